This is an optimization exercise on Yosys and OpenROAD, whose aim is small area, not a production implementation.
At most, simulation tests tie the RTL to the original design; equivalence was not proved.
Order is by start time. A run may have started before the one above it ended, and the first run may already hold edits.
Not every run is shown, and edits may drop behaviour that the tests do not exercise.
For run 1, only the layout was checked, not whether the RTL still works.
No activity file was given, so power comes from the tool's default toggle rates. The flow treats the clock pin as an ideal source, which a real chip does not have.

File: design/flow/design.v
`default_nettype none
`timescale 1ns/1ps
module lix_and  #(
    parameter  W = 32
  )(
    input  wire [W-1:0] i_x,
    input  wire [W-1:0] i_y,
    output wire [W-1:0] o_z);
  genvar i;
  generate
  for (i = 0 ; i < W ; i = i + 1)begin: GAND
    assign o_z[i] = i_x[i] & i_y[i];
  end
  endgenerate
endmodule
`default_nettype none
`timescale 1ns/1ps
module lix_not #(
    parameter  W = 32
  )(
    input  wire  [W-1:0] i_x,
    output wire  [W-1:0] o_z);
  genvar i;
  generate
  for (i = 0 ; i < W ; i = i + 1)begin: GNOT
    assign o_z[i] = ~ i_x[i];
  end
  endgenerate
endmodule
`default_nettype none
`timescale 1ns/1ps
module lix_or  #(
    parameter  W = 32
  )(
    input  wire [W-1:0] i_x,
    input  wire [W-1:0] i_y,
    output wire [W-1:0] o_z);
  genvar i;
  generate
  for (i = 0 ; i < W ; i = i + 1)begin: GOR
    assign o_z[i] = i_x[i] | i_y[i];
  end
  endgenerate
endmodule
`default_nettype none
`timescale 1ns/1ps
module lix_reg #(
    parameter  W = 32
  )(
    input  wire          clk_i,
    input  wire          rst_ni,
    input  wire          i_vld,
    input  wire          i_en,
    input  wire  [W-1:0] i_x,
    output wire  [W-1:0] o_z);
  reg [W-1:0] data;
  genvar i;
  generate
  for (i = 0 ; i < W ; i = i + 1)begin: GREG
    always@(negedge rst_ni or posedge clk_i) begin
      if (~rst_ni)begin
        data[i] <= 1'b0;
      end else if (i_vld && i_en) begin
        data[i] <= i_x[i];
      end
    end
    assign o_z[i] = data[i];
  end
  endgenerate
endmodule
`default_nettype none
`timescale 1ns/1ps
module lix_shr0 #(
    parameter  W = 32   ,
    parameter  N = 2    
  )(
    input  wire          clk_i,
    input  wire          rst_ni,
    input  wire          i_vld,
    input  wire          i_en,
    input  wire  [W-1:0] i_x,
    output wire  [W-1:0] o_z);
  genvar i;
  wire [N-1:0] valid;
  wire [W-1:0] data [N:0];
  assign valid[0] = i_vld;
  generate
    for (i = 0 ; i < N -1; i = i +1)begin: GVLD
      lix_reg #(.W(1))
      u_reg_vld(
        .clk_i   (clk_i),
        .rst_ni  (rst_ni),
        .i_vld   (i_en),
        .i_en    (i_en),
        .i_x     (valid[i]),
        .o_z     (valid[i+1]));
    end
  endgenerate
  assign data[0] = i_x;
  generate
    for (i = 0 ; i < N ; i = i +1) begin: GDAT
      lix_reg #(.W(W))
      u_reg_dat(
        .clk_i   (clk_i),
        .rst_ni  (rst_ni),
        .i_vld   (valid[i]),
        .i_en    (i_en),
        .i_x     (data[i]),
        .o_z     (data[i+1]));
    end
  endgenerate
  assign o_z = data[N];
endmodule
`default_nettype none
`timescale 1ns/1ps
module lix_shr1 #(
    parameter  W = 32   ,
    parameter  N = 2    
  )(
    input  wire          clk_i,
    input  wire          rst_ni,
    input  wire          i_vld,
    input  wire          i_en,
    input  wire  [W-1:0] i_x,
    output wire          o_vld,
    output wire  [W-1:0] o_z);
  genvar i;
  wire [N:0] valid;
  wire [W-1:0] data [N:0];
  assign valid[0] = i_vld;
  generate
    for (i = 0 ; i < N ; i = i +1)begin: GVLD
      lix_reg #(.W(1))
      u_reg_vld(
        .clk_i   (clk_i),
        .rst_ni  (rst_ni),
        .i_vld   (i_en),
        .i_en    (i_en),
        .i_x     (valid[i]),
        .o_z     (valid[i+1]));
    end
  endgenerate
  assign o_vld = valid[N];
  assign data[0] = i_x;
  generate
    for (i = 0 ; i < N ; i = i +1) begin: GDAT
      lix_reg #(.W(W))
      u_reg_dat(
        .clk_i   (clk_i),
        .rst_ni  (rst_ni),
        .i_vld   (valid[i]),
        .i_en    (i_en),
        .i_x     (data[i]),
        .o_z     (data[i+1]));
    end
  endgenerate
  assign o_z = data[N];
endmodule
`default_nettype none
`timescale 1ns/1ps
module lix_xor  #(
    parameter  W = 32
  )(
    input  wire [W-1:0] i_x,
    input  wire [W-1:0] i_y,
    output wire [W-1:0] o_z);
  genvar i;
  generate
  for (i = 0 ; i < W ; i = i + 1)begin: GXOR
    assign o_z[i] = i_x[i] ^ i_y[i];
  end
  endgenerate
endmodule
`timescale 1ns/1ps
module SecCSATree_n3k32(
    input  wire        clk_i,
    input  wire        rst_ni,
    input  wire        i_dvld,
    input  wire        i_rvld,
    input  wire [95:0] i_n,
    input  wire [95:0] i_x,
    output wire [95:0] o_s,
    output wire [95:0] o_c,
    output wire        o_dvld);
wire     [95:0] y1;
wire     [95:0] y2;
wire     [95:0] y3;
wire            vc;
assign y1[0+:32] = i_x[0+:32];
assign y1[32+:32] = 32'd0;
assign y1[64+:32] = 32'd0;
assign y2[0+:32] = 32'd0;
assign y2[32+:32] = i_x[32+:32];
assign y2[64+:32] = 32'd0;
assign y3[0+:32] = 32'd0;
assign y3[32+:32] = 32'd0;
assign y3[64+:32] = i_x[64+:32];
assign vc = i_dvld;
SecCSA_n3k32
  u0_SecCSA_n3k32
   (.clk_i  (clk_i),
    .rst_ni (rst_ni),
    .i_dvld (vc),
    .i_rvld (i_rvld),
    .i_n    (i_n[0+:96]),
    .i_x    (y1),
    .i_y    (y2),
    .i_c_in (y3),
    .o_s    (o_s),
    .o_c    (o_c),
    .o_dvld (o_dvld));
endmodule
`timescale 1ns/1ps
module SecAnd_PINI1_n3k32_1(
    input  wire        clk_i,
    input  wire        rst_ni,
    input  wire        i_dvld,
    input  wire        i_rvld,
    input  wire [95:0] i_n,
    input  wire [95:0] i_x,
    input  wire [95:0] i_y,
    output wire [95:0] o_c,
    output wire        o_dvld);
(*DONT_TOUCH="YES"*)(*KEEP="TRUE"*)wire  vldd1; 
(*DONT_TOUCH="YES"*)(*KEEP="TRUE"*)wire [31:0] xd_0; 
(*DONT_TOUCH="YES"*)(*KEEP="TRUE"*)wire [31:0] xd_1; 
(*DONT_TOUCH="YES"*)(*KEEP="TRUE"*)wire [31:0] xd_2; 
(*DONT_TOUCH="YES"*)(*KEEP="TRUE"*)wire [31:0] yd_0; 
(*DONT_TOUCH="YES"*)(*KEEP="TRUE"*)wire [31:0] yd_1; 
(*DONT_TOUCH="YES"*)(*KEEP="TRUE"*)wire [31:0] yd_2; 
(*DONT_TOUCH="YES"*)(*KEEP="TRUE"*)wire [31:0] r_0; 
(*DONT_TOUCH="YES"*)(*KEEP="TRUE"*)wire [31:0] r_1; 
(*DONT_TOUCH="YES"*)(*KEEP="TRUE"*)wire [31:0] r_2; 
(*DONT_TOUCH="YES"*)(*KEEP="TRUE"*)wire [31:0] r_3; 
(*DONT_TOUCH="YES"*)(*KEEP="TRUE"*)wire [31:0] r_4; 
(*DONT_TOUCH="YES"*)(*KEEP="TRUE"*)wire [31:0] r_5; 
(*DONT_TOUCH="YES"*)(*KEEP="TRUE"*)wire [31:0] yxn_0; 
(*DONT_TOUCH="YES"*)(*KEEP="TRUE"*)wire [31:0] yxn_1; 
(*DONT_TOUCH="YES"*)(*KEEP="TRUE"*)wire [31:0] yxn_2; 
(*DONT_TOUCH="YES"*)(*KEEP="TRUE"*)wire [31:0] yxn_3; 
(*DONT_TOUCH="YES"*)(*KEEP="TRUE"*)wire [31:0] yxn_4; 
(*DONT_TOUCH="YES"*)(*KEEP="TRUE"*)wire [31:0] yxn_5; 
(*DONT_TOUCH="YES"*)(*KEEP="TRUE"*)wire [31:0] v_0; 
(*DONT_TOUCH="YES"*)(*KEEP="TRUE"*)wire [31:0] v_1; 
(*DONT_TOUCH="YES"*)(*KEEP="TRUE"*)wire [31:0] v_2; 
(*DONT_TOUCH="YES"*)(*KEEP="TRUE"*)wire [31:0] v_3; 
(*DONT_TOUCH="YES"*)(*KEEP="TRUE"*)wire [31:0] v_4; 
(*DONT_TOUCH="YES"*)(*KEEP="TRUE"*)wire [31:0] v_5; 
(*DONT_TOUCH="YES"*)(*KEEP="TRUE"*)wire vldd2;
(*DONT_TOUCH="YES"*)(*KEEP="TRUE"*)wire [31:0] xdn_0; 
(*DONT_TOUCH="YES"*)(*KEEP="TRUE"*)wire [31:0] xdn_1; 
(*DONT_TOUCH="YES"*)(*KEEP="TRUE"*)wire [31:0] xdn_2; 
(*DONT_TOUCH="YES"*)(*KEEP="TRUE"*)wire [31:0] xdn_3; 
(*DONT_TOUCH="YES"*)(*KEEP="TRUE"*)wire [31:0] xdn_4; 
(*DONT_TOUCH="YES"*)(*KEEP="TRUE"*)wire [31:0] xdn_5; 
(*DONT_TOUCH="YES"*)(*KEEP="TRUE"*)wire [31:0] xar_0; 
(*DONT_TOUCH="YES"*)(*KEEP="TRUE"*)wire [31:0] xar_1; 
(*DONT_TOUCH="YES"*)(*KEEP="TRUE"*)wire [31:0] xar_2; 
(*DONT_TOUCH="YES"*)(*KEEP="TRUE"*)wire [31:0] xar_3; 
(*DONT_TOUCH="YES"*)(*KEEP="TRUE"*)wire [31:0] xar_4; 
(*DONT_TOUCH="YES"*)(*KEEP="TRUE"*)wire [31:0] xar_5; 
(*DONT_TOUCH="YES"*)(*KEEP="TRUE"*)wire [31:0] u_0; 
(*DONT_TOUCH="YES"*)(*KEEP="TRUE"*)wire [31:0] u_1; 
(*DONT_TOUCH="YES"*)(*KEEP="TRUE"*)wire [31:0] u_2; 
(*DONT_TOUCH="YES"*)(*KEEP="TRUE"*)wire [31:0] u_3; 
(*DONT_TOUCH="YES"*)(*KEEP="TRUE"*)wire [31:0] u_4; 
(*DONT_TOUCH="YES"*)(*KEEP="TRUE"*)wire [31:0] u_5; 
(*DONT_TOUCH="YES"*)(*KEEP="TRUE"*)wire [31:0] xay_0; 
(*DONT_TOUCH="YES"*)(*KEEP="TRUE"*)wire [31:0] xay_1; 
(*DONT_TOUCH="YES"*)(*KEEP="TRUE"*)wire [31:0] xay_2; 
(*DONT_TOUCH="YES"*)(*KEEP="TRUE"*)wire [31:0] k_0; 
(*DONT_TOUCH="YES"*)(*KEEP="TRUE"*)wire [31:0] k_1; 
(*DONT_TOUCH="YES"*)(*KEEP="TRUE"*)wire [31:0] k_2; 
(*DONT_TOUCH="YES"*)(*KEEP="TRUE"*)wire [31:0] xav_0; 
(*DONT_TOUCH="YES"*)(*KEEP="TRUE"*)wire [31:0] xav_1; 
(*DONT_TOUCH="YES"*)(*KEEP="TRUE"*)wire [31:0] xav_2; 
(*DONT_TOUCH="YES"*)(*KEEP="TRUE"*)wire [31:0] xav_3; 
(*DONT_TOUCH="YES"*)(*KEEP="TRUE"*)wire [31:0] xav_4; 
(*DONT_TOUCH="YES"*)(*KEEP="TRUE"*)wire [31:0] xav_5; 
(*DONT_TOUCH="YES"*)(*KEEP="TRUE"*)wire [31:0] t_0; 
(*DONT_TOUCH="YES"*)(*KEEP="TRUE"*)wire [31:0] t_1; 
(*DONT_TOUCH="YES"*)(*KEEP="TRUE"*)wire [31:0] t_2; 
(*DONT_TOUCH="YES"*)(*KEEP="TRUE"*)wire [31:0] t_3; 
(*DONT_TOUCH="YES"*)(*KEEP="TRUE"*)wire [31:0] t_4; 
(*DONT_TOUCH="YES"*)(*KEEP="TRUE"*)wire [31:0] t_5; 
(*DONT_TOUCH="YES"*)(*KEEP="TRUE"*)wire [31:0] z_0; 
(*DONT_TOUCH="YES"*)(*KEEP="TRUE"*)wire [31:0] z_1; 
(*DONT_TOUCH="YES"*)(*KEEP="TRUE"*)wire [31:0] z_2; 
(*DONT_TOUCH="YES"*)(*KEEP="TRUE"*)wire [31:0] z_3; 
(*DONT_TOUCH="YES"*)(*KEEP="TRUE"*)wire [31:0] z_4; 
(*DONT_TOUCH="YES"*)(*KEEP="TRUE"*)wire [31:0] z_5; 
(*DONT_TOUCH="YES"*)(*KEEP="TRUE"*)wire [31:0] zxz_0; 
(*DONT_TOUCH="YES"*)(*KEEP="TRUE"*)wire [31:0] zxz_1; 
(*DONT_TOUCH="YES"*)(*KEEP="TRUE"*)wire [31:0] zxz_2; 
lix_reg
  #(.W (1))
  u0_lix_reg
   (.clk_i  (clk_i),
    .rst_ni (rst_ni),
    .i_vld  (1'd1),
    .i_en   (i_rvld),
    .i_x    (i_dvld),
    .o_z    (vldd1));
lix_reg
  #(.W (32))
  u1_lix_reg
   (.clk_i  (clk_i),
    .rst_ni (rst_ni),
    .i_vld  (i_dvld),
    .i_en   (i_rvld),
    .i_x    (i_x[0+:32]),
    .o_z    (xd_0));
lix_reg
  #(.W (32))
  u2_lix_reg
   (.clk_i  (clk_i),
    .rst_ni (rst_ni),
    .i_vld  (i_dvld),
    .i_en   (i_rvld),
    .i_x    (i_x[32+:32]),
    .o_z    (xd_1));
lix_reg
  #(.W (32))
  u3_lix_reg
   (.clk_i  (clk_i),
    .rst_ni (rst_ni),
    .i_vld  (i_dvld),
    .i_en   (i_rvld),
    .i_x    (i_x[64+:32]),
    .o_z    (xd_2));
lix_reg
  #(.W (32))
  u4_lix_reg
   (.clk_i  (clk_i),
    .rst_ni (rst_ni),
    .i_vld  (i_dvld),
    .i_en   (i_rvld),
    .i_x    (i_y[0+:32]),
    .o_z    (yd_0));
lix_reg
  #(.W (32))
  u5_lix_reg
   (.clk_i  (clk_i),
    .rst_ni (rst_ni),
    .i_vld  (i_dvld),
    .i_en   (i_rvld),
    .i_x    (i_y[32+:32]),
    .o_z    (yd_1));
lix_reg
  #(.W (32))
  u6_lix_reg
   (.clk_i  (clk_i),
    .rst_ni (rst_ni),
    .i_vld  (i_dvld),
    .i_en   (i_rvld),
    .i_x    (i_y[64+:32]),
    .o_z    (yd_2));
lix_reg
  #(.W (32))
  u7_lix_reg
   (.clk_i  (clk_i),
    .rst_ni (rst_ni),
    .i_vld  (i_dvld),
    .i_en   (i_rvld),
    .i_x    (i_n[0+:32]),
    .o_z    (r_0));
lix_reg
  #(.W (32))
  u8_lix_reg
   (.clk_i  (clk_i),
    .rst_ni (rst_ni),
    .i_vld  (i_dvld),
    .i_en   (i_rvld),
    .i_x    (i_n[32+:32]),
    .o_z    (r_1));
lix_reg
  #(.W (32))
  u9_lix_reg
   (.clk_i  (clk_i),
    .rst_ni (rst_ni),
    .i_vld  (i_dvld),
    .i_en   (i_rvld),
    .i_x    (i_n[0+:32]),
    .o_z    (r_2));
lix_reg
  #(.W (32))
  u10_lix_reg
   (.clk_i  (clk_i),
    .rst_ni (rst_ni),
    .i_vld  (i_dvld),
    .i_en   (i_rvld),
    .i_x    (i_n[64+:32]),
    .o_z    (r_3));
lix_reg
  #(.W (32))
  u11_lix_reg
   (.clk_i  (clk_i),
    .rst_ni (rst_ni),
    .i_vld  (i_dvld),
    .i_en   (i_rvld),
    .i_x    (i_n[32+:32]),
    .o_z    (r_4));
lix_reg
  #(.W (32))
  u12_lix_reg
   (.clk_i  (clk_i),
    .rst_ni (rst_ni),
    .i_vld  (i_dvld),
    .i_en   (i_rvld),
    .i_x    (i_n[64+:32]),
    .o_z    (r_5));
lix_xor
  #(.W (32))
  u13_lix_xor
   (.i_x (i_y[32+:32]),
    .i_y (i_n[0+:32]),
    .o_z (yxn_0));
lix_xor
  #(.W (32))
  u14_lix_xor
   (.i_x (i_y[64+:32]),
    .i_y (i_n[32+:32]),
    .o_z (yxn_1));
lix_xor
  #(.W (32))
  u15_lix_xor
   (.i_x (i_y[0+:32]),
    .i_y (i_n[0+:32]),
    .o_z (yxn_2));
lix_xor
  #(.W (32))
  u16_lix_xor
   (.i_x (i_y[64+:32]),
    .i_y (i_n[64+:32]),
    .o_z (yxn_3));
lix_xor
  #(.W (32))
  u17_lix_xor
   (.i_x (i_y[0+:32]),
    .i_y (i_n[32+:32]),
    .o_z (yxn_4));
lix_xor
  #(.W (32))
  u18_lix_xor
   (.i_x (i_y[32+:32]),
    .i_y (i_n[64+:32]),
    .o_z (yxn_5));
lix_reg
  #(.W (32))
  u19_lix_reg
   (.clk_i  (clk_i),
    .rst_ni (rst_ni),
    .i_vld  (i_dvld),
    .i_en   (i_rvld),
    .i_x    (yxn_0),
    .o_z    (v_0));
lix_reg
  #(.W (32))
  u20_lix_reg
   (.clk_i  (clk_i),
    .rst_ni (rst_ni),
    .i_vld  (i_dvld),
    .i_en   (i_rvld),
    .i_x    (yxn_1),
    .o_z    (v_1));
lix_reg
  #(.W (32))
  u21_lix_reg
   (.clk_i  (clk_i),
    .rst_ni (rst_ni),
    .i_vld  (i_dvld),
    .i_en   (i_rvld),
    .i_x    (yxn_2),
    .o_z    (v_2));
lix_reg
  #(.W (32))
  u22_lix_reg
   (.clk_i  (clk_i),
    .rst_ni (rst_ni),
    .i_vld  (i_dvld),
    .i_en   (i_rvld),
    .i_x    (yxn_3),
    .o_z    (v_3));
lix_reg
  #(.W (32))
  u23_lix_reg
   (.clk_i  (clk_i),
    .rst_ni (rst_ni),
    .i_vld  (i_dvld),
    .i_en   (i_rvld),
    .i_x    (yxn_4),
    .o_z    (v_4));
lix_reg
  #(.W (32))
  u24_lix_reg
   (.clk_i  (clk_i),
    .rst_ni (rst_ni),
    .i_vld  (i_dvld),
    .i_en   (i_rvld),
    .i_x    (yxn_5),
    .o_z    (v_5));
lix_reg
  #(.W (1))
  u25_lix_reg
   (.clk_i  (clk_i),
    .rst_ni (rst_ni),
    .i_vld  (1'd1),
    .i_en   (i_rvld),
    .i_x    (vldd1),
    .o_z    (vldd2));
lix_not
  #(.W (32))
  u26_lix_not
   (.i_x (xd_0),
    .o_z (xdn_0));
lix_not
  #(.W (32))
  u27_lix_not
   (.i_x (xd_1),
    .o_z (xdn_1));
lix_not
  #(.W (32))
  u28_lix_not
   (.i_x (xd_2),
    .o_z (xdn_2));
lix_and
  #(.W (32))
  u29_lix_and
   (.i_x (xdn_0),
    .i_y (r_0),
    .o_z (xar_0));
lix_and
  #(.W (32))
  u30_lix_and
   (.i_x (xdn_0),
    .i_y (r_1),
    .o_z (xar_1));
lix_and
  #(.W (32))
  u31_lix_and
   (.i_x (xdn_1),
    .i_y (r_2),
    .o_z (xar_2));
lix_and
  #(.W (32))
  u32_lix_and
   (.i_x (xdn_1),
    .i_y (r_3),
    .o_z (xar_3));
lix_and
  #(.W (32))
  u33_lix_and
   (.i_x (xdn_2),
    .i_y (r_4),
    .o_z (xar_4));
lix_and
  #(.W (32))
  u34_lix_and
   (.i_x (xdn_2),
    .i_y (r_5),
    .o_z (xar_5));
lix_reg
  #(.W (32))
  u35_lix_reg
   (.clk_i  (clk_i),
    .rst_ni (rst_ni),
    .i_vld  (vldd1),
    .i_en   (i_rvld),
    .i_x    (xar_0),
    .o_z    (u_0));
lix_reg
  #(.W (32))
  u36_lix_reg
   (.clk_i  (clk_i),
    .rst_ni (rst_ni),
    .i_vld  (vldd1),
    .i_en   (i_rvld),
    .i_x    (xar_1),
    .o_z    (u_1));
lix_reg
  #(.W (32))
  u37_lix_reg
   (.clk_i  (clk_i),
    .rst_ni (rst_ni),
    .i_vld  (vldd1),
    .i_en   (i_rvld),
    .i_x    (xar_2),
    .o_z    (u_2));
lix_reg
  #(.W (32))
  u38_lix_reg
   (.clk_i  (clk_i),
    .rst_ni (rst_ni),
    .i_vld  (vldd1),
    .i_en   (i_rvld),
    .i_x    (xar_3),
    .o_z    (u_3));
lix_reg
  #(.W (32))
  u39_lix_reg
   (.clk_i  (clk_i),
    .rst_ni (rst_ni),
    .i_vld  (vldd1),
    .i_en   (i_rvld),
    .i_x    (xar_4),
    .o_z    (u_4));
lix_reg
  #(.W (32))
  u40_lix_reg
   (.clk_i  (clk_i),
    .rst_ni (rst_ni),
    .i_vld  (vldd1),
    .i_en   (i_rvld),
    .i_x    (xar_5),
    .o_z    (u_5));
lix_and
  #(.W (32))
  u41_lix_and
   (.i_x (xd_0),
    .i_y (yd_0),
    .o_z (xay_0));
lix_and
  #(.W (32))
  u42_lix_and
   (.i_x (xd_1),
    .i_y (yd_1),
    .o_z (xay_1));
lix_and
  #(.W (32))
  u43_lix_and
   (.i_x (xd_2),
    .i_y (yd_2),
    .o_z (xay_2));
lix_reg
  #(.W (32))
  u44_lix_reg
   (.clk_i  (clk_i),
    .rst_ni (rst_ni),
    .i_vld  (vldd1),
    .i_en   (i_rvld),
    .i_x    (xay_0),
    .o_z    (k_0));
lix_reg
  #(.W (32))
  u45_lix_reg
   (.clk_i  (clk_i),
    .rst_ni (rst_ni),
    .i_vld  (vldd1),
    .i_en   (i_rvld),
    .i_x    (xay_1),
    .o_z    (k_1));
lix_reg
  #(.W (32))
  u46_lix_reg
   (.clk_i  (clk_i),
    .rst_ni (rst_ni),
    .i_vld  (vldd1),
    .i_en   (i_rvld),
    .i_x    (xay_2),
    .o_z    (k_2));
lix_and
  #(.W (32))
  u47_lix_and
   (.i_x (xd_0),
    .i_y (v_0),
    .o_z (xav_0));
lix_and
  #(.W (32))
  u48_lix_and
   (.i_x (xd_0),
    .i_y (v_1),
    .o_z (xav_1));
lix_and
  #(.W (32))
  u49_lix_and
   (.i_x (xd_1),
    .i_y (v_2),
    .o_z (xav_2));
lix_and
  #(.W (32))
  u50_lix_and
   (.i_x (xd_1),
    .i_y (v_3),
    .o_z (xav_3));
lix_and
  #(.W (32))
  u51_lix_and
   (.i_x (xd_2),
    .i_y (v_4),
    .o_z (xav_4));
lix_and
  #(.W (32))
  u52_lix_and
   (.i_x (xd_2),
    .i_y (v_5),
    .o_z (xav_5));
lix_reg
  #(.W (32))
  u53_lix_reg
   (.clk_i  (clk_i),
    .rst_ni (rst_ni),
    .i_vld  (vldd1),
    .i_en   (i_rvld),
    .i_x    (xav_0),
    .o_z    (t_0));
lix_reg
  #(.W (32))
  u54_lix_reg
   (.clk_i  (clk_i),
    .rst_ni (rst_ni),
    .i_vld  (vldd1),
    .i_en   (i_rvld),
    .i_x    (xav_1),
    .o_z    (t_1));
lix_reg
  #(.W (32))
  u55_lix_reg
   (.clk_i  (clk_i),
    .rst_ni (rst_ni),
    .i_vld  (vldd1),
    .i_en   (i_rvld),
    .i_x    (xav_2),
    .o_z    (t_2));
lix_reg
  #(.W (32))
  u56_lix_reg
   (.clk_i  (clk_i),
    .rst_ni (rst_ni),
    .i_vld  (vldd1),
    .i_en   (i_rvld),
    .i_x    (xav_3),
    .o_z    (t_3));
lix_reg
  #(.W (32))
  u57_lix_reg
   (.clk_i  (clk_i),
    .rst_ni (rst_ni),
    .i_vld  (vldd1),
    .i_en   (i_rvld),
    .i_x    (xav_4),
    .o_z    (t_4));
lix_reg
  #(.W (32))
  u58_lix_reg
   (.clk_i  (clk_i),
    .rst_ni (rst_ni),
    .i_vld  (vldd1),
    .i_en   (i_rvld),
    .i_x    (xav_5),
    .o_z    (t_5));
lix_xor
  #(.W (32))
  u59_lix_xor
   (.i_x (u_0),
    .i_y (t_0),
    .o_z (z_0));
lix_xor
  #(.W (32))
  u60_lix_xor
   (.i_x (u_1),
    .i_y (t_1),
    .o_z (z_1));
lix_xor
  #(.W (32))
  u61_lix_xor
   (.i_x (u_2),
    .i_y (t_2),
    .o_z (z_2));
lix_xor
  #(.W (32))
  u62_lix_xor
   (.i_x (u_3),
    .i_y (t_3),
    .o_z (z_3));
lix_xor
  #(.W (32))
  u63_lix_xor
   (.i_x (u_4),
    .i_y (t_4),
    .o_z (z_4));
lix_xor
  #(.W (32))
  u64_lix_xor
   (.i_x (u_5),
    .i_y (t_5),
    .o_z (z_5));
lix_xor
  #(.W (32))
  u65_lix_xor
   (.i_x (z_0),
    .i_y (z_1),
    .o_z (zxz_0));
lix_xor
  #(.W (32))
  u66_lix_xor
   (.i_x (z_2),
    .i_y (z_3),
    .o_z (zxz_1));
lix_xor
  #(.W (32))
  u67_lix_xor
   (.i_x (z_4),
    .i_y (z_5),
    .o_z (zxz_2));
lix_xor
  #(.W (32))
  u68_lix_xor
   (.i_x (k_0),
    .i_y (zxz_0),
    .o_z (o_c[0+:32]));
lix_xor
  #(.W (32))
  u69_lix_xor
   (.i_x (k_1),
    .i_y (zxz_1),
    .o_z (o_c[32+:32]));
lix_xor
  #(.W (32))
  u70_lix_xor
   (.i_x (k_2),
    .i_y (zxz_2),
    .o_z (o_c[64+:32]));
assign o_dvld = vldd2;
endmodule
`timescale 1ns/1ps
module SecCSA_n3k32(
    input  wire        clk_i,
    input  wire        rst_ni,
    input  wire        i_dvld,
    input  wire        i_rvld,
    input  wire [95:0] i_n,
    input  wire [95:0] i_x,
    input  wire [95:0] i_y,
    input  wire [95:0] i_c_in,
    output wire [95:0] o_c,
    output wire [95:0] o_s,
    output wire        o_dvld);
wire     [95:0] a;
wire     [95:0] s;
wire     [95:0] w;
wire     [95:0] v;
wire     [95:0] vls;
wire     [95:0] sd;
wire     [95:0] xd;
wire     [95:0] xxv;
lix_xor
  #(.W (96))
  u0_lix_xor
   (.i_x (i_x),
    .i_y (i_y),
    .o_z (a));
lix_xor
  #(.W (96))
  u1_lix_xor
   (.i_x (a),
    .i_y (i_c_in),
    .o_z (s));
lix_xor
  #(.W (96))
  u2_lix_xor
   (.i_x (i_x),
    .i_y (i_c_in),
    .o_z (w));
SecAnd_PINI1_n3k32_1
  u3_SecAnd_PINI1_n3k32_1
   (.clk_i  (clk_i),
    .rst_ni (rst_ni),
    .i_dvld (i_dvld),
    .i_rvld (i_rvld),
    .i_n    (i_n),
    .i_x    (a),
    .i_y    (w),
    .o_c    (v),
    .o_dvld (o_dvld));
lix_shr0
  #(.W (96),
    .N (2))
  u4_lix_shr0
   (.clk_i  (clk_i),
    .rst_ni (rst_ni),
    .i_vld  (i_dvld),
    .i_en   (i_rvld),
    .i_x    (s),
    .o_z    (sd));
lix_shr0
  #(.W (96),
    .N (2))
  u5_lix_shr0
   (.clk_i  (clk_i),
    .rst_ni (rst_ni),
    .i_vld  (i_dvld),
    .i_en   (i_rvld),
    .i_x    (i_x),
    .o_z    (xd));
lix_xor
  #(.W (96))
  u6_lix_xor
   (.i_x (xd),
    .i_y (v),
    .o_z (xxv));
assign vls[ 0+:32] = xxv[ 0+:32]  <<  1;
assign vls[32+:32] = xxv[32+:32]  <<  1;
assign vls[64+:32] = xxv[64+:32]  <<  1;
assign o_c[ 0+:96] = vls[ 0+:96];
assign o_s[ 0+:96] = sd[ 0+:96];
endmodule
`timescale 1ns/1ps
module SecAnd_PINI1_n3k32_0(
    input  wire        clk_i,
    input  wire        rst_ni,
    input  wire        i_dvld,
    input  wire        i_rvld,
    input  wire [95:0] i_n,
    input  wire [95:0] i_x,
    input  wire [95:0] i_y,
    output wire [95:0] o_c);
(*DONT_TOUCH="YES"*)(*KEEP="TRUE"*)wire  vldd1; 
(*DONT_TOUCH="YES"*)(*KEEP="TRUE"*)wire [31:0] xd_0; 
(*DONT_TOUCH="YES"*)(*KEEP="TRUE"*)wire [31:0] xd_1; 
(*DONT_TOUCH="YES"*)(*KEEP="TRUE"*)wire [31:0] xd_2; 
(*DONT_TOUCH="YES"*)(*KEEP="TRUE"*)wire [31:0] yd_0; 
(*DONT_TOUCH="YES"*)(*KEEP="TRUE"*)wire [31:0] yd_1; 
(*DONT_TOUCH="YES"*)(*KEEP="TRUE"*)wire [31:0] yd_2; 
(*DONT_TOUCH="YES"*)(*KEEP="TRUE"*)wire [31:0] r_0; 
(*DONT_TOUCH="YES"*)(*KEEP="TRUE"*)wire [31:0] r_1; 
(*DONT_TOUCH="YES"*)(*KEEP="TRUE"*)wire [31:0] r_2; 
(*DONT_TOUCH="YES"*)(*KEEP="TRUE"*)wire [31:0] r_3; 
(*DONT_TOUCH="YES"*)(*KEEP="TRUE"*)wire [31:0] r_4; 
(*DONT_TOUCH="YES"*)(*KEEP="TRUE"*)wire [31:0] r_5; 
(*DONT_TOUCH="YES"*)(*KEEP="TRUE"*)wire [31:0] yxn_0; 
(*DONT_TOUCH="YES"*)(*KEEP="TRUE"*)wire [31:0] yxn_1; 
(*DONT_TOUCH="YES"*)(*KEEP="TRUE"*)wire [31:0] yxn_2; 
(*DONT_TOUCH="YES"*)(*KEEP="TRUE"*)wire [31:0] yxn_3; 
(*DONT_TOUCH="YES"*)(*KEEP="TRUE"*)wire [31:0] yxn_4; 
(*DONT_TOUCH="YES"*)(*KEEP="TRUE"*)wire [31:0] yxn_5; 
(*DONT_TOUCH="YES"*)(*KEEP="TRUE"*)wire [31:0] v_0; 
(*DONT_TOUCH="YES"*)(*KEEP="TRUE"*)wire [31:0] v_1; 
(*DONT_TOUCH="YES"*)(*KEEP="TRUE"*)wire [31:0] v_2; 
(*DONT_TOUCH="YES"*)(*KEEP="TRUE"*)wire [31:0] v_3; 
(*DONT_TOUCH="YES"*)(*KEEP="TRUE"*)wire [31:0] v_4; 
(*DONT_TOUCH="YES"*)(*KEEP="TRUE"*)wire [31:0] v_5; 
(*DONT_TOUCH="YES"*)(*KEEP="TRUE"*)wire [31:0] xdn_0; 
(*DONT_TOUCH="YES"*)(*KEEP="TRUE"*)wire [31:0] xdn_1; 
(*DONT_TOUCH="YES"*)(*KEEP="TRUE"*)wire [31:0] xdn_2; 
(*DONT_TOUCH="YES"*)(*KEEP="TRUE"*)wire [31:0] xdn_3; 
(*DONT_TOUCH="YES"*)(*KEEP="TRUE"*)wire [31:0] xdn_4; 
(*DONT_TOUCH="YES"*)(*KEEP="TRUE"*)wire [31:0] xdn_5; 
(*DONT_TOUCH="YES"*)(*KEEP="TRUE"*)wire [31:0] xar_0; 
(*DONT_TOUCH="YES"*)(*KEEP="TRUE"*)wire [31:0] xar_1; 
(*DONT_TOUCH="YES"*)(*KEEP="TRUE"*)wire [31:0] xar_2; 
(*DONT_TOUCH="YES"*)(*KEEP="TRUE"*)wire [31:0] xar_3; 
(*DONT_TOUCH="YES"*)(*KEEP="TRUE"*)wire [31:0] xar_4; 
(*DONT_TOUCH="YES"*)(*KEEP="TRUE"*)wire [31:0] xar_5; 
(*DONT_TOUCH="YES"*)(*KEEP="TRUE"*)wire [31:0] u_0; 
(*DONT_TOUCH="YES"*)(*KEEP="TRUE"*)wire [31:0] u_1; 
(*DONT_TOUCH="YES"*)(*KEEP="TRUE"*)wire [31:0] u_2; 
(*DONT_TOUCH="YES"*)(*KEEP="TRUE"*)wire [31:0] u_3; 
(*DONT_TOUCH="YES"*)(*KEEP="TRUE"*)wire [31:0] u_4; 
(*DONT_TOUCH="YES"*)(*KEEP="TRUE"*)wire [31:0] u_5; 
(*DONT_TOUCH="YES"*)(*KEEP="TRUE"*)wire [31:0] xay_0; 
(*DONT_TOUCH="YES"*)(*KEEP="TRUE"*)wire [31:0] xay_1; 
(*DONT_TOUCH="YES"*)(*KEEP="TRUE"*)wire [31:0] xay_2; 
(*DONT_TOUCH="YES"*)(*KEEP="TRUE"*)wire [31:0] k_0; 
(*DONT_TOUCH="YES"*)(*KEEP="TRUE"*)wire [31:0] k_1; 
(*DONT_TOUCH="YES"*)(*KEEP="TRUE"*)wire [31:0] k_2; 
(*DONT_TOUCH="YES"*)(*KEEP="TRUE"*)wire [31:0] xav_0; 
(*DONT_TOUCH="YES"*)(*KEEP="TRUE"*)wire [31:0] xav_1; 
(*DONT_TOUCH="YES"*)(*KEEP="TRUE"*)wire [31:0] xav_2; 
(*DONT_TOUCH="YES"*)(*KEEP="TRUE"*)wire [31:0] xav_3; 
(*DONT_TOUCH="YES"*)(*KEEP="TRUE"*)wire [31:0] xav_4; 
(*DONT_TOUCH="YES"*)(*KEEP="TRUE"*)wire [31:0] xav_5; 
(*DONT_TOUCH="YES"*)(*KEEP="TRUE"*)wire [31:0] t_0; 
(*DONT_TOUCH="YES"*)(*KEEP="TRUE"*)wire [31:0] t_1; 
(*DONT_TOUCH="YES"*)(*KEEP="TRUE"*)wire [31:0] t_2; 
(*DONT_TOUCH="YES"*)(*KEEP="TRUE"*)wire [31:0] t_3; 
(*DONT_TOUCH="YES"*)(*KEEP="TRUE"*)wire [31:0] t_4; 
(*DONT_TOUCH="YES"*)(*KEEP="TRUE"*)wire [31:0] t_5; 
(*DONT_TOUCH="YES"*)(*KEEP="TRUE"*)wire [31:0] z_0; 
(*DONT_TOUCH="YES"*)(*KEEP="TRUE"*)wire [31:0] z_1; 
(*DONT_TOUCH="YES"*)(*KEEP="TRUE"*)wire [31:0] z_2; 
(*DONT_TOUCH="YES"*)(*KEEP="TRUE"*)wire [31:0] z_3; 
(*DONT_TOUCH="YES"*)(*KEEP="TRUE"*)wire [31:0] z_4; 
(*DONT_TOUCH="YES"*)(*KEEP="TRUE"*)wire [31:0] z_5; 
(*DONT_TOUCH="YES"*)(*KEEP="TRUE"*)wire [31:0] zxz_0; 
(*DONT_TOUCH="YES"*)(*KEEP="TRUE"*)wire [31:0] zxz_1; 
(*DONT_TOUCH="YES"*)(*KEEP="TRUE"*)wire [31:0] zxz_2; 
lix_reg
  #(.W (1))
  u0_lix_reg
   (.clk_i  (clk_i),
    .rst_ni (rst_ni),
    .i_vld  (1'd1),
    .i_en   (i_rvld),
    .i_x    (i_dvld),
    .o_z    (vldd1));
lix_reg
  #(.W (32))
  u1_lix_reg
   (.clk_i  (clk_i),
    .rst_ni (rst_ni),
    .i_vld  (i_dvld),
    .i_en   (i_rvld),
    .i_x    (i_x[0+:32]),
    .o_z    (xd_0));
lix_reg
  #(.W (32))
  u2_lix_reg
   (.clk_i  (clk_i),
    .rst_ni (rst_ni),
    .i_vld  (i_dvld),
    .i_en   (i_rvld),
    .i_x    (i_x[32+:32]),
    .o_z    (xd_1));
lix_reg
  #(.W (32))
  u3_lix_reg
   (.clk_i  (clk_i),
    .rst_ni (rst_ni),
    .i_vld  (i_dvld),
    .i_en   (i_rvld),
    .i_x    (i_x[64+:32]),
    .o_z    (xd_2));
lix_reg
  #(.W (32))
  u4_lix_reg
   (.clk_i  (clk_i),
    .rst_ni (rst_ni),
    .i_vld  (i_dvld),
    .i_en   (i_rvld),
    .i_x    (i_y[0+:32]),
    .o_z    (yd_0));
lix_reg
  #(.W (32))
  u5_lix_reg
   (.clk_i  (clk_i),
    .rst_ni (rst_ni),
    .i_vld  (i_dvld),
    .i_en   (i_rvld),
    .i_x    (i_y[32+:32]),
    .o_z    (yd_1));
lix_reg
  #(.W (32))
  u6_lix_reg
   (.clk_i  (clk_i),
    .rst_ni (rst_ni),
    .i_vld  (i_dvld),
    .i_en   (i_rvld),
    .i_x    (i_y[64+:32]),
    .o_z    (yd_2));
lix_reg
  #(.W (32))
  u7_lix_reg
   (.clk_i  (clk_i),
    .rst_ni (rst_ni),
    .i_vld  (i_dvld),
    .i_en   (i_rvld),
    .i_x    (i_n[0+:32]),
    .o_z    (r_0));
lix_reg
  #(.W (32))
  u8_lix_reg
   (.clk_i  (clk_i),
    .rst_ni (rst_ni),
    .i_vld  (i_dvld),
    .i_en   (i_rvld),
    .i_x    (i_n[32+:32]),
    .o_z    (r_1));
lix_reg
  #(.W (32))
  u9_lix_reg
   (.clk_i  (clk_i),
    .rst_ni (rst_ni),
    .i_vld  (i_dvld),
    .i_en   (i_rvld),
    .i_x    (i_n[0+:32]),
    .o_z    (r_2));
lix_reg
  #(.W (32))
  u10_lix_reg
   (.clk_i  (clk_i),
    .rst_ni (rst_ni),
    .i_vld  (i_dvld),
    .i_en   (i_rvld),
    .i_x    (i_n[64+:32]),
    .o_z    (r_3));
lix_reg
  #(.W (32))
  u11_lix_reg
   (.clk_i  (clk_i),
    .rst_ni (rst_ni),
    .i_vld  (i_dvld),
    .i_en   (i_rvld),
    .i_x    (i_n[32+:32]),
    .o_z    (r_4));
lix_reg
  #(.W (32))
  u12_lix_reg
   (.clk_i  (clk_i),
    .rst_ni (rst_ni),
    .i_vld  (i_dvld),
    .i_en   (i_rvld),
    .i_x    (i_n[64+:32]),
    .o_z    (r_5));
lix_xor
  #(.W (32))
  u13_lix_xor
   (.i_x (i_y[32+:32]),
    .i_y (i_n[0+:32]),
    .o_z (yxn_0));
lix_xor
  #(.W (32))
  u14_lix_xor
   (.i_x (i_y[64+:32]),
    .i_y (i_n[32+:32]),
    .o_z (yxn_1));
lix_xor
  #(.W (32))
  u15_lix_xor
   (.i_x (i_y[0+:32]),
    .i_y (i_n[0+:32]),
    .o_z (yxn_2));
lix_xor
  #(.W (32))
  u16_lix_xor
   (.i_x (i_y[64+:32]),
    .i_y (i_n[64+:32]),
    .o_z (yxn_3));
lix_xor
  #(.W (32))
  u17_lix_xor
   (.i_x (i_y[0+:32]),
    .i_y (i_n[32+:32]),
    .o_z (yxn_4));
lix_xor
  #(.W (32))
  u18_lix_xor
   (.i_x (i_y[32+:32]),
    .i_y (i_n[64+:32]),
    .o_z (yxn_5));
lix_reg
  #(.W (32))
  u19_lix_reg
   (.clk_i  (clk_i),
    .rst_ni (rst_ni),
    .i_vld  (i_dvld),
    .i_en   (i_rvld),
    .i_x    (yxn_0),
    .o_z    (v_0));
lix_reg
  #(.W (32))
  u20_lix_reg
   (.clk_i  (clk_i),
    .rst_ni (rst_ni),
    .i_vld  (i_dvld),
    .i_en   (i_rvld),
    .i_x    (yxn_1),
    .o_z    (v_1));
lix_reg
  #(.W (32))
  u21_lix_reg
   (.clk_i  (clk_i),
    .rst_ni (rst_ni),
    .i_vld  (i_dvld),
    .i_en   (i_rvld),
    .i_x    (yxn_2),
    .o_z    (v_2));
lix_reg
  #(.W (32))
  u22_lix_reg
   (.clk_i  (clk_i),
    .rst_ni (rst_ni),
    .i_vld  (i_dvld),
    .i_en   (i_rvld),
    .i_x    (yxn_3),
    .o_z    (v_3));
lix_reg
  #(.W (32))
  u23_lix_reg
   (.clk_i  (clk_i),
    .rst_ni (rst_ni),
    .i_vld  (i_dvld),
    .i_en   (i_rvld),
    .i_x    (yxn_4),
    .o_z    (v_4));
lix_reg
  #(.W (32))
  u24_lix_reg
   (.clk_i  (clk_i),
    .rst_ni (rst_ni),
    .i_vld  (i_dvld),
    .i_en   (i_rvld),
    .i_x    (yxn_5),
    .o_z    (v_5));
lix_not
  #(.W (32))
  u25_lix_not
   (.i_x (xd_0),
    .o_z (xdn_0));
lix_not
  #(.W (32))
  u26_lix_not
   (.i_x (xd_1),
    .o_z (xdn_1));
lix_not
  #(.W (32))
  u27_lix_not
   (.i_x (xd_2),
    .o_z (xdn_2));
lix_and
  #(.W (32))
  u28_lix_and
   (.i_x (xdn_0),
    .i_y (r_0),
    .o_z (xar_0));
lix_and
  #(.W (32))
  u29_lix_and
   (.i_x (xdn_0),
    .i_y (r_1),
    .o_z (xar_1));
lix_and
  #(.W (32))
  u30_lix_and
   (.i_x (xdn_1),
    .i_y (r_2),
    .o_z (xar_2));
lix_and
  #(.W (32))
  u31_lix_and
   (.i_x (xdn_1),
    .i_y (r_3),
    .o_z (xar_3));
lix_and
  #(.W (32))
  u32_lix_and
   (.i_x (xdn_2),
    .i_y (r_4),
    .o_z (xar_4));
lix_and
  #(.W (32))
  u33_lix_and
   (.i_x (xdn_2),
    .i_y (r_5),
    .o_z (xar_5));
lix_reg
  #(.W (32))
  u34_lix_reg
   (.clk_i  (clk_i),
    .rst_ni (rst_ni),
    .i_vld  (vldd1),
    .i_en   (i_rvld),
    .i_x    (xar_0),
    .o_z    (u_0));
lix_reg
  #(.W (32))
  u35_lix_reg
   (.clk_i  (clk_i),
    .rst_ni (rst_ni),
    .i_vld  (vldd1),
    .i_en   (i_rvld),
    .i_x    (xar_1),
    .o_z    (u_1));
lix_reg
  #(.W (32))
  u36_lix_reg
   (.clk_i  (clk_i),
    .rst_ni (rst_ni),
    .i_vld  (vldd1),
    .i_en   (i_rvld),
    .i_x    (xar_2),
    .o_z    (u_2));
lix_reg
  #(.W (32))
  u37_lix_reg
   (.clk_i  (clk_i),
    .rst_ni (rst_ni),
    .i_vld  (vldd1),
    .i_en   (i_rvld),
    .i_x    (xar_3),
    .o_z    (u_3));
lix_reg
  #(.W (32))
  u38_lix_reg
   (.clk_i  (clk_i),
    .rst_ni (rst_ni),
    .i_vld  (vldd1),
    .i_en   (i_rvld),
    .i_x    (xar_4),
    .o_z    (u_4));
lix_reg
  #(.W (32))
  u39_lix_reg
   (.clk_i  (clk_i),
    .rst_ni (rst_ni),
    .i_vld  (vldd1),
    .i_en   (i_rvld),
    .i_x    (xar_5),
    .o_z    (u_5));
lix_and
  #(.W (32))
  u40_lix_and
   (.i_x (xd_0),
    .i_y (yd_0),
    .o_z (xay_0));
lix_and
  #(.W (32))
  u41_lix_and
   (.i_x (xd_1),
    .i_y (yd_1),
    .o_z (xay_1));
lix_and
  #(.W (32))
  u42_lix_and
   (.i_x (xd_2),
    .i_y (yd_2),
    .o_z (xay_2));
lix_reg
  #(.W (32))
  u43_lix_reg
   (.clk_i  (clk_i),
    .rst_ni (rst_ni),
    .i_vld  (vldd1),
    .i_en   (i_rvld),
    .i_x    (xay_0),
    .o_z    (k_0));
lix_reg
  #(.W (32))
  u44_lix_reg
   (.clk_i  (clk_i),
    .rst_ni (rst_ni),
    .i_vld  (vldd1),
    .i_en   (i_rvld),
    .i_x    (xay_1),
    .o_z    (k_1));
lix_reg
  #(.W (32))
  u45_lix_reg
   (.clk_i  (clk_i),
    .rst_ni (rst_ni),
    .i_vld  (vldd1),
    .i_en   (i_rvld),
    .i_x    (xay_2),
    .o_z    (k_2));
lix_and
  #(.W (32))
  u46_lix_and
   (.i_x (xd_0),
    .i_y (v_0),
    .o_z (xav_0));
lix_and
  #(.W (32))
  u47_lix_and
   (.i_x (xd_0),
    .i_y (v_1),
    .o_z (xav_1));
lix_and
  #(.W (32))
  u48_lix_and
   (.i_x (xd_1),
    .i_y (v_2),
    .o_z (xav_2));
lix_and
  #(.W (32))
  u49_lix_and
   (.i_x (xd_1),
    .i_y (v_3),
    .o_z (xav_3));
lix_and
  #(.W (32))
  u50_lix_and
   (.i_x (xd_2),
    .i_y (v_4),
    .o_z (xav_4));
lix_and
  #(.W (32))
  u51_lix_and
   (.i_x (xd_2),
    .i_y (v_5),
    .o_z (xav_5));
lix_reg
  #(.W (32))
  u52_lix_reg
   (.clk_i  (clk_i),
    .rst_ni (rst_ni),
    .i_vld  (vldd1),
    .i_en   (i_rvld),
    .i_x    (xav_0),
    .o_z    (t_0));
lix_reg
  #(.W (32))
  u53_lix_reg
   (.clk_i  (clk_i),
    .rst_ni (rst_ni),
    .i_vld  (vldd1),
    .i_en   (i_rvld),
    .i_x    (xav_1),
    .o_z    (t_1));
lix_reg
  #(.W (32))
  u54_lix_reg
   (.clk_i  (clk_i),
    .rst_ni (rst_ni),
    .i_vld  (vldd1),
    .i_en   (i_rvld),
    .i_x    (xav_2),
    .o_z    (t_2));
lix_reg
  #(.W (32))
  u55_lix_reg
   (.clk_i  (clk_i),
    .rst_ni (rst_ni),
    .i_vld  (vldd1),
    .i_en   (i_rvld),
    .i_x    (xav_3),
    .o_z    (t_3));
lix_reg
  #(.W (32))
  u56_lix_reg
   (.clk_i  (clk_i),
    .rst_ni (rst_ni),
    .i_vld  (vldd1),
    .i_en   (i_rvld),
    .i_x    (xav_4),
    .o_z    (t_4));
lix_reg
  #(.W (32))
  u57_lix_reg
   (.clk_i  (clk_i),
    .rst_ni (rst_ni),
    .i_vld  (vldd1),
    .i_en   (i_rvld),
    .i_x    (xav_5),
    .o_z    (t_5));
lix_xor
  #(.W (32))
  u58_lix_xor
   (.i_x (u_0),
    .i_y (t_0),
    .o_z (z_0));
lix_xor
  #(.W (32))
  u59_lix_xor
   (.i_x (u_1),
    .i_y (t_1),
    .o_z (z_1));
lix_xor
  #(.W (32))
  u60_lix_xor
   (.i_x (u_2),
    .i_y (t_2),
    .o_z (z_2));
lix_xor
  #(.W (32))
  u61_lix_xor
   (.i_x (u_3),
    .i_y (t_3),
    .o_z (z_3));
lix_xor
  #(.W (32))
  u62_lix_xor
   (.i_x (u_4),
    .i_y (t_4),
    .o_z (z_4));
lix_xor
  #(.W (32))
  u63_lix_xor
   (.i_x (u_5),
    .i_y (t_5),
    .o_z (z_5));
lix_xor
  #(.W (32))
  u64_lix_xor
   (.i_x (z_0),
    .i_y (z_1),
    .o_z (zxz_0));
lix_xor
  #(.W (32))
  u65_lix_xor
   (.i_x (z_2),
    .i_y (z_3),
    .o_z (zxz_1));
lix_xor
  #(.W (32))
  u66_lix_xor
   (.i_x (z_4),
    .i_y (z_5),
    .o_z (zxz_2));
lix_xor
  #(.W (32))
  u67_lix_xor
   (.i_x (k_0),
    .i_y (zxz_0),
    .o_z (o_c[0+:32]));
lix_xor
  #(.W (32))
  u68_lix_xor
   (.i_x (k_1),
    .i_y (zxz_1),
    .o_z (o_c[32+:32]));
lix_xor
  #(.W (32))
  u69_lix_xor
   (.i_x (k_2),
    .i_y (zxz_2),
    .o_z (o_c[64+:32]));
endmodule
`timescale 1ns/1ps
module SecKSA_1l_n3k32   #(
    parameter  SHIFT = 1,
    parameter  POW = 2**SHIFT
  )(
    input  wire         clk_i,
    input  wire         rst_ni,
    input  wire         i_dvld,
    input  wire         i_rvld,
    input  wire [191:0] i_n,
    input  wire  [95:0] i_p,
    input  wire  [95:0] i_g,
    output wire  [95:0] o_p,
    output wire  [95:0] o_g,
    output wire         o_dvld);
wire     [95:0] tmp1;
wire     [95:0] a1;
wire     [95:0] gd;
wire     [95:0] tmp2;
wire     [95:0] a2;
assign tmp1[ 0+:32] = i_g[ 0+:32]  <<  POW;
assign tmp1[32+:32] = i_g[32+:32]  <<  POW;
assign tmp1[64+:32] = i_g[64+:32]  <<  POW;
assign tmp2[ 0+:32] = i_p[ 0+:32]  <<  POW;
assign tmp2[32+:32] = i_p[32+:32]  <<  POW;
assign tmp2[64+:32] = i_p[64+:32]  <<  POW;
SecAnd_PINI1_n3k32_1
  u0_SecAnd_PINI1_n3k32_1
   (.clk_i  (clk_i),
    .rst_ni (rst_ni),
    .i_dvld (i_dvld),
    .i_rvld (i_rvld),
    .i_n    (i_n[0+:96]),
    .i_x    (i_p),
    .i_y    (tmp1),
    .o_c    (a1),
    .o_dvld (o_dvld));
SecAnd_PINI1_n3k32_0
  u1_SecAnd_PINI1_n3k32_0
   (.clk_i  (clk_i),
    .rst_ni (rst_ni),
    .i_dvld (i_dvld),
    .i_rvld (i_rvld),
    .i_n    (i_n[96+:96]),
    .i_x    (i_p),
    .i_y    (tmp2),
    .o_c    (a2));
lix_shr0
  #(.W (96),
    .N (2))
  u2_lix_shr0
   (.clk_i  (clk_i),
    .rst_ni (rst_ni),
    .i_vld  (i_dvld),
    .i_en   (i_rvld),
    .i_x    (i_g),
    .o_z    (gd));
lix_xor
  #(.W (96))
  u3_lix_xor
   (.i_x (gd),
    .i_y (a1),
    .o_z (o_g));
assign o_p[ 0+:96] = a2[ 0+:96];
endmodule
`timescale 1ns/1ps
module SecKSA_n3k32_1(
    input  wire         clk_i,
    input  wire         rst_ni,
    input  wire         i_dvld,
    input  wire         i_rvld,
    input  wire [959:0] i_n,
    input  wire  [95:0] i_x,
    input  wire  [95:0] i_y,
    output wire  [95:0] o_z,
    output wire         o_dvld);
wire     [95:0] p;
wire     [95:0] g;
wire     [95:0] tmp;
wire     [95:0] a;
wire            vld0;
wire      [4:0] vld;
wire    [479:0] pl;
wire    [479:0] gl;
wire     [95:0] ga;
wire     [95:0] xd;
wire     [95:0] yd;
wire     [95:0] gd;
wire     [95:0] glw;
wire     [95:0] glh;
wire     [95:0] gals;
wire     [95:0] pd;
wire     [95:0] plh;
wire            vld5;
wire     [95:0] xxy;
lix_xor
  #(.W (96))
  u0_lix_xor
   (.i_x (i_x),
    .i_y (i_y),
    .o_z (p));
lix_shr0
  #(.W (96),
    .N (2))
  u1_lix_shr0
   (.clk_i  (clk_i),
    .rst_ni (rst_ni),
    .i_vld  (i_dvld),
    .i_en   (i_rvld),
    .i_x    (p),
    .o_z    (pd));
SecAnd_PINI1_n3k32_1
  u2_SecAnd_PINI1_n3k32_1
   (.clk_i  (clk_i),
    .rst_ni (rst_ni),
    .i_dvld (i_dvld),
    .i_rvld (i_rvld),
    .i_n    (i_n[0+:96]),
    .i_x    (i_x),
    .i_y    (i_y),
    .o_c    (g),
    .o_dvld (vld0));
assign vld[0] = vld0;
assign pl[ 0+:96] = pd[ 0+:96];
assign gl[ 0+:96] = g[ 0+:96];
SecKSA_1l_n3k32
  #(.SHIFT (0))
  u3_SecKSA_1l_n3k32
   (.clk_i  (clk_i),
    .rst_ni (rst_ni),
    .i_dvld (vld[0]),
    .i_rvld (i_rvld),
    .i_n    (i_n[96+:192]),
    .i_p    (pl[0+:96]),
    .i_g    (gl[0+:96]),
    .o_p    (pl[96+:96]),
    .o_g    (gl[96+:96]),
    .o_dvld (vld[1]));
SecKSA_1l_n3k32
  #(.SHIFT (1))
  u4_SecKSA_1l_n3k32
   (.clk_i  (clk_i),
    .rst_ni (rst_ni),
    .i_dvld (vld[1]),
    .i_rvld (i_rvld),
    .i_n    (i_n[288+:192]),
    .i_p    (pl[96+:96]),
    .i_g    (gl[96+:96]),
    .o_p    (pl[192+:96]),
    .o_g    (gl[192+:96]),
    .o_dvld (vld[2]));
SecKSA_1l_n3k32
  #(.SHIFT (2))
  u5_SecKSA_1l_n3k32
   (.clk_i  (clk_i),
    .rst_ni (rst_ni),
    .i_dvld (vld[2]),
    .i_rvld (i_rvld),
    .i_n    (i_n[480+:192]),
    .i_p    (pl[192+:96]),
    .i_g    (gl[192+:96]),
    .o_p    (pl[288+:96]),
    .o_g    (gl[288+:96]),
    .o_dvld (vld[3]));
SecKSA_1l_n3k32
  #(.SHIFT (3))
  u6_SecKSA_1l_n3k32
   (.clk_i  (clk_i),
    .rst_ni (rst_ni),
    .i_dvld (vld[3]),
    .i_rvld (i_rvld),
    .i_n    (i_n[672+:192]),
    .i_p    (pl[288+:96]),
    .i_g    (gl[288+:96]),
    .o_p    (pl[384+:96]),
    .o_g    (gl[384+:96]),
    .o_dvld (vld[4]));
assign glh[ 0+:96] = gl[384+:96];
assign plh[ 0+:96] = pl[384+:96];
assign vld5 = vld[4];
assign tmp[ 0+:32] = glh[ 0+:32]  <<  16;
assign tmp[32+:32] = glh[32+:32]  <<  16;
assign tmp[64+:32] = glh[64+:32]  <<  16;
lix_shr0
  #(.W (96),
    .N (2))
  u7_lix_shr0
   (.clk_i  (clk_i),
    .rst_ni (rst_ni),
    .i_vld  (vld5),
    .i_en   (i_rvld),
    .i_x    (glh),
    .o_z    (gd));
SecAnd_PINI1_n3k32_1
  u8_SecAnd_PINI1_n3k32_1
   (.clk_i  (clk_i),
    .rst_ni (rst_ni),
    .i_dvld (vld[4]),
    .i_rvld (i_rvld),
    .i_n    (i_n[864+:96]),
    .i_x    (plh[0+:96]),
    .i_y    (tmp[0+:96]),
    .o_c    (a[0+:96]),
    .o_dvld (o_dvld));
lix_xor
  #(.W (96))
  u9_lix_xor
   (.i_x (gd),
    .i_y (a),
    .o_z (ga));
lix_shr0
  #(.W (96),
    .N (12))
  u10_lix_shr0
   (.clk_i  (clk_i),
    .rst_ni (rst_ni),
    .i_vld  (i_dvld),
    .i_en   (i_rvld),
    .i_x    (i_x),
    .o_z    (xd));
lix_shr0
  #(.W (96),
    .N (12))
  u11_lix_shr0
   (.clk_i  (clk_i),
    .rst_ni (rst_ni),
    .i_vld  (i_dvld),
    .i_en   (i_rvld),
    .i_x    (i_y),
    .o_z    (yd));
assign gals[ 0+:32] = ga[ 0+:32]  <<  1;
assign gals[32+:32] = ga[32+:32]  <<  1;
assign gals[64+:32] = ga[64+:32]  <<  1;
lix_xor
  #(.W (96))
  u12_lix_xor
   (.i_x (xd),
    .i_y (yd),
    .o_z (xxy));
lix_xor
  #(.W (96))
  u13_lix_xor
   (.i_x (gals),
    .i_y (xxy),
    .o_z (o_z));
endmodule
`timescale 1ns/1ps
module SecA2B_n3k32_1(
    input  wire          clk_i,
    input  wire          rst_ni,
    input  wire          i_dvld,
    input  wire          i_rvld,
    input  wire [1055:0] i_n,
    input  wire   [95:0] i_a,
    output wire   [95:0] o_z,
    output wire          o_dvld);
wire     [95:0] s;
wire     [95:0] c;
wire            vk;
SecCSATree_n3k32
  u0_SecCSATree_n3k32
   (.clk_i  (clk_i),
    .rst_ni (rst_ni),
    .i_dvld (i_dvld),
    .i_rvld (i_rvld),
    .i_n    (i_n[0+:96]),
    .i_x    (i_a),
    .o_s    (s),
    .o_c    (c),
    .o_dvld (vk));
SecKSA_n3k32_1
  u1_SecKSA_n3k32_1
   (.clk_i  (clk_i),
    .rst_ni (rst_ni),
    .i_dvld (vk),
    .i_rvld (i_rvld),
    .i_n    (i_n[96+:960]),
    .i_x    (s),
    .i_y    (c),
    .o_z    (o_z),
    .o_dvld (o_dvld));
endmodule
File: design/flow/run.sh
#!/bin/bash
# synth_recipe.tcl (not shown) runs the flow's synth.tcl, then flattens the netlist and writes it again
# the make line also repeats each setting of config.mk as NAME=value (left out here)
make -C /OpenROAD-flow-scripts/flow DESIGN_CONFIG=/design/flow/config.mk WORK_HOME=/design/flow/orfs CLKGATE_MAP_FILE= SYNTH_SCRIPT=/design/flow/synth_recipe.tcl finish
File: design/flow/config.mk
export PLATFORM = sky130hd
export DESIGN_NAME = SecA2B_n3k32_1
export DESIGN_NICKNAME = SecA2B_n3k32_1
export VERILOG_FILES = /design/flow/design.v
export SDC_FILE = /design/flow/constraint.sdc
export NUM_CORES = 8
export LEC_CHECK = 0
export CAP_MARGIN = 20
export CORE_MARGIN = 2
export CORE_UTILIZATION = 40
export PLACE_DENSITY = 0.6
export SETUP_SLACK_MARGIN = 0.3
export SLEW_MARGIN = 20
File: design/flow/constraint.sdc
create_clock -name core_clock -period 5.0 [get_ports {clk_i}]
set_input_delay 1.0000 -clock core_clock [delete_from_list [all_inputs] [get_ports {clk_i}]]
set_output_delay 1.0000 -clock core_clock [all_outputs]
set_load 0.01 [all_outputs]
==> out/metrics.cfg, run 1 <==
[clocking]
cts.sinks = 11559
clock_path_buffers = 6
htree_levels = 7
clkTransAtPathRegs_ns = 0.06
cts-root-buf = clkbuf_16
cts_tree = built
numCtsBuffers = 1311
cts_setup_buffers = 0
worstSkewPairLatency_ns = 1.34

[timing]
fin_ws_ns = 0.2372
timing.final.crit_period_ns = 4.763
hold_viol_final = 0
finalSetupTns_ns = 0
rsz0062_at_grt = no
finClkSkew_ns = 0.1496
finalSetupViolCount = 0
max_freq_mhz = 210.0
slew_violations = 0
finalCritPeriodShare = 0.9526
worst_pin_slew_ns = 1.291
slew_headroom = 0.1393
holdWs_ns = 0.2347

[synth]
synth.distinct_cells = 20
synth-edff-count = 0
syn_area_mm2 = 0.5250
synth.largest_area_cell = dfrtp_1
synth-seq-area-share = 0.5509
synth_common_cells = nand2_1, dfrtp_1, o21ai_0
syn_nets = 48994
synth-main-ff-cell = dfrtp_1
ys_warn_count = 5
syn_inst = 47838
synth_area_leaders = dfrtp_1, nand2_1, xnor3_1
ys_ff_latch = 11559
synth.most_common_cell = nand2_1
synthArstFlopShare = 1.000
syn_avg_cell_area_um2 = 10.98
synth.top_cell.area_share = 0.5509

[critical_path]
slowest_stage = xnor2_1
path_max_fanout = 2
crit_top_cell = xnor2_1
path_class = register to primary output
cp.required_ns = 4.00
critPathMaxStageDelay_ns = 0.76
cp-end-kind = primary output
critical_path.cell_chain = xor2_1 > buf_4 > xnor2_1 > xnor2_1 > clkdlybuf4s50_1
arrival_ns = 3.76
setup.worst_path.start_class = register

[route]
detail-route-antenna-nets = 0
avgRoutedWirePerCell_um = 28.09
via_count = 344749
drtIter0Drc = 36239
routed_wl_um = 1890000
drc = 0
vias_per_cell = 5.125
firstDrtPassIters = 8

[power]
vdd_ir_drop_max_v = 0.0004039
powerDensity_mw_per_mm2 = 752.0
p_total_mw = 451.4
p_leak_nw = 289.8

[floorplan]
die_h_um = 1150
io_pins = 1253
start_util = 0.4014
die_area_mm2 = 1.322
die_w_um = 1150
coreArea_mm2 = 1.308
num_rows = 420

[global_routing]
overflow = 0
grt_start_max_net_pins = 259
grtUsageTotal = 0.2817
first_global_vias = 321171
grt_pass1_wl_um = 2610000
antenna_found_initial = 767

[finish]
syn_to_final_growth_pct = 14.34
fin_util = 0.4590
nets = 49532
layout-drive-gt1-share = 0.1023

[job]
max_cap_viol_count = 0

[place]
gp_congestion = 0.9318
dp_slack_ns = 1.021
dp_hpwl_um = 1468000
portBuffers = 1219

[run_status]
outcome = no timing/DRC/antenna violations

[hold_path]
hold_path_class = input port to register

## cell families after synthesis
family,after synthesis,synth area share
simple gates,18400,0.1417
mux,2230,0.04783
flops,11559,0.5509
compound gates,7051,0.06721
xor+xnor,5893,0.1700
buf+inv,2705,0.02235
## cell usage in the layout (no fill, tap or decap), types with 2 or more instances in the layout
| cell | count |
|---|---|
| o21ai_0 | 7051 |
| nand3_1 | 124 |
| and2_4 | 6 |
| xor3_2 | 2 |
| xor2_1 | 653 |
| clkinv_8 | 10 |
| dfrtp_2 | 2 |
| clkbuf_8 | 297 |
| diode_2 | 655 |
| clkinv_2 | 210 |
| mux2_2 | 2225 |
| clkinv_4 | 3 |
| clkdlybuf4s50_1 | 1213 |
| buf_12 | 215 |
| clkinvlp_4 | 23 |
| xor2_4 | 4 |
| nand2_8 | 8 |
| mux2_1 | 5 |
| dfrtp_1 | 11557 |
| xnor3_1 | 1839 |
| buf_4 | 481 |
| nand2_4 | 6 |
| bufinv_16 | 76 |
| xor2_2 | 86 |
| inv_1 | 14 |
| clkbuf_1 | 276 |
| clkbuf_16 | 1333 |
| inv_6 | 24 |
| xor3_1 | 820 |
| nand2b_1 | 1860 |
| nand2_1 | 16272 |
| nand3b_1 | 124 |
| xnor2_1 | 2457 |
| dlygate4sd2_1 | 3 |
| xnor2_2 | 32 |
## final cells by class
type / count / area [um^2]
Antenna cell: 655 / 1639
Inverter: 14 / 52.55
Fill cell: 121768 / 707700
Clock inverter: 347 / 3925
Multi-Input combinational cell: 33574 / 225200
Clock buffer: 1905 / 38470
Sequential cell: 11559 / 289300
Tap cell: 17302 / 21650
Timing Repair Buffer: 1916 / 20140
## per-stage QoR
step,cells,instance area (um^2)
floorplan,47838,525000
global placement,64363,555800
detailed placement,64363,555900
CTS,66616,598600
global route,67055,599800
finish,67272,600300
## report_power, final
| part | leakage, nW | internal (mW) | total, mW | switching, mW |
|---|---|---|---|---|
| clock network | 21.0 | 57.1 | 96.7 | 39.6 |
| logic | 118 | 88.8 | 185 | 95.9 |
| registers | 150 | 128 | 170 | 42.1 |
| total | 290 | 274 | 451 | 178 |
## metal layers
layer	part of all wire	track usage	vias up
li1	-	-	157627
met1	0.43	0.4017	172590
met2	0.42	0.3970	11193
met3	0.092	0.07686	2987
met4	0.054	0.1373	352
met5	0.0012	0	-
## worst max-delay path: cells and delay by family (launching register included)
family / cells / cell delay, ns
xor+xnor: 3 / 1.30
buf+inv: 2 / 0.84
flops: 1 / 0.39
## path summary, 6_finish.rpt
check | from | end | slack [ns] | cells past startpoint
worst max-delay path | register | o_z[89] | 0.24 | 5
worst min-delay path | i_n[805] | register | 0.23 | 3
worst max register to register | register | register | 2.43 | 4
worst min register to register | register | register | 0.40 | 2
max in group asynchronous | rst_ni | async pin | 2.82 | 5
min in group asynchronous | rst_ni | async pin | 0.28 | 2
## repair_timing
action                     4_1_cts  5_1_grt
hold endpoints to repair       143        0
hold buffers                     1        0
setup endpoints to repair       39        3
pin swaps                        0        0
resized for setup               48        3
==> inputs of run 2 (changes only) <==
==> design/flow/design.v (replaced) <==
`default_nettype none
`timescale 1ns/1ps
module lix_and  #(
    parameter  W = 32
  )(
    input  wire [W-1:0] i_x,
    input  wire [W-1:0] i_y,
    output wire [W-1:0] o_z);
  genvar i;
  generate
  for (i = 0 ; i < W ; i = i + 1)begin: GAND
    assign o_z[i] = i_x[i] & i_y[i];
  end
  endgenerate
endmodule
`default_nettype none
`timescale 1ns/1ps
module lix_not #(
    parameter  W = 32
  )(
    input  wire  [W-1:0] i_x,
    output wire  [W-1:0] o_z);
  genvar i;
  generate
  for (i = 0 ; i < W ; i = i + 1)begin: GNOT
    assign o_z[i] = ~ i_x[i];
  end
  endgenerate
endmodule
`default_nettype none
`timescale 1ns/1ps
module lix_or  #(
    parameter  W = 32
  )(
    input  wire [W-1:0] i_x,
    input  wire [W-1:0] i_y,
    output wire [W-1:0] o_z);
  genvar i;
  generate
  for (i = 0 ; i < W ; i = i + 1)begin: GOR
    assign o_z[i] = i_x[i] | i_y[i];
  end
  endgenerate
endmodule
`default_nettype none
`timescale 1ns/1ps
module lix_reg #(
    parameter  W = 32
  )(
    input  wire          clk_i,
    input  wire          i_en,
    input  wire  [W-1:0] i_x,
    output reg   [W-1:0] o_z);
  always @(posedge clk_i) begin
    if (i_en) o_z <= i_x;
  end
endmodule
module lix_vreg (
    input  wire clk_i,
    input  wire rst_ni,
    input  wire i_en,
    input  wire i_x,
    output reg  o_z);
  always @(negedge rst_ni or posedge clk_i) begin
    if (~rst_ni)   o_z <= 1'b0;
    else if (i_en) o_z <= i_x;
  end
endmodule
`default_nettype none
`timescale 1ns/1ps
module lix_shr0 #(
    parameter  W = 32   ,
    parameter  N = 2
  )(
    input  wire          clk_i,
    input  wire          i_en,
    input  wire  [W-1:0] i_x,
    output wire  [W-1:0] o_z);
  wire [W-1:0] data [N:0];
  assign data[0] = i_x;
  genvar i;
  generate
    for (i = 0 ; i < N ; i = i + 1) begin: GDAT
      lix_reg #(.W(W)) u_reg_dat (
        .clk_i (clk_i),
        .i_en  (i_en),
        .i_x   (data[i]),
        .o_z   (data[i+1]));
    end
  endgenerate
  assign o_z = data[N];
endmodule
`default_nettype none
`timescale 1ns/1ps
module lix_shr1 #(
    parameter  N = 2
  )(
    input  wire          clk_i,
    input  wire          rst_ni,
    input  wire          i_en,
    input  wire          i_vld,
    output wire  [N:0]   o_vld);
  assign o_vld[0] = i_vld;
  genvar i;
  generate
    for (i = 0 ; i < N ; i = i + 1) begin: GVLD
      lix_vreg u_reg_vld (
        .clk_i  (clk_i),
        .rst_ni (rst_ni),
        .i_en   (i_en),
        .i_x    (o_vld[i]),
        .o_z    (o_vld[i+1]));
    end
  endgenerate
endmodule
`default_nettype none
`timescale 1ns/1ps
module lix_xor  #(
    parameter  W = 32
  )(
    input  wire [W-1:0] i_x,
    input  wire [W-1:0] i_y,
    output wire [W-1:0] o_z);
  genvar i;
  generate
  for (i = 0 ; i < W ; i = i + 1)begin: GXOR
    assign o_z[i] = i_x[i] ^ i_y[i];
  end
  endgenerate
endmodule
`default_nettype none
`timescale 1ns/1ps
module SecCSATree_n3k32(
    input  wire        clk_i,
    input  wire        i_en,
    input  wire [95:0] i_n,
    input  wire [95:0] i_x,
    output wire [95:0] o_s,
    output wire [95:0] o_c);
  wire [95:0] y1 = {32'd0, 32'd0, i_x[0+:32]};
  wire [95:0] y2 = {32'd0, i_x[32+:32], 32'd0};
  wire [95:0] y3 = {i_x[64+:32], 32'd0, 32'd0};
  SecCSA_n3k32 #(.YZ({32'd0, 32'hFFFF_FFFF, 32'd0})) u0_SecCSA_n3k32 (
    .clk_i  (clk_i),
    .i_en   (i_en),
    .i_n    (i_n[0+:96]),
    .i_x    (y1),
    .i_y    (y2),
    .i_c_in (y3),
    .o_s    (o_s),
    .o_c    (o_c));
endmodule
`default_nettype none
`timescale 1ns/1ps
module SecAnd_PINI1_n3k32_1 #(
    parameter [95:0] YZ = 96'd0
  )(
    input  wire        clk_i,
    input  wire        i_en,
    input  wire [95:0] i_n,
    input  wire [95:0] i_x,
    input  wire [95:0] i_y,
    output wire [95:0] o_c);
  localparam [17:0] LJ = {3'd2, 3'd2, 3'd1, 3'd1, 3'd0, 3'd0};
  localparam [17:0] LI = {3'd1, 3'd0, 3'd2, 3'd0, 3'd2, 3'd1};
  localparam [17:0] LQ = {3'd2, 3'd1, 3'd2, 3'd0, 3'd1, 3'd0};
  wire [95:0] xd;
  wire [95:0] yd;
  wire [95:0] r;
  lix_reg #(.W(96)) u_xd (.clk_i(clk_i), .i_en(i_en), .i_x(i_x), .o_z(xd));
  lix_reg #(.W(96)) u_yd (.clk_i(clk_i), .i_en(i_en), .i_x(i_y), .o_z(yd));
  lix_reg #(.W(96)) u_r  (.clk_i(clk_i), .i_en(i_en), .i_x(i_n), .o_z(r));
  wire [95:0] k;
  wire [95:0] rr;        
  wire [191:0] z;        
  lix_reg #(.W(96)) u_k  (.clk_i(clk_i), .i_en(i_en), .i_x(xd & yd), .o_z(k));
  lix_reg #(.W(96)) u_rr (.clk_i(clk_i), .i_en(i_en), .i_x(r), .o_z(rr));
  genvar m, b;
  generate
    for (m = 0; m < 6; m = m + 1) begin: GL
      localparam integer J = LJ[3*m +: 3];
      localparam integer I = LI[3*m +: 3];
      localparam integer Q = LQ[3*m +: 3];
      for (b = 0; b < 32; b = b + 1) begin: GB
        if (YZ[32*I + b]) begin: GDEG
          assign z[32*m + b] = rr[32*Q + b];
        end else begin: GFULL
          wire v, u, t;
          lix_reg #(.W(1)) u_v (.clk_i(clk_i), .i_en(i_en),
                                .i_x(i_y[32*I + b] ^ i_n[32*Q + b]), .o_z(v));
          lix_reg #(.W(1)) u_u (.clk_i(clk_i), .i_en(i_en),
                                .i_x(~xd[32*J + b] & r[32*Q + b]), .o_z(u));
          lix_reg #(.W(1)) u_t (.clk_i(clk_i), .i_en(i_en),
                                .i_x(xd[32*J + b] & v), .o_z(t));
          assign z[32*m + b] = u ^ t;
        end
      end
    end
  endgenerate
  assign o_c[ 0+:32] = k[ 0+:32] ^ z[ 0+:32] ^ z[ 32+:32];
  assign o_c[32+:32] = k[32+:32] ^ z[64+:32] ^ z[ 96+:32];
  assign o_c[64+:32] = k[64+:32] ^ z[128+:32] ^ z[160+:32];
endmodule
`default_nettype none
`timescale 1ns/1ps
module SecCSA_n3k32 #(
    parameter [95:0] YZ = 96'd0
  )(
    input  wire        clk_i,
    input  wire        i_en,
    input  wire [95:0] i_n,
    input  wire [95:0] i_x,
    input  wire [95:0] i_y,
    input  wire [95:0] i_c_in,
    output wire [95:0] o_c,
    output wire [95:0] o_s);
  wire [95:0] a   = i_x ^ i_y;
  wire [95:0] s   = a ^ i_c_in;
  wire [95:0] w   = i_x ^ i_c_in;
  wire [95:0] v;
  wire [95:0] sd;
  wire [95:0] xd;
  wire [95:0] xxv;
  SecAnd_PINI1_n3k32_1 #(.YZ(YZ)) u3_SecAnd_PINI1_n3k32_1 (
    .clk_i (clk_i),
    .i_en  (i_en),
    .i_n   (i_n),
    .i_x   (a),
    .i_y   (w),
    .o_c   (v));
  lix_shr0 #(.W(96), .N(2)) u4_lix_shr0 (
    .clk_i (clk_i), .i_en (i_en), .i_x (s), .o_z (sd));
  lix_shr0 #(.W(96), .N(2)) u5_lix_shr0 (
    .clk_i (clk_i), .i_en (i_en), .i_x (i_x), .o_z (xd));
  assign xxv = xd ^ v;
  assign o_c[ 0+:32] = xxv[ 0+:32] << 1;
  assign o_c[32+:32] = xxv[32+:32] << 1;
  assign o_c[64+:32] = xxv[64+:32] << 1;
  assign o_s = sd;
endmodule
`default_nettype none
`timescale 1ns/1ps
module SecKSA_1l_n3k32   #(
    parameter  SHIFT = 1,
    parameter  POW = 2**SHIFT
  )(
    input  wire         clk_i,
    input  wire         i_en,
    input  wire [191:0] i_n,
    input  wire  [95:0] i_p,
    input  wire  [95:0] i_g,
    output wire  [95:0] o_p,
    output wire  [95:0] o_g);
  localparam [31:0] LOW = (32'd1 << POW) - 32'd1;
  wire [95:0] tmp1;
  wire [95:0] tmp2;
  wire [95:0] a1;
  wire [95:0] gd;
  assign tmp1[ 0+:32] = i_g[ 0+:32] << POW;
  assign tmp1[32+:32] = i_g[32+:32] << POW;
  assign tmp1[64+:32] = i_g[64+:32] << POW;
  assign tmp2[ 0+:32] = i_p[ 0+:32] << POW;
  assign tmp2[32+:32] = i_p[32+:32] << POW;
  assign tmp2[64+:32] = i_p[64+:32] << POW;
  SecAnd_PINI1_n3k32_1 #(.YZ({3{LOW}})) u0_SecAnd_PINI1_n3k32_1 (
    .clk_i (clk_i),
    .i_en  (i_en),
    .i_n   (i_n[0+:96]),
    .i_x   (i_p),
    .i_y   (tmp1),
    .o_c   (a1));
  SecAnd_PINI1_n3k32_1 #(.YZ({3{LOW}})) u1_SecAnd_PINI1_n3k32_0 (
    .clk_i (clk_i),
    .i_en  (i_en),
    .i_n   (i_n[96+:96]),
    .i_x   (i_p),
    .i_y   (tmp2),
    .o_c   (o_p));
  lix_shr0 #(.W(96), .N(2)) u2_lix_shr0 (
    .clk_i (clk_i), .i_en (i_en), .i_x (i_g), .o_z (gd));
  assign o_g = gd ^ a1;
endmodule
`default_nettype none
`timescale 1ns/1ps
module SecKSA_n3k32_1(
    input  wire         clk_i,
    input  wire         i_en,
    input  wire [959:0] i_n,
    input  wire  [95:0] i_x,
    input  wire  [95:0] i_y,
    output wire  [95:0] o_z);
  wire [95:0] p = i_x ^ i_y;
  wire [95:0] pd;        
  wire [95:0] pz;        
  wire [95:0] g;
  wire [479:0] pl;
  wire [479:0] gl;
  wire [95:0] tmp;
  wire [95:0] a;
  wire [95:0] gd;
  wire [95:0] ga;
  wire [95:0] gals;
  lix_shr0 #(.W(96), .N(2))  u1_lix_shr0 (
    .clk_i (clk_i), .i_en (i_en), .i_x (p),  .o_z (pd));
  lix_shr0 #(.W(96), .N(10)) u10_lix_shr0 (
    .clk_i (clk_i), .i_en (i_en), .i_x (pd), .o_z (pz));
  SecAnd_PINI1_n3k32_1 #(.YZ({3{32'h1}})) u2_SecAnd_PINI1_n3k32_1 (
    .clk_i (clk_i),
    .i_en  (i_en),
    .i_n   (i_n[0+:96]),
    .i_x   (i_x),
    .i_y   (i_y),
    .o_c   (g));
  assign pl[0+:96] = pd;
  assign gl[0+:96] = g;
  genvar l;
  generate
    for (l = 0; l < 4; l = l + 1) begin: GLAYER
      SecKSA_1l_n3k32 #(.SHIFT(l)) u_SecKSA_1l_n3k32 (
        .clk_i (clk_i),
        .i_en  (i_en),
        .i_n   (i_n[96 + 192*l +: 192]),
        .i_p   (pl[96*l +: 96]),
        .i_g   (gl[96*l +: 96]),
        .o_p   (pl[96*(l+1) +: 96]),
        .o_g   (gl[96*(l+1) +: 96]));
    end
  endgenerate
  assign tmp[ 0+:32] = gl[384+:32] << 16;
  assign tmp[32+:32] = gl[416+:32] << 16;
  assign tmp[64+:32] = gl[448+:32] << 16;
  SecAnd_PINI1_n3k32_1 #(.YZ({3{32'hFFFF}})) u8_SecAnd_PINI1_n3k32_1 (
    .clk_i (clk_i),
    .i_en  (i_en),
    .i_n   (i_n[864+:96]),
    .i_x   (pl[384+:96]),
    .i_y   (tmp),
    .o_c   (a));
  lix_shr0 #(.W(96), .N(2)) u7_lix_shr0 (
    .clk_i (clk_i), .i_en (i_en), .i_x (gl[384+:96]), .o_z (gd));
  assign ga = gd ^ a;
  assign gals[ 0+:32] = ga[ 0+:32] << 1;
  assign gals[32+:32] = ga[32+:32] << 1;
  assign gals[64+:32] = ga[64+:32] << 1;
  assign o_z = pz ^ gals;
endmodule
`timescale 1ns/1ps
module SecA2B_n3k32_1(
    input  wire          clk_i,
    input  wire          rst_ni,
    input  wire          i_dvld,
    input  wire          i_rvld,
    input  wire [1055:0] i_n,
    input  wire   [95:0] i_a,
    output wire   [95:0] o_z,
    output wire          o_dvld);
wire     [95:0] s;
wire     [95:0] c;
wire     [14:0] vld;
lix_shr1 #(.N(14)) u_vld (
    .clk_i  (clk_i),
    .rst_ni (rst_ni),
    .i_en   (i_rvld),
    .i_vld  (i_dvld),
    .o_vld  (vld));
assign o_dvld = vld[14];
SecCSATree_n3k32
  u0_SecCSATree_n3k32
   (.clk_i  (clk_i),
    .i_en   (i_rvld),
    .i_n    (i_n[0+:96]),
    .i_x    (i_a),
    .o_s    (s),
    .o_c    (c));
SecKSA_n3k32_1
  u1_SecKSA_n3k32_1
   (.clk_i  (clk_i),
    .i_en   (i_rvld),
    .i_n    (i_n[96+:960]),
    .i_x    (s),
    .i_y    (c),
    .o_z    (o_z));
endmodule
==> run 2 against run 1 <==
Still clean. Power down 48%. Synthesized area down 25%. Global-route usage down 11 points. Cell area down 24%. Cell count down 48%. Hold slack better by 0.011 ns. Critical path type unchanged. Largest cell class unchanged.
==> out/metrics.cfg, run 2 <==
[run_status]
outcome = no timing/DRC/antenna violations

[finish]
instances_no_fill = 34717  ; -48%
fin_util = 0.4639  ; +0.004898
syn_to_final_growth_pct = 15.49
layout-drive-gt1-share = 0.1013  ; -0.0009874
nets = 21924  ; -56%
final_cell_mix = edfxtp_1, and2_1, xnor3_1
layout_commonest_cell = edfxtp_1

[power]
powerDensity_mw_per_mm2 = 519.9  ; -31%
p_sw_mw = 59.96  ; -66%
pwr-share-clk = 0.304  ; +0.090
p_sw_frac = 0.2544  ; -0.1391
p_comb_frac = 0.194  ; -0.215
p_leak_nw = 171.6  ; -41%
seqPwrFrac = 0.502  ; +0.125
vdd_ir_drop_max_v = 0.0004578  ; +13%
intPower_mw = 175.8  ; -36%

[place]
gp_congestion = 0.8222  ; -12%
dp_cells = 32746  ; -49%
portBuffers = 1129  ; -7.4%
dp_hpwl_um = 648000  ; -56%

[critical_path]
cp_num_buf_inv = 1  ; -1
slowest_stage = clkdlybuf4s50_1
path_max_fanout = 1  ; -1
setup.worst_path.start_class = register
crit_family = buffers and inverters
crit_top_cell = xnor3_1
critical_path.cell_chain = xnor3_1 > xnor3_1 > clkdlybuf4s50_1
arrival_ns = 3.17  ; -0.59 ns
cp-end-kind = primary output
path_class = register to primary output
rrSetupSlack_ns = 2.83  ; +0.40 ns
cp.required_ns = 4.00  ; about the same
critPathMaxStageDelay_ns = 1.01  ; +0.25 ns

[floorplan]
num_rows = 363  ; -14%
io_pins = 1253  ; unchanged
die_area_mm2 = 0.9894  ; -25%
die_w_um = 994.7  ; -13%
coreArea_mm2 = 0.9774  ; -25%
die_h_um = 994.7  ; -13%
start_util = 0.4016  ; about the same

[timing]
finClkSkew_ns = 0.1806  ; +0.03101 ns
max_freq_mhz = 239.8  ; +14%
finalCritPeriodShare = 0.8342  ; -0.1184
hold_viol_final = 0  ; unchanged
worst_pin_slew_ns = 1.184  ; -0.1070 ns
rsz0062_at_grt = no
timing.final.crit_period_ns = 4.171  ; -0.5918 ns
slew_violations = 0  ; unchanged
slew_headroom = 0.2106  ; +0.07130
finalSetupViolCount = 0  ; unchanged
finalSetupTns_ns = 0  ; unchanged

[job]
max_cap_viol_count = 0  ; unchanged

[synth]
syn_inst = 18727  ; -61%
synth.distinct_cells = 15  ; -25%
synthArstFlopShare = 0.001496  ; -0.9985
synth.top_cell.area_share = 0.7148  ; +0.1639
ys_ff_latch = 9359  ; -19%
syn_avg_cell_area_um2 = 20.96  ; +91%
ys_warn_count = 5  ; unchanged
synth_common_cells = edfxtp_1, and2_1, xnor3_1
synth.most_common_cell = edfxtp_1
synth_area_leaders = edfxtp_1, xnor3_1, and2_1
syn_area_mm2 = 0.3926  ; -25%
syn_nets = 19883  ; -59%
synth.largest_area_cell = edfxtp_1
synth-seq-area-share = 0.7157  ; +0.1648
synth-edff-count = 9345  ; +9345
synth-main-ff-cell = edfxtp_1

[global_routing]
grt_start_max_net_pins = 186  ; -28%
grt_pass1_wl_um = 1205000  ; -54%
first_global_vias = 161956  ; -50%
antenna_found_initial = 572  ; -25%
grtUsageTotal = 0.1718  ; -0.1100
overflow = 0  ; unchanged

[route]
routed_wl_um = 870700  ; -54%
detail-route-antenna-nets = 0  ; unchanged
drtIter0Drc = 14663  ; -60%
firstDrtPassIters = 5  ; -3
vias_per_cell = 4.663  ; -9.0%
avgRoutedWirePerCell_um = 25.08  ; -11%
drc = 0  ; unchanged
via_count = 161880  ; -53%

[clocking]
cts.sinks = 9359  ; -19%
worstSkewPairLatency_ns = 1.17  ; -0.17 ns
hold_buffers = 0  ; -1
cts_tree = built
clkTransAtPathRegs_ns = 0.06  ; about the same
numCtsBuffers = 976  ; -26%
clock_path_buffers = 5  ; -1
cts_resized = 0  ; -100%
htree_levels = 6  ; -1
cts-root-buf = clkbuf_16
cts_setup_buffers = 0  ; unchanged

[hold_path]
hold_path_class = input port to register

==> run 2: cell count changes after synthesis, sizes merged, moves of 256 or more <==
cell	change
nand2	-16286
dfrtp	-11545
edfxtp	+9345
o21ai	-7051
and2	+2319
mux2	-2216
nand2b	-1860
nor2b	+1581
buf	-1266
clkbuf	-1184
xor3	-450
xor2	-306
xnor2	-294
xnor3	+256
==> run 2: path summary, 6_finish.rpt <==
check,cells after the start,start,endpoint
setup / recovery,3,register,o_z[30]
hold / removal,1,i_rvld,register
setup reg to reg,2,register,register
hold reg to reg,0,register,register
max in group asynchronous,1,rst_ni,u_vld.GVLD[4].u_reg_vld.o_z
min in group asynchronous,1,rst_ni,u_vld.GVLD[10].u_reg_vld.o_z
==> run 2: final cells by class <==
class,count,area [um^2]
diodes,178,445.4
clock buffers,1138,25070
clock inverters,654,6540
inverters,108,405.4
fillers,81133,524000
multi-input cells,9019,110300
repair buffers,1304,13440
well taps,12957,16210
flip-flops and latches,9359,281000
==> run 2: power by group through the flow <==
| stage | combinational (mW) | sequential [mW] | clock [mW] |
|---|---|---|---|
| 3_5_place_dp | 45.8 | 120 | 0 |
| 5_1_grt | 48.6 | 120 | 76.5 |
| 4_1_cts | 46.4 | 119 | 73.6 |
| 3_3_place_gp | 45.5 | 120 | 0 |
| 2_1_floorplan | 33.3 | 113 | 0 |
| 6_report | 45.7 | 118 | 71.7 |
==> run 2: metal layers <==
metal  global-route usage  vias to the layer above  share of wire
li1                     -                    73345              -
met1               0.2317                    82384           0.42
met2               0.2816                     4335           0.48
met3              0.04082                     1646          0.069
met4              0.04518                      170          0.026
met5                    0                        -         0.0013
==> run 2: logic make-up after synthesis <==
group         synth area share
simple gates           0.06225
xor+xnor                0.2183
mux                  0.0004016
buf+inv               0.003369
flops                   0.7157
==> run 2: stage by stage <==
step / power, mW / hold WS, ns / setup WS, ns / cell area [um^2]
floorplan: 146.0 / 0.4003 / 3.044 / 392600
global placement: 165.4 / 0.4004 / 1.830 / 421300
detailed placement: 166.1 / 0.4045 / 1.824 / 421300
CTS: 238.7 / 0.1552 / 0.6272 / 452900
global route: 244.9 / 0.1835 / 0.6370 / 453100
finish: 235.7 / 0.2462 / 0.8290 / 453400
==> inputs of run 3 (changes only) <==
--- a/design/flow/design.v
+++ b/design/flow/design.v
@@ -170,10 +170,12 @@
   lix_reg #(.W(96)) u_xd (.clk_i(clk_i), .i_en(i_en), .i_x(i_x), .o_z(xd));
   lix_reg #(.W(96)) u_yd (.clk_i(clk_i), .i_en(i_en), .i_x(i_y), .o_z(yd));
   lix_reg #(.W(96)) u_r  (.clk_i(clk_i), .i_en(i_en), .i_x(i_n), .o_z(r));
-  wire [95:0] k;
+  wire [95:0] kn;       
   wire [95:0] rr;        
   wire [191:0] z;        
-  lix_reg #(.W(96)) u_k  (.clk_i(clk_i), .i_en(i_en), .i_x(xd & yd), .o_z(k));
+  wire [95:0] knr;
+  lix_reg #(.W(96)) u_k  (.clk_i(clk_i), .i_en(i_en), .i_x(~(xd & yd)), .o_z(knr));
+  assign kn = knr | YZ;    
   lix_reg #(.W(96)) u_rr (.clk_i(clk_i), .i_en(i_en), .i_x(r), .o_z(rr));
   genvar m, b;
   generate
@@ -185,21 +187,21 @@
         if (YZ[32*I + b]) begin: GDEG
           assign z[32*m + b] = rr[32*Q + b];
         end else begin: GFULL
-          wire v, u, t;
+          wire v, un, tn;
           lix_reg #(.W(1)) u_v (.clk_i(clk_i), .i_en(i_en),
                                 .i_x(i_y[32*I + b] ^ i_n[32*Q + b]), .o_z(v));
           lix_reg #(.W(1)) u_u (.clk_i(clk_i), .i_en(i_en),
-                                .i_x(~xd[32*J + b] & r[32*Q + b]), .o_z(u));
+                                .i_x(~(~xd[32*J + b] & r[32*Q + b])), .o_z(un));
           lix_reg #(.W(1)) u_t (.clk_i(clk_i), .i_en(i_en),
-                                .i_x(xd[32*J + b] & v), .o_z(t));
-          assign z[32*m + b] = u ^ t;
+                                .i_x(~(xd[32*J + b] & v)), .o_z(tn));
+          assign z[32*m + b] = ~(un & tn);
         end
       end
     end
   endgenerate
-  assign o_c[ 0+:32] = k[ 0+:32] ^ z[ 0+:32] ^ z[ 32+:32];
-  assign o_c[32+:32] = k[32+:32] ^ z[64+:32] ^ z[ 96+:32];
-  assign o_c[64+:32] = k[64+:32] ^ z[128+:32] ^ z[160+:32];
+  assign o_c[ 0+:32] = ~kn[ 0+:32] ^ z[ 0+:32] ^ z[ 32+:32];
+  assign o_c[32+:32] = ~kn[32+:32] ^ z[64+:32] ^ z[ 96+:32];
+  assign o_c[64+:32] = ~kn[64+:32] ^ z[128+:32] ^ z[160+:32];
 endmodule
 `default_nettype none
 `timescale 1ns/1ps
--- a/design/flow/config.mk
+++ b/design/flow/config.mk
@@ -7,7 +7,9 @@
 export LEC_CHECK = 0
 export CAP_MARGIN = 20
 export CORE_MARGIN = 2
-export CORE_UTILIZATION = 40
-export PLACE_DENSITY = 0.6
-export SETUP_SLACK_MARGIN = 0.3
+export CORE_UTILIZATION = 65
+export CTS_CLUSTER_DIAMETER = 80
+export CTS_CLUSTER_SIZE = 30
+export PLACE_DENSITY = 0.75
+export SETUP_SLACK_MARGIN = 0.05
 export SLEW_MARGIN = 20
==> run 3 against run 2 <==
Sequential share of layout area rose by 12 points. Routed wire length shrank 24%. Clock power down 46%. Largest power group unchanged. Critical path type unchanged. Flip-flop and latch count is 31 higher. Worst setup slack got worse by 0.038 ns. Via count decreased by 7.5%.
==> out/metrics.cfg, run 3 <==
[timing]
worst_pin_slew_ns = 1.202  ; +0.01764 ns
slew_headroom = 0.1961  ; -0.01447
rsz0062_at_grt = no
finalSetupViolCount = 0  ; unchanged
finalCritPeriodShare = 0.8417  ; +0.007537
finalSetupTns_ns = 0  ; unchanged
finClkSkew_ns = 0.05164  ; -0.1289 ns
max_freq_mhz = 237.6  ; -0.90%
timing.final.crit_period_ns = 4.209  ; +0.03769 ns
slew_violations = 0  ; unchanged
hold_viol_final = 0  ; unchanged

[synth]
synth_area_leaders = edfxtp_1, xor2_1, nand2_1
synthArstFlopShare = 0.001491  ; -0.000004938
synth-main-ff-cell = edfxtp_1
synth.distinct_cells = 14  ; -1
syn_inst = 18898  ; +0.91%
synth.most_common_cell = edfxtp_1
synth_common_cells = edfxtp_1, nand2_1, xor2_1
synth.top_cell.area_share = 0.8121  ; +0.09731
syn_avg_cell_area_um2 = 18.34  ; -12%
syn_area_mm2 = 0.3467  ; -12%
ys_warn_count = 5  ; unchanged
synth-seq-area-share = 0.8131  ; +0.09743
syn_nets = 20054  ; +0.86%
ys_ff_latch = 9390  ; +0.33%
synth.largest_area_cell = edfxtp_1
synth-edff-count = 9376  ; +0.33%

[clocking]
clock_path_buffers = 4  ; -1
worstSkewPairLatency_ns = 1.04  ; -0.13 ns
cts_setup_buffers = 0  ; unchanged
clkTransAtPathRegs_ns = 0.11  ; +0.05 ns
cts-root-buf = clkbuf_16
hold_buffers = 0  ; unchanged
htree_levels = 5  ; -1
cts_resized = 0  ; unchanged
numCtsBuffers = 389  ; -60%
cts.sinks = 9390  ; +0.33%
cts_tree = built

[place]
placed_cell_area_mm2 = 0.3678  ; -13%
portBuffers = 1129  ; unchanged
dp_hpwl_um = 481400  ; -26%
gp_congestion = 0.8194  ; -0.34%

[route]
wl_met3_um = 53580  ; -11%
routed_wl_um = 657700  ; -24%
drc = 0  ; unchanged
firstDrtPassIters = 7  ; +2
via_count = 149702  ; -7.5%
vias_per_cell = 5.415  ; +16%
avgRoutedWirePerCell_um = 23.79  ; -5.2%
drtIter0Drc = 15886  ; +8.3%
dr.max_layer_used = met5
met2_length_um = 321700  ; -23%
detail-route-antenna-nets = 0  ; unchanged
routedLengthMet1_um = 267200  ; -27%

[global_routing]
grt_pass1_wl_um = 935200  ; -22%
antenna_found_initial = 432  ; -24%
first_global_vias = 144205  ; -11%
grt_start_max_net_pins = 198  ; +6.5%
overflow = 0  ; unchanged
grtUsageTotal = 0.2413  ; +0.06950

[job]
max_cap_viol_count = 0  ; unchanged

[critical_path]
path_depth = 4  ; +1
cp_num_buf_inv = 1  ; unchanged
cp.required_ns = 4.00  ; about the same
crit_family = XOR/XNOR gates
slowest_stage = clkdlybuf4s50_1
setup.worst_path.start_class = register
rrSetupSlack_ns = 3.00  ; +0.17 ns
critical_path.cell_chain = xnor2_1 > xnor2_1 > xnor2_1 > clkdlybuf4s50_1
critPathMaxStageDelay_ns = 0.69  ; -0.32 ns
cp-end-kind = primary output
path_class = register to primary output
crit_top_cell = xnor2_1
cp-endpoint = o_z[88]
path_max_fanout = 1  ; unchanged
rr_worst_depth = 2  ; unchanged
arrival_ns = 3.21  ; +0.04 ns

[finish]
final_cell_mix = edfxtp_1, nand2_1, xor2_1
seq_area_mm2 = 0.2819  ; +0.33%
multiInputGateArea_mm2 = 0.06317  ; -43%
layout-drive-gt1-share = 0.03947  ; -0.06186
syn_to_final_growth_pct = 9.634
layout_commonest_cell = edfxtp_1
fillers = 31807  ; -61%
nets = 21456  ; -2.1%
stdcell_area_mm2 = 0.3801  ; -16%

[power]
vdd_ir_drop_max_v = 0.0004745  ; +3.6%
powerDensity_mw_per_mm2 = 429.6  ; -17%
p_leak_nw = 133.8  ; -22%

[floorplan]
die_w_um = 734.3  ; -26%
coreArea_mm2 = 0.5318  ; -46%
die_h_um = 734.3  ; -26%
io_pins = 1253  ; unchanged
die_area_mm2 = 0.5392  ; -45%
start_util = 0.6519  ; +0.2502
num_rows = 268  ; -26%

[hold_path]
hold_path_class = input port to async pin

[run_status]
outcome = no timing/DRC/antenna violations

[run 3: cell types whose count changed in the layout (fill, tap and decap cells not counted), sizes merged, moves of 1550 or more]
cell	previous run	this run
and2	2325	0
nand2	0	3937
nand2b	0	1550
nor2b	1581	0
xnor3	2095	496
xor2	437	1989
[run 3: per-stage QoR]
stage	hold slack (ns)	utilization	setup slack, ns	power (mW)	cells
floorplan	0.4003	-	3.103	115.7	18898
global placement	0.4003	0.6915	1.747	125.6	26929
detailed placement	0.4045	0.6915	1.761	126.6	26929
CTS	0.2568	0.7140	0.5860	164.5	27516
global route	0.2975	0.7142	0.6840	169.3	27545
finish	0.3481	0.7147	0.7914	163.3	27648
[run 3: layer usage]
metal,vias to the layer above,GRT usage
met5,-,0
met4,204,0.05083
met3,1000,0.05655
met2,3977,0.3953
met1,74806,0.3384
li1,69715,-
[run 3: where the power goes]
| group | switching [mW] | leakage (nW) | internal [mW] | total (mW) |
|---|---|---|---|---|
| clock | 23.2 | 5.84 | 15.5 | 38.6 |
| sequential | 5.07 | 88.5 | 99.5 | 105 |
| combinational | 11.4 | 39.4 | 8.71 | 20.1 |
| total | 39.6 | 134 | 124 | 163 |
[run 3: cell families (layout without fill, tap and decap cells)]
logic type,after synthesis,in the layout,synth area share
XOR/XNOR,3581,3581,0.1112
buffers and inverters,426,2024,0.004648
flip-flops,9390,9390,0.8131
multiplexers,14,14,0.0004547
other,0,132,0
AND/OR/NAND/NOR,5487,5487,0.07060
[run 3: layout make-up]
| type | instances | area share |
|---|---|---|
| sequential | 9390 | 0.7417 |
| antenna | 132 | 0.0008691 |
| clock inverter | 175 | 0.005284 |
| tap | 7020 | 0.02311 |
| inverter | 140 | 0.001383 |
| timing repair buffer | 1297 | 0.03521 |
| multi-input combinational | 9082 | 0.1662 |
| clock buffer | 412 | 0.02626 |
[run 3: worst min-delay path by stage]
stage,startpoint,slack [ns],endpoint
final,rst_ni,0.35,u_vld.GVLD[0].u_reg_vld.o_z
after global routing,i_rvld,0.30,register
after CTS,rst_ni,0.26,u_vld.GVLD[0].u_reg_vld.o_z
after detailed placement,register,0.40,register
after global placement,register,0.40,register
after floorplan,register,0.40,register
==> inputs of run 4 (changes only) <==
--- a/design/flow/config.mk
+++ b/design/flow/config.mk
@@ -7,9 +7,9 @@
 export LEC_CHECK = 0
 export CAP_MARGIN = 20
 export CORE_MARGIN = 2
-export CORE_UTILIZATION = 65
-export CTS_CLUSTER_DIAMETER = 80
-export CTS_CLUSTER_SIZE = 30
-export PLACE_DENSITY = 0.75
+export CORE_UTILIZATION = 55
+export CTS_CLUSTER_DIAMETER = 60
+export CTS_CLUSTER_SIZE = 24
+export PLACE_DENSITY = 0.65
 export SETUP_SLACK_MARGIN = 0.05
 export SLEW_MARGIN = 20
==> run 4 against run 3 <==
Largest cell class unchanged. Fmax is 5.9% lower. Combinational power about the same. Die area up 18%. Synthesized cell count did not move. Count of clock-buffer cells in the layout increased by 228. Critical path depth unchanged. Worst setup slack lost 0.27 ns. Clock skew down 0.016 ns.
==> out/metrics.cfg, run 4 <==
[timing]
rsz0062_at_grt = no
hold_viol_final = 0  ; unchanged
finClkSkew_ns = 0.03532  ; -0.01631 ns
worst_pin_slew_ns = 1.199  ; -0.002659 ns
slew_violations = 0  ; unchanged
finalCritPeriodShare = 0.8948  ; +0.05310
slew_headroom = 0.2006  ; +0.004490
finalSetupViolCount = 0  ; unchanged
finalSetupTns_ns = 0  ; unchanged
max_freq_mhz = 223.5  ; -5.9%
timing.final.crit_period_ns = 4.474  ; +0.2655 ns

[clocking]
cts_tree = built
clkTransAtPathRegs_ns = 0.08  ; -0.03 ns
cts.sinks = 9390  ; unchanged
cts_resized = 0  ; unchanged
htree_levels = 6  ; +1
clock_path_buffers = 4  ; unchanged
numCtsBuffers = 575  ; +48%
cts_setup_buffers = 0  ; unchanged
worstSkewPairLatency_ns = 1.11  ; +0.07 ns
cts-root-buf = clkbuf_16
hold_buffers = 0  ; unchanged

[synth]
syn_area_mm2 = 0.3467  ; unchanged
synth-main-ff-cell = edfxtp_1
synth.top_cell.area_share = 0.8121  ; unchanged
synth-seq-area-share = 0.8131  ; unchanged
synth-xor-area-share = 0.1112  ; unchanged
synth.distinct_cells = 14  ; unchanged
syn_inst = 18898  ; unchanged
syn_nets = 20054  ; unchanged
synth_compound_area_frac = 0  ; unchanged
synth_top_family_by_area = XOR/XNOR gates
synth-edff-count = 9376  ; unchanged
syn_avg_cell_area_um2 = 18.34  ; unchanged
ys_warn_count = 5  ; unchanged
ys_ff_latch = 9390  ; unchanged
synth_area_leaders = edfxtp_1, xor2_1, nand2_1
synthArstFlopShare = 0.001491  ; unchanged
synth_mux_area_frac = 0.0004547  ; unchanged
synth-adder-area-share = 0  ; unchanged
synth.largest_area_cell = edfxtp_1
yosys.area_share.simple = 0.07060  ; unchanged
synth.most_common_cell = edfxtp_1
synth_common_cells = edfxtp_1, nand2_1, xor2_1

[finish]
final_cell_mix = edfxtp_1, nand2_1, xor2_1
syn_to_final_growth_pct = 12.48
nets = 21694  ; +1.1%
layout-drive-gt1-share = 0.06032  ; +0.02085
layout_commonest_cell = edfxtp_1
stdcell_area_mm2 = 0.3899  ; +2.6%
instances_no_fill = 29434  ; +6.5%

[floorplan]
die_h_um = 797.9  ; +8.7%
io_pins = 1253  ; unchanged
start_util = 0.5520  ; -0.09990
num_rows = 291  ; +8.6%
coreArea_mm2 = 0.6281  ; +18%
die_w_um = 797.9  ; +8.7%
die_area_mm2 = 0.6367  ; +18%

[place]
dp_cells = 28311  ; +5.1%
placed_cell_area_mm2 = 0.3701  ; +0.64%
portBuffers = 1129  ; unchanged
dp_hpwl_um = 498500  ; +3.5%
gp_congestion = 0.8034  ; -2.0%

[route]
vias_per_cell = 5.083  ; -6.1%
routed_wl_um = 685400  ; +4.2%
avgRoutedWirePerCell_um = 23.29  ; -2.1%
via_count = 149619  ; -0.055%
drtIter0Drc = 14130  ; -11%
firstDrtPassIters = 5  ; -2
drc = 0  ; unchanged
detail-route-antenna-nets = 0  ; unchanged

[power]
p_total_mw = 176.3  ; +8.0%
p_sw_frac = 0.2455  ; +0.002812
intPower_mw = 133.0  ; +7.6%
p_comb_frac = 0.115  ; -0.008
powerDensity_mw_per_mm2 = 452.1  ; +5.2%
p_sw_mw = 43.28  ; +9.2%
vdd_ir_drop_max_v = 0.0004031  ; -15%
pwr-share-clk = 0.292  ; +0.055
seqPwrFrac = 0.593  ; -0.047
p_leak_nw = 137.8  ; +3.0%

[global_routing]
grtUsageTotal = 0.2121  ; -0.02922
antenna_found_initial = 457  ; +5.8%
first_global_vias = 145068  ; +0.60%
overflow = 0  ; unchanged
grt_start_max_net_pins = 175  ; -12%
grt_pass1_wl_um = 969400  ; +3.7%

[critical_path]
cp.required_ns = 4.00  ; about the same
cp-end-kind = primary output
path_class = register to primary output
setup.worst_path.start_class = register
arrival_ns = 3.47  ; +0.26 ns
path_max_fanout = 1  ; unchanged

[run_status]
outcome = no timing/DRC/antenna violations

[hold_path]
hold_path_class = input port to async pin

[job]
max_cap_viol_count = 0  ; unchanged

[run 4: cell count changes in the layout (fill, tap and decap cells not counted), moves of 22 or more]
cell,delta
clkinv_2,+28
inv_8,+23
clkinv_8,+23
bufinv_16,+27
buf_4,+31
clkbuf_16,+203
clkinvlp_4,+27
inv_6,+48
clkbuf_1,+26
buf_12,+22
diode_2,-37
[run 4: cell families (layout without fill, tap and decap cells)]
group | after synthesis | after routing
other | 0 | 95
multiplexers | 14 | 14
flip-flops | 9390 | 9390
AND/OR/NAND/NOR | 5487 | 5487
XOR/XNOR | 3581 | 3581
buffers and inverters | 426 | 2517
[run 4: area by class of cell]
| cell class | instances | area (um^2) |
|---|---|---|
| diodes | 95 | 237.7 |
| clock buffers | 640 | 15140 |
| clock inverters | 388 | 4472 |
| fillers | 44076 | 238100 |
| inverters | 140 | 525.5 |
| multi-input cells | 9082 | 63180 |
| flip-flops and latches | 9390 | 281900 |
| well taps | 8350 | 10450 |
| repair buffers | 1349 | 14050 |
[run 4: worst max-delay path, cell delays in order (launching register included)]
cell             delay [ns]
edfxtp_1               0.39
xnor2_1                0.26
xnor2_1                0.12
xnor2_1                0.90
clkdlybuf4s50_1        0.71
[run 4: per-layer routing]
metal | global-route usage | routed length (um) | up-vias | part of all wire
met4 | 0.04235 | 15160 | 180 | 0.022
li1 | - | - | 70549 | -
met2 | 0.3508 | 332000 | 3472 | 0.48
met1 | 0.2927 | 286500 | 74151 | 0.42
met5 | 0 | 1123 | - | 0.0016
met3 | 0.04936 | 50710 | 1267 | 0.074
[run 4: worst paths after layout]
kind                       slack [ns]                          end  cells after the start
min in group core_clock          0.39                     register                      0
min                              0.30  u_vld.GVLD[0].u_reg_vld.o_z                      1
max in group asynchronous        4.31  u_vld.GVLD[8].u_reg_vld.o_z                      1
max                              0.53                      o_z[84]                      4
min reg2reg                      0.39                     register                      0
max reg2reg                      3.05                     register                      2
[run 4: through the flow]
| stage | hold WS (ns) | setup WS [ns] | util |
|---|---|---|---|
| 2_1_floorplan | 0.4003 | 3.103 | - |
| 3_3_place_gp | 0.4002 | 1.673 | 0.5892 |
| 3_5_place_dp | 0.4045 | 1.701 | 0.5893 |
| 4_1_cts | 0.1888 | 0.4253 | 0.6205 |
| 5_1_grt | 0.2761 | 0.3927 | 0.6206 |
| 6_report | 0.3009 | 0.5258 | 0.6209 |
[run 4: power by group through the flow]
stage	sequential [mW]	combinational [mW]	clock, mW
after floorplan	103	12.2	0
after global placement	106	20.1	0
after detailed placement	106	20.5	0
after CTS	105	20.6	52.8
after global routing	106	22.0	55.4
final	105	20.2	51.5
==> inputs of run 5 (changes only) <==
--- a/design/flow/design.v
+++ b/design/flow/design.v
@@ -140,7 +140,8 @@
   wire [95:0] y1 = {32'd0, 32'd0, i_x[0+:32]};
   wire [95:0] y2 = {32'd0, i_x[32+:32], 32'd0};
   wire [95:0] y3 = {i_x[64+:32], 32'd0, 32'd0};
-  SecCSA_n3k32 #(.YZ({32'd0, 32'hFFFF_FFFF, 32'd0})) u0_SecCSA_n3k32 (
+  SecCSA_n3k32 #(.YZ({32'd0, 32'hFFFF_FFFF, 32'd0}),
+                 .KP({64'd0, 32'hFFFF_FFFF})) u0_SecCSA_n3k32 (
     .clk_i  (clk_i),
     .i_en   (i_en),
     .i_n    (i_n[0+:96]),
@@ -153,7 +154,8 @@
 `default_nettype none
 `timescale 1ns/1ps
 module SecAnd_PINI1_n3k32_1 #(
-    parameter [95:0] YZ = 96'd0
+    parameter [95:0] YZ = 96'd0,
+    parameter [95:0] KP = 96'd0
   )(
     input  wire        clk_i,
     input  wire        i_en,
@@ -174,8 +176,8 @@
   wire [95:0] rr;        
   wire [191:0] z;        
   wire [95:0] knr;
-  lix_reg #(.W(96)) u_k  (.clk_i(clk_i), .i_en(i_en), .i_x(~(xd & yd)), .o_z(knr));
-  assign kn = knr | YZ;    
+  lix_reg #(.W(96)) u_k  (.clk_i(clk_i), .i_en(i_en), .i_x(~(xd & yd) ^ KP), .o_z(knr));
+  assign kn = (knr ^ KP) | YZ;    
   lix_reg #(.W(96)) u_rr (.clk_i(clk_i), .i_en(i_en), .i_x(r), .o_z(rr));
   genvar m, b;
   generate
@@ -206,7 +208,8 @@
 `default_nettype none
 `timescale 1ns/1ps
 module SecCSA_n3k32 #(
-    parameter [95:0] YZ = 96'd0
+    parameter [95:0] YZ = 96'd0,
+    parameter [95:0] KP = 96'd0
   )(
     input  wire        clk_i,
     input  wire        i_en,
@@ -223,7 +226,7 @@
   wire [95:0] sd;
   wire [95:0] xd;
   wire [95:0] xxv;
-  SecAnd_PINI1_n3k32_1 #(.YZ(YZ)) u3_SecAnd_PINI1_n3k32_1 (
+  SecAnd_PINI1_n3k32_1 #(.YZ(YZ), .KP(KP)) u3_SecAnd_PINI1_n3k32_1 (
     .clk_i (clk_i),
     .i_en  (i_en),
     .i_n   (i_n),
--- a/design/flow/config.mk
+++ b/design/flow/config.mk
@@ -7,9 +7,9 @@
 export LEC_CHECK = 0
 export CAP_MARGIN = 20
 export CORE_MARGIN = 2
-export CORE_UTILIZATION = 55
-export CTS_CLUSTER_DIAMETER = 60
-export CTS_CLUSTER_SIZE = 24
-export PLACE_DENSITY = 0.65
+export CORE_UTILIZATION = 65
+export CTS_CLUSTER_DIAMETER = 80
+export CTS_CLUSTER_SIZE = 30
+export PLACE_DENSITY = 0.75
 export SETUP_SLACK_MARGIN = 0.05
 export SLEW_MARGIN = 20
==> run 5 against run 4 <==
Worst setup slack improved by 0.11 ns. Flip-flop and latch count decreased by 31. Synthesized cell count about the same. Clock power decreased by 24%. First-iteration DRC count increased by 12%. Fmax increased by 2.4%. Register-to-register slack about the same. Power decreased by 7.8%. Cell area decreased by 2.5%. Sequential power about the same. Clock skew increased by 0.029 ns. Combinational power decreased by 2%.
==> out/metrics.cfg, run 5 <==
[run_status]
outcome = no timing/DRC/antenna violations

[clocking]
htree_levels = 5  ; -1
clkTransAtPathRegs_ns = 0.10  ; +0.02 ns
cts_resized = 0  ; unchanged
numCtsBuffers = 391  ; -32%
cts_setup_buffers = 0  ; unchanged
hold_buffers = 0  ; unchanged
worstSkewPairLatency_ns = 1.06  ; -0.05 ns
cts.sinks = 9359  ; -0.33%
cts-root-buf = clkbuf_16
clock_path_buffers = 4  ; unchanged
cts_tree = built

[route]
detail-route-antenna-nets = 0  ; unchanged
routed_wl_um = 657800  ; -4.0%
drtIter0Drc = 15879  ; +12%
firstDrtPassIters = 6  ; +1
avgRoutedWirePerCell_um = 23.77  ; +2.1%
via_count = 149459  ; -0.11%
vias_per_cell = 5.401  ; +6.3%
drc = 0  ; unchanged

[critical_path]
setup.worst_path.start_class = register
cp-end-kind = primary output
arrival_ns = 3.37  ; -0.10 ns
rrSetupSlack_ns = 3.05  ; about the same
path_class = register to primary output
rr_worst_depth = 2  ; unchanged
cp-endpoint = o_z[92]
path_max_fanout = 1  ; unchanged
cp.required_ns = 4.00  ; about the same

[place]
dp_hpwl_um = 482600  ; -3.2%
dp_cells = 26964  ; -4.8%
gp_congestion = 0.8388  ; +4.4%
portBuffers = 1129  ; unchanged

[synth]
synth_top_family_by_area = XOR/XNOR gates
synth_area_leaders = edfxtp_1, xor2_1, nand2_1
ys_ff_latch = 9359  ; -0.33%
synth.largest_area_cell = edfxtp_1
yosys.area_share.simple = 0.07087  ; +0.0002752
synth-edff-count = 9345  ; -0.33%
synth-main-ff-cell = edfxtp_1
syn_inst = 18912  ; +0.074%
synth_mux_area_frac = 0.0004551  ; about the same
synth_common_cells = edfxtp_1, nand2_1, xor2_1
syn_area_mm2 = 0.3464  ; about the same
syn_nets = 20068  ; +0.070%
synth.most_common_cell = edfxtp_1
synth.distinct_cells = 14  ; unchanged
ys_warn_count = 5  ; unchanged
synth-xor-area-share = 0.1133  ; +0.002147
synth-seq-area-share = 0.8110  ; -0.002097
synthArstFlopShare = 0.001496  ; +0.000004938
synth.top_cell.area_share = 0.8100  ; -0.002098
synth-adder-area-share = 0  ; unchanged
synth_compound_area_frac = 0  ; unchanged
syn_avg_cell_area_um2 = 18.32  ; -0.15%

[global_routing]
overflow = 0  ; unchanged
gr-usage-met3 = 0.06107  ; +0.01171
grt.busiest_layer = met2
grt_pass1_wl_um = 932500  ; -3.8%
met1_usage = 0.3362  ; +0.04352
grtUsageMet2 = 0.3959  ; +0.04504
antenna_found_initial = 443  ; -3.1%
first_global_vias = 143336  ; -1.2%
grt_start_max_net_pins = 198  ; +13%
grtUsageTotal = 0.2414  ; +0.02933

[floorplan]
die_w_um = 734.0  ; -8.0%
die_h_um = 734.0  ; -8.0%
start_util = 0.6514  ; +0.09943
io_pins = 1253  ; unchanged
num_rows = 268  ; -7.9%
coreArea_mm2 = 0.5318  ; -15%
die_area_mm2 = 0.5388  ; -15%

[finish]
instances_no_fill = 27671  ; -6.0%
syn_to_final_growth_pct = 9.778
layout_commonest_cell = edfxtp_1
layout-drive-gt1-share = 0.05191  ; -0.008406
final_cell_mix = edfxtp_1, nand2_1, xor2_1
nets = 21493  ; -0.93%

[timing]
worst_pin_slew_ns = 1.223  ; +0.02383 ns
hold_viol_final = 0  ; unchanged
finClkSkew_ns = 0.06410  ; +0.02878 ns
timing.final.crit_period_ns = 4.369  ; -0.1051 ns
slew_headroom = 0.1820  ; -0.01865
slew_violations = 0  ; unchanged
finalCritPeriodShare = 0.8738  ; -0.02102
finalSetupViolCount = 0  ; unchanged
finalSetupTns_ns = 0  ; unchanged
rsz0062_at_grt = no
max_freq_mhz = 228.9  ; +2.4%

[power]
powerDensity_mw_per_mm2 = 427.6  ; -5.4%
p_total_mw = 162.6  ; -7.8%
p_leak_nw = 133.0  ; -3.5%
vdd_ir_drop_max_v = 0.0003399  ; -16%

[hold_path]
hold_path_class = input port to async pin

[job]
max_cap_viol_count = 0  ; unchanged

-- run 5: cell types whose count changed after synthesis, sizes merged --
cell	change
edfxtp	-31
inv	-31
nand2	-31
nand2b	+31
xnor2	+179
xnor3	-66
xor2	-37
-- run 5: worst min path at each step --
stage | slack [ns] | to
CTS | 0.28 | u_vld.GVLD[0].u_reg_vld.o_z
finish | 0.35 | u_vld.GVLD[1].u_reg_vld.o_z
floorplan | 0.40 | register
global placement | 0.40 | register
global route | 0.35 | u_vld.GVLD[3].u_reg_vld.o_z
detailed placement | 0.40 | register
-- run 5: cell families (layout without fill, tap and decap cells) --
logic type,Yosys count,count (layout)
simple gates,5487,5487
buf+inv,395,2018
xor+xnor,3657,3657
mux,14,14
other cells,0,116
flops,9359,9359
-- run 5: per-stage QoR --
step | setup WS, ns | area, um^2 | utilization | hold slack [ns]
6_report | 0.6309 | 380300 | 0.7151 | 0.3481
2_1_floorplan | 3.103 | 346400 | - | 0.4003
5_1_grt | 0.5548 | 380100 | 0.7147 | 0.3527
3_5_place_dp | 1.743 | 367700 | 0.6914 | 0.4045
4_1_cts | 0.5731 | 380000 | 0.7146 | 0.2751
3_3_place_gp | 1.719 | 367700 | 0.6913 | 0.4002
-- run 5: cell type report --
cell class	count	area (um^2)
Sequential cell	9359	281000
Fill cell	31763	151500
Multi-Input combinational cell	9158	63990
Timing Repair Buffer	1318	13530
Clock buffer	415	10070
Tap cell	7020	8783
Clock inverter	176	2267
Inverter	109	409.1
Antenna cell	116	290.3
-- run 5: routing by layer --
metal / up-vias / wire, um
met2: 3968 / 318500
li1: 69669 / -
met3: 1061 / 55160
met4: 230 / 15430
met1: 74531 / 267300
met5: - / 1479
-- run 5: worst max-delay path, cell delays in order, from the launching register on --
cell             delay (ns)
edfxtp_1               0.39
xnor2_1                0.25
xnor2_1                0.12
xnor2_1                0.88
clkdlybuf4s50_1        0.72
-- run 5: where the power goes --
part | internal (mW) | switching (mW) | leakage, nW
Sequential | 98.8 | 4.97 | 88.2
Clock | 16.0 | 23.2 | 5.96
Combinational | 8.70 | 11.0 | 38.8
==> inputs of run 6 (changes only) <==
==> design/flow/flow/run.sh (new file) <==
#!/bin/bash
# Own layout flow: the standard layout (standard.sh), with two changes.
#  1. After the standard synthesis, the combinational logic between the
#     registers is mapped again by ABC for area (remap.tcl).  The registers
#     stay as the standard synthesis made them: same instances, names and
#     cell types.
#  2. Placement buffers the ports with sky130_fd_sc_hd__buf_1 cells.
# Each tool's output goes to a log file of its own in this folder.
set -euo pipefail
R=orfs/results/${FLOW_PLATFORM}/SecA2B_n3k32_1/base
LIB=${FLOW_HOME}/platforms/${FLOW_PLATFORM}/lib/sky130_fd_sc_hd__tt_025C_1v80.lib

bash standard.sh synth > 1_synth_standard.log 2>&1
cp ${R}/1_2_yosys.v ${R}/1_2_yosys_standard.v

REMAP_IN=${R}/1_2_yosys_standard.v REMAP_OUT=${R}/1_2_yosys.v REMAP_LIB=${LIB} \
  REMAP_ABC=flow/area.abc REMAP_TOP=${FLOW_TOP} \
  yosys -c flow/remap.tcl > 1_remap_yosys.log 2>&1
rm -f ${R}/1_synth.odb

BUFFER_PORTS_ARGS="-buffer_cell sky130_fd_sc_hd__buf_1" \
  bash standard.sh finish > 2_layout_standard.log 2>&1
==> design/flow/flow/area.abc (new file) <==
strash
dch
map -a
topo
==> design/flow/flow/remap.tcl (new file) <==
# Map the combinational logic of the standard synthesis netlist again, for
# area.  Sequential cells and tie cells are kept as black boxes, so every
# register keeps its instance name, cell type and connections.
yosys -import
read_liberty -overwrite -ignore_miss_func -setattr liberty_cell $::env(REMAP_LIB)
read_verilog -overwrite $::env(REMAP_IN)
hierarchy -top $::env(REMAP_TOP)
setattr -mod -set blackbox 1 sky130_fd_sc_hd__df* sky130_fd_sc_hd__edf* sky130_fd_sc_hd__sdf* sky130_fd_sc_hd__sedf* sky130_fd_sc_hd__dl* sky130_fd_sc_hd__conb*
tee -o remap_before.txt stat
flatten
opt_clean -purge
techmap
opt -fast -purge
abc -liberty $::env(REMAP_LIB) -script $::env(REMAP_ABC) \
  -dont_use sky130_fd_sc_hd__probe_p_8 -dont_use sky130_fd_sc_hd__probec_p_8 \
  -dont_use *lpflow* -dont_use *clkdlybuf* -dont_use *dlygate* -dont_use *dlymetal*
opt_clean -purge
hilomap -singleton -hicell sky130_fd_sc_hd__conb_1 HI -locell sky130_fd_sc_hd__conb_1 LO
splitnets
opt_clean -purge
insbuf -buf sky130_fd_sc_hd__buf_4 A X
yosys rename -enumerate -pattern remap_%_ w:$* c:$*
tee -o remap_after.txt stat
check
write_verilog -noattr -nohex -nodec $::env(REMAP_OUT)
==> design/flow/standard.sh (new file) <==
#!/bin/bash
# synth_recipe.tcl (not shown) runs the flow's synth.tcl, then flattens the netlist and writes it again
# the make line also repeats each setting of config.mk as NAME=value (left out here)
make -C /OpenROAD-flow-scripts/flow DESIGN_CONFIG=/design/flow/config.mk WORK_HOME=/design/flow/orfs CLKGATE_MAP_FILE= SYNTH_SCRIPT=/design/flow/synth_recipe.tcl "${@:-finish}"
removed: design/flow/run.sh
==> run 6 against run 5 <==
Clock power down 1%. The layout now fails its checks (antenna rules). Register-to-register slack worse by 0.24 ns. Die area down 2.4%. Critical path type unchanged. Sequential share of layout area up 2.9 points. Clock skew down 0.0028 ns. Sequential power about the same. Core utilization down 0.78 points.
==> out/metrics.cfg, run 6 <==
[run_status]
outcome = failed layout checks
violations = antenna rules

[floorplan]
die_w_um = 725.1  ; -1.2%
die_area_mm2 = 0.5258  ; -2.4%
num_rows = 264  ; -1.5%
io_pins = 1253  ; unchanged
start_util = 0.6530  ; +0.001641
coreArea_mm2 = 0.5176  ; -2.7%
die_h_um = 725.1  ; -1.2%

[global_routing]
grtUsageTotal = 0.2421  ; +0.0006847
first_global_vias = 145872  ; +1.8%
grt_pass1_wl_um = 922500  ; -1.1%
overflow = 0  ; unchanged
antenna_found_initial = 454  ; +2.5%
grt_start_max_net_pins = 175  ; -12%

[clocking]
worstSkewPairLatency_ns = 1.04  ; -0.02 ns
cts_tree = built
cts.sinks = 9359  ; unchanged
clock_path_buffers = 4  ; unchanged
cts-root-buf = clkbuf_16
numCtsBuffers = 385  ; -1.5%
clkTransAtPathRegs_ns = 0.11  ; about the same
cts_setup_buffers = 0  ; unchanged
htree_levels = 5  ; unchanged

[critical_path]
slowest_stage = xor2_1
setup.worst_path.start_class = register
critPathMaxStageDelay_ns = 0.84  ; -0.04 ns
critical_path.cell_chain = xnor2_1 > xor2_1 > xor2_1 > buf_1
crit_family = XOR/XNOR gates
path_class = register to primary output
arrival_ns = 2.98  ; -0.39 ns
path_max_fanout = 1  ; unchanged
cp_num_buf_inv = 1  ; unchanged
cp.required_ns = 4.00  ; about the same
crit_top_cell = xor2_1
cp-end-kind = primary output

[synth]
syn_nets = 20470  ; +2.0%
ys_warn_count = 5  ; unchanged
syn_inst = 19314  ; +2.1%
syn_area_mm2 = 0.3380  ; -2.4%
syn_avg_cell_area_um2 = 17.50  ; -4.5%

[route]
detail-route-antenna-nets = 1  ; +1
firstDrtPassIters = 6  ; unchanged
avgRoutedWirePerCell_um = 22.64  ; -4.8%
routed_wl_um = 641300  ; -2.5%
drtIter0Drc = 16648  ; +4.8%
drc = 0  ; unchanged
vias_per_cell = 5.334  ; -1.2%
via_count = 151077  ; +1.1%

[finish]
layout_commonest_cell = edfxtp_1
syn_to_final_growth_pct = 8.309
instances_no_fill = 28323  ; +2.4%
seq_area_mm2 = 0.2810  ; unchanged
multiInputGateArea_mm2 = 0.05520  ; -14%
final_cell_mix = edfxtp_1, nand2_1, xor2_1
fillers = 31919  ; +0.49%
layout-drive-gt1-share = 0.03875  ; -0.01316
nets = 22220  ; +3.4%

[place]
dp_slack_ns = 1.683  ; -0.05989 ns
dp_cells = 27592  ; +2.3%
portBuffers = 1129  ; unchanged
dp_hpwl_um = 477700  ; -1.0%
gp_congestion = 0.8444  ; +0.67%

[power]
p_leak_nw = 126.1  ; -5.2%
powerDensity_mw_per_mm2 = 434.7  ; +1.7%
vdd_ir_drop_max_v = 0.0004100  ; +21%

[timing]
fin_ws_ns = 1.020  ; +0.3887 ns
slew_violations = 0  ; unchanged
rsz0062_at_grt = no
hold_viol_final = 0  ; unchanged
slew_headroom = 0.1744  ; -0.007602
timing.final.crit_period_ns = 3.980  ; -0.3887 ns
finClkSkew_ns = 0.06131  ; -0.002793 ns
finalCritPeriodShare = 0.7961  ; -0.07775
finalSetupViolCount = 0  ; unchanged
worst_pin_slew_ns = 1.234  ; +0.01137 ns
finalSetupTns_ns = 0  ; unchanged
max_freq_mhz = 251.2  ; +9.8%

[job]
max_cap_viol_count = 0  ; unchanged

[hold_path]
hp-start = i_n[1031]
hold_path_class = input port to register

[run 6: per-layer routing]
metal / vias to the layer above / wire length [um] / GRT usage
met4: 196 / 16080 / 0.05759
met2: 4239 / 316500 / 0.4030
li1: 71181 / - / -
met1: 74362 / 253000 / 0.3327
met5: - / 1244 / 0
met3: 1099 / 54400 / 0.05288
[run 6: cell type report]
type                       count  share of cell area
timing repair buffer        1366             0.01902
multi-input combinational   9422              0.1508
sequential                  9359              0.7675
clock buffer                 412             0.02735
inverter                     530            0.005434
clock inverter               148            0.005188
tap                         6916             0.02364
antenna                      170            0.001162
[run 6: per-stage QoR]
| step | area, um^2 | utilization | hold slack (ns) | total power, mW |
|---|---|---|---|---|
| floorplan | 338000 | - | 0.4003 | 112.7 |
| global placement | 353700 | 0.6834 | 0.4004 | 121.7 |
| detailed placement | 353700 | 0.6834 | 0.4045 | 122.6 |
| CTS | 365700 | 0.7064 | 0.01536 | 160.2 |
| global route | 365800 | 0.7067 | 0.06611 | 164.9 |
| finish | 366100 | 0.7073 | 0.1246 | 159.1 |
[run 6: worst register-to-register path, stage by stage (launching register included)]
cell	delay [ns]
edfxtp_1	0.35
nand2_1	0.08
xnor2_1	0.28
xor2_1	0.98
xor2_1	0.19
[run 6: timing repair]
item / in CTS / in global routing
hold buffers: 1 / 0
endpoints found under the hold margin: 14 / 0
resized for setup: 0 / 0
[run 6: final timing paths]
kind / end / slack (ns) / cells past startpoint
worst max-delay path: o_z[61] / 1.02 / 4
worst min register to register: register / 0.40 / 0
max in group asynchronous: u_vld.GVLD[11].u_reg_vld.o_z / 4.00 / 2
worst max register to register: register / 2.81 / 4
min in group asynchronous: u_vld.GVLD[0].u_reg_vld.o_z / 0.53 / 2
worst min-delay path: register / 0.12 / 1
[run 6: report_power, final]
| group | switching [mW] | internal, mW | total [mW] | leakage [nW] |
|---|---|---|---|---|
| registers | 4.76 | 98.8 | 104 | 88.2 |
| clock network | 22.9 | 15.8 | 38.7 | 5.80 |
| logic | 11.4 | 5.56 | 16.9 | 32.1 |
==> inputs of run 7 (changes only) <==
==> design/flow/flow/run.sh (replaced) <==
#!/bin/bash
# Own layout flow: the standard layout (standard.sh), with these changes.
#  1. After the standard synthesis, the combinational logic between the
#     registers is mapped again by ABC for area (remap.tcl).  The registers
#     stay as the standard synthesis made them: same instances, names and
#     cell types.
#  2. Placement buffers the ports with sky130_fd_sc_hd__buf_1 cells.
#  3. If the routed layout still has an antenna violation, placement and
#     routing are run again with the placement density moved by 0.01.
# Each tool's output goes to a log file of its own in this folder.
set -euo pipefail
R=orfs/results/${FLOW_PLATFORM}/SecA2B_n3k32_1/base
REP=orfs/reports/${FLOW_PLATFORM}/SecA2B_n3k32_1/base
LIB=${FLOW_HOME}/platforms/${FLOW_PLATFORM}/lib/sky130_fd_sc_hd__tt_025C_1v80.lib

bash standard.sh synth > 1_synth_standard.log 2>&1
cp ${R}/1_2_yosys.v ${R}/1_2_yosys_standard.v

REMAP_IN=${R}/1_2_yosys_standard.v REMAP_OUT=${R}/1_2_yosys.v REMAP_LIB=${LIB} \
  REMAP_ABC=flow/area.abc REMAP_TOP=${FLOW_TOP} \
  yosys -c flow/remap.tcl > 1_remap_yosys.log 2>&1
rm -f ${R}/1_synth.odb

export BUFFER_PORTS_ARGS="-buffer_cell sky130_fd_sc_hd__buf_1"
PD=$(sed -n 's/^export PLACE_DENSITY = //p' config.mk)
PD=${PD:-0.6}
n=0
for d in 0 -0.01 0.01 -0.02 0.02; do
  n=$((n + 1))
  dens=$(python3 -c "print(round(${PD} + (${d}), 3))")
  bash standard.sh PLACE_DENSITY=${dens} route > 2_layout_try${n}.log 2>&1
  if ! grep -q VIOLATED ${REP}/drt_antennas.log; then
    break
  fi
  # placement onwards again, at the next density
  rm -f ${R}/3_3_* ${R}/3_4_* ${R}/3_5_* ${R}/3_place.* ${R}/4_* ${R}/5_*
done
bash standard.sh PLACE_DENSITY=${dens} finish > 3_finish_standard.log 2>&1
==> run 7 against run 6 <==
The run now finishes clean. Synthesized area stayed put. Hold slack worse by 0.018 ns. Core utilization is 0.092 points higher. Cell count hardly changed. Cell area is 0.13% higher. Critical path type unchanged. Critical endpoint is now o_z[24].
==> out/metrics.cfg, run 7 <==
[route]
vias_per_cell = 5.339  ; about the same
avgRoutedWirePerCell_um = 22.71  ; +0.29%
drtIter0Drc = 15840  ; -4.9%
routed_wl_um = 643700  ; +0.38%
firstDrtPassIters = 6  ; unchanged
detail-route-antenna-nets = 0  ; -1
drc = 0  ; unchanged
via_count = 151362  ; +0.19%

[timing]
max_freq_mhz = 253.7  ; +0.98%
rsz0062_at_grt = no
finClkSkew_ns = 0.05106  ; -0.01024 ns
slew_violations = 0  ; unchanged
slew_headroom = 0.1814  ; +0.007059
worst_pin_slew_ns = 1.224  ; -0.01055 ns
timing.final.crit_period_ns = 3.942  ; -0.03860 ns
finalSetupTns_ns = 0  ; unchanged
finalSetupViolCount = 0  ; unchanged
finalCritPeriodShare = 0.7883  ; -0.007720
hold_viol_final = 0  ; unchanged

[place]
dp_cells = 27634  ; +0.15%
gp_congestion = 0.8399  ; -0.53%
portBuffers = 1129  ; unchanged
dp_hpwl_um = 480700  ; +0.63%

[clocking]
worstSkewPairLatency_ns = 1.03  ; about the same
htree_levels = 5  ; unchanged
clkTransAtPathRegs_ns = 0.11  ; about the same
cts.sinks = 9359  ; unchanged
numCtsBuffers = 389  ; +1.0%
cts_tree = built
clock_path_buffers = 4  ; unchanged
cts_resized = 0  ; unchanged
cts-root-buf = clkbuf_16

[critical_path]
arrival_ns = 2.94  ; -0.04 ns
path_depth = 4  ; unchanged
path_class = register to primary output
crit_top_cell = xor2_1
cp-endpoint = o_z[24]
critPathMaxStageDelay_ns = 0.87  ; +0.03 ns
critical_path.cell_chain = xnor2_1 > xor2_1 > xor2_1 > buf_1
rrSetupSlack_ns = 2.92  ; +0.11 ns
rr_worst_depth = 4  ; unchanged
path_max_fanout = 1  ; unchanged
crit_family = XOR/XNOR gates
setup.worst_path.start_class = register
cp-end-kind = primary output
cp.required_ns = 4.00  ; about the same
cp_num_buf_inv = 1  ; unchanged
slowest_stage = xor2_1

[power]
p_sw_frac = 0.2466  ; +0.001079
p_total_mw = 159.3  ; about the same
p_comb_frac = 0.106  ; about the same
pwr-share-clk = 0.244  ; about the same
p_leak_nw = 126.4  ; +0.23%
p_sw_mw = 39.29  ; +0.54%
seqPwrFrac = 0.650  ; about the same
intPower_mw = 120.0  ; about the same
vdd_ir_drop_max_v = 0.0005607  ; +37%
powerDensity_mw_per_mm2 = 434.6  ; about the same

[global_routing]
grt_pass1_wl_um = 930100  ; +0.83%
first_global_vias = 146254  ; +0.26%
antenna_found_initial = 453  ; -0.22%
gr-usage-met3 = 0.05177  ; -0.001112
grt.busiest_layer = met2
grtUsageTotal = 0.2436  ; +0.001532
met1_usage = 0.3373  ; +0.004597
overflow = 0  ; unchanged
grt_start_max_net_pins = 172  ; -1.7%
grtUsageMet2 = 0.4037  ; +0.0007020

[synth]
ys_warn_count = 5  ; unchanged
syn_nets = 20470  ; unchanged
syn_inst = 19314  ; unchanged
syn_area_mm2 = 0.3380  ; unchanged
syn_avg_cell_area_um2 = 17.50  ; unchanged

[floorplan]
coreArea_mm2 = 0.5176  ; unchanged
die_h_um = 725.1  ; unchanged
die_area_mm2 = 0.5258  ; unchanged
num_rows = 264  ; unchanged
die_w_um = 725.1  ; unchanged
start_util = 0.6530  ; unchanged
io_pins = 1253  ; unchanged

[finish]
final_cell_mix = edfxtp_1, nand2_1, xor2_1
instances_no_fill = 28349  ; +0.092%
layout_commonest_cell = edfxtp_1
fin_util = 0.7082  ; +0.0009160
layout-drive-gt1-share = 0.04108  ; +0.002329
nets = 22266  ; +0.21%
syn_to_final_growth_pct = 8.449

[run_status]
outcome = no timing/DRC/antenna violations

[job]
max_cap_viol_count = 0  ; unchanged

[hold_path]
hold_path_class = input port to register

[run 7: how the worst min path moves through the flow]
stage          startpoint        to  slack [ns]  cells past startpoint
3_5_place_dp     register  register        0.40                      0
2_1_floorplan    register  register        0.40                      0
4_1_cts           i_a[46]  register        0.02                      1
6_report          i_a[43]  register        0.11                      1
5_1_grt          i_n[972]  register        0.05                      1
3_3_place_gp     register  register        0.40                      0
[run 7: stage by stage]
stage          hold slack (ns)  instance area, um^2  setup slack (ns)
2_1_floorplan           0.4003               338000             3.035
3_3_place_gp            0.4004               354200             1.703
3_5_place_dp            0.4045               354200             1.713
4_1_cts                0.01980               366200            0.9630
5_1_grt                0.04642               366300            0.8771
6_report                0.1064               366600             1.058
[run 7: metal layers]
layer,vias to the layer above,part of all wire
met1,74569,0.40
li1,71255,-
met5,-,0.0022
met2,4118,0.49
met4,224,0.029
met3,1196,0.081
[run 7: power by group through the flow]
stage	combinational, mW	clock (mW)	sequential [mW]
global placement	16.6	0	105
detailed placement	17.1	0	105
finish	17.0	38.8	104
floorplan	9.62	0	103
CTS	17.2	39.5	104
global route	18.7	42.0	105
[run 7: timing repair]
item / CTS / global route
setup buffers: 0 / 0
hold buffers: 1 / 0
hold endpoints to repair: 14 / 0
[run 7: area by class of cell]
type | instances | area [um^2]
Multi-Input combinational cell | 9422 | 55190
Timing Repair Buffer | 1408 | 7415
Antenna cell | 134 | 335.3
Fill cell | 31874 | 151000
Sequential cell | 9359 | 281000
Clock buffer | 432 | 10090
Clock inverter | 148 | 1943
Tap cell | 6916 | 8653
Inverter | 530 | 1989
==> inputs of run 8 (changes only) <==
--- a/design/flow/config.mk
+++ b/design/flow/config.mk
@@ -7,9 +7,9 @@
 export LEC_CHECK = 0
 export CAP_MARGIN = 20
 export CORE_MARGIN = 2
-export CORE_UTILIZATION = 65
-export CTS_CLUSTER_DIAMETER = 80
+export CORE_UTILIZATION = 70
+export CTS_CLUSTER_DIAMETER = 100
 export CTS_CLUSTER_SIZE = 30
-export PLACE_DENSITY = 0.75
+export PLACE_DENSITY = 0.78
 export SETUP_SLACK_MARGIN = 0.05
 export SLEW_MARGIN = 20
==> run 8 against run 7 <==
Still clean. Routed wire length shrank 1.2%. Critical path depth is the same. Count of clock-buffer cells in the layout shrank 45. Critical path type unchanged. Critical endpoint is now o_z[88].
==> out/metrics.cfg, run 8 <==
[timing]
fin_ws_ns = 1.113  ; +0.05454 ns
finalSetupViolCount = 0  ; unchanged
timing.final.crit_period_ns = 3.887  ; -0.05454 ns
finalCritPeriodShare = 0.7774  ; -0.01091
finClkSkew_ns = 0.06140  ; +0.01034 ns
max_freq_mhz = 257.3  ; +1.4%
hold_viol_final = 0  ; unchanged
slew_violations = 0  ; unchanged
slew_headroom = 0.1963  ; +0.01491
finalSetupTns_ns = 0  ; unchanged
worst_pin_slew_ns = 1.201  ; -0.02229 ns
rsz0062_at_grt = no

[synth]
syn_area_mm2 = 0.3380  ; unchanged
syn_avg_cell_area_um2 = 17.50  ; unchanged
syn_inst = 19314  ; unchanged
syn_nets = 20470  ; unchanged
ys_warn_count = 5  ; unchanged

[route]
drc = 0  ; unchanged
drtIter0Drc = 17318  ; +9.3%
firstDrtPassIters = 6  ; unchanged
detail-route-antenna-nets = 0  ; unchanged
via_count = 151461  ; +0.065%
vias_per_cell = 5.478  ; +2.6%
routed_wl_um = 636200  ; -1.2%
avgRoutedWirePerCell_um = 23.01  ; +1.3%

[critical_path]
slowest_stage = xor2_1
setup.worst_path.start_class = register
path_class = register to primary output
crit_family = XOR/XNOR gates
arrival_ns = 2.89  ; -0.05 ns
critical_path.cell_chain = xnor2_1 > xor2_1 > xor2_1 > buf_1
cp_num_buf_inv = 1  ; unchanged
cp-end-kind = primary output
cp.required_ns = 4.00  ; about the same
path_max_fanout = 1  ; unchanged
crit_top_cell = xor2_1
critPathMaxStageDelay_ns = 0.84  ; -0.03 ns

[clocking]
numCtsBuffers = 351  ; -9.8%
worstSkewPairLatency_ns = 1.01  ; -0.02 ns
clkTransAtPathRegs_ns = 0.11  ; about the same
cts_resized = 0  ; unchanged
htree_levels = 5  ; unchanged
clock_path_buffers = 4  ; unchanged
cts-root-buf = clkbuf_16
cts_tree = built
cts.sinks = 9359  ; unchanged

[power]
vdd_ir_drop_max_v = 0.0003664  ; -35%
powerDensity_mw_per_mm2 = 427.9  ; -1.5%
p_leak_nw = 124.8  ; -1.3%
p_total_mw = 155.2  ; -2.5%

[floorplan]
coreArea_mm2 = 0.4818  ; -6.9%
die_area_mm2 = 0.4885  ; -7.1%
die_w_um = 698.9  ; -3.6%
start_util = 0.7016  ; +0.04857
io_pins = 1253  ; unchanged
die_h_um = 698.9  ; -3.6%
num_rows = 255  ; -3.4%

[place]
portBuffers = 1129  ; unchanged
gp_congestion = 0.8562  ; +1.9%
dp_cells = 27074  ; -2.0%
dp_slack_ns = 1.625  ; -0.08755 ns
dp_hpwl_um = 473000  ; -1.6%

[global_routing]
grtUsageTotal = 0.2594  ; +0.01583
antenna_found_initial = 436  ; -3.8%
first_global_vias = 145672  ; -0.40%
grt_pass1_wl_um = 915000  ; -1.6%
overflow = 0  ; unchanged
grt_start_max_net_pins = 183  ; +6.4%

[finish]
syn_to_final_growth_pct = 7.327
fillers = 26971  ; -15%
nets = 22159  ; -0.48%
layout_commonest_cell = edfxtp_1
fin_util = 0.7530  ; +0.04480
instances_no_fill = 27650  ; -2.5%
layout-drive-gt1-share = 0.03059  ; -0.01049
final_cell_mix = edfxtp_1, nand2_1, xor2_1

[hold_path]
hold_path_class = input port to register

[job]
max_cap_viol_count = 0  ; unchanged

[run_status]
outcome = no timing/DRC/antenna violations

-- run 8: final cells by class --
type / instances / area [um^2] / share of cell area
antenna: 171 / 427.9 / 0.001180
clock buffer: 387 / 9259 / 0.02552
clock inverter: 17 / 252.7 / 0.0006967
inverter: 530 / 1989 / 0.005484
multi-input combinational: 9422 / 55170 / 0.1521
sequential: 9359 / 281000 / 0.7745
tap: 6425 / 8039 / 0.02216
timing repair buffer: 1339 / 6684 / 0.01842
-- run 8: final timing paths --
check                           startpoint  slack (ns)                     endpoint  depth (start not counted)
worst max-delay path              register        1.11                      o_z[88]                          4
min in group asynchronous           rst_ni        0.60  u_vld.GVLD[7].u_reg_vld.o_z                          2
worst min-delay path               i_a[43]        0.14                     register                          1
worst min register to register    register        0.42                     register                          0
max in group asynchronous           rst_ni        3.90  u_vld.GVLD[3].u_reg_vld.o_z                          2
worst max register to register    register        2.90                     register                          4
-- run 8: repair_timing --
action / in CTS / in global routing
buffers inserted: 0 / 0
hold endpoints to repair: 14 / 0
hold buffers: 1 / 0
-- run 8: through the flow --
| stage | area [um^2] | hold WS, ns |
|---|---|---|
| 3_5_place_dp | 352800 | 0.4045 |
| 3_3_place_gp | 352800 | 0.4005 |
| 2_1_floorplan | 338000 | 0.4003 |
| 4_1_cts | 362400 | 0.03088 |
| 6_report | 362800 | 0.1378 |
| 5_1_grt | 362500 | 0.07370 |
-- run 8: where the power goes --
group	switching [mW]	internal [mW]	total, mW
Combinational	11.4	5.52	16.9
Clock	21.4	13.4	34.8
Sequential	4.77	98.8	104
Total	37.5	118	155
-- run 8: metal layers --
metal	global-route usage	wire (um)
met5	0	1257
met1	0.3584	245400
met2	0.4287	313600
met3	0.05562	57070
met4	0.07002	18830
-- run 8: worst register-to-register path, stage by stage (launching register included) --
cell      delay (ns)
edfxtp_1        0.35
nand2_1         0.07
xnor2_1         0.29
xor2_1          0.89
xor2_1          0.19
==> inputs of run 9 (changes only) <==
--- a/design/flow/design.v
+++ b/design/flow/design.v
@@ -140,8 +140,7 @@
   wire [95:0] y1 = {32'd0, 32'd0, i_x[0+:32]};
   wire [95:0] y2 = {32'd0, i_x[32+:32], 32'd0};
   wire [95:0] y3 = {i_x[64+:32], 32'd0, 32'd0};
-  SecCSA_n3k32 #(.YZ({32'd0, 32'hFFFF_FFFF, 32'd0}),
-                 .KP({64'd0, 32'hFFFF_FFFF})) u0_SecCSA_n3k32 (
+  SecCSA_n3k32 #(.KP({64'd0, 32'hFFFF_FFFF})) u0_SecCSA_n3k32 (
     .clk_i  (clk_i),
     .i_en   (i_en),
     .i_n    (i_n[0+:96]),
@@ -154,7 +153,6 @@
 `default_nettype none
 `timescale 1ns/1ps
 module SecAnd_PINI1_n3k32_1 #(
-    parameter [95:0] YZ = 96'd0,
     parameter [95:0] KP = 96'd0
   )(
     input  wire        clk_i,
@@ -173,12 +171,10 @@
   lix_reg #(.W(96)) u_yd (.clk_i(clk_i), .i_en(i_en), .i_x(i_y), .o_z(yd));
   lix_reg #(.W(96)) u_r  (.clk_i(clk_i), .i_en(i_en), .i_x(i_n), .o_z(r));
   wire [95:0] kn;       
-  wire [95:0] rr;        
   wire [191:0] z;        
   wire [95:0] knr;
   lix_reg #(.W(96)) u_k  (.clk_i(clk_i), .i_en(i_en), .i_x(~(xd & yd) ^ KP), .o_z(knr));
-  assign kn = (knr ^ KP) | YZ;    
-  lix_reg #(.W(96)) u_rr (.clk_i(clk_i), .i_en(i_en), .i_x(r), .o_z(rr));
+  assign kn = knr ^ KP;
   genvar m, b;
   generate
     for (m = 0; m < 6; m = m + 1) begin: GL
@@ -186,18 +182,14 @@
       localparam integer I = LI[3*m +: 3];
       localparam integer Q = LQ[3*m +: 3];
       for (b = 0; b < 32; b = b + 1) begin: GB
-        if (YZ[32*I + b]) begin: GDEG
-          assign z[32*m + b] = rr[32*Q + b];
-        end else begin: GFULL
-          wire v, un, tn;
-          lix_reg #(.W(1)) u_v (.clk_i(clk_i), .i_en(i_en),
-                                .i_x(i_y[32*I + b] ^ i_n[32*Q + b]), .o_z(v));
-          lix_reg #(.W(1)) u_u (.clk_i(clk_i), .i_en(i_en),
-                                .i_x(~(~xd[32*J + b] & r[32*Q + b])), .o_z(un));
-          lix_reg #(.W(1)) u_t (.clk_i(clk_i), .i_en(i_en),
-                                .i_x(~(xd[32*J + b] & v)), .o_z(tn));
-          assign z[32*m + b] = ~(un & tn);
-        end
+        wire v, un, tn;
+        lix_reg #(.W(1)) u_v (.clk_i(clk_i), .i_en(i_en),
+                              .i_x(i_y[32*I + b] ^ i_n[32*Q + b]), .o_z(v));
+        lix_reg #(.W(1)) u_u (.clk_i(clk_i), .i_en(i_en),
+                              .i_x(~(~xd[32*J + b] & r[32*Q + b])), .o_z(un));
+        lix_reg #(.W(1)) u_t (.clk_i(clk_i), .i_en(i_en),
+                              .i_x(~(xd[32*J + b] & v)), .o_z(tn));
+        assign z[32*m + b] = ~(un & tn);
       end
     end
   endgenerate
@@ -208,7 +200,6 @@
 `default_nettype none
 `timescale 1ns/1ps
 module SecCSA_n3k32 #(
-    parameter [95:0] YZ = 96'd0,
     parameter [95:0] KP = 96'd0
   )(
     input  wire        clk_i,
@@ -226,7 +217,7 @@
   wire [95:0] sd;
   wire [95:0] xd;
   wire [95:0] xxv;
-  SecAnd_PINI1_n3k32_1 #(.YZ(YZ), .KP(KP)) u3_SecAnd_PINI1_n3k32_1 (
+  SecAnd_PINI1_n3k32_1 #(.KP(KP)) u3_SecAnd_PINI1_n3k32_1 (
     .clk_i (clk_i),
     .i_en  (i_en),
     .i_n   (i_n),
@@ -256,7 +247,6 @@
     input  wire  [95:0] i_g,
     output wire  [95:0] o_p,
     output wire  [95:0] o_g);
-  localparam [31:0] LOW = (32'd1 << POW) - 32'd1;
   wire [95:0] tmp1;
   wire [95:0] tmp2;
   wire [95:0] a1;
@@ -267,14 +257,14 @@
   assign tmp2[ 0+:32] = i_p[ 0+:32] << POW;
   assign tmp2[32+:32] = i_p[32+:32] << POW;
   assign tmp2[64+:32] = i_p[64+:32] << POW;
-  SecAnd_PINI1_n3k32_1 #(.YZ({3{LOW}})) u0_SecAnd_PINI1_n3k32_1 (
+  SecAnd_PINI1_n3k32_1 u0_SecAnd_PINI1_n3k32_1 (
     .clk_i (clk_i),
     .i_en  (i_en),
     .i_n   (i_n[0+:96]),
     .i_x   (i_p),
     .i_y   (tmp1),
     .o_c   (a1));
-  SecAnd_PINI1_n3k32_1 #(.YZ({3{LOW}})) u1_SecAnd_PINI1_n3k32_0 (
+  SecAnd_PINI1_n3k32_1 u1_SecAnd_PINI1_n3k32_0 (
     .clk_i (clk_i),
     .i_en  (i_en),
     .i_n   (i_n[96+:96]),
@@ -296,7 +286,8 @@
     output wire  [95:0] o_z);
   wire [95:0] p = i_x ^ i_y;
   wire [95:0] pd;        
-  wire [95:0] pz;        
+  wire [95:0] xd;        
+  wire [95:0] yd;        
   wire [95:0] g;
   wire [479:0] pl;
   wire [479:0] gl;
@@ -307,9 +298,11 @@
   wire [95:0] gals;
   lix_shr0 #(.W(96), .N(2))  u1_lix_shr0 (
     .clk_i (clk_i), .i_en (i_en), .i_x (p),  .o_z (pd));
-  lix_shr0 #(.W(96), .N(10)) u10_lix_shr0 (
-    .clk_i (clk_i), .i_en (i_en), .i_x (pd), .o_z (pz));
-  SecAnd_PINI1_n3k32_1 #(.YZ({3{32'h1}})) u2_SecAnd_PINI1_n3k32_1 (
+  lix_shr0 #(.W(96), .N(12)) u10_lix_shr0 (
+    .clk_i (clk_i), .i_en (i_en), .i_x (i_x), .o_z (xd));
+  lix_shr0 #(.W(96), .N(12)) u11_lix_shr0 (
+    .clk_i (clk_i), .i_en (i_en), .i_x (i_y), .o_z (yd));
+  SecAnd_PINI1_n3k32_1 u2_SecAnd_PINI1_n3k32_1 (
     .clk_i (clk_i),
     .i_en  (i_en),
     .i_n   (i_n[0+:96]),
@@ -334,7 +327,7 @@
   assign tmp[ 0+:32] = gl[384+:32] << 16;
   assign tmp[32+:32] = gl[416+:32] << 16;
   assign tmp[64+:32] = gl[448+:32] << 16;
-  SecAnd_PINI1_n3k32_1 #(.YZ({3{32'hFFFF}})) u8_SecAnd_PINI1_n3k32_1 (
+  SecAnd_PINI1_n3k32_1 u8_SecAnd_PINI1_n3k32_1 (
     .clk_i (clk_i),
     .i_en  (i_en),
     .i_n   (i_n[864+:96]),
@@ -347,7 +340,7 @@
   assign gals[ 0+:32] = ga[ 0+:32] << 1;
   assign gals[32+:32] = ga[32+:32] << 1;
   assign gals[64+:32] = ga[64+:32] << 1;
-  assign o_z = pz ^ gals;
+  assign o_z = xd ^ yd ^ gals;
 endmodule
 `timescale 1ns/1ps
 module SecA2B_n3k32_1(
==> run 9 against run 8 <==
Critical path depth unchanged. Flip-flop and latch count increased by 2200. Hold slack got worse by 0.050 ns. Largest power group unchanged. Power increased by 22%. Count of clock-buffer cells in the layout increased by 45. Die area increased by 22%. Clock power increased by about 20%. Synthesized area increased by 22%. Register-to-register slack improved by 0.04 ns. Clock skew increased by 0.017 ns. Synthesized cell count increased by 20%. Worst setup slack got worse by 0.58 ns. Critical path type unchanged.
==> out/metrics.cfg, run 9 <==
[route]
routed_wl_um = 815200  ; +28%
via_count = 185170  ; +22%
vias_per_cell = 5.574  ; +1.7%
firstDrtPassIters = 6  ; unchanged
drc = 0  ; unchanged
drtIter0Drc = 21347  ; +23%
avgRoutedWirePerCell_um = 24.54  ; +6.6%
detail-route-antenna-nets = 0  ; unchanged

[clocking]
clkTransAtPathRegs_ns = 0.11  ; about the same
cts_resized = 0  ; unchanged
clock_path_buffers = 4  ; unchanged
cts.sinks = 11559  ; +24%
htree_levels = 5  ; unchanged
worstSkewPairLatency_ns = 1.12  ; +0.11 ns
cts_tree = built
numCtsBuffers = 424  ; +21%
cts-root-buf = clkbuf_16

[finish]
fillers = 32416  ; +20%
multiInputGateArea_mm2 = 0.06278  ; +14%
fin_util = 0.7537  ; about the same
layout_commonest_cell = edfxtp_1
seq_area_mm2 = 0.3470  ; +24%
final_cell_mix = edfxtp_1, nand2_1, xor2_1
stdcell_area_mm2 = 0.4417  ; +22%
syn_to_final_growth_pct = 7.204
nets = 26311  ; +19%
layout-drive-gt1-share = 0.02931  ; -0.001281

[power]
p_comb_frac = 0.107  ; -0.002
p_leak_nw = 151.9  ; +22%
p_sw_mw = 46.07  ; +23%
vdd_ir_drop_max_v = 0.0003908  ; +6.7%
p_sw_frac = 0.2438  ; +0.001994
pwr-share-clk = 0.222  ; -0.002
powerDensity_mw_per_mm2 = 427.8  ; about the same
seqPwrFrac = 0.671  ; +0.004
intPower_mw = 142.9  ; +21%

[critical_path]
cp-endpoint = o_z[38]
rr_worst_depth = 3  ; -1
rrSetupSlack_ns = 2.94  ; +0.04 ns
critical_path.cell_chain = xnor2_2 > xor2_1 > xor2_1 > buf_1
critPathMaxStageDelay_ns = 0.89  ; +0.05 ns
cp-end-kind = primary output
slowest_stage = xnor2_2
setup.worst_path.start_class = register
path_max_fanout = 1  ; unchanged
cp.required_ns = 4.00  ; about the same
crit_top_cell = xor2_1
arrival_ns = 3.46  ; +0.57 ns
path_class = register to primary output

[synth]
ys_warn_count = 5  ; unchanged
syn_area_mm2 = 0.4121  ; +22%
syn_nets = 24400  ; +19%
syn_avg_cell_area_um2 = 17.73  ; +1.3%
syn_inst = 23244  ; +20%

[floorplan]
die_h_um = 771.2  ; +10%
die_w_um = 771.2  ; +10%
num_rows = 281  ; +10%
die_area_mm2 = 0.5948  ; +22%
start_util = 0.7031  ; +0.001451
io_pins = 1253  ; unchanged
coreArea_mm2 = 0.5861  ; +22%

[global_routing]
antenna_found_initial = 504  ; +16%
grt_pass1_wl_um = 1151000  ; +26%
overflow = 0  ; unchanged
grt_start_max_net_pins = 204  ; +11%
first_global_vias = 176741  ; +21%
grtUsageTotal = 0.2723  ; +0.01289

[hold_path]
worstHoldPathCells = 1  ; unchanged
hold_path_class = input port to register
hp-start = i_n[707]

[timing]
finalCritPeriodShare = 0.8925  ; +0.1151
holdWs_ns = 0.08733  ; -0.05047 ns
slew_headroom = 0.1790  ; -0.01731
finalSetupViolCount = 0  ; unchanged
max_freq_mhz = 224.1  ; -13%
finalSetupTns_ns = 0  ; unchanged
timing.final.crit_period_ns = 4.463  ; +0.5754 ns
rsz0062_at_grt = no
hold_viol_final = 0  ; unchanged
finClkSkew_ns = 0.07837  ; +0.01697 ns
slew_violations = 0  ; unchanged
worst_pin_slew_ns = 1.223  ; +0.02126 ns
fin_ws_ns = 0.5374  ; -0.5754 ns

[run_status]
outcome = no timing/DRC/antenna violations

[place]
dp_slack_ns = 1.584  ; -0.04063 ns
placed_cell_area_mm2 = 0.4296  ; +22%
dp_hpwl_um = 611000  ; +29%
gp_congestion = 0.8806  ; +2.8%
portBuffers = 1219  ; +8.0%

[job]
max_cap_viol_count = 0  ; unchanged

-- run 9: metrics by stage --
step	total power [mW]	std cells
global placement	148.1	32478
floorplan	137.0	23244
finish	189.0	33223
CTS	189.7	32964
global route	195.1	33055
detailed placement	149.4	32478
-- run 9: timing repair --
| item | CTS | global route |
|---|---|---|
| hold endpoints to repair | 46 | 0 |
| setup buffers | 0 | 0 |
| hold buffers | 33 | 0 |
-- run 9: worst min path at each step --
stage,endpoint,slack (ns)
after floorplan,register,0.40
after global placement,register,0.40
after detailed placement,register,0.40
after CTS,register,0.0004
after global routing,register,0.04
final,register,0.09
-- run 9: metal layers --
layer / track usage / part of all wire
met2: 0.4339 / 0.48
met4: 0.09647 / 0.040
met1: 0.3841 / 0.39
met3: 0.05632 / 0.093
met5: 0 / 0.0018
-- run 9: area by class of cell --
class / count / share of cell area
Sequential cell: 11559 / 0.7856
Multi-Input combinational cell: 10993 / 0.1421
Clock buffer: 432 / 0.02447
Tap cell: 7782 / 0.02204
Timing Repair Buffer: 1488 / 0.01762
Inverter: 689 / 0.005855
Antenna cell: 259 / 0.001467
Clock inverter: 21 / 0.0008356
-- run 9: power by group through the flow --
stage / Clock [mW] / Sequential [mW] / Combinational, mW
final: 41.9 / 127 / 20.2
after detailed placement: 0 / 129 / 20.2
after CTS: 42.3 / 127 / 20.4
after global placement: 0 / 129 / 19.5
after floorplan: 0 / 126 / 10.9
after global routing: 45.2 / 128 / 22.0
-- run 9: worst max-delay path: cells and delay by family, from the launching register on --
family                 cells  cell delay (ns)
XOR/XNOR                   3             1.75
buffers and inverters      1             0.17
flip-flops                 1             0.42
==> inputs of run 10 (changes only) <==
--- a/design/flow/design.v
+++ b/design/flow/design.v
@@ -140,7 +140,8 @@
   wire [95:0] y1 = {32'd0, 32'd0, i_x[0+:32]};
   wire [95:0] y2 = {32'd0, i_x[32+:32], 32'd0};
   wire [95:0] y3 = {i_x[64+:32], 32'd0, 32'd0};
-  SecCSA_n3k32 #(.KP({64'd0, 32'hFFFF_FFFF})) u0_SecCSA_n3k32 (
+  SecCSA_n3k32 #(.YZ({32'd0, 32'hFFFF_FFFF, 32'd0}),
+                 .KP({64'd0, 32'hFFFF_FFFF})) u0_SecCSA_n3k32 (
     .clk_i  (clk_i),
     .i_en   (i_en),
     .i_n    (i_n[0+:96]),
@@ -153,6 +154,7 @@
 `default_nettype none
 `timescale 1ns/1ps
 module SecAnd_PINI1_n3k32_1 #(
+    parameter [95:0] YZ = 96'd0,
     parameter [95:0] KP = 96'd0
   )(
     input  wire        clk_i,
@@ -171,10 +173,12 @@
   lix_reg #(.W(96)) u_yd (.clk_i(clk_i), .i_en(i_en), .i_x(i_y), .o_z(yd));
   lix_reg #(.W(96)) u_r  (.clk_i(clk_i), .i_en(i_en), .i_x(i_n), .o_z(r));
   wire [95:0] kn;       
+  wire [95:0] rr;        
   wire [191:0] z;        
   wire [95:0] knr;
   lix_reg #(.W(96)) u_k  (.clk_i(clk_i), .i_en(i_en), .i_x(~(xd & yd) ^ KP), .o_z(knr));
-  assign kn = knr ^ KP;
+  assign kn = (knr ^ KP) | YZ;    
+  lix_reg #(.W(96)) u_rr (.clk_i(clk_i), .i_en(i_en), .i_x(r), .o_z(rr));
   genvar m, b;
   generate
     for (m = 0; m < 6; m = m + 1) begin: GL
@@ -182,14 +186,18 @@
       localparam integer I = LI[3*m +: 3];
       localparam integer Q = LQ[3*m +: 3];
       for (b = 0; b < 32; b = b + 1) begin: GB
-        wire v, un, tn;
-        lix_reg #(.W(1)) u_v (.clk_i(clk_i), .i_en(i_en),
-                              .i_x(i_y[32*I + b] ^ i_n[32*Q + b]), .o_z(v));
-        lix_reg #(.W(1)) u_u (.clk_i(clk_i), .i_en(i_en),
-                              .i_x(~(~xd[32*J + b] & r[32*Q + b])), .o_z(un));
-        lix_reg #(.W(1)) u_t (.clk_i(clk_i), .i_en(i_en),
-                              .i_x(~(xd[32*J + b] & v)), .o_z(tn));
-        assign z[32*m + b] = ~(un & tn);
+        if (YZ[32*I + b]) begin: GDEG
+          assign z[32*m + b] = rr[32*Q + b];
+        end else begin: GFULL
+          wire v, un, tn;
+          lix_reg #(.W(1)) u_v (.clk_i(clk_i), .i_en(i_en),
+                                .i_x(i_y[32*I + b] ^ i_n[32*Q + b]), .o_z(v));
+          lix_reg #(.W(1)) u_u (.clk_i(clk_i), .i_en(i_en),
+                                .i_x(~(~xd[32*J + b] & r[32*Q + b])), .o_z(un));
+          lix_reg #(.W(1)) u_t (.clk_i(clk_i), .i_en(i_en),
+                                .i_x(~(xd[32*J + b] & v)), .o_z(tn));
+          assign z[32*m + b] = ~(un & tn);
+        end
       end
     end
   endgenerate
@@ -200,6 +208,7 @@
 `default_nettype none
 `timescale 1ns/1ps
 module SecCSA_n3k32 #(
+    parameter [95:0] YZ = 96'd0,
     parameter [95:0] KP = 96'd0
   )(
     input  wire        clk_i,
@@ -217,7 +226,7 @@
   wire [95:0] sd;
   wire [95:0] xd;
   wire [95:0] xxv;
-  SecAnd_PINI1_n3k32_1 #(.KP(KP)) u3_SecAnd_PINI1_n3k32_1 (
+  SecAnd_PINI1_n3k32_1 #(.YZ(YZ), .KP(KP)) u3_SecAnd_PINI1_n3k32_1 (
     .clk_i (clk_i),
     .i_en  (i_en),
     .i_n   (i_n),
@@ -247,6 +256,7 @@
     input  wire  [95:0] i_g,
     output wire  [95:0] o_p,
     output wire  [95:0] o_g);
+  localparam [31:0] LOW = (32'd1 << POW) - 32'd1;
   wire [95:0] tmp1;
   wire [95:0] tmp2;
   wire [95:0] a1;
@@ -257,14 +267,14 @@
   assign tmp2[ 0+:32] = i_p[ 0+:32] << POW;
   assign tmp2[32+:32] = i_p[32+:32] << POW;
   assign tmp2[64+:32] = i_p[64+:32] << POW;
-  SecAnd_PINI1_n3k32_1 u0_SecAnd_PINI1_n3k32_1 (
+  SecAnd_PINI1_n3k32_1 #(.YZ({3{LOW}})) u0_SecAnd_PINI1_n3k32_1 (
     .clk_i (clk_i),
     .i_en  (i_en),
     .i_n   (i_n[0+:96]),
     .i_x   (i_p),
     .i_y   (tmp1),
     .o_c   (a1));
-  SecAnd_PINI1_n3k32_1 u1_SecAnd_PINI1_n3k32_0 (
+  SecAnd_PINI1_n3k32_1 #(.YZ({3{LOW}})) u1_SecAnd_PINI1_n3k32_0 (
     .clk_i (clk_i),
     .i_en  (i_en),
     .i_n   (i_n[96+:96]),
@@ -302,7 +312,7 @@
     .clk_i (clk_i), .i_en (i_en), .i_x (i_x), .o_z (xd));
   lix_shr0 #(.W(96), .N(12)) u11_lix_shr0 (
     .clk_i (clk_i), .i_en (i_en), .i_x (i_y), .o_z (yd));
-  SecAnd_PINI1_n3k32_1 u2_SecAnd_PINI1_n3k32_1 (
+  SecAnd_PINI1_n3k32_1 #(.YZ({3{32'h1}})) u2_SecAnd_PINI1_n3k32_1 (
     .clk_i (clk_i),
     .i_en  (i_en),
     .i_n   (i_n[0+:96]),
@@ -327,7 +337,7 @@
   assign tmp[ 0+:32] = gl[384+:32] << 16;
   assign tmp[32+:32] = gl[416+:32] << 16;
   assign tmp[64+:32] = gl[448+:32] << 16;
-  SecAnd_PINI1_n3k32_1 u8_SecAnd_PINI1_n3k32_1 (
+  SecAnd_PINI1_n3k32_1 #(.YZ({3{32'hFFFF}})) u8_SecAnd_PINI1_n3k32_1 (
     .clk_i (clk_i),
     .i_en  (i_en),
     .i_n   (i_n[864+:96]),
==> run 10 against run 9 <==
Worst setup slack improved by 0.24 ns. Fmax is 5.7% higher. Count of clock-buffer cells in the layout down 14. Critical path depth did not move. Synthesized cell count down 11%. Hold slack gained 0.048 ns. Die area fell by 8.9%. Sequential power down 9%. Via count down 10%. Combinational power is 11% lower. Clock power down 8.1%. Critical path type unchanged. Critical endpoint is now o_z[26]. Largest cell class unchanged. Highest routed layer unchanged.
==> out/metrics.cfg, run 10 <==
[run_status]
outcome = no timing/DRC/antenna violations

[finish]
layout_commonest_cell = edfxtp_1
final_cell_mix = edfxtp_1, nand2_1, xor2_1
fillers = 29062  ; -10%
multiInputGateArea_mm2 = 0.05612  ; -11%
layout-drive-gt1-share = 0.03717  ; +0.007859
seq_area_mm2 = 0.3172  ; -8.6%
stdcell_area_mm2 = 0.4034  ; -8.7%
syn_to_final_growth_pct = 7.564
nets = 23630  ; -10%

[global_routing]
grtUsageTotal = 0.2652  ; -0.007121
antenna_found_initial = 433  ; -14%
grt_start_max_net_pins = 156  ; -24%
grt_pass1_wl_um = 1026000  ; -11%
first_global_vias = 160505  ; -9.2%
overflow = 0  ; unchanged

[hold_path]
hp-start = i_a[55]
worstHoldPathCells = 1  ; unchanged
hold_path_class = input port to register

[route]
routed_wl_um = 724300  ; -11%
firstDrtPassIters = 6  ; unchanged
drc = 0  ; unchanged
drtIter0Drc = 19477  ; -8.8%
vias_per_cell = 5.579  ; +0.11%
avgRoutedWirePerCell_um = 24.33  ; -0.83%
detail-route-antenna-nets = 0  ; unchanged
via_count = 166072  ; -10%

[critical_path]
arrival_ns = 3.22  ; -0.24 ns
rr_worst_depth = 4  ; +1
path_max_fanout = 1  ; unchanged
path_class = register to primary output
setup.worst_path.start_class = register
cp.required_ns = 4.00  ; about the same
cp-end-kind = primary output
rrSetupSlack_ns = 2.80  ; -0.14 ns

[timing]
finalCritPeriodShare = 0.8444  ; -0.04811
rsz0062_at_grt = no
max_freq_mhz = 236.9  ; +5.7%
hold_viol_final = 0  ; unchanged
finClkSkew_ns = 0.04751  ; -0.03086 ns
finalSetupTns_ns = 0  ; unchanged
finalSetupViolCount = 0  ; unchanged
worst_pin_slew_ns = 1.210  ; -0.01273 ns
timing.final.crit_period_ns = 4.222  ; -0.2406 ns
slew_headroom = 0.1906  ; +0.01161
slew_violations = 0  ; unchanged

[synth]
syn_nets = 21766  ; -11%
ys_warn_count = 5  ; unchanged
syn_inst = 20610  ; -11%
syn_avg_cell_area_um2 = 18.20  ; +2.6%
syn_area_mm2 = 0.3750  ; -9.0%

[power]
p_sw_frac = 0.2409  ; -0.002877
powerDensity_mw_per_mm2 = 427.3  ; -0.11%
p_total_mw = 172.4  ; -8.8%
vdd_ir_drop_max_v = 0.0004371  ; +12%
p_sw_mw = 41.52  ; -9.9%
seqPwrFrac = 0.672  ; about the same
p_comb_frac = 0.104  ; -0.003
p_leak_nw = 138.3  ; -8.9%
pwr-share-clk = 0.223  ; about the same
intPower_mw = 130.9  ; -8.4%

[floorplan]
io_pins = 1253  ; unchanged
die_area_mm2 = 0.5416  ; -8.9%
coreArea_mm2 = 0.5332  ; -9.0%
start_util = 0.7034  ; about the same
die_w_um = 735.9  ; -4.6%
die_h_um = 735.9  ; -4.6%
num_rows = 268  ; -4.6%

[clocking]
cts.sinks = 10565  ; -8.6%
cts-root-buf = clkbuf_16
cts_resized = 0  ; unchanged
numCtsBuffers = 391  ; -7.8%
clock_path_buffers = 4  ; unchanged
htree_levels = 5  ; unchanged
clkTransAtPathRegs_ns = 0.11  ; about the same
cts_tree = built
cts_setup_buffers = 0  ; unchanged
worstSkewPairLatency_ns = 1.03  ; -0.09 ns

[place]
portBuffers = 1129  ; -7.4%
dp_hpwl_um = 541800  ; -11%
placed_cell_area_mm2 = 0.3924  ; -8.7%
gp_congestion = 0.8666  ; -1.6%

[job]
max_cap_viol_count = 0  ; unchanged

==> run 10: what timing repair did <==
item,CTS,global route
endpoints found under the setup margin,0,0
hold buffers,1,0
hold endpoints to repair,14,0
==> run 10: worst max-delay path, stage by stage, from the launching register on <==
cell      delay [ns]
edfxtp_1        0.43
xnor2_2         0.64
xnor2_1         0.26
xor2_1          0.63
buf_1           0.22
==> run 10: power groups by stage <==
stage / Clock, mW / Sequential [mW] / Combinational (mW)
after CTS: 39.0 / 116 / 18.1
after detailed placement: 0 / 118 / 18.0
after global placement: 0 / 118 / 17.3
final: 38.5 / 116 / 18.0
after floorplan: 0 / 115 / 9.80
after global routing: 41.6 / 117 / 19.7
==> run 10: worst max path at each step <==
stage | end | slack (ns) | cells after the start | from
3_5_place_dp | o_z[26] | 1.74 | 4 | register
5_1_grt | o_z[26] | 0.72 | 4 | register
3_3_place_gp | register | 1.60 | 4 | i_rvld
2_1_floorplan | o_z[69] | 2.99 | 3 | register
4_1_cts | o_z[26] | 0.55 | 4 | register
6_report | o_z[26] | 0.78 | 4 | register
==> run 10: cell type report <==
type                            instances  area share
Timing Repair Buffer                 1474     0.02079
Antenna cell                          224    0.001390
Multi-Input combinational cell       9512      0.1391
Inverter                              530    0.004932
Sequential cell                     10565      0.7863
Clock buffer                          418     0.02488
Clock inverter                         22   0.0008220
Tap cell                             7020     0.02177
==> run 10: stage by stage <==
step                setup WS [ns]  hold WS, ns    util  std cells
finish                     0.7780       0.1355  0.7566      29765
global route               0.7241      0.06750  0.7559      29613
CTS                        0.5539      0.02711  0.7555      29540
detailed placement          1.738       0.4045  0.7360      29099
global placement            1.602       0.4002  0.7359      29099
floorplan                   2.989       0.4003       -      20610
==> run 10: layer usage <==
metal,vias to the layer above,track usage,routed length (um),share of wire
li1,76412,-,-,-
met1,82846,0.3658,277200,0.38
met2,5421,0.4362,356700,0.49
met3,1225,0.05068,62820,0.087
met4,168,0.08841,26550,0.037
met5,-,0,1090,0.0015

[port drivers added, routing unchanged]
Ports are ideal in the flow. The routed layouts listed here were re-timed in OpenROAD.
Step 1 sets driving cells, clkbuf_16 on the clock port and buf_2 on the other inputs (assumed; they add their load-dependent delay and slew).
Step 2, shift: input delay + t, output delay - t, t = (earliest + latest rising clock arrival at the registers) / 2. This alone moves slack from input paths to output paths.
Three values: ideal ports, drivers, drivers and shift; two values: the first two.
| run | shift t [ns] | setup WS [ns] | hold slack, ns | latest minus earliest clock arrival (ns) |
|---|---|---|---|---|
| run 1 | 1.456 | 0.237 / 0.052 / 0.919 | 0.235 / 0.075 / 0.404 | 0.158 / 0.157 |
| run 2 | 1.247 | 0.829 / 0.668 / 1.773 | 0.246 / 0.147 / 0.254 | 0.233 / 0.234 |
| run 3 | 1.148 | 0.791 / 0.656 / 1.804 | 0.348 / 0.237 / 0.405 | 0.067 / 0.067 |
| run 4 | 1.226 | 0.526 / 0.386 / 1.613 | 0.301 / 0.188 / 0.393 | 0.058 / 0.057 |
| run 5 | 1.151 | 0.631 / 0.505 / 1.656 | 0.348 / 0.247 / 0.406 | 0.087 / 0.087 |
| run 6 | 1.134 | 1.020 / 0.891 / 1.675 | 0.125 / 0.020 / 0.396 | 0.069 / 0.070 |
| run 7 | 1.145 | 1.058 / 0.928 / 1.728 | 0.106 / 0.002 / 0.407 | 0.081 / 0.081 |
| run 8 | 1.118 | 1.113 / 0.983 / 1.664 | 0.138 / 0.029 / 0.417 | 0.078 / 0.078 |
| run 9 | 1.220 | 0.537 / 0.392 / 1.508 | 0.087 / -0.030 / 0.400 | 0.091 / 0.091 |
| run 10 | 1.145 | 0.778 / 0.643 / 1.788 | 0.136 / 0.024 / 0.410 | 0.052 / 0.053 |
